From an optimization exercise on the open Yosys and OpenROAD flow, aimed at small area; shortcuts taken in it are not production practice. RTL that was checked went through simulation tests only; none was proved equivalent to the original. Runs are listed by start time; runs that overlapped did not see each other's results, and the first one shown may already differ from the original design. Not every run is shown, and edits may drop behaviour that the tests do not exercise. The RTL of runs 3, 6, 10, 15 and 18 was laid out without a check of its function. Power figures rest on the tool's default switching activity, not on a simulated workload.

`design/flow/constraint.sdc`:
```
create_clock -name core_clock -period 5.5 [get_ports {clock}]
set_input_delay 1.1000 -clock core_clock [delete_from_list [all_inputs] [get_ports {clock}]]
set_output_delay 1.1000 -clock core_clock [all_outputs]
set_load 0.01 [all_outputs]
```
`design/flow/design.v`:
```
`timescale 1ns/1ps
module gen_delta #(
	parameter	X_DISPLACEMENT	= 16,
	parameter	DSIZE			= 16,
	parameter	DT_I			= 8,
	parameter	DT_D			= 4
)(
	input						clock			,
	input [DSIZE-1:0]			y_displacement	,
	output[DT_I+DT_D-1:0]		delta
);
localparam [DSIZE-1:0]	X_RECIPROCAL	= 2**DSIZE/X_DISPLACEMENT;  
reg [2*DSIZE-1:0]	slope;
always@(posedge clock)
	slope	<= y_displacement * X_RECIPROCAL;
reg [DT_I+DT_D-1:0]	delta_reg;		 
always@(posedge clock)
	if(|slope[2*DSIZE-1:DSIZE+DT_I+1])
			delta_reg	<= {(DT_I+DT_D){1'b1}};
	else 	delta_reg	<= {slope[DSIZE+:DT_I],slope[DSIZE-1-:DT_D]};
assign	delta	= delta_reg;
endmodule
`timescale 1ns/1ps
module gen_deltas_list #(
	parameter					DSIZE			= 16, 
    parameter					DT_I			= 8, 
	parameter					DT_D			= 4, 
	parameter [DSIZE-1:0]		M00				= 0,
	parameter [DSIZE-1:0]		M01         	= 16+M00,
	parameter [DSIZE-1:0]		M02         	= 16+M01,
	parameter [DSIZE-1:0]		M03         	= 16+M02,
	parameter [DSIZE-1:0]		M04         	= 16+M03,
	parameter [DSIZE-1:0]		M05         	= 16+M04,
	parameter [DSIZE-1:0]		M06         	= 16+M05,
	parameter [DSIZE-1:0]		M07         	= 16+M06,
	parameter [DSIZE-1:0]		M08         	= 16+M07,
	parameter [DSIZE-1:0]		M09         	= 16+M08,
	parameter [DSIZE-1:0]		M10         	= 16+M09,
	parameter [DSIZE-1:0]		M11         	= 16+M10,
	parameter [DSIZE-1:0]		M12         	= 16+M11,
	parameter [DSIZE-1:0]		M13         	= 16+M12,
	parameter [DSIZE-1:0]		M14         	= 16+M13,
	parameter [DSIZE-1:0]		M15         	= 16+M14,
	parameter [DSIZE-1:0]		M16         	= 16+M15
)(
	input					clock		,
	input					rst_n       ,
	input					cal_begin   ,
	output					cal_valid   ,
	input [DSIZE-1:0]		C00			, 
	input [DSIZE-1:0]		C01         , 
	input [DSIZE-1:0]		C02         , 
	input [DSIZE-1:0]		C03         , 
	input [DSIZE-1:0]		C04         , 
	input [DSIZE-1:0]		C05         , 
	input [DSIZE-1:0]		C06         , 
	input [DSIZE-1:0]		C07         , 
	input [DSIZE-1:0]		C08         , 
	input [DSIZE-1:0]		C09         , 
	input [DSIZE-1:0]		C10         , 
	input [DSIZE-1:0]		C11         , 
	input [DSIZE-1:0]		C12         , 
	input [DSIZE-1:0]		C13         , 
	input [DSIZE-1:0]		C14         , 
	input [DSIZE-1:0]		C15         ,
	input [DSIZE-1:0]		C16			,  
	output [DT_I+DT_D-1:0]			delta00 	,
	output [DT_I+DT_D-1:0]			delta01     ,
	output [DT_I+DT_D-1:0]			delta02     ,
	output [DT_I+DT_D-1:0]			delta03     ,
	output [DT_I+DT_D-1:0]			delta04     ,
	output [DT_I+DT_D-1:0]			delta05     ,
	output [DT_I+DT_D-1:0]			delta06     ,
	output [DT_I+DT_D-1:0]			delta07     ,
	output [DT_I+DT_D-1:0]			delta08     ,
	output [DT_I+DT_D-1:0]			delta09     ,
	output [DT_I+DT_D-1:0]			delta10     ,
	output [DT_I+DT_D-1:0]			delta11     ,
	output [DT_I+DT_D-1:0]			delta12     ,
	output [DT_I+DT_D-1:0]			delta13     ,
	output [DT_I+DT_D-1:0]			delta14     ,
	output [DT_I+DT_D-1:0]			delta15 
);
reg [3:0]	cstate,nstate;
localparam 	IDLE	= 4'd0	,
			LAT		= 4'd1  ,
			FSH		= 4'd2  ;
always@(posedge clock,negedge rst_n)
	if(~rst_n)	cstate	<= IDLE;
	else		cstate	<= nstate;
reg		cnt_fsh;
always@(*)
	case(cstate)
	IDLE:	nstate	= LAT;
	LAT: 	if(cnt_fsh)		nstate	= FSH;
			else			nstate	= LAT;
	FSH:	if(cal_begin)	nstate	= IDLE;  
			else			nstate	= FSH;
	default:				nstate	= IDLE;
	endcase
always@(posedge clock,negedge rst_n)begin:COUNTER
reg [2:0]	cnt;
	if(~rst_n)begin
		cnt_fsh	<= 1'b0;
		cnt		<= 3'd0;
	end else begin
		cnt_fsh	<= &cnt;
		case(nstate)
		LAT:	cnt	<= cnt + 1'b1;
		default:cnt	<= 3'd0;
		endcase
end end
reg		valid;
always@(posedge clock,negedge rst_n)
	if(~rst_n)	valid	<= 1'b0;
	else 
		case(nstate)
		FSH:	valid	<= 1'b1;
		default:valid	<= 1'b0;
		endcase
reg [DSIZE-1:0]		DC00		;
reg [DSIZE-1:0]		DC01        ;
reg [DSIZE-1:0]		DC02        ;
reg [DSIZE-1:0]		DC03        ;
reg [DSIZE-1:0]		DC04        ;
reg [DSIZE-1:0]		DC05        ;
reg [DSIZE-1:0]		DC06        ;
reg [DSIZE-1:0]		DC07        ;
reg [DSIZE-1:0]		DC08        ;
reg [DSIZE-1:0]		DC09        ;
reg [DSIZE-1:0]		DC10        ;
reg [DSIZE-1:0]		DC11        ;
reg [DSIZE-1:0]		DC12        ;
reg [DSIZE-1:0]		DC13        ;
reg [DSIZE-1:0]		DC14        ;
reg [DSIZE-1:0]		DC15        ;
always@(*)begin
	DC00	= C01	- C00	;	
	DC01    = C02	- C01   ;
	DC02    = C03	- C02   ;
	DC03    = C04	- C03   ;
	DC04    = C05	- C04   ;
	DC05    = C06	- C05   ;
	DC06    = C07	- C06   ;
	DC07    = C08	- C07   ;
	DC08    = C09	- C08   ;
	DC09    = C10	- C09   ;
	DC10    = C11	- C10   ;
	DC11    = C12	- C11   ;
	DC12    = C13	- C12   ;
	DC13    = C14	- C13   ;
	DC14    = C15	- C14   ;
	DC15    = C16	- C15   ;
end
gen_delta #(.X_DISPLACEMENT(M01-M00),.DSIZE(DSIZE),.DT_I(DT_I),.DT_D(DT_D))gen_delta_inst00(.clock(clock),.y_displacement(DC00),.delta(delta00));
gen_delta #(.X_DISPLACEMENT(M02-M01),.DSIZE(DSIZE),.DT_I(DT_I),.DT_D(DT_D))gen_delta_inst01(.clock(clock),.y_displacement(DC01),.delta(delta01));
gen_delta #(.X_DISPLACEMENT(M03-M02),.DSIZE(DSIZE),.DT_I(DT_I),.DT_D(DT_D))gen_delta_inst02(.clock(clock),.y_displacement(DC02),.delta(delta02));
gen_delta #(.X_DISPLACEMENT(M04-M03),.DSIZE(DSIZE),.DT_I(DT_I),.DT_D(DT_D))gen_delta_inst03(.clock(clock),.y_displacement(DC03),.delta(delta03));
gen_delta #(.X_DISPLACEMENT(M05-M04),.DSIZE(DSIZE),.DT_I(DT_I),.DT_D(DT_D))gen_delta_inst04(.clock(clock),.y_displacement(DC04),.delta(delta04));
gen_delta #(.X_DISPLACEMENT(M06-M05),.DSIZE(DSIZE),.DT_I(DT_I),.DT_D(DT_D))gen_delta_inst05(.clock(clock),.y_displacement(DC05),.delta(delta05));
gen_delta #(.X_DISPLACEMENT(M07-M06),.DSIZE(DSIZE),.DT_I(DT_I),.DT_D(DT_D))gen_delta_inst06(.clock(clock),.y_displacement(DC06),.delta(delta06));
gen_delta #(.X_DISPLACEMENT(M08-M07),.DSIZE(DSIZE),.DT_I(DT_I),.DT_D(DT_D))gen_delta_inst07(.clock(clock),.y_displacement(DC07),.delta(delta07));
gen_delta #(.X_DISPLACEMENT(M09-M08),.DSIZE(DSIZE),.DT_I(DT_I),.DT_D(DT_D))gen_delta_inst08(.clock(clock),.y_displacement(DC08),.delta(delta08));
gen_delta #(.X_DISPLACEMENT(M10-M09),.DSIZE(DSIZE),.DT_I(DT_I),.DT_D(DT_D))gen_delta_inst09(.clock(clock),.y_displacement(DC09),.delta(delta09));
gen_delta #(.X_DISPLACEMENT(M11-M10),.DSIZE(DSIZE),.DT_I(DT_I),.DT_D(DT_D))gen_delta_inst10(.clock(clock),.y_displacement(DC10),.delta(delta10));
gen_delta #(.X_DISPLACEMENT(M12-M11),.DSIZE(DSIZE),.DT_I(DT_I),.DT_D(DT_D))gen_delta_inst11(.clock(clock),.y_displacement(DC11),.delta(delta11));
gen_delta #(.X_DISPLACEMENT(M13-M12),.DSIZE(DSIZE),.DT_I(DT_I),.DT_D(DT_D))gen_delta_inst12(.clock(clock),.y_displacement(DC12),.delta(delta12));
gen_delta #(.X_DISPLACEMENT(M14-M13),.DSIZE(DSIZE),.DT_I(DT_I),.DT_D(DT_D))gen_delta_inst13(.clock(clock),.y_displacement(DC13),.delta(delta13));
gen_delta #(.X_DISPLACEMENT(M15-M14),.DSIZE(DSIZE),.DT_I(DT_I),.DT_D(DT_D))gen_delta_inst14(.clock(clock),.y_displacement(DC14),.delta(delta14));   
gen_delta #(.X_DISPLACEMENT(M16-M15),.DSIZE(DSIZE),.DT_I(DT_I),.DT_D(DT_D))gen_delta_inst15(.clock(clock),.y_displacement(DC15),.delta(delta15));   
assign	cal_valid	= !cal_begin && valid;
endmodule
`timescale 1ns/1ps
module linear_transfomation_func #(
	parameter	DSIZE		= 12,
	parameter	DT_I		= 8,
	parameter	DT_D		= 4
)(
	input					clock 		,
	input [DSIZE-1:0]		indata      ,
	output[DSIZE-1:0]		outdata     ,
	input [DT_I+DT_D-1:0]			delta00 	,
	input [DT_I+DT_D-1:0]			delta01     ,
	input [DT_I+DT_D-1:0]			delta02     ,
	input [DT_I+DT_D-1:0]			delta03     ,
	input [DT_I+DT_D-1:0]			delta04     ,
	input [DT_I+DT_D-1:0]			delta05     ,
	input [DT_I+DT_D-1:0]			delta06     ,
	input [DT_I+DT_D-1:0]			delta07     ,
	input [DT_I+DT_D-1:0]			delta08     ,
	input [DT_I+DT_D-1:0]			delta09     ,
	input [DT_I+DT_D-1:0]			delta10     ,
	input [DT_I+DT_D-1:0]			delta11     ,
	input [DT_I+DT_D-1:0]			delta12     ,
	input [DT_I+DT_D-1:0]			delta13     ,
	input [DT_I+DT_D-1:0]			delta14     ,
	input [DT_I+DT_D-1:0]			delta15     ,
	input [DSIZE-1:0]		M00			,
	input [DSIZE-1:0]		M01         ,
	input [DSIZE-1:0]		M02         ,
	input [DSIZE-1:0]		M03         ,
	input [DSIZE-1:0]		M04         ,
	input [DSIZE-1:0]		M05         ,
	input [DSIZE-1:0]		M06         ,
	input [DSIZE-1:0]		M07         ,
	input [DSIZE-1:0]		M08         ,
	input [DSIZE-1:0]		M09         ,
	input [DSIZE-1:0]		M10         ,
	input [DSIZE-1:0]		M11         ,
	input [DSIZE-1:0]		M12         ,
	input [DSIZE-1:0]		M13         ,
	input [DSIZE-1:0]		M14         ,
	input [DSIZE-1:0]		M15			,
	input [DSIZE-1:0]		C00			,
	input [DSIZE-1:0]		C01         ,
	input [DSIZE-1:0]		C02         ,
	input [DSIZE-1:0]		C03         ,
	input [DSIZE-1:0]		C04         ,
	input [DSIZE-1:0]		C05         ,
	input [DSIZE-1:0]		C06         ,
	input [DSIZE-1:0]		C07         ,
	input [DSIZE-1:0]		C08         ,
	input [DSIZE-1:0]		C09         ,
	input [DSIZE-1:0]		C10         ,
	input [DSIZE-1:0]		C11         ,
	input [DSIZE-1:0]		C12         ,
	input [DSIZE-1:0]		C13         ,
	input [DSIZE-1:0]		C14         ,
	input [DSIZE-1:0]		C15          
);
wire[15:0]		cmp;
assign	cmp[ 0]	=  indata > M00;
assign	cmp[ 1]	=  indata > M01;
assign	cmp[ 2]	=  indata > M02;
assign	cmp[ 3]	=  indata > M03;
assign	cmp[ 4]	=  indata > M04;
assign	cmp[ 5]	=  indata > M05;
assign	cmp[ 6]	=  indata > M06;
assign	cmp[ 7]	=  indata > M07;
assign	cmp[ 8]	=  indata > M08;
assign	cmp[ 9]	=  indata > M09;
assign	cmp[10]	=  indata > M10;
assign	cmp[11]	=  indata > M11;
assign	cmp[12]	=  indata > M12;
assign	cmp[13]	=  indata > M13;
assign	cmp[14]	=  indata > M14;
assign	cmp[15]	=  indata > M15;
reg[15:0]		cmp_lat1;
always@(posedge clock)	cmp_lat1	<= cmp;
reg[DSIZE-1:0]	indata_lat1;
always@(posedge clock)	indata_lat1	<= indata;
reg [DSIZE-1:0]	M_L_lat2;
reg [DSIZE-1:0]	M_H_lat2; 
always@(posedge clock)
	M_L_lat2 <= select(	cmp_lat1[7:0],
						M00	,
            			M01	,
            			M02	,
            			M03	,
            			M04	,
            			M05	,
            			M06	,
            			M07	);
always@(posedge clock)
	M_H_lat2 <= select(	cmp_lat1[15:8],
						M08	,
            			M09	,
            			M10	,
            			M11	,
            			M12	,
            			M13	,
            			M14	,
            			M15	);
reg [DT_I+DT_D-1:0]	D_L_lat2;
reg [DT_I+DT_D-1:0]	D_H_lat2;
always@(posedge clock)
	D_L_lat2 <= select(	cmp_lat1[7:0],
						delta00	,
            			delta01	,
            			delta02	,
            			delta03	,
            			delta04	,
            			delta05	,
            			delta06	,
            			delta07	);
always@(posedge clock)
	D_H_lat2 <= select(	cmp_lat1[15:8],
						delta08	,
            			delta09	,
            			delta10	,
            			delta11	,
            			delta12	,
            			delta13	,
            			delta14	,
            			delta15	);
reg 	h_l_lat2;
always@(posedge clock)
	if(|cmp_lat1[15:8])
			h_l_lat2	<= 1'b1;
	else	h_l_lat2	<= 1'b0;
reg [DSIZE-1:0]	indata_lat2;
always@(posedge clock)	indata_lat2	<= indata_lat1;
reg [DSIZE-1:0]	indata_H_lat2;
reg [DSIZE-1:0]	indata_L_lat2;
always@(posedge clock)
	indata_L_lat2 <= select(	cmp_lat1[7:0],
						C00	,
            			C01	,
            			C02	,
            			C03	,
            			C04	,
            			C05	,
            			C06	,
            			C07	);
always@(posedge clock)
	indata_H_lat2 <= select(	cmp_lat1[15:8],
						C08	,
            			C09	,
            			C10	,
            			C11	,
            			C12	,
            			C13	,
            			C14	,
            			C15	);
reg [DSIZE-1:0]		M_lat3;
reg [DT_I+DT_D-1:0]	D_lat3;
always@(posedge clock)	M_lat3	<= h_l_lat2? M_H_lat2 : M_L_lat2;
always@(posedge clock)	D_lat3	<= h_l_lat2? D_H_lat2 : D_L_lat2;
reg [DSIZE-1:0]	indata_lat3;
always@(posedge clock)	indata_lat3	<= indata_lat2;
reg [DSIZE-1:0]	Cdata_lat3;
always@(posedge clock)	Cdata_lat3	<= h_l_lat2? indata_H_lat2 : indata_L_lat2;
reg [DSIZE-1:0]	Sub_lat4;
always@(posedge clock)	Sub_lat4	<= indata_lat3 - M_lat3;
reg [DT_I+DT_D-1:0]	D_lat4;
always@(posedge clock)	D_lat4		<= D_lat3;
reg [DSIZE-1:0]	indata_lat4;
always@(posedge clock)	indata_lat4	<= Cdata_lat3; 
reg [DSIZE+DT_I+DT_D-1:0]	Mul_lat5;
always@(posedge clock)	Mul_lat5	<= Sub_lat4 * D_lat4;
reg [DSIZE-1:0]	indata_lat5;
always@(posedge clock)	indata_lat5	<= indata_lat4; 
reg [DSIZE:0]	odata_lat6;
always@(posedge clock)	odata_lat6	<= indata_lat5 + { Mul_lat5[DSIZE+DT_I+DT_D-1:DT_D+1], |Mul_lat5[DT_D:DT_D-2]};
function automatic [DSIZE-1:0] select;
	input [7:0]				key	;
	input [DSIZE-1:0]		S00	;
	input [DSIZE-1:0]		S01	;
	input [DSIZE-1:0]		S02	;
	input [DSIZE-1:0]		S03	;
	input [DSIZE-1:0]		S04	;
	input [DSIZE-1:0]		S05	;
	input [DSIZE-1:0]		S06	;
	input [DSIZE-1:0]		S07	;		
begin
	casex(key)
	8'b1111_1111:	select	= S07;
	8'b0111_1111:	select	= S06;
	8'b0011_1111:	select	= S05;
	8'b0001_1111:	select	= S04;
	8'b0000_1111:	select	= S03;
	8'b0000_0111:	select	= S02;
	8'b0000_0011:	select	= S01;
	8'b0000_0001:	select	= S00; 
	8'b0000_0000:	select	= S00;
	default:		select	= S00;
	endcase
end
endfunction
assign	outdata	= odata_lat6[DSIZE]? {DSIZE{1'b1}} : odata_lat6[DSIZE-1:0];
integer test_data;
always@(*)	test_data	= { Mul_lat5[DSIZE+DT_I+DT_D-1:DT_D+1], |Mul_lat5[DT_D:DT_D-2]};
endmodule
`timescale 1ns/1ps
module linear_transfomation #(
	parameter					DSIZE			= 12,
	parameter					DT_I			= 8, 
	parameter					DT_D			= 4,
	parameter [DSIZE-1:0]		M00				= 0,
	parameter [DSIZE-1:0]		M01         	= 256+M00,
	parameter [DSIZE-1:0]		M02         	= 256+M01,
	parameter [DSIZE-1:0]		M03         	= 256+M02,
	parameter [DSIZE-1:0]		M04         	= 256+M03,
	parameter [DSIZE-1:0]		M05         	= 256+M04,
	parameter [DSIZE-1:0]		M06         	= 256+M05,
	parameter [DSIZE-1:0]		M07         	= 256+M06,
	parameter [DSIZE-1:0]		M08         	= 256+M07,
	parameter [DSIZE-1:0]		M09         	= 256+M08,
	parameter [DSIZE-1:0]		M10         	= 256+M09,
	parameter [DSIZE-1:0]		M11         	= 256+M10,
	parameter [DSIZE-1:0]		M12         	= 256+M11,
	parameter [DSIZE-1:0]		M13         	= 256+M12,
	parameter [DSIZE-1:0]		M14         	= 256+M13,
	parameter [DSIZE-1:0]		M15         	= 256+M14,
	parameter [DSIZE-1:0]		M16         	= 256+M15-1
)(
	input					clock 		,	
	input					rst_n       ,
	input					cal_begin   ,
	output					cal_valid   ,
	input [DSIZE-1:0]		indata      ,
	output[DSIZE-1:0]		outdata     ,
	input [DSIZE-1:0]		C00			,
	input [DSIZE-1:0]		C01         ,
	input [DSIZE-1:0]		C02         ,
	input [DSIZE-1:0]		C03         ,
	input [DSIZE-1:0]		C04         ,
	input [DSIZE-1:0]		C05         ,
	input [DSIZE-1:0]		C06         ,
	input [DSIZE-1:0]		C07         ,
	input [DSIZE-1:0]		C08         ,
	input [DSIZE-1:0]		C09         ,
	input [DSIZE-1:0]		C10         ,
	input [DSIZE-1:0]		C11         ,
	input [DSIZE-1:0]		C12         ,
	input [DSIZE-1:0]		C13         ,
	input [DSIZE-1:0]		C14         ,
	input [DSIZE-1:0]		C15         ,
	input [DSIZE-1:0]		C16           
);
wire [DT_I+DT_D-1:0]			delta00 	;
wire [DT_I+DT_D-1:0]			delta01     ;
wire [DT_I+DT_D-1:0]			delta02     ;
wire [DT_I+DT_D-1:0]			delta03     ;
wire [DT_I+DT_D-1:0]			delta04     ;
wire [DT_I+DT_D-1:0]			delta05     ;
wire [DT_I+DT_D-1:0]			delta06     ;
wire [DT_I+DT_D-1:0]			delta07     ;
wire [DT_I+DT_D-1:0]			delta08     ;
wire [DT_I+DT_D-1:0]			delta09     ;
wire [DT_I+DT_D-1:0]			delta10     ;
wire [DT_I+DT_D-1:0]			delta11     ;
wire [DT_I+DT_D-1:0]			delta12     ;
wire [DT_I+DT_D-1:0]			delta13     ;
wire [DT_I+DT_D-1:0]			delta14     ;  
wire [DT_I+DT_D-1:0]			delta15     ;     
gen_deltas_list #(
	.DSIZE				(DSIZE		),				 
    .DT_I				(DT_I		),
	.DT_D				(DT_D		),
	.M00				(M00		),
	.M01         		(M01		),
	.M02         		(M02		),
	.M03         		(M03		),
	.M04         		(M04		),
	.M05         		(M05		),
	.M06         		(M06		),
	.M07         		(M07		),
	.M08         		(M08		),
	.M09         		(M09		),
	.M10         		(M10		),
	.M11         		(M11		),
	.M12         		(M12		),
	.M13         		(M13		),
	.M14         		(M14		),
	.M15         		(M15		),
	.M16         		(M16		)
)gen_deltas_list_inst(
 	.clock 		(clock 		),		
 	.rst_n      (rst_n      ), 
 	.cal_begin  (cal_begin  ), 
 	.cal_valid  (cal_valid  ), 
 	.C00		(C00		),			
 	.C01        (C01        ),
 	.C02        (C02        ),
 	.C03        (C03        ),
 	.C04        (C04        ),
 	.C05        (C05        ),
 	.C06        (C06        ),
 	.C07        (C07        ),
 	.C08        (C08        ),
 	.C09        (C09        ),
 	.C10        (C10        ),
 	.C11        (C11        ),
 	.C12        (C12        ),
 	.C13        (C13        ),
 	.C14        (C14        ),
 	.C15        (C15        ),
 	.C16        (C16        ),
 	.delta00	(delta00	), 	
 	.delta01    (delta01    ),
 	.delta02    (delta02    ),
 	.delta03    (delta03    ),
 	.delta04    (delta04    ),
 	.delta05    (delta05    ),
 	.delta06    (delta06    ),
 	.delta07    (delta07    ),
 	.delta08    (delta08    ),
 	.delta09    (delta09    ),
 	.delta10    (delta10    ),
 	.delta11    (delta11    ),
 	.delta12    (delta12    ),
 	.delta13    (delta13    ),
 	.delta14    (delta14    ),
 	.delta15    (delta15    )
);
linear_transfomation_func #(
	.DSIZE			(DSIZE	),	
	.DT_I			(DT_I	),
	.DT_D			(DT_D	)
)linear_transfomation_func_inst(
 	.clock 		(clock 		),		
 	.indata     (indata     ),
 	.outdata    (outdata    ),
 	.delta00 	(delta00	),	
 	.delta01    (delta01    ),
 	.delta02    (delta02    ),
 	.delta03    (delta03    ),
 	.delta04    (delta04    ),
 	.delta05    (delta05    ),
 	.delta06    (delta06    ),
 	.delta07    (delta07    ),
 	.delta08    (delta08    ),
 	.delta09    (delta09    ),
 	.delta10    (delta10    ),
 	.delta11    (delta11    ),
 	.delta12    (delta12    ),
 	.delta13    (delta13    ),
 	.delta14    (delta14    ),
 	.delta15    (delta15 	),
 	.M00		(M00		),			
 	.M01        (M01		),
 	.M02        (M02		),
 	.M03        (M03		),
 	.M04        (M04		),
 	.M05        (M05		),
 	.M06        (M06		),
 	.M07        (M07		),
 	.M08        (M08		),
 	.M09        (M09		),
 	.M10        (M10		),
 	.M11        (M11		),
 	.M12        (M12		),
 	.M13        (M13		),
 	.M14        (M14		),
 	.M15        (M15		),
 	.C00		(C00		),			
 	.C01        (C01        ),
 	.C02        (C02        ),
 	.C03        (C03        ),
 	.C04        (C04        ),
 	.C05        (C05        ),
 	.C06        (C06        ),
 	.C07        (C07        ),
 	.C08        (C08        ),
 	.C09        (C09        ),
 	.C10        (C10        ),
 	.C11        (C11        ),
 	.C12        (C12        ),
 	.C13        (C13        ),
 	.C14        (C14        ),
 	.C15        (C15        )
);
endmodule
```
`design/flow/config.mk`:
```
export PLATFORM = sky130hd
export DESIGN_NAME = linear_transfomation
export DESIGN_NICKNAME = linear_transfomation
export VERILOG_FILES = /design/flow/design.v
export SDC_FILE = /design/flow/constraint.sdc
export NUM_CORES = 4
export LEC_CHECK = 0
export ABC_AREA = 0
export CAP_MARGIN = 20
export CORE_MARGIN = 2
export CORE_UTILIZATION = 40
export PLACE_DENSITY = 0.6
export SLEW_MARGIN = 20
```
`design/flow/run.sh`:
```
#!/bin/bash
# synth_recipe.tcl (not shown) runs the flow's synth.tcl, then flattens the netlist and writes it again
# the make line also repeats each setting of config.mk as NAME=value (left out here)
make -C /OpenROAD-flow-scripts/flow DESIGN_CONFIG=/design/flow/config.mk WORK_HOME=/design/flow/orfs CLKGATE_MAP_FILE= SYNTH_SCRIPT=/design/flow/synth_recipe.tcl finish
```
==> results.py, run 1 <==
metrics = {
    "route": {
        "drc_errors": 0,
        "drt_via_density": 5.03,
        "routed_wire_length_per_instance_um": 18.2,
        "drt_iter0_markers": 1141,
        "detail-route-antenna-nets": 0,
        "drt_pre_antenna_iters": 5,
        "routed_wirelength_mm": 62.4,
        "routed-via-count": 17271,
    },
    "critical_path": {
        "reg2regPathDepth": 16,
        "setup.worst_path.end_class": "flip-flop",
        "critPathArrivalTime_ns": 5.27,
        "critical_path_class": "flip-flop to flip-flop",
        "crit_path_max_fanout": 12,
        "worstPathRequired_ns": 6.01,
        "cp-start-kind": "flip-flop",
    },
    "die": {
        "die_w_um": 243,
        "die_height_um": 243,
        "floorplan.die_area_mm2": 0.0591,
        "initial_core_utilization_pct": 40.5,
        "pin_count": 232,
        "row_count": 87,
        "core_region_area_mm2": 0.0565,
    },
    "place": {
        "gp_congestion": 0.894,
        "hpwlAfterDp_mm": 50.9,
        "portBuffers": 231,
    },
    "synth": {
        "synthSimpleGateAreaFrac_pct": 13.5,
        "yosys.cell_types.count": 72,
        "postSynthRegisterBits": 458,
        "postSynth.topFlopCell": "sky130_fd_sc_hd__dfxtp_1",
        "top_post_synthesis_cells_by_area": "sky130_fd_sc_hd__dfxtp_1 39%, sky130_fd_sc_hd__ha_1 12%, sky130_fd_sc_hd__fa_1 5.2%, sky130_fd_sc_hd__inv_1 4.4%, sky130_fd_sc_hd__a21oi_1 3.7%",
        "syn-mean-instance-area_um2": 9.48,
        "post_synth_mux_area_share_pct": 4.30,
        "fraction_of_the_mapped_netlist_area_in_compound_gates_pct": 14.1,
        "synth_commonest_cells": "451 x sky130_fd_sc_hd__dfxtp_1, 268 x sky130_fd_sc_hd__inv_1, 224 x sky130_fd_sc_hd__ha_1",
        "synth_sequential_area_ratio_pct": 40.3,
        "yosysTopAreaCell": "sky130_fd_sc_hd__dfxtp_1",
        "synthesis.instances": 2413,
        "synth_enable_flop_cells": 0,
        "synth_nets": 2915,
        "synth_fa_ha_area_share_pct": 17.4,
        "synth.yosys.warnings": 4,
        "netlist.area_leader.share_pct": 39.5,
        "synthesis.area_mm2": 0.0229,
        "yosys.cell_count.top_type": "sky130_fd_sc_hd__dfxtp_1",
        "synth_top_family_by_area": "adder cells",
        "proportion_of_register_bits_with_asynchronous_set_or_reset_after_synthesis_pct": 1.53,
        "synth-xor-area-share_pct": 4.79,
    },
    "clock_tree": {
        "clock_latency_ns": 0.59,
        "cts_resized": 0,
        "clk_transition_reported_paths_ns": 0.06,
        "tritoncts": "yes",
        "cts_setup_buffers": 0,
        "cts_hold_repair.buffers": 0,
        "ctsHtreeMaxLevel": 2,
        "cts.path.max_buffers": 3,
        "cts_buffers": 47,
        "sink_count": 458,
        "cts_root_buf": "sky130_fd_sc_hd__clkbuf_16",
    },
    "worst_hold_path": {
        "cell_depth_of_the_worst_min_delay_path": 0,
        "hold_path_class": "flip-flop to flip-flop",
    },
    "run": {
        "drv.max_cap_violation_count": 0,
    },
    "pwr": {
        "power.leakage_nw": 12.4,
        "power_per_cell_area_mw_per_mm2": 449,
        "ir_drop_mv": 0.443,
        "p_total_mw": 12.4,
    },
    "sta": {
        "worst_clock_skew_ns": 0.0171,
        "rsz_0062_raised_after_global_routing": "false",
        "slew_headroom_pct": 26.5,
        "timing.setup.tns_ns": 0,
        "min_period_over_period_pct": 86.5,
        "final_period_minus_worst_setup_slack_ns": 4.76,
        "actual_transition_at_the_worst_max_transition_pin_ns": 1.10,
        "final-max-slew-violation-count": 0,
        "max_freq_mhz": 210,
        "hold_violations": 0,
        "setup_viol": 0,
        "worst_hold_slack_ns": 0.316,
    },
    "layout": {
        "largest_registers": "linear_transfomation_func_inst.cmp_lat1 x16, linear_transfomation_func_inst.Mul_lat5 x15, linear_transfomation_func_inst.odata_lat6 x13",
        "antenna_diode_count": 0,
        "post-route-util_pct": 48.8,
        "regMostFlops": "linear_transfomation_func_inst.cmp_lat1",
        "drive_above_1_share_pct": 7.02,
        "final_nets": 3144,
        "flow.area_growth_from_synthesis_pct": 20.6,
        "max_reg_flops": 16,
    },
    "grt": {
        "number_of_antenna_violations_at_the_first_check_in_global_routing": 0,
        "first_pass_grt_wire_length_mm": 96.9,
        "grt.total_usage_pct": 21.0,
        "grt_max_degree": 33,
        "grt_remaining_overflow": 0,
        "first_global_vias": 17360,
    },
    "outcome": {
        "run_status": "complete, no violations",
    },
}
[worst paths after layout]
| kind | start | slack (ns) | end |
|---|---|---|---|
| setup reg to reg | linear_transfomation_func_inst.D_lat4[4] | 0.74 | linear_transfomation_func_inst.Mul_lat5[15] |
| setup / recovery | linear_transfomation_func_inst.D_lat4[4] | 0.74 | linear_transfomation_func_inst.Mul_lat5[15] |
| hold reg to reg | gen_deltas_list_inst.gen_delta_inst10.slope[8] | 0.32 | gen_deltas_list_inst.gen_delta_inst10.delta_reg[0] |
| max in group asynchronous | rst_n | 4.49 | gen_deltas_list_inst.cstate[1] |
| min in group asynchronous | rst_n | 0.77 | gen_deltas_list_inst.COUNTER.cnt[1] |
| hold / removal | gen_deltas_list_inst.gen_delta_inst10.slope[8] | 0.32 | gen_deltas_list_inst.gen_delta_inst10.delta_reg[0] |
[layout make-up]
class                           count  area [um^2]
Clock buffer                       61         1330
Sequential cell                   458         9200
Multi-Input combinational cell   1622        12400
Clock inverter                     25          315
Tap cell                          756          946
Timing Repair Buffer              244         2410
Fill cell                        5268        28900
Inverter                          269         1010
[critical path, cell delays in order (launching register included)]
cell	delay, ns
sky130_fd_sc_hd__dfxtp_1	0.56
sky130_fd_sc_hd__nand2_1	0.13
sky130_fd_sc_hd__fa_1	0.52
sky130_fd_sc_hd__inv_1	0.05
sky130_fd_sc_hd__fa_1	0.41
sky130_fd_sc_hd__fa_1	0.50
sky130_fd_sc_hd__fa_1	0.49
sky130_fd_sc_hd__inv_1	0.05
sky130_fd_sc_hd__fa_1	0.53
sky130_fd_sc_hd__inv_1	0.04
sky130_fd_sc_hd__ha_1	0.22
sky130_fd_sc_hd__nor3_1	0.24
sky130_fd_sc_hd__o211ai_1	0.18
sky130_fd_sc_hd__a41oi_1	0.33
sky130_fd_sc_hd__o21bai_1	0.10
sky130_fd_sc_hd__a21oi_1	0.20
sky130_fd_sc_hd__xnor2_1	0.13
[stage by stage]
step                instances  worst slack [ns]  area [um^2]
detailed placement       3349             0.720        25900
finish                   3435             0.741        27600
floorplan                2413              1.00        22900
global placement         3349             0.853        25900
CTS                      3435             0.696        27600
global route             3435             0.384        27600
[kinds of logic (layout without fill, tap and decap cells)]
logic type                 after synthesis  count (layout)
buffers and inverters                  333             599
and+or+nand+nor                        620             620
xor gates and xnor gates               125             125
muxes                                   94              94
AOI/OAI and AO/OA                      500             500
DFF                                    458             458
adders and majority gates              283             283
[where the power goes]
group          leakage, nW  internal (mW)  switching (mW)
sequential            3.89           4.06           0.280
combinational         7.73           2.23            2.49
clock                0.789           1.96            1.35
total                 12.4           8.26            4.12
[placed cells by master (no fill, tap or decap), types with 17 or more instances in the layout]
| cell type | count |
|---|---|
| sky130_fd_sc_hd__nand2b_1 | 30 |
| sky130_fd_sc_hd__mux2_2 | 34 |
| sky130_fd_sc_hd__clkdlybuf4s50_1 | 231 |
| sky130_fd_sc_hd__xor2_1 | 47 |
| sky130_fd_sc_hd__nand3_1 | 26 |
| sky130_fd_sc_hd__inv_1 | 268 |
| sky130_fd_sc_hd__a21oi_1 | 171 |
| sky130_fd_sc_hd__and2_1 | 48 |
| sky130_fd_sc_hd__a21o_1 | 29 |
| sky130_fd_sc_hd__fa_1 | 59 |
| sky130_fd_sc_hd__a22oi_1 | 40 |
| sky130_fd_sc_hd__or2_2 | 21 |
| sky130_fd_sc_hd__nor2_1 | 216 |
| sky130_fd_sc_hd__clkbuf_16 | 47 |
| sky130_fd_sc_hd__mux2i_1 | 60 |
| sky130_fd_sc_hd__o21ai_0 | 111 |
| sky130_fd_sc_hd__xnor2_1 | 78 |
| sky130_fd_sc_hd__ha_1 | 224 |
| sky130_fd_sc_hd__nor3_1 | 34 |
| sky130_fd_sc_hd__o22ai_1 | 25 |
| sky130_fd_sc_hd__nand2_1 | 133 |
| sky130_fd_sc_hd__nor2b_1 | 20 |
| sky130_fd_sc_hd__dfxtp_1 | 451 |
| sky130_fd_sc_hd__a21boi_0 | 17 |
[routing by layer]
| layer | part of all wire [%] | track usage (%) | up-vias | wire [um] |
|---|---|---|---|---|
| met4 | 2.5 | 5.86 | 0 | 1590 |
| li1 | - | - | 8645 | - |
| met5 | 0 | 0 | - | 0 |
| met1 | 46 | 28.3 | 8135 | 28900 |
| met3 | 4.2 | 2.81 | 99 | 2620 |
| met2 | 47 | 35.1 | 392 | 29400 |
==> run 2, diff against run 1 <==
==> design/flow/design.v (replaced) <==
`timescale 1ns/1ps
module linear_transfomation (
	input			clock,
	input			rst_n,
	input			cal_begin,
	output			cal_valid,
	input  [11:0]	indata,
	output [11:0]	outdata,
	input  [11:0]	C00, C01, C02, C03, C04, C05, C06, C07, C08,
	input  [11:0]	C09, C10, C11, C12, C13, C14, C15, C16
);
reg  [3:0]	cnt;		 
wire		ready = cnt[3] & cnt[0];
always @(posedge clock, negedge rst_n)
	if (~rst_n)			cnt <= 4'd0;
	else if (ready)		cnt <= cal_begin ? 4'd0 : 4'd9;
	else				cnt <= cnt + 4'd1;
assign cal_valid = ready & ~cal_begin;
reg [11:0]	x1;
always @(posedge clock) x1 <= indata;
wire		lo_zero	= ~|x1[7:0];
wire		full	= lo_zero & |x1[11:8];
wire [3:0]	s		= x1[11:8] - {3'd0, full};
wire [2:0]	j		= s[3:1];
wire [3:0]	e		= {1'b0, j} + {3'd0, s[0]};
reg [11:0]	codd, ceven;
always @(*) begin
	case (j)
	3'd0: codd = C01;
	3'd1: codd = C03;
	3'd2: codd = C05;
	3'd3: codd = C07;
	3'd4: codd = C09;
	3'd5: codd = C11;
	3'd6: codd = C13;
	default: codd = C15;
	endcase
	case (e)
	4'd0: ceven = C00;
	4'd1: ceven = C02;
	4'd2: ceven = C04;
	4'd3: ceven = C06;
	4'd4: ceven = C08;
	4'd5: ceven = C10;
	4'd6: ceven = C12;
	4'd7: ceven = C14;
	default: ceven = C16;
	endcase
end
wire [11:0]	c_lo	= s[0] ? codd  : ceven;
wire [11:0]	c_hi	= s[0] ? ceven : codd;
wire [11:0]	dc		= c_hi - c_lo;
wire [7:0]	d		= dc[11:4];
wire [15:0]	p		= full ? {d, 8'd0} : x1[7:0] * d;
wire [11:0]	a		= {p[15:5], |p[4:2]};
reg [11:0]	y2, y3, y4, y5, y6;
always @(posedge clock) begin
	y2 <= c_lo + a;
	y3 <= y2;
	y4 <= y3;
	y5 <= y4;
	y6 <= y5;
end
assign outdata = y6;
endmodule
==> results.py, run 2 <==
metrics = {
    "clock_tree": {
        "ctsHtreeMaxLevel": 3,
        "cts_root_buf": "sky130_fd_sc_hd__clkbuf_16",
        "cts_buffers": 9,
        "cts_hold_repair.buffers": 0,
        "tritoncts": "yes",
        "clock_latency_ns": 0.34,
        "clk_transition_reported_paths_ns": 0.07,
        "cts.path.max_buffers": 2,
        "sink_count": 76,
    },
    "synth": {
        "synth_commonest_cells": "78 x sky130_fd_sc_hd__inv_1, 72 x sky130_fd_sc_hd__dfxtp_1, 61 x sky130_fd_sc_hd__ha_1",
        "syn-mean-instance-area_um2": 8.96,
        "yosys.cell_types.count": 78,
        "post_synth_mux_area_share_pct": 10.3,
        "synthesis.area_mm2": 0.00691,
        "fraction_of_the_mapped_netlist_area_in_compound_gates_pct": 18.3,
        "postSynthRegisterBits": 76,
        "synth_nets": 1089,
        "synth_enable_flop_cells": 0,
        "netlist.area_leader.share_pct": 20.8,
        "proportion_of_register_bits_with_asynchronous_set_or_reset_after_synthesis_pct": 5.26,
        "synthesis.instances": 772,
        "synth_top_family_by_area": "adder cells",
        "postSynth.topFlopCell": "sky130_fd_sc_hd__dfxtp_1",
        "top_post_synthesis_cells_by_area": "sky130_fd_sc_hd__dfxtp_1 21%, sky130_fd_sc_hd__ha_1 11%, sky130_fd_sc_hd__fa_1 11%, sky130_fd_sc_hd__mux2i_1 8.5%, sky130_fd_sc_hd__and2_1 4.4%",
        "synth_sequential_area_ratio_pct": 22.3,
        "synth_fa_ha_area_share_pct": 21.8,
        "synth-xor-area-share_pct": 5.16,
        "yosysTopAreaCell": "sky130_fd_sc_hd__dfxtp_1",
        "yosys.cell_count.top_type": "sky130_fd_sc_hd__inv_1",
        "synthSimpleGateAreaFrac_pct": 16.2,
        "synth.yosys.warnings": 1,
    },
    "sta": {
        "setup_viol": 12,
        "final-max-slew-violation-count": 0,
        "worst_clock_skew_ns": 0.0109,
        "timing.setup.tns_ns": -42.99,
        "rsz_0062_raised_after_global_routing": "true",
        "slew_headroom_pct": 56.7,
        "max_freq_mhz": 100,
        "min_period_over_period_pct": 182,
        "final.setup.worst_slack_ns": -4.50,
        "actual_transition_at_the_worst_max_transition_pin_ns": 0.643,
        "hold_violations": 0,
        "final_period_minus_worst_setup_slack_ns": 10.0,
    },
    "worst_hold_path": {
        "cell_depth_of_the_worst_min_delay_path": 0,
        "hold_path_class": "flip-flop to flip-flop",
    },
    "die": {
        "row_count": 48,
        "die_w_um": 135,
        "core_region_area_mm2": 0.0171,
        "pin_count": 232,
        "initial_core_utilization_pct": 40.4,
        "die_height_um": 135,
        "floorplan.die_area_mm2": 0.0184,
    },
    "grt": {
        "first_pass_grt_wire_length_mm": 41.1,
        "grt.total_usage_pct": 29.1,
        "grt_remaining_overflow": 0,
        "first_global_vias": 8039,
        "number_of_antenna_violations_at_the_first_check_in_global_routing": 3,
        "grt_max_degree": 36,
    },
    "route": {
        "detail-route-antenna-nets": 0,
        "routed-via-count": 7720,
        "routed_wire_length_per_instance_um": 19.3,
        "drt_pre_antenna_iters": 5,
        "drc_errors": 0,
        "routed_wirelength_mm": 28.3,
        "drt_via_density": 5.27,
        "drt_iter0_markers": 292,
    },
    "critical_path": {
        "critical_path_class": "flip-flop to flip-flop",
        "setup.worst_path.end_class": "flip-flop",
        "slowest_delay_ns": 0.54,
        "timing.critical_path.slowest_stage_cell": "sky130_fd_sc_hd__fa_2",
        "crit_path_frequent_cell": "sky130_fd_sc_hd__ha_4",
        "worstPathRequired_ns": 5.75,
        "cp-start-kind": "flip-flop",
        "reg2regPathDepth": 52,
        "path_depth": 52,
        "critPathArrivalTime_ns": 10.25,
        "path_delay_family": "adder cells",
        "critical_path_buf_inv_count": 10,
        "crit_path_max_fanout": 7,
    },
    "layout": {
        "nFillCells": 1183,
        "drive_above_1_share_pct": 35.8,
        "most-common-layout-cells": "231 x sky130_fd_sc_hd__clkdlybuf4s50_1, 217 x sky130_fd_sc_hd__buf_4, 68 x sky130_fd_sc_hd__dfxtp_1",
        "flow.area_growth_from_synthesis_pct": 82.0,
        "final_nets": 1548,
        "layout_commonest_cell": "sky130_fd_sc_hd__clkdlybuf4s50_1",
        "post-route-util_pct": 73.5,
    },
    "outcome": {
        "run_status": "complete, but fails checks",
        "check.faults": "negative setup slack",
    },
    "place": {
        "portBuffers": 231,
        "hpwlAfterDp_mm": 21.4,
        "gp_congestion": 0.955,
    },
    "run": {
        "drv.max_cap_violation_count": 0,
    },
}
[run 2: cell count changes in the layout (fill, tap and decap cells not counted), sizes merged, moves of 32 or more]
cell / delta
dfxtp: -379
clkbuf: -52
ha: -163
nand2: -83
nor2: -177
or2: -32
buf: +231
a21oi: -130
xor2: -38
inv: -191
xnor2: -51
o21ai: -80
[run 2: area by class of cell]
cell class | instances | area, um^2 | share of cell area [%]
inverter | 79 | 317 | 2.51
clock inverter | 7 | 67.6 | 0.537
clock buffer | 9 | 225 | 1.79
multi-input combinational | 590 | 5880 | 46.7
tap | 225 | 282 | 2.24
sequential | 76 | 1550 | 12.3
antenna | 3 | 7.51 | 0.0596
timing repair buffer | 475 | 4260 | 33.9
[run 2: routing by layer]
| metal | up-vias | GRT usage, % | routed length, um |
|---|---|---|---|
| met3 | 63 | 5.80 | 1520 |
| met5 | - | 0 | 0 |
| met4 | 0 | 13.3 | 1100 |
| met2 | 285 | 52.7 | 14700 |
| li1 | 3654 | - | - |
| met1 | 3718 | 32.9 | 10900 |
[run 2: worst paths after layout]
kind / start / endpoint / slack [ns]
min in group asynchronous: rst_n / cnt[3] / 0.96
max in group asynchronous: rst_n / cnt[1] / 4.37
hold / removal: y5[9] / y6[9] / 0.32
setup reg to reg: x1[11] / y2[11] / -4.50
hold reg to reg: y5[9] / y6[9] / 0.32
setup / recovery: x1[11] / y2[11] / -4.50
[run 2: cell families after synthesis]
family | after synthesis
compound gates | 178
xor+xnor | 36
fa+ha+maj | 98
buf+inv | 106
flops | 76
mux | 67
simple gates | 211
[run 2: repair_timing]
action | in CTS | in global routing
resized for setup | 68 | 121
buffers inserted | 64 | 33
pin swaps | 62 | 104
setup endpoints to repair | 12 | 12
[run 2: stage by stage]
stage	hold WS, ns	setup slack, ns	instance area [um^2]	instances
after CTS	0.324	-4.30	11900	1442
after global placement	0.310	-4.39	10800	1365
after global routing	0.329	-4.89	12600	1464
after floorplan	0.310	-4.80	7220	772
after detailed placement	0.312	-4.79	10800	1365
final	0.324	-4.50	12600	1464
Power of run 2 is left out: the tool's default activity adds up to more than one toggle a clock period on the data nets, which glitch-free logic cannot reach.
==> run 3, diff against run 2 <==
--- a/design/flow/design.v
+++ b/design/flow/design.v
@@ -18,7 +18,5 @@
 assign cal_valid = ready & ~cal_begin;
-reg [11:0]	x1;
-always @(posedge clock) x1 <= indata;
-wire		lo_zero	= ~|x1[7:0];
-wire		full	= lo_zero & |x1[11:8];
-wire [3:0]	s		= x1[11:8] - {3'd0, full};
+wire [11:0]	x		= indata;
+wire		full	= ~|x[7:0] & |x[11:8];
+wire [3:0]	s		= x[11:8] - {3'd0, full};
 wire [2:0]	j		= s[3:1];
@@ -52,9 +50,21 @@
 wire [11:0]	dc		= c_hi - c_lo;
-wire [7:0]	d		= dc[11:4];
-wire [15:0]	p		= full ? {d, 8'd0} : x1[7:0] * d;
+reg [11:0]	c1;
+reg [7:0]	d1, u1;
+reg			full1;
+always @(posedge clock) begin
+	c1		<= c_lo;
+	d1		<= dc[11:4];
+	u1		<= x[7:0];
+	full1	<= full;
+end
+wire [15:0]	p		= full1 ? {d1, 8'd0} : u1 * d1;
 wire [11:0]	a		= {p[15:5], |p[4:2]};
-reg [11:0]	y2, y3, y4, y5, y6;
+reg [11:0]	c2, a2;
 always @(posedge clock) begin
-	y2 <= c_lo + a;
-	y3 <= y2;
+	c2 <= c1;
+	a2 <= a;
+end
+reg [11:0]	y3, y4, y5, y6;
+always @(posedge clock) begin
+	y3 <= c2 + a2;
 	y4 <= y3;
==> results.py, run 3 <==
metrics = {
    "synth": {
        "yosys.cell_types.count": 66,
        "top_post_synthesis_cells_by_area": "sky130_fd_sc_hd__dfxtp_1 29%, sky130_fd_sc_hd__ha_1 11%, sky130_fd_sc_hd__fa_1 10%, sky130_fd_sc_hd__a22oi_1 5.5%, sky130_fd_sc_hd__inv_1 3.5%",
        "proportion_of_register_bits_with_asynchronous_set_or_reset_after_synthesis_pct": 3.81,
        "yosysTopAreaCell": "sky130_fd_sc_hd__dfxtp_1",
        "yosys.cell_count.top_type": "sky130_fd_sc_hd__dfxtp_1",
        "netlist.area_leader.share_pct": 28.6,
        "synth_enable_flop_cells": 0,
        "synthesis.instances": 756,
        "synth_sequential_area_ratio_pct": 30.0,
        "synthesis.area_mm2": 0.00707,
        "synth.yosys.warnings": 1,
        "synth_nets": 1073,
        "postSynthRegisterBits": 105,
        "syn-mean-instance-area_um2": 9.36,
        "postSynth.topFlopCell": "sky130_fd_sc_hd__dfxtp_1",
        "synth_commonest_cells": "101 x sky130_fd_sc_hd__dfxtp_1, 66 x sky130_fd_sc_hd__inv_1, 61 x sky130_fd_sc_hd__ha_1",
    },
    "place": {
        "portBuffers": 231,
        "pre_cts_ws_ns": -0.880,
        "hpwlAfterDp_mm": 19.2,
        "dpl-instance-area_mm2": 0.0103,
        "gp_congestion": 0.942,
    },
    "layout": {
        "final_nets": 1379,
        "nFillCells": 1403,
        "most-common-layout-cells": "219 x sky130_fd_sc_hd__clkdlybuf4s50_1, 101 x sky130_fd_sc_hd__dfxtp_1, 90 x sky130_fd_sc_hd__buf_4",
        "post-route-util_pct": 63.1,
        "layout_commonest_cell": "sky130_fd_sc_hd__clkdlybuf4s50_1",
        "drive_above_1_share_pct": 17.9,
        "area_of_the_multi_input_gates_mm2": 0.00491,
        "final_design_area_no_fill_mm2": 0.0109,
        "flow.area_growth_from_synthesis_pct": 54.2,
        "seqCellArea_mm2": 0.00212,
    },
    "worst_hold_path": {
        "hold_path_class": "flip-flop to flip-flop",
        "worst_hold_startpoint": "c1[11]",
        "min_to": "c2[11]",
        "cell_depth_of_the_worst_min_delay_path": 0,
    },
    "sta": {
        "max_freq_mhz": 182,
        "slew_headroom_pct": 55.0,
        "final_period_minus_worst_setup_slack_ns": 5.51,
        "worst_clock_skew_ns": 0.0164,
        "hold_violations": 0,
        "final.setup.worst_slack_ns": -0.00841,
        "min_period_over_period_pct": 100,
        "setup_viol": 1,
        "rsz_0062_raised_after_global_routing": "true",
        "actual_transition_at_the_worst_max_transition_pin_ns": 0.674,
        "final-max-slew-violation-count": 0,
    },
    "die": {
        "pin_count": 232,
        "initial_core_utilization_pct": 40.9,
        "die_w_um": 137,
        "row_count": 48,
        "core_region_area_mm2": 0.0173,
        "die_height_um": 137,
        "floorplan.die_area_mm2": 0.0188,
    },
    "route": {
        "dr_wl_met2_mm": 11.3,
        "wl_met3_mm": 1.23,
        "wirelength_met1_mm": 9.38,
        "drc_errors": 0,
        "drt_via_density": 5.30,
        "maxUsedRoutingLayer": "met4",
        "drt_pre_antenna_iters": 5,
        "routed-via-count": 6869,
        "routed_wirelength_mm": 22.5,
        "detail-route-antenna-nets": 0,
        "drt_iter0_markers": 416,
        "routed_wire_length_per_instance_um": 17.3,
    },
    "critical_path": {
        "timing.critical_path.slowest_stage_cell": "sky130_fd_sc_hd__or3b_4",
        "r2r-start": "d1[2]",
        "critPathArrivalTime_ns": 5.77,
        "crit_path_max_fanout": 6,
        "worstReg2RegEnd": "a2[11]",
        "critical_path_class": "input port to flip-flop",
        "worstPathRequired_ns": 5.76,
        "cp-start-kind": "input port",
        "reg2regPathDepth": 17,
        "regToRegSetupSlack_ns": 0.58,
        "slowest_delay_ns": 0.41,
        "crit_path_frequent_cell": "sky130_fd_sc_hd__ha_4",
        "setup.worst_path.end_class": "flip-flop",
    },
    "clock_tree": {
        "cts.path.max_buffers": 2,
        "cts_root_buf": "sky130_fd_sc_hd__clkbuf_16",
        "ctsHtreeMaxLevel": 3,
        "sink_count": 105,
        "clock_latency_ns": 0.35,
        "cts_buffers": 9,
        "clk_transition_reported_paths_ns": 0.08,
        "cts_hold_repair.buffers": 0,
        "tritoncts": "yes",
    },
    "pwr": {
        "power_per_cell_area_mw_per_mm2": 558,
        "power.leakage_nw": 4.78,
        "ir_drop_mv": 0.590,
    },
    "grt": {
        "grt_remaining_overflow": 0,
        "first_pass_grt_wire_length_mm": 35.7,
        "number_of_antenna_violations_at_the_first_check_in_global_routing": 4,
        "grt.total_usage_pct": 24.6,
        "grt_max_degree": 26,
        "first_global_vias": 7224,
    },
    "outcome": {
        "run_status": "complete, but fails checks",
        "check.faults": "negative setup slack",
    },
    "run": {
        "drv.max_cap_violation_count": 0,
    },
}
## run 3: cell count changes after synthesis, sizes merged, moves of 12 or more
cell | before | now
a21oi | 50 | 18
dfxtp | 72 | 101
mux2i | 59 | 17
inv | 78 | 66
a22oi | 11 | 53
and2 | 54 | 38
## run 3: logic make-up (layout without fill, tap and decap cells)
family	Yosys count	after routing	share of synthesized area, %
simple gates	209	209	14.7
compound gates	183	183	19.3
flops	105	105	30.0
fa+ha+maj	98	98	21.3
buf+inv	97	408	5.38
xor+xnor	32	32	3.96
mux	32	32	5.43
other cells	0	5	0
## run 3: where the power goes
part,leakage (nW),internal (mW),switching (mW)
logic,3.73,2.05,2.10
clock network,0.150,0.333,0.293
registers,0.900,1.14,0.173
total,4.78,3.52,2.57
## run 3: layer usage
| layer | vias up | GRT usage, % |
|---|---|---|
| met3 | 30 | 3.74 |
| met4 | 0 | 9.51 |
| met5 | - | 0 |
| met1 | 3266 | 30.3 |
| li1 | 3313 | - |
| met2 | 260 | 43.1 |
## run 3: area by class of cell
cell class / count / area share [%]
Tap cell: 225 / 2.58
Antenna cell: 5 / 0.115
Timing Repair Buffer: 325 / 27.7
Inverter: 67 / 2.35
Multi-Input combinational cell: 554 / 45.0
Clock inverter: 6 / 0.596
Clock buffer: 10 / 2.19
Sequential cell: 105 / 19.4
## run 3: worst max-delay path: cells and delay by family
| family | cells | cell delay [ns] |
|---|---|---|
| compound gates | 7 | 1.71 |
| simple gates | 9 | 1.25 |
| fa+ha+maj | 4 | 0.84 |
| buf+inv | 2 | 0.42 |
| xor+xnor | 2 | 0.34 |
| mux | 1 | 0.11 |
## run 3: how the worst max path moves through the flow
stage,start,end,slack (ns)
2_1_floorplan,indata[11],d1[7],-0.50
3_3_place_gp,indata[10],d1[6],-0.66
3_5_place_dp,indata[10],d1[6],-0.88
4_1_cts,indata[11],d1[7],0.03
5_1_grt,indata[6],d1[7],-0.24
6_report,indata[6],d1[7],-0.008
## run 3: repair_timing
item	4_1_cts	5_1_grt
endpoints found under the setup margin	7	6
buffers inserted	7	1
gates resized for setup	47	34
pin swaps	29	24
## run 3: through the flow
step / hold WS [ns] / std cells / setup TNS, ns / power (mW)
floorplan: 0.310 / 756 / -2.18 / 4.29
global placement: 0.310 / 1268 / -3.88 / 5.41
detailed placement: 0.312 / 1268 / -5.77 / 5.46
CTS: 0.318 / 1291 / 0 / 6.18
global route: 0.322 / 1297 / -0.948 / 6.82
finish: 0.314 / 1297 / -0.00841 / 6.09
==> run 4, diff against run 3 <==
--- a/design/flow/design.v
+++ b/design/flow/design.v
@@ -18,3 +18,4 @@
 assign cal_valid = ready & ~cal_begin;
-wire [11:0]	x		= indata;
+reg [11:0]	x;
+always @(posedge clock) x <= indata;
 wire		full	= ~|x[7:0] & |x[11:8];
@@ -66,6 +67,5 @@
 end
-reg [11:0]	y3, y4, y5, y6;
+reg [11:0]	y4, y5, y6;
 always @(posedge clock) begin
-	y3 <= c2 + a2;
-	y4 <= y3;
+	y4 <= c2 + a2;
 	y5 <= y4;
==> design/flow/flow/run.sh (new file) <==
#!/bin/bash
# Standard layout, with the port buffers made from the smallest buffer cell.
export BUFFER_PORTS_ARGS="-buffer_cell sky130_fd_sc_hd__buf_1"
bash standard.sh > standard.log 2>&1
==> design/flow/standard.sh (new file) <==
#!/bin/bash
# synth_recipe.tcl (not shown) runs the flow's synth.tcl, then flattens the netlist and writes it again
# the make line also repeats each setting of config.mk as NAME=value (left out here)
make -C /OpenROAD-flow-scripts/flow DESIGN_CONFIG=/design/flow/config.mk WORK_HOME=/design/flow/orfs CLKGATE_MAP_FILE= SYNTH_SCRIPT=/design/flow/synth_recipe.tcl "${@:-finish}"
--- a/design/flow/config.mk
+++ b/design/flow/config.mk
@@ -10,4 +10,4 @@
 export CORE_MARGIN = 2
-export CORE_UTILIZATION = 40
-export PLACE_DENSITY = 0.6
+export CORE_UTILIZATION = 65
+export PLACE_DENSITY = 0.75
 export SLEW_MARGIN = 20
removed: design/flow/run.sh
==> results.py, run 4 <==
metrics = {
    "run": {
        "drv.max_cap_violation_count": 0,
    },
    "layout": {
        "layout_commonest_cell": "sky130_fd_sc_hd__buf_1",
        "flow.area_growth_from_synthesis_pct": 21.9,
        "final-instance-count-excl-fill": 1143,
        "most-common-layout-cells": "231 x sky130_fd_sc_hd__buf_1, 101 x sky130_fd_sc_hd__dfxtp_1, 65 x sky130_fd_sc_hd__inv_1",
        "drive_above_1_share_pct": 9.67,
        "final_nets": 1315,
        "antenna_diode_count": 0,
    },
    "synth": {
        "postSynthRegisterBits": 105,
        "syn-mean-instance-area_um2": 9.36,
        "yosys.cell_types.count": 66,
        "synth_nets": 1073,
        "synthesis.area_mm2": 0.00707,
        "yosys.cell_count.top_type": "sky130_fd_sc_hd__dfxtp_1",
        "proportion_of_register_bits_with_asynchronous_set_or_reset_after_synthesis_pct": 3.81,
        "top_post_synthesis_cells_by_area": "sky130_fd_sc_hd__dfxtp_1 29%, sky130_fd_sc_hd__ha_1 11%, sky130_fd_sc_hd__fa_1 10%, sky130_fd_sc_hd__a22oi_1 5.5%, sky130_fd_sc_hd__inv_1 3.5%",
        "synth.yosys.warnings": 1,
        "netlist.area_leader.share_pct": 28.6,
        "synth_sequential_area_ratio_pct": 30.0,
        "synth_enable_flop_cells": 0,
        "synthesis.instances": 756,
        "synth_commonest_cells": "101 x sky130_fd_sc_hd__dfxtp_1, 66 x sky130_fd_sc_hd__inv_1, 61 x sky130_fd_sc_hd__ha_1",
        "yosysTopAreaCell": "sky130_fd_sc_hd__dfxtp_1",
        "postSynth.topFlopCell": "sky130_fd_sc_hd__dfxtp_1",
    },
    "critical_path": {
        "setup.worst_path.end_class": "flip-flop",
        "critical_path_class": "flip-flop to flip-flop",
        "cp-start-kind": "flip-flop",
        "regToRegSetupSlack_ns": 0.11,
        "worstPathRequired_ns": 5.76,
        "crit_path_max_fanout": 6,
        "critPathArrivalTime_ns": 5.65,
    },
    "clock_tree": {
        "sink_count": 105,
        "ctsHtreeMaxLevel": 3,
        "cts_root_buf": "sky130_fd_sc_hd__clkbuf_8",
        "clk_transition_reported_paths_ns": 0.12,
        "clock_latency_ns": 0.37,
        "cts.path.max_buffers": 2,
        "tritoncts": "yes",
        "cts_buffers": 9,
    },
    "route": {
        "drc_errors": 0,
        "routed_wire_length_per_instance_um": 18.7,
        "drt_pre_antenna_iters": 6,
        "routed-via-count": 7002,
        "routed_wirelength_mm": 21.4,
        "drt_via_density": 6.13,
        "detail-route-antenna-nets": 0,
        "drt_iter0_markers": 715,
    },
    "pwr": {
        "power.leakage_nw": 3.72,
        "p_total_mw": 5.80,
        "power_per_cell_area_mw_per_mm2": 672,
        "ir_drop_mv": 0.693,
    },
    "die": {
        "pin_count": 232,
        "row_count": 38,
        "die_height_um": 108,
        "initial_core_utilization_pct": 65.8,
        "core_region_area_mm2": 0.0107,
        "die_w_um": 108,
        "floorplan.die_area_mm2": 0.0117,
    },
    "grt": {
        "grt.total_usage_pct": 35.8,
        "number_of_antenna_violations_at_the_first_check_in_global_routing": 0,
        "first_global_vias": 6881,
        "grt_max_degree": 26,
        "grt_remaining_overflow": 0,
        "first_pass_grt_wire_length_mm": 32.5,
    },
    "sta": {
        "hold_violations": 0,
        "final-max-slew-violation-count": 0,
        "setup_viol": 0,
        "final_period_minus_worst_setup_slack_ns": 5.39,
        "min_period_over_period_pct": 97.9,
        "slew_headroom_pct": 37.6,
        "worst_clock_skew_ns": 0.0197,
        "max_freq_mhz": 186,
        "actual_transition_at_the_worst_max_transition_pin_ns": 0.936,
        "final.setup.worst_slack_ns": 0.114,
    },
    "outcome": {
        "run_status": "complete, no violations",
    },
    "worst_hold_path": {
        "hold_path_class": "flip-flop to flip-flop",
    },
    "place": {
        "gp_congestion": 1.06,
        "pre_cts_ws_ns": -0.258,
        "hpwlAfterDp_mm": 17.0,
        "placed_cells": 1117,
        "portBuffers": 231,
    },
}
run 4: changes by cell type in the layout (fill, tap and decap cells not counted), moves of 5 or more:
cell / change
sky130_fd_sc_hd__clkdlybuf4s50_1: -219
sky130_fd_sc_hd__a221oi_2: -5
sky130_fd_sc_hd__clkbuf_8: +8
sky130_fd_sc_hd__clkbuf_16: -9
sky130_fd_sc_hd__clkbuf_2: -7
sky130_fd_sc_hd__buf_4: -61
sky130_fd_sc_hd__diode_2: -5
sky130_fd_sc_hd__a221oi_1: +5
sky130_fd_sc_hd__buf_1: +231
run 4: critical path, cell delays in order (launching register included):
cell	delay (ns)
sky130_fd_sc_hd__dfxtp_1	0.35
sky130_fd_sc_hd__or2_2	0.32
sky130_fd_sc_hd__o311a_4	0.35
sky130_fd_sc_hd__ha_4	0.19
sky130_fd_sc_hd__xor2_4	0.19
sky130_fd_sc_hd__ha_4	0.20
sky130_fd_sc_hd__ha_4	0.17
sky130_fd_sc_hd__or3b_2	0.46
sky130_fd_sc_hd__nand3b_1	0.17
sky130_fd_sc_hd__a22oi_2	0.14
sky130_fd_sc_hd__nor3_2	0.25
sky130_fd_sc_hd__buf_4	0.19
sky130_fd_sc_hd__a22o_1	0.13
sky130_fd_sc_hd__a221oi_1	0.05
sky130_fd_sc_hd__nand4_1	0.14
sky130_fd_sc_hd__o21ai_2	0.10
sky130_fd_sc_hd__mux2_2	0.31
sky130_fd_sc_hd__ha_1	0.33
sky130_fd_sc_hd__nand2_1	0.09
sky130_fd_sc_hd__nor2_2	0.15
sky130_fd_sc_hd__nand2_1	0.10
sky130_fd_sc_hd__o32ai_4	0.34
sky130_fd_sc_hd__nand2_1	0.13
sky130_fd_sc_hd__a311oi_2	0.31
sky130_fd_sc_hd__xnor2_1	0.10
run 4: worst paths after layout:
kind / from / to / cells after the start
setup / recovery: x[11] / d1[7] / 24
max in group asynchronous: rst_n / cnt[0] / 1
min in group asynchronous: rst_n / cnt[3] / 1
hold / removal: y4[4] / y5[4] / 0
hold reg to reg: y4[4] / y5[4] / 0
setup reg to reg: x[11] / d1[7] / 24
run 4: power by group:
part	total, mW	internal (mW)	switching, mW
registers	1.27	1.10	0.173
logic	4.04	1.83	2.21
clock network	0.483	0.186	0.297
total	5.80	3.11	2.68
run 4: cell type report:
class / count / area [um^2]
clock buffer: 9 / 124
clock inverter: 7 / 91.3
fill: 690 / 2120
inverter: 67 / 251
multi-input combinational: 554 / 4770
sequential: 105 / 2120
tap: 140 / 175
timing repair buffer: 261 / 1090
run 4: kinds of logic after synthesis:
group           synth area share, %
compound gates                 19.3
xor+xnor                       3.96
fa+ha+maj                      21.3
buf+inv                        5.38
flops                          30.0
mux                            5.43
simple gates                   14.7
run 4: timing repair:
action                                  4_1_cts  5_1_grt
endpoints found under the setup margin        6        7
resized for setup                             6       31
hold buffers                                  0        0
pin swaps                                     1       15
gates cloned                                  0        1
buffers inserted                              1        8
run 4: through the flow:
stage	area [um^2]	TNS, ns	utilization (%)	hold slack [ns]
after global placement	8150	0	75.8	0.310
after CTS	8390	0	78.1	0.330
after global routing	8620	-0.163	80.3	0.327
after detailed placement	8150	-0.903	75.8	0.312
final	8620	0	80.3	0.332
after floorplan	7090	-0.000428	-	0.310
run 4: per-layer routing:
metal / global-route usage [%] / up-vias / routed length (um)
li1: - / 3187 / -
met1: 42.4 / 3278 / 7950
met2: 61.5 / 440 / 10500
met3: 6.09 / 97 / 1690
met4: 19.6 / 0 / 1200
met5: 0 / - / 0
==> run 5, diff against run 4 <==
--- a/design/flow/config.mk
+++ b/design/flow/config.mk
@@ -10,4 +10,4 @@
 export CORE_MARGIN = 2
-export CORE_UTILIZATION = 65
-export PLACE_DENSITY = 0.75
+export CORE_UTILIZATION = 40
+export PLACE_DENSITY = 0.6
 export SLEW_MARGIN = 20
==> results.py, run 5 <==
metrics = {
    "outcome": {
        "run_status": "complete, no violations",
    },
    "die": {
        "die_height_um": 137,
        "floorplan.die_area_mm2": 0.0188,
        "core_region_area_mm2": 0.0173,
        "die_w_um": 137,
        "initial_core_utilization_pct": 40.9,
        "row_count": 48,
        "pin_count": 232,
    },
    "clock_tree": {
        "cts_buffers": 9,
        "cts.path.max_buffers": 2,
        "clock_latency_ns": 0.35,
        "sink_count": 105,
        "cts_hold_repair.buffers": 0,
        "clk_transition_reported_paths_ns": 0.08,
        "ctsHtreeMaxLevel": 3,
        "tritoncts": "yes",
        "cts_root_buf": "sky130_fd_sc_hd__clkbuf_16",
    },
    "worst_hold_path": {
        "hold_path_class": "flip-flop to flip-flop",
    },
    "grt": {
        "grt_remaining_overflow": 0,
        "first_pass_grt_wire_length_mm": 31.8,
        "number_of_antenna_violations_at_the_first_check_in_global_routing": 1,
        "grt.total_usage_pct": 21.9,
        "grt_max_degree": 26,
        "first_global_vias": 6411,
    },
    "sta": {
        "min_period_over_period_pct": 93.3,
        "final-max-slew-violation-count": 0,
        "slew_headroom_pct": 50.5,
        "worst_clock_skew_ns": 0.0115,
        "final.setup.worst_slack_ns": 0.367,
        "max_freq_mhz": 195,
        "hold_violations": 0,
        "final_period_minus_worst_setup_slack_ns": 5.13,
        "setup_viol": 0,
        "actual_transition_at_the_worst_max_transition_pin_ns": 0.724,
        "timing.setup.tns_ns": 0,
    },
    "place": {
        "portBuffers": 231,
        "hpwlAfterDp_mm": 16.7,
        "gp_congestion": 0.933,
        "dpl-instance-area_mm2": 0.00828,
        "pre_cts_ws_ns": 0.0689,
    },
    "pwr": {
        "clock_network_fraction_of_design_power_pct": 11.3,
        "sequentialPowerShare_pct": 22.2,
        "p_total_mw": 5.70,
        "power_per_cell_area_mw_per_mm2": 655,
        "swShare_pct": 43.9,
        "power.switching_mw": 2.50,
        "ir_drop_mv": 0.492,
        "power_report.internal_total_mw": 3.20,
        "power.leakage_nw": 3.72,
        "combPwrFrac_pct": 66.5,
    },
    "layout": {
        "flow.area_growth_from_synthesis_pct": 22.9,
        "final_nets": 1312,
        "final_design_area_no_fill_mm2": 0.00870,
        "nFillCells": 1687,
        "drive_above_1_share_pct": 8.50,
        "most-common-layout-cells": "231 x sky130_fd_sc_hd__buf_1, 101 x sky130_fd_sc_hd__dfxtp_1, 66 x sky130_fd_sc_hd__inv_1",
        "layout_commonest_cell": "sky130_fd_sc_hd__buf_1",
    },
    "synth": {
        "syn-mean-instance-area_um2": 9.36,
        "yosys.cell_count.top_type": "sky130_fd_sc_hd__dfxtp_1",
        "synthesis.area_mm2": 0.00707,
        "synth_sequential_area_ratio_pct": 30.0,
        "proportion_of_register_bits_with_asynchronous_set_or_reset_after_synthesis_pct": 3.81,
        "postSynth.topFlopCell": "sky130_fd_sc_hd__dfxtp_1",
        "yosysTopAreaCell": "sky130_fd_sc_hd__dfxtp_1",
        "postSynthRegisterBits": 105,
        "synthesis.instances": 756,
        "synth_nets": 1073,
        "netlist.area_leader.share_pct": 28.6,
        "synth_enable_flop_cells": 0,
        "synth_commonest_cells": "101 x sky130_fd_sc_hd__dfxtp_1, 66 x sky130_fd_sc_hd__inv_1, 61 x sky130_fd_sc_hd__ha_1",
        "synth.yosys.warnings": 1,
        "top_post_synthesis_cells_by_area": "sky130_fd_sc_hd__dfxtp_1 29%, sky130_fd_sc_hd__ha_1 11%, sky130_fd_sc_hd__fa_1 10%, sky130_fd_sc_hd__a22oi_1 5.5%, sky130_fd_sc_hd__inv_1 3.5%",
        "yosys.cell_types.count": 66,
    },
    "route": {
        "drt_via_density": 5.28,
        "routed_wire_length_per_instance_um": 16.3,
        "drt_pre_antenna_iters": 5,
        "routed-via-count": 6479,
        "drt_iter0_markers": 393,
        "drc_errors": 0,
        "routed_wirelength_mm": 20.0,
        "detail-route-antenna-nets": 0,
    },
    "critical_path": {
        "cp-start-kind": "flip-flop",
        "worstPathRequired_ns": 5.74,
        "crit_path_max_fanout": 7,
        "setup.worst_path.end_class": "flip-flop",
        "critPathArrivalTime_ns": 5.37,
        "critical_path_class": "flip-flop to flip-flop",
    },
    "run": {
        "drv.max_cap_violation_count": 0,
    },
}
==> run 5: kinds of logic (layout without fill, tap and decap cells) <==
| group | count (synthesis) | count (layout) | synth area share (%) |
|---|---|---|---|
| AND/OR/NAND/NOR | 209 | 209 | 14.7 |
| buffers and inverters | 97 | 341 | 5.38 |
| adder cells (fa/ha/maj) | 98 | 98 | 21.3 |
| XOR/XNOR | 32 | 32 | 3.96 |
| multiplexers | 32 | 32 | 5.43 |
| flip-flops | 105 | 105 | 30.0 |
| AO/OA/AOI/OAI | 183 | 183 | 19.3 |
| other | 0 | 1 | 0 |
==> run 5: per-layer routing <==
| metal | vias up | wire length (um) | track usage [%] | share of wire (%) |
|---|---|---|---|---|
| met1 | 3009 | 8330 | 26.4 | 42 |
| met2 | 249 | 10000 | 38.6 | 50 |
| met5 | - | 0 | 0 | 0 |
| met3 | 35 | 1030 | 3.74 | 5.2 |
| li1 | 3186 | - | - | - |
| met4 | 0 | 671 | 8.93 | 3.3 |
==> run 5: power by group through the flow <==
stage,sequential (mW),combinational [mW],clock (mW)
floorplan,1.22,2.99,0
global placement,1.28,3.81,0
detailed placement,1.29,3.83,0
CTS,1.27,3.87,0.662
global route,1.31,4.41,0.700
finish,1.26,3.79,0.646
==> run 5: cell type report <==
| type | instances | area, um^2 | area share (%) |
|---|---|---|---|
| inverters | 67 | 251 | 2.89 |
| diodes | 1 | 2.50 | 0.0288 |
| clock inverters | 7 | 91.3 | 1.05 |
| well taps | 225 | 282 | 3.24 |
| repair buffers | 258 | 1070 | 12.3 |
| flip-flops and latches | 105 | 2120 | 24.4 |
| clock buffers | 9 | 225 | 2.59 |
| multi-input cells | 554 | 4650 | 53.5 |
==> run 5: critical path, cell delays in order (launching register included) <==
cell                       delay [ns]
sky130_fd_sc_hd__dfxtp_1         0.33
sky130_fd_sc_hd__nor4_2          0.28
sky130_fd_sc_hd__buf_4           0.16
sky130_fd_sc_hd__o311a_1         0.21
sky130_fd_sc_hd__ha_2            0.22
sky130_fd_sc_hd__xor2_2          0.18
sky130_fd_sc_hd__ha_2            0.23
sky130_fd_sc_hd__ha_4            0.17
sky130_fd_sc_hd__or3b_2          0.45
sky130_fd_sc_hd__nand3b_1        0.13
sky130_fd_sc_hd__a22oi_2         0.11
sky130_fd_sc_hd__nor3_2          0.18
sky130_fd_sc_hd__buf_4           0.17
sky130_fd_sc_hd__a22o_1          0.14
sky130_fd_sc_hd__a221oi_1        0.04
sky130_fd_sc_hd__nand4_1         0.14
sky130_fd_sc_hd__o21ai_0         0.11
sky130_fd_sc_hd__mux2_2          0.30
sky130_fd_sc_hd__ha_1            0.33
sky130_fd_sc_hd__nand2_1         0.07
sky130_fd_sc_hd__nor2_1          0.14
sky130_fd_sc_hd__nand2_1         0.10
sky130_fd_sc_hd__o32ai_4         0.38
sky130_fd_sc_hd__nand2_1         0.12
sky130_fd_sc_hd__a311oi_2        0.23
sky130_fd_sc_hd__xnor2_1         0.10
==> run 5: timing repair <==
| action | 4_1_cts | 5_1_grt |
|---|---|---|
| gates resized for setup | 0 | 14 |
| setup endpoints to repair | 0 | 7 |
| setup buffers | 0 | 3 |
==> run 5: final timing paths <==
kind / startpoint / end / slack (ns) / cells after the start
max: x[0] / d1[7] / 0.37 / 25
min in group asynchronous: rst_n / cnt[0] / 0.56 / 1
min: c1[6] / c2[6] / 0.32 / 0
max in group asynchronous: rst_n / cnt[1] / 4.75 / 1
min reg2reg: c1[6] / c2[6] / 0.32 / 0
max reg2reg: x[0] / d1[7] / 0.37 / 25
==> run 5: metrics by stage <==
| step | utilization (%) | hold slack (ns) | instances |
|---|---|---|---|
| final | 50.3 | 0.321 | 1226 |
| after global routing | 50.3 | 0.324 | 1226 |
| after CTS | 49.7 | 0.323 | 1222 |
| after detailed placement | 47.9 | 0.312 | 1206 |
| after global placement | 47.9 | 0.311 | 1206 |
| after floorplan | - | 0.310 | 756 |
==> run 6, diff against run 5 <==
--- a/design/flow/design.v
+++ b/design/flow/design.v
@@ -60,12 +60,9 @@
 end
-wire [15:0]	p		= full1 ? {d1, 8'd0} : u1 * d1;
-wire [11:0]	a		= {p[15:5], |p[4:2]};
-reg [11:0]	c2, a2;
+wire [15:0]	m		= u1 * d1 + {d1 & {8{full1}}, 8'd0}
+					+ {c1[11:1], c1[0], c1[0], c1[0], 2'b00};
+wire [4:0]	pl		= u1[4:0] * d1[4:0];
+reg [11:0]	y3, y4, y5, y6;
 always @(posedge clock) begin
-	c2 <= c1;
-	a2 <= a;
-end
-reg [11:0]	y4, y5, y6;
-always @(posedge clock) begin
-	y4 <= c2 + a2;
+	y3 <= {m[15:5], c1[0] ^ (|pl[4:2])};
+	y4 <= y3;
 	y5 <= y4;
==> results.py, run 6 <==
metrics = {
    "outcome": {
        "run_status": "complete, no violations",
    },
    "synth": {
        "synthesis.instances": 777,
        "synth_nets": 1105,
        "synthesis.area_mm2": 0.00719,
        "synth_commonest_cells": "96 x sky130_fd_sc_hd__inv_1, 93 x sky130_fd_sc_hd__nand2_1, 89 x sky130_fd_sc_hd__dfxtp_1",
        "synth_sequential_area_ratio_pct": 26.2,
        "top_post_synthesis_cells_by_area": "sky130_fd_sc_hd__dfxtp_1 25%, sky130_fd_sc_hd__fa_1 16%, sky130_fd_sc_hd__ha_1 9.0%, sky130_fd_sc_hd__inv_1 5.0%, sky130_fd_sc_hd__mux4_2 5.0%",
        "proportion_of_register_bits_with_asynchronous_set_or_reset_after_synthesis_pct": 4.30,
        "synth_enable_flop_cells": 0,
        "yosys.cell_types.count": 64,
        "postSynthRegisterBits": 93,
        "yosysTopAreaCell": "sky130_fd_sc_hd__dfxtp_1",
        "netlist.area_leader.share_pct": 24.8,
        "yosys.cell_count.top_type": "sky130_fd_sc_hd__inv_1",
        "syn-mean-instance-area_um2": 9.26,
        "synth.yosys.warnings": 1,
        "postSynth.topFlopCell": "sky130_fd_sc_hd__dfxtp_1",
    },
    "die": {
        "core_region_area_mm2": 0.0178,
        "pin_count": 232,
        "die_w_um": 138,
        "floorplan.die_area_mm2": 0.0191,
        "initial_core_utilization_pct": 40.5,
        "row_count": 49,
        "die_height_um": 138,
    },
    "critical_path": {
        "critical_path_class": "flip-flop to flip-flop",
        "setup.worst_path.end_class": "flip-flop",
        "worstPathRequired_ns": 5.73,
        "launch_point_of_the_worst_path": "x[0]",
        "worstReg2RegEnd": "d1[7]",
        "setup.worst_path.end": "d1[7]",
        "critPathArrivalTime_ns": 5.29,
        "r2r-start": "x[0]",
        "reg2regPathDepth": 20,
        "crit_path_max_fanout": 13,
        "cp-start-kind": "flip-flop",
        "regToRegSetupSlack_ns": 0.44,
    },
    "route": {
        "drt_iter0_markers": 260,
        "routed_wirelength_mm": 20.7,
        "drt_pre_antenna_iters": 4,
        "wl_met3_um": 970,
        "drc_errors": 0,
        "dr_wl_met2_mm": 10.8,
        "detail-route-antenna-nets": 0,
        "maxUsedRoutingLayer": "met4",
        "routed_wire_length_per_instance_um": 16.6,
        "routed-via-count": 6343,
        "drt_via_density": 5.07,
        "wirelength_met1_mm": 8.11,
    },
    "layout": {
        "layout_commonest_cell": "sky130_fd_sc_hd__buf_1",
        "drive_above_1_share_pct": 8.33,
        "antenna_diode_count": 0,
        "flow.area_growth_from_synthesis_pct": 21.2,
        "final-instance-count-excl-fill": 1250,
        "nFillCells": 1838,
        "seqCellArea_mm2": 0.00188,
        "most-common-layout-cells": "231 x sky130_fd_sc_hd__buf_1, 96 x sky130_fd_sc_hd__inv_1, 93 x sky130_fd_sc_hd__nand2_1",
        "area_of_the_multi_input_gates_mm2": 0.00484,
        "final_nets": 1344,
        "final_design_area_no_fill_mm2": 0.00872,
    },
    "pwr": {
        "p_total_mw": 6.39,
        "power.leakage_nw": 3.81,
        "ir_drop_mv": 0.569,
        "power_per_cell_area_mw_per_mm2": 733,
    },
    "clock_tree": {
        "tritoncts": "yes",
        "clk_transition_reported_paths_ns": 0.07,
        "cts.path.max_buffers": 2,
        "cts_root_buf": "sky130_fd_sc_hd__clkbuf_16",
        "cts_buffers": 9,
        "ctsHtreeMaxLevel": 3,
        "clock_latency_ns": 0.34,
        "cts_hold_repair.buffers": 0,
        "sink_count": 93,
    },
    "place": {
        "gp_congestion": 0.908,
        "placed_cells": 1234,
        "hpwlAfterDp_mm": 17.6,
        "portBuffers": 231,
        "dpl-instance-area_mm2": 0.00841,
    },
    "grt": {
        "grt_remaining_overflow": 0,
        "number_of_antenna_violations_at_the_first_check_in_global_routing": 0,
        "first_pass_grt_wire_length_mm": 33.5,
        "first_global_vias": 6639,
        "grt.total_usage_pct": 21.9,
        "grt_max_degree": 20,
    },
    "sta": {
        "max_freq_mhz": 198,
        "slew_headroom_pct": 44.1,
        "actual_transition_at_the_worst_max_transition_pin_ns": 0.832,
        "setup_viol": 0,
        "final-max-slew-violation-count": 0,
        "hold_violations": 0,
        "timing.setup.tns_ns": 0,
        "min_period_over_period_pct": 92.0,
        "rsz_0062_raised_after_global_routing": "false",
        "worst_clock_skew_ns": 0.0101,
        "final_period_minus_worst_setup_slack_ns": 5.06,
    },
    "run": {
        "drv.max_cap_violation_count": 0,
    },
    "worst_hold_path": {
        "hold_path_class": "flip-flop to flip-flop",
        "cell_depth_of_the_worst_min_delay_path": 0,
    },
}
[run 6: changes by cell type after synthesis, sizes merged, moves of 18 or more]
cell,change
a22oi,-42
nand2,+37
inv,+31
fa,+20
a221oi,-19
a21oi,+18
[run 6: repair_timing]
action,4_1_cts,5_1_grt
buffers inserted,0,0
resized for setup,0,4
setup endpoints to repair,0,5
[run 6: kinds of logic after synthesis]
kind of cell    share of synthesized area (%)
compound gates                           12.9
mux                                      9.29
simple gates                             15.5
buf+inv                                  6.68
xor+xnor                                 4.47
fa+ha+maj                                24.9
flops                                    26.2
[run 6: power by group]
group / internal (mW) / switching, mW / total [mW]
clock: 0.359 / 0.267 / 0.626
sequential: 1.03 / 0.147 / 1.18
combinational: 2.25 / 2.34 / 4.59
[run 6: cell type report]
| class | instances | area share [%] |
|---|---|---|
| multi-input combinational | 560 | 55.6 |
| sequential | 93 | 21.6 |
| timing repair buffer | 254 | 11.9 |
| inverter | 98 | 4.22 |
| tap | 229 | 3.29 |
| clock buffer | 11 | 2.67 |
| clock inverter | 5 | 0.746 |
[run 6: layer usage]
layer	up-vias	GRT usage, %
li1	3101	-
met5	-	0
met4	0	9.72
met1	2981	24.9
met2	218	40.6
met3	43	3.36
[run 6: worst min-delay path by stage]
stage                     start     to  slack (ns)
after floorplan           y3[0]  y4[0]        0.31
after global placement    y3[7]  y4[7]        0.31
after detailed placement  y5[6]  y6[6]        0.31
after CTS                 y5[6]  y6[6]        0.33
after global routing      y3[9]  y4[9]        0.33
final                     y4[2]  y5[2]        0.33
[run 6: stage by stage]
stage / hold WS (ns) / setup slack [ns] / util, %
floorplan: 0.310 / 0.0723 / -
finish: 0.326 / 0.442 / 49.0
CTS: 0.327 / 0.218 / 49.0
global placement: 0.310 / 0.339 / 47.3
detailed placement: 0.312 / 0.207 / 47.3
global route: 0.329 / 0.00429 / 49.0
[run 6: worst max-delay path: stages (launching register included)]
cell                        delay [ns]
sky130_fd_sc_hd__dfxtp_1          0.31
sky130_fd_sc_hd__nor4_1           0.35
sky130_fd_sc_hd__nand2_1          0.10
sky130_fd_sc_hd__a21oi_1          0.22
sky130_fd_sc_hd__ha_2             0.31
sky130_fd_sc_hd__xnor2_2          0.14
sky130_fd_sc_hd__clkinv_1         0.12
sky130_fd_sc_hd__ha_2             0.23
sky130_fd_sc_hd__ha_2             0.50
sky130_fd_sc_hd__mux4_2           0.34
sky130_fd_sc_hd__a22o_1           0.23
sky130_fd_sc_hd__a21oi_1          0.26
sky130_fd_sc_hd__mux2_2           0.23
sky130_fd_sc_hd__ha_1             0.24
sky130_fd_sc_hd__a21o_1           0.18
sky130_fd_sc_hd__a21oi_1          0.28
sky130_fd_sc_hd__nand4bb_1        0.15
sky130_fd_sc_hd__a41oi_2          0.26
sky130_fd_sc_hd__o31ai_2          0.14
sky130_fd_sc_hd__o41ai_2          0.24
sky130_fd_sc_hd__xnor2_1          0.11
==> run 7, diff against run 6 <==
--- a/design/flow/design.v
+++ b/design/flow/design.v
@@ -60,9 +60,12 @@
 end
-wire [15:0]	m		= u1 * d1 + {d1 & {8{full1}}, 8'd0}
-					+ {c1[11:1], c1[0], c1[0], c1[0], 2'b00};
-wire [4:0]	pl		= u1[4:0] * d1[4:0];
-reg [11:0]	y3, y4, y5, y6;
+wire [15:0]	p		= full1 ? {d1, 8'd0} : u1 * d1;
+wire [11:0]	a		= {p[15:5], |p[4:2]};
+reg [11:0]	c2, a2;
 always @(posedge clock) begin
-	y3 <= {m[15:5], c1[0] ^ (|pl[4:2])};
-	y4 <= y3;
+	c2 <= c1;
+	a2 <= a;
+end
+reg [11:0]	y4, y5, y6;
+always @(posedge clock) begin
+	y4 <= c2 + a2;
 	y5 <= y4;
==> design/flow/flow/run.sh (replaced) <==
#!/bin/bash
# Standard layout, with the port buffers made from the smallest buffer cell,
# a clock tree of small buffers without dummy loads, and power (area)
# recovery on paths with positive slack.
export BUFFER_PORTS_ARGS="-buffer_cell sky130_fd_sc_hd__buf_1"
export CTS_ARGS="-sink_clustering_enable -repair_clock_nets -dont_use_dummy_load -buf_list {sky130_fd_sc_hd__clkbuf_4 sky130_fd_sc_hd__clkbuf_8}"
export RECOVER_POWER=100
bash standard.sh > standard.log 2>&1
==> results.py, run 7 <==
metrics = {
    "grt": {
        "first_pass_grt_wire_length_mm": 31.6,
        "number_of_antenna_violations_at_the_first_check_in_global_routing": 1,
        "grt_max_degree": 26,
        "grt_remaining_overflow": 0,
        "first_global_vias": 6381,
        "grt.total_usage_pct": 21.7,
    },
    "synth": {
        "top_post_synthesis_cells_by_area": "sky130_fd_sc_hd__dfxtp_1 29%, sky130_fd_sc_hd__ha_1 11%, sky130_fd_sc_hd__fa_1 10%, sky130_fd_sc_hd__a22oi_1 5.5%, sky130_fd_sc_hd__inv_1 3.5%",
        "yosysTopAreaCell": "sky130_fd_sc_hd__dfxtp_1",
        "proportion_of_register_bits_with_asynchronous_set_or_reset_after_synthesis_pct": 3.81,
        "synth_nets": 1073,
        "synth_sequential_area_ratio_pct": 30.0,
        "netlist.area_leader.share_pct": 28.6,
        "yosys.cell_count.top_type": "sky130_fd_sc_hd__dfxtp_1",
        "synth_enable_flop_cells": 0,
        "yosys.cell_types.count": 66,
        "syn-mean-instance-area_um2": 9.36,
        "postSynthRegisterBits": 105,
        "synth_commonest_cells": "101 x sky130_fd_sc_hd__dfxtp_1, 66 x sky130_fd_sc_hd__inv_1, 61 x sky130_fd_sc_hd__ha_1",
        "synth.yosys.warnings": 1,
        "postSynth.topFlopCell": "sky130_fd_sc_hd__dfxtp_1",
        "synthesis.area_mm2": 0.00707,
        "synthesis.instances": 756,
    },
    "layout": {
        "final_nets": 1312,
        "flow.area_growth_from_synthesis_pct": 20.2,
        "drive_above_1_share_pct": 7.85,
        "layout_commonest_cell": "sky130_fd_sc_hd__buf_1",
        "most-common-layout-cells": "231 x sky130_fd_sc_hd__buf_1, 101 x sky130_fd_sc_hd__dfxtp_1, 66 x sky130_fd_sc_hd__inv_1",
    },
    "sta": {
        "max_freq_mhz": 195,
        "actual_transition_at_the_worst_max_transition_pin_ns": 0.738,
        "timing.setup.tns_ns": 0,
        "worst_hold_slack_ns": 0.288,
        "min_period_over_period_pct": 93.2,
        "hold_violations": 0,
        "slew_headroom_pct": 49.5,
        "setup_viol": 0,
        "final-max-slew-violation-count": 0,
        "final_period_minus_worst_setup_slack_ns": 5.13,
        "worst_clock_skew_ns": 0.0502,
    },
    "place": {
        "gp_congestion": 0.933,
        "portBuffers": 231,
        "hpwlAfterDp_mm": 16.7,
    },
    "critical_path": {
        "setup.worst_path.end_class": "flip-flop",
        "r2r-start": "x[0]",
        "worstPathRequired_ns": 5.75,
        "reg2regPathDepth": 25,
        "regToRegSetupSlack_ns": 0.37,
        "critical_path_class": "flip-flop to flip-flop",
        "worstReg2RegEnd": "d1[7]",
        "cp-start-kind": "flip-flop",
        "critPathArrivalTime_ns": 5.38,
        "crit_path_max_fanout": 7,
    },
    "clock_tree": {
        "ctsHtreeMaxLevel": 3,
        "tritoncts": "yes",
        "cts_buffers": 9,
        "cts_root_buf": "sky130_fd_sc_hd__clkbuf_8",
        "clk_transition_reported_paths_ns": 0.09,
        "cts.path.max_buffers": 2,
        "cts_hold_repair.buffers": 0,
        "sink_count": 105,
        "clock_latency_ns": 0.38,
    },
    "route": {
        "drc_errors": 0,
        "detail-route-antenna-nets": 0,
        "routed_wire_length_per_instance_um": 16.4,
        "drt_via_density": 5.28,
        "routed-via-count": 6438,
        "routed_wirelength_mm": 20.0,
        "drt_pre_antenna_iters": 7,
        "drt_iter0_markers": 406,
    },
    "die": {
        "core_region_area_mm2": 0.0173,
        "floorplan.die_area_mm2": 0.0188,
        "initial_core_utilization_pct": 40.9,
        "pin_count": 232,
        "die_height_um": 137,
        "die_w_um": 137,
        "row_count": 48,
    },
    "worst_hold_path": {
        "worst_hold_startpoint": "c1[6]",
        "cell_depth_of_the_worst_min_delay_path": 0,
        "min_to": "c2[6]",
        "hold_path_class": "flip-flop to flip-flop",
    },
    "pwr": {
        "power_per_cell_area_mw_per_mm2": 637,
        "ir_drop_mv": 0.476,
        "power.leakage_nw": 3.63,
    },
    "run": {
        "drv.max_cap_violation_count": 0,
    },
    "outcome": {
        "run_status": "complete, no violations",
    },
}
==> run 7: changes by cell type in the layout (fill, tap and decap cells not counted), moves of 9 or more <==
cell / before / now
sky130_fd_sc_hd__a22oi_1: 11 / 51
sky130_fd_sc_hd__nand2_1: 93 / 58
sky130_fd_sc_hd__inv_1: 96 / 66
sky130_fd_sc_hd__fa_1: 57 / 37
sky130_fd_sc_hd__a21oi_1: 36 / 17
sky130_fd_sc_hd__a221oi_1: 3 / 22
sky130_fd_sc_hd__dfxtp_1: 88 / 101
sky130_fd_sc_hd__mux4_2: 16 / 4
sky130_fd_sc_hd__clkbuf_16: 9 / 0
sky130_fd_sc_hd__clkbuf_8: 0 / 9
sky130_fd_sc_hd__ha_1: 49 / 58
sky130_fd_sc_hd__nand4_1: 2 / 11
==> run 7: cell families after synthesis <==
logic type | after synthesis | synth area share [%]
DFF | 105 | 30.0
buffers and inverters | 97 | 5.38
and+or+nand+nor | 209 | 14.7
AOI/OAI and AO/OA | 183 | 19.3
xor gates and xnor gates | 32 | 3.96
muxes | 32 | 5.43
adders and majority gates | 98 | 21.3
==> run 7: stage by stage <==
step	worst slack (ns)	util, %	cells	instance area (um^2)	power, mW
finish	0.372	49.2	1219	8500	5.41
global route	-0.0528	49.2	1219	8500	6.12
CTS	0.0390	48.6	1215	8410	5.52
detailed placement	0.0689	47.9	1206	8280	5.12
global placement	0.117	47.9	1206	8280	5.10
floorplan	-0.000428	-	756	7090	4.22
==> run 7: repair_timing <==
action                                  in CTS  in global routing
gates resized for setup                      0                 14
endpoints found under the setup margin       0                  7
buffers inserted                             0                  3
==> run 7: final cells by class <==
type	count	area (um^2)
Fill cell	1707	8790
Multi-Input combinational cell	554	4650
Sequential cell	105	2120
Timing Repair Buffer	258	1070
Tap cell	225	282
Inverter	67	251
Clock buffer	9	124
Antenna cell	1	2.50
==> run 7: per-layer routing <==
metal	global-route usage, %	up-vias	wire (um)
met3	3.41	40	1080
li1	-	3171	-
met2	38.2	261	9870
met4	9.11	0	731
met1	26.3	2966	8270
met5	0	-	0
==> run 7: how the worst max path moves through the flow <==
| stage | start | endpoint | slack, ns | cells past startpoint |
|---|---|---|---|---|
| 2_1_floorplan | x[11] | d1[6] | -0.0004 | 28 |
| 4_1_cts | x[1] | d1[6] | 0.04 | 24 |
| 3_5_place_dp | x[1] | d1[6] | 0.07 | 24 |
| 5_1_grt | x[0] | d1[7] | -0.05 | 25 |
| 3_3_place_gp | x[11] | d1[6] | 0.12 | 24 |
| 6_report | x[0] | d1[7] | 0.37 | 25 |
==> run 7: report_power, final <==
part           switching, mW  leakage (nW)  internal (mW)
logic                   2.02          2.66           1.77
registers              0.162         0.900           1.10
clock network          0.218        0.0647          0.147
total                   2.40          3.63           3.02
==> run 7: critical path: stages, from the launching register on <==
cell and delay [ns]:
sky130_fd_sc_hd__dfxtp_1 0.33, sky130_fd_sc_hd__nor4_2 0.28, sky130_fd_sc_hd__buf_4 0.16, sky130_fd_sc_hd__o311a_1 0.21, sky130_fd_sc_hd__ha_2 0.22, sky130_fd_sc_hd__xor2_2 0.17, sky130_fd_sc_hd__ha_2 0.22, sky130_fd_sc_hd__ha_4 0.17
sky130_fd_sc_hd__or3b_2 0.45, sky130_fd_sc_hd__nand3b_1 0.13, sky130_fd_sc_hd__a22oi_2 0.11, sky130_fd_sc_hd__nor3_2 0.18, sky130_fd_sc_hd__buf_4 0.17, sky130_fd_sc_hd__a22o_1 0.14, sky130_fd_sc_hd__a221oi_1 0.04, sky130_fd_sc_hd__nand4_1 0.14
sky130_fd_sc_hd__o21ai_0 0.11, sky130_fd_sc_hd__mux2_2 0.30, sky130_fd_sc_hd__ha_1 0.33, sky130_fd_sc_hd__nand2_1 0.07, sky130_fd_sc_hd__nor2_1 0.14, sky130_fd_sc_hd__nand2_1 0.10, sky130_fd_sc_hd__o32ai_4 0.38, sky130_fd_sc_hd__nand2_1 0.12
sky130_fd_sc_hd__a311oi_2 0.23, sky130_fd_sc_hd__xnor2_1 0.10
==> run 8, diff against run 7 <==
--- a/design/flow/flow/run.sh
+++ b/design/flow/flow/run.sh
@@ -5,3 +5,3 @@
 export BUFFER_PORTS_ARGS="-buffer_cell sky130_fd_sc_hd__buf_1"
-export CTS_ARGS="-sink_clustering_enable -repair_clock_nets -dont_use_dummy_load -buf_list {sky130_fd_sc_hd__clkbuf_4 sky130_fd_sc_hd__clkbuf_8}"
+export CTS_ARGS="-sink_clustering_enable -repair_clock_nets -dont_use_dummy_load -sink_clustering_size 30 -buf_list {sky130_fd_sc_hd__clkbuf_4 sky130_fd_sc_hd__clkbuf_8}"
 export RECOVER_POWER=100
--- a/design/flow/config.mk
+++ b/design/flow/config.mk
@@ -11,2 +11,3 @@
 export CORE_UTILIZATION = 40
+export GPL_TIMING_DRIVEN = 0
 export PLACE_DENSITY = 0.6
==> results.py, run 8 <==
metrics = {
    "outcome": {
        "run_status": "complete, no violations",
    },
    "sta": {
        "timing.setup.tns_ns": 0,
        "min_period_over_period_pct": 97.6,
        "worst_clock_skew_ns": 0.0468,
        "final.setup.worst_slack_ns": 0.135,
        "hold_violations": 0,
        "actual_transition_at_the_worst_max_transition_pin_ns": 1.07,
        "slew_headroom_pct": 28.6,
        "setup_viol": 0,
        "final-max-slew-violation-count": 0,
        "final_period_minus_worst_setup_slack_ns": 5.37,
        "max_freq_mhz": 186,
    },
    "grt": {
        "grt.total_usage_pct": 21.3,
        "first_global_vias": 6548,
        "first_pass_grt_wire_length_mm": 31.0,
        "grt_remaining_overflow": 0,
        "grt_max_degree": 22,
        "number_of_antenna_violations_at_the_first_check_in_global_routing": 0,
    },
    "place": {
        "hpwlAfterDp_mm": 16.0,
        "placed_cells": 1212,
        "gp_congestion": 0.960,
        "portBuffers": 231,
        "dpl-instance-area_mm2": 0.00824,
        "pre_cts_ws_ns": -1.14,
    },
    "synth": {
        "synth_commonest_cells": "101 x sky130_fd_sc_hd__dfxtp_1, 66 x sky130_fd_sc_hd__inv_1, 61 x sky130_fd_sc_hd__ha_1",
        "synthesis.instances": 756,
        "synth_enable_flop_cells": 0,
        "postSynthRegisterBits": 105,
        "netlist.area_leader.share_pct": 28.6,
        "syn-mean-instance-area_um2": 9.36,
        "postSynth.topFlopCell": "sky130_fd_sc_hd__dfxtp_1",
        "synth_nets": 1073,
        "synth_sequential_area_ratio_pct": 30.0,
        "proportion_of_register_bits_with_asynchronous_set_or_reset_after_synthesis_pct": 3.81,
        "yosys.cell_count.top_type": "sky130_fd_sc_hd__dfxtp_1",
        "yosysTopAreaCell": "sky130_fd_sc_hd__dfxtp_1",
        "yosys.cell_types.count": 66,
        "top_post_synthesis_cells_by_area": "sky130_fd_sc_hd__dfxtp_1 29%, sky130_fd_sc_hd__ha_1 11%, sky130_fd_sc_hd__fa_1 10%, sky130_fd_sc_hd__a22oi_1 5.5%, sky130_fd_sc_hd__inv_1 3.5%",
        "synth.yosys.warnings": 1,
        "synthesis.area_mm2": 0.00707,
    },
    "clock_tree": {
        "cts_root_buf": "sky130_fd_sc_hd__clkbuf_8",
        "sink_count": 105,
        "cts_buffers": 9,
        "tritoncts": "yes",
        "cts_hold_repair.buffers": 0,
        "cts.path.max_buffers": 2,
        "ctsHtreeMaxLevel": 3,
        "clk_transition_reported_paths_ns": 0.11,
        "clock_latency_ns": 0.38,
    },
    "die": {
        "pin_count": 232,
        "initial_core_utilization_pct": 40.9,
        "die_height_um": 137,
        "die_w_um": 137,
        "floorplan.die_area_mm2": 0.0188,
        "row_count": 48,
        "core_region_area_mm2": 0.0173,
    },
    "route": {
        "routed_wirelength_mm": 19.9,
        "drt_iter0_markers": 460,
        "drt_via_density": 5.25,
        "drt_pre_antenna_iters": 8,
        "detail-route-antenna-nets": 0,
        "drc_errors": 0,
        "routed_wire_length_per_instance_um": 16.0,
        "routed-via-count": 6520,
    },
    "layout": {
        "drive_above_1_share_pct": 11.1,
        "post-route-util_pct": 51.2,
        "final_design_area_no_fill_mm2": 0.00886,
        "flow.area_growth_from_synthesis_pct": 25.3,
        "layout_commonest_cell": "sky130_fd_sc_hd__buf_1",
        "most-common-layout-cells": "232 x sky130_fd_sc_hd__buf_1, 99 x sky130_fd_sc_hd__dfxtp_1, 65 x sky130_fd_sc_hd__inv_1",
        "final_nets": 1336,
        "final-instance-count-excl-fill": 1242,
        "antenna_diode_count": 0,
    },
    "pwr": {
        "ir_drop_mv": 0.571,
        "swShare_pct": 44.8,
        "power_per_cell_area_mw_per_mm2": 629,
        "clock_network_fraction_of_design_power_pct": 6.7,
        "combPwrFrac_pct": 71.2,
        "power.switching_mw": 2.50,
        "power.leakage_nw": 3.75,
        "sequentialPowerShare_pct": 22.1,
        "power_report.internal_total_mw": 3.08,
    },
    "critical_path": {
        "crit_path_max_fanout": 10,
        "setup.worst_path.end_class": "flip-flop",
        "critical_path_class": "flip-flop to flip-flop",
        "worstPathRequired_ns": 5.74,
        "reg2regPathDepth": 25,
        "critPathArrivalTime_ns": 5.60,
        "cp-start-kind": "flip-flop",
    },
    "worst_hold_path": {
        "cell_depth_of_the_worst_min_delay_path": 0,
        "hold_path_class": "flip-flop to flip-flop",
    },
    "run": {
        "drv.max_cap_violation_count": 0,
    },
}
==> run 8: changes by cell type in the layout (fill, tap and decap cells not counted), sizes merged <==
cell	change
buf	+10
clkbuf	+14
diode	-1
==> run 8: timing repair <==
item | CTS | global route
setup buffers | 14 | 11
pin swaps | 18 | 23
endpoints found under the setup margin | 8 | 7
gates resized for setup | 53 | 31
==> run 8: area by class of cell <==
cell class	count	area, um^2
plain buffers	26	173
fillers	1711	8430
flip-flops and latches	105	2130
clock buffers	9	124
well taps	225	282
multi-input cells	554	4850
inverters	67	251
repair buffers	256	1050
==> run 8: final timing paths <==
| path | start | endpoint | slack (ns) |
|---|---|---|---|
| min in group asynchronous | rst_n | cnt[1] | 0.54 |
| max in group asynchronous | rst_n | cnt[0] | 4.78 |
| hold reg to reg | y4[8] | y5[8] | 0.28 |
| setup / recovery | x[11] | d1[6] | 0.13 |
| hold / removal | y4[8] | y5[8] | 0.28 |
| setup reg to reg | x[11] | d1[6] | 0.13 |
==> run 8: cells by family (layout without fill, tap and decap cells) <==
kind of cell             Yosys count  count (layout)  synth area share, %
AO/OA/AOI/OAI                    183             183                 19.3
XOR/XNOR                          32              32                 3.96
adder cells (fa/ha/maj)           98              98                 21.3
buffers and inverters             97             358                 5.38
flip-flops                       105             105                 30.0
multiplexers                      32              32                 5.43
AND/OR/NAND/NOR                  209             209                 14.7
==> run 8: per-layer routing <==
layer	vias up	track usage, %	wire length, um
li1	3214	-	-
met1	3018	24.6	8070
met2	250	38.8	10000
met3	38	3.48	1100
met4	0	9.05	663
met5	-	0	0
==> run 8: worst max-delay path, stage by stage (launching register included) <==
cell and delay [ns]:
sky130_fd_sc_hd__dfxtp_4 0.36, sky130_fd_sc_hd__buf_6 0.14, sky130_fd_sc_hd__or2_4 0.26, sky130_fd_sc_hd__o311a_4 0.38, sky130_fd_sc_hd__ha_4 0.30, sky130_fd_sc_hd__inv_2 0.07, sky130_fd_sc_hd__buf_8 0.13, sky130_fd_sc_hd__ha_4 0.16
sky130_fd_sc_hd__ha_4 0.17, sky130_fd_sc_hd__nand2_1 0.08, sky130_fd_sc_hd__or3b_4 0.39, sky130_fd_sc_hd__a22oi_4 0.22, sky130_fd_sc_hd__nor3_2 0.08, sky130_fd_sc_hd__buf_4 0.20, sky130_fd_sc_hd__a22o_1 0.25, sky130_fd_sc_hd__a221oi_2 0.18
sky130_fd_sc_hd__nand4_1 0.30, sky130_fd_sc_hd__o21ai_2 0.18, sky130_fd_sc_hd__mux2i_1 0.10, sky130_fd_sc_hd__ha_1 0.28, sky130_fd_sc_hd__a21o_1 0.18, sky130_fd_sc_hd__a21o_1 0.19, sky130_fd_sc_hd__a21oi_2 0.17, sky130_fd_sc_hd__a21boi_2 0.21
sky130_fd_sc_hd__o21bai_1 0.10, sky130_fd_sc_hd__xor2_1 0.16
==> run 8: metrics by stage <==
stage / power, mW / hold slack (ns)
floorplan: 4.22 / 0.310
CTS: 5.59 / 0.285
global placement: 5.06 / 0.310
finish: 5.58 / 0.283
detailed placement: 5.10 / 0.312
global route: 6.24 / 0.281
==> run 8: power groups by stage <==
stage	Combinational (mW)	Sequential, mW	Clock, mW
after detailed placement	3.85	1.25	0
after global placement	3.81	1.25	0
after global routing	4.55	1.27	0.424
after CTS	3.96	1.24	0.391
final	3.97	1.23	0.376
after floorplan	2.99	1.22	0
==> run 9, diff against run 8 <==
--- a/design/flow/config.mk
+++ b/design/flow/config.mk
@@ -10,5 +10,5 @@
 export CORE_MARGIN = 2
-export CORE_UTILIZATION = 40
+export CORE_UTILIZATION = 55
 export GPL_TIMING_DRIVEN = 0
-export PLACE_DENSITY = 0.6
+export PLACE_DENSITY = 0.7
 export SLEW_MARGIN = 20
==> results.py, run 9 <==
metrics = {
    "die": {
        "pin_count": 232,
        "die_w_um": 117,
        "floorplan.die_area_mm2": 0.0138,
        "core_region_area_mm2": 0.0126,
        "row_count": 41,
        "die_height_um": 117,
        "initial_core_utilization_pct": 56.3,
    },
    "synth": {
        "synth_enable_flop_cells": 0,
        "syn-mean-instance-area_um2": 9.36,
        "synthesis.area_mm2": 0.00707,
        "postSynth.topFlopCell": "sky130_fd_sc_hd__dfxtp_1",
        "yosys.cell_types.count": 66,
        "synthesis.instances": 756,
        "synth_commonest_cells": "101 x sky130_fd_sc_hd__dfxtp_1, 66 x sky130_fd_sc_hd__inv_1, 61 x sky130_fd_sc_hd__ha_1",
        "synth_nets": 1073,
        "postSynthRegisterBits": 105,
        "netlist.area_leader.share_pct": 28.6,
        "proportion_of_register_bits_with_asynchronous_set_or_reset_after_synthesis_pct": 3.81,
        "top_post_synthesis_cells_by_area": "sky130_fd_sc_hd__dfxtp_1 29%, sky130_fd_sc_hd__ha_1 11%, sky130_fd_sc_hd__fa_1 10%, sky130_fd_sc_hd__a22oi_1 5.5%, sky130_fd_sc_hd__inv_1 3.5%",
        "synth_sequential_area_ratio_pct": 30.0,
        "synth.yosys.warnings": 1,
        "yosysTopAreaCell": "sky130_fd_sc_hd__dfxtp_1",
        "yosys.cell_count.top_type": "sky130_fd_sc_hd__dfxtp_1",
    },
    "critical_path": {
        "cp-start-kind": "flip-flop",
        "critPathArrivalTime_ns": 5.59,
        "crit_path_frequent_cell": "sky130_fd_sc_hd__ha_4",
        "slowest_delay_ns": 0.38,
        "critical_path_class": "flip-flop to flip-flop",
        "timing.critical_path.slowest_stage_cell": "sky130_fd_sc_hd__o311a_4",
        "setup.worst_path.end_class": "flip-flop",
        "crit_path_max_fanout": 10,
        "path_delay_family": "compound AO/OA/AOI/OAI gates",
        "critical_path_buf_inv_count": 5,
        "worstPathRequired_ns": 5.75,
    },
    "place": {
        "hpwlAfterDp_mm": 15.8,
        "gp_congestion": 0.944,
        "pre_cts_ws_ns": -0.986,
        "placed_cells": 1159,
        "portBuffers": 231,
    },
    "route": {
        "routed-via-count": 6583,
        "routed_wire_length_per_instance_um": 16.4,
        "routed_wirelength_mm": 19.5,
        "drt_pre_antenna_iters": 6,
        "drt_iter0_markers": 403,
        "drc_errors": 0,
        "drt_via_density": 5.54,
        "detail-route-antenna-nets": 0,
    },
    "clock_tree": {
        "ctsHtreeMaxLevel": 3,
        "sink_count": 105,
        "clk_transition_reported_paths_ns": 0.08,
        "tritoncts": "yes",
        "clock_latency_ns": 0.38,
        "cts_root_buf": "sky130_fd_sc_hd__clkbuf_8",
        "cts.path.max_buffers": 2,
        "cts_buffers": 9,
    },
    "run": {
        "drv.max_cap_violation_count": 0,
    },
    "layout": {
        "final_nets": 1334,
        "seqCellArea_mm2": 0.00213,
        "nFillCells": 1057,
        "layout_commonest_cell": "sky130_fd_sc_hd__buf_1",
        "flow.area_growth_from_synthesis_pct": 24.6,
        "final-instance-count-excl-fill": 1189,
        "most-common-layout-cells": "231 x sky130_fd_sc_hd__buf_1, 99 x sky130_fd_sc_hd__dfxtp_1, 65 x sky130_fd_sc_hd__inv_1",
        "area_of_the_multi_input_gates_mm2": 0.00487,
        "drive_above_1_share_pct": 11.4,
    },
    "sta": {
        "final-max-slew-violation-count": 0,
        "slew_headroom_pct": 34.0,
        "actual_transition_at_the_worst_max_transition_pin_ns": 0.990,
        "min_period_over_period_pct": 97.1,
        "hold_violations": 0,
        "final.setup.worst_slack_ns": 0.160,
        "setup_viol": 0,
        "final_period_minus_worst_setup_slack_ns": 5.34,
        "worst_clock_skew_ns": 0.0324,
        "max_freq_mhz": 187,
        "timing.setup.tns_ns": 0,
    },
    "outcome": {
        "run_status": "complete, no violations",
    },
    "grt": {
        "first_global_vias": 6496,
        "grt.total_usage_pct": 28.2,
        "first_pass_grt_wire_length_mm": 31.1,
        "grt_remaining_overflow": 0,
        "grt_max_degree": 21,
        "number_of_antenna_violations_at_the_first_check_in_global_routing": 2,
    },
    "pwr": {
        "power_per_cell_area_mw_per_mm2": 621,
        "power.leakage_nw": 3.73,
        "ir_drop_mv": 0.633,
    },
    "worst_hold_path": {
        "hold_path_class": "flip-flop to flip-flop",
    },
}
run 9: worst register-to-register path: cells and delay by family, from the launching register on:
kind,cells,cell delay [ns]
AOI/OAI and AO/OA,10,1.90
and+or+nand+nor,6,1.04
adders and majority gates,4,0.90
buffers and inverters,5,0.66
DFF,1,0.35
muxes,1,0.22
xor gates and xnor gates,1,0.16
run 9: layout make-up:
class / instances / area share, %
multi-input combinational: 554 / 55.2
sequential: 105 / 24.2
antenna: 2 / 0.0568
clock buffer: 9 / 1.40
timing repair buffer: 253 / 11.8
buffer: 27 / 2.06
tap: 172 / 2.44
inverter: 67 / 2.88
run 9: report_power, final:
group | leakage (nW) | switching (mW) | internal (mW) | total [mW]
Clock | 0.0647 | 0.221 | 0.147 | 0.369
Combinational | 2.77 | 2.05 | 1.82 | 3.87
Sequential | 0.900 | 0.136 | 1.10 | 1.24
Total | 3.73 | 2.41 | 3.07 | 5.48
run 9: logic make-up after synthesis:
| kind of cell | synth area share (%) |
|---|---|
| mux | 5.43 |
| simple gates | 14.7 |
| compound gates | 19.3 |
| fa+ha+maj | 21.3 |
| flops | 30.0 |
| buf+inv | 5.38 |
| xor+xnor | 3.96 |
run 9: worst paths after layout:
| path | cells after the start | slack (ns) | to | start |
|---|---|---|---|---|
| min in group asynchronous | 1 | 0.53 | cnt[0] | rst_n |
| max in group asynchronous | 1 | 4.78 | cnt[1] | rst_n |
| hold / removal | 0 | 0.32 | c2[6] | c1[6] |
| hold reg to reg | 0 | 0.32 | c2[6] | c1[6] |
| setup / recovery | 27 | 0.16 | d1[6] | x[11] |
| setup reg to reg | 27 | 0.16 | d1[6] | x[11] |
run 9: timing repair:
action / 4_1_cts / 5_1_grt
hold buffers: 0 / 0
pin swaps: 13 / 31
gates resized for setup: 48 / 48
endpoints found under the setup margin: 8 / 6
setup buffers: 9 / 12
gates cloned: 0 / 1
run 9: per-layer routing:
layer | vias up | share of wire [%] | GRT usage [%]
met2 | 263 | 49 | 47.8
met3 | 67 | 6.7 | 6.86
met5 | - | 0 | 0
met4 | 0 | 4.7 | 13.9
li1 | 3217 | - | -
met1 | 3036 | 40 | 33.4
run 9: metrics by stage:
step | instance area (um^2) | util (%) | power [mW] | hold WS (ns)
after floorplan | 7090 | - | 4.22 | 0.310
after global placement | 8170 | 65.0 | 4.97 | 0.310
after detailed placement | 8170 | 65.0 | 5.03 | 0.312
after CTS | 8530 | 67.9 | 5.47 | 0.317
after global routing | 8820 | 70.2 | 6.14 | 0.318
final | 8820 | 70.2 | 5.48 | 0.321
==> run 10, diff against run 9 <==
==> design/flow/design.v (replaced) <==
`timescale 1ns/1ps
module linear_transfomation (
	input			clock,
	input			rst_n,
	input			cal_begin,
	output			cal_valid,
	input  [11:0]	indata,
	output [11:0]	outdata,
	input  [11:0]	C00, C01, C02, C03, C04, C05, C06, C07, C08,
	input  [11:0]	C09, C10, C11, C12, C13, C14, C15, C16
);
reg  [3:0]	cnt;		 
wire		ready = cnt[3] & cnt[0];
always @(posedge clock, negedge rst_n)
	if (~rst_n)			cnt <= 4'd0;
	else if (ready)		cnt <= cal_begin ? 4'd0 : 4'd9;
	else				cnt <= cnt + 4'd1;
assign cal_valid = ready & ~cal_begin;
reg [11:0]	x;
always @(posedge clock) x <= indata;
wire		full	= ~|x[7:0] & |x[11:8];
wire [3:0]	s		= x[11:8] - {3'd0, full};
wire [2:0]	j		= s[3:1];
wire [3:0]	e		= {1'b0, j} + {3'd0, s[0]};
wire [11:0]	o01		= j[0] ? C03 : C01;
wire [11:0]	o23		= j[0] ? C07 : C05;
wire [11:0]	o45		= j[0] ? C11 : C09;
wire [11:0]	o67		= j[0] ? C15 : C13;
wire [11:0]	o03		= j[1] ? o23 : o01;
wire [11:0]	o47		= j[1] ? o67 : o45;
wire [11:0]	codd	= j[2] ? o47 : o03;
wire [11:0]	e01		= e[0] ? C02 : C00;
wire [11:0]	e23		= e[0] ? C06 : C04;
wire [11:0]	e45		= e[0] ? C10 : C08;
wire [11:0]	e67		= e[0] ? C14 : C12;
wire [11:0]	e03		= e[1] ? e23 : e01;
wire [11:0]	e47		= e[1] ? e67 : e45;
wire [11:0]	ceven	= e[3] ? C16 : e[2] ? e47 : e03;
wire [11:0]	c_lo	= s[0] ? codd  : ceven;
wire [11:0]	t		= codd + ~ceven + {11'd0, ~s[0]};
wire [11:0]	dc		= t ^ {12{s[0]}};
reg [11:0]	c1;
reg [7:0]	d1, u1;
reg			full1;
always @(posedge clock) begin
	c1		<= c_lo;
	d1		<= dc[11:4];
	u1		<= x[7:0];
	full1	<= full;
end
wire [15:0]	m		= u1 * d1 + {d1 & {8{full1}}, 8'd0}
					+ {c1[11:1], c1[0], c1[0], c1[0], 2'b00};
wire [4:0]	pl		= u1[4:0] * d1[4:0];
reg [11:0]	y3, y4, y5, y6;
always @(posedge clock) begin
	y3 <= {m[15:5], c1[0] ^ (|pl[4:2])};
	y4 <= y3;
	y5 <= y4;
	y6 <= y5;
end
assign outdata = y6;
endmodule
==> design/flow/flow/run.sh (replaced) <==
#!/bin/bash
# Standard layout, with the port buffers made from the smallest buffer cell,
# a clock tree of small buffers without dummy loads, and power (area)
# recovery on paths with positive slack.
export BUFFER_PORTS_ARGS="-buffer_cell sky130_fd_sc_hd__buf_1"
export CTS_ARGS="-sink_clustering_enable -repair_clock_nets -dont_use_dummy_load -buf_list {sky130_fd_sc_hd__clkbuf_4 sky130_fd_sc_hd__clkbuf_8}"
export RECOVER_POWER=100
bash standard.sh > standard.log 2>&1
--- a/design/flow/config.mk
+++ b/design/flow/config.mk
@@ -10,5 +10,4 @@
 export CORE_MARGIN = 2
-export CORE_UTILIZATION = 55
-export GPL_TIMING_DRIVEN = 0
-export PLACE_DENSITY = 0.7
+export CORE_UTILIZATION = 40
+export PLACE_DENSITY = 0.6
 export SLEW_MARGIN = 20
==> results.py, run 10 <==
metrics = {
    "clock_tree": {
        "clock_latency_ns": 0.36,
        "cts_hold_repair.buffers": 0,
        "tritoncts": "yes",
        "ctsHtreeMaxLevel": 3,
        "cts_resized": 0,
        "sink_count": 93,
        "clk_transition_reported_paths_ns": 0.08,
        "cts_setup_buffers": 0,
        "cts.path.max_buffers": 2,
        "cts_root_buf": "sky130_fd_sc_hd__clkbuf_8",
        "cts_buffers": 9,
    },
    "layout": {
        "nFillCells": 1587,
        "drive_above_1_share_pct": 10.0,
        "antenna_diode_count": 0,
        "layout_commonest_cell": "sky130_fd_sc_hd__buf_1",
        "flow.area_growth_from_synthesis_pct": 18.5,
        "final_nets": 1171,
        "most-common-layout-cells": "230 x sky130_fd_sc_hd__buf_1, 89 x sky130_fd_sc_hd__dfxtp_1, 87 x sky130_fd_sc_hd__inv_1",
    },
    "route": {
        "routed_wire_length_per_instance_um": 16.1,
        "drt_iter0_markers": 234,
        "detail-route-antenna-nets": 0,
        "drc_errors": 0,
        "drt_pre_antenna_iters": 4,
        "drt_via_density": 4.85,
        "routed_wirelength_mm": 17.1,
        "routed-via-count": 5140,
    },
    "synth": {
        "yosysTopAreaCell": "sky130_fd_sc_hd__dfxtp_1",
        "yosys.cell_types.count": 42,
        "top_post_synthesis_cells_by_area": "sky130_fd_sc_hd__dfxtp_1 26%, sky130_fd_sc_hd__fa_1 17%, sky130_fd_sc_hd__mux4_2 16%, sky130_fd_sc_hd__ha_1 9.7%, sky130_fd_sc_hd__inv_1 4.8%",
        "netlist.area_leader.share_pct": 26.0,
        "synth_sequential_area_ratio_pct": 27.5,
        "proportion_of_register_bits_with_asynchronous_set_or_reset_after_synthesis_pct": 4.30,
        "synthesis.area_mm2": 0.00685,
        "syn-mean-instance-area_um2": 11.2,
        "postSynthRegisterBits": 93,
        "synth_commonest_cells": "89 x sky130_fd_sc_hd__dfxtp_1, 87 x sky130_fd_sc_hd__inv_1, 57 x sky130_fd_sc_hd__fa_1",
        "yosys.cell_count.top_type": "sky130_fd_sc_hd__dfxtp_1",
        "synth.yosys.warnings": 1,
        "synth_enable_flop_cells": 0,
        "synth_nets": 939,
        "postSynth.topFlopCell": "sky130_fd_sc_hd__dfxtp_1",
        "synthesis.instances": 610,
    },
    "die": {
        "initial_core_utilization_pct": 41.1,
        "floorplan.die_area_mm2": 0.0182,
        "pin_count": 232,
        "core_region_area_mm2": 0.0166,
        "die_height_um": 135,
        "row_count": 47,
        "die_w_um": 135,
    },
    "sta": {
        "setup_viol": 0,
        "min_period_over_period_pct": 92.3,
        "final-max-slew-violation-count": 0,
        "actual_transition_at_the_worst_max_transition_pin_ns": 0.583,
        "max_freq_mhz": 197,
        "final_period_minus_worst_setup_slack_ns": 5.08,
        "worst_clock_skew_ns": 0.0239,
        "rsz_0062_raised_after_global_routing": "false",
        "hold_violations": 0,
        "timing.setup.tns_ns": 0,
        "slew_headroom_pct": 61.1,
    },
    "worst_hold_path": {
        "worst_hold_startpoint": "y3[8]",
        "min_to": "y4[8]",
        "cell_depth_of_the_worst_min_delay_path": 0,
        "hold_path_class": "flip-flop to flip-flop",
    },
    "place": {
        "gp_congestion": 0.892,
        "portBuffers": 231,
        "hpwlAfterDp_mm": 15.0,
    },
    "grt": {
        "grt.total_usage_pct": 19.3,
        "grt_remaining_overflow": 0,
        "first_global_vias": 5438,
        "first_pass_grt_wire_length_mm": 26.8,
        "number_of_antenna_violations_at_the_first_check_in_global_routing": 0,
        "grt_max_degree": 33,
    },
    "critical_path": {
        "critical_path_class": "flip-flop to flip-flop",
        "crit_path_max_fanout": 8,
        "path_delay_family": "adder cells",
        "worstReg2RegEnd": "y3[11]",
        "cp-start-kind": "flip-flop",
        "worstPathRequired_ns": 5.73,
        "critical_path_buf_inv_count": 3,
        "reg2regPathDepth": 17,
        "regToRegSetupSlack_ns": 0.42,
        "slowest_delay_ns": 0.51,
        "timing.critical_path.slowest_stage_cell": "sky130_fd_sc_hd__fa_1",
        "crit_path_frequent_cell": "sky130_fd_sc_hd__fa_1",
        "r2r-start": "d1[0]",
        "critPathArrivalTime_ns": 5.31,
        "critical_path_cell_sequence": "nand2_1, fa_1, inv_1, fa_1, inv_1, fa_1, fa_1, inv_1, ha_1, fa_1, a21o_1, a21oi_1, nor2b_1, o21a_1, o41ai_1, o21ai_0, xnor2_1",
        "setup.worst_path.end_class": "flip-flop",
    },
    "run": {
        "drv.max_cap_violation_count": 0,
    },
    "outcome": {
        "run_status": "complete, no violations",
    },
}
-- run 10: kinds of logic (layout without fill, tap and decap cells) --
family	Yosys count	count (layout)	share of synthesized area, %
buffers and inverters	107	337	6.00
DFF	93	93	27.5
and+or+nand+nor	126	126	9.10
adders and majority gates	110	110	26.4
muxes	73	73	19.9
xor gates and xnor gates	40	40	5.54
AOI/OAI and AO/OA	61	61	5.59
-- run 10: layout make-up --
class / instances / area, um^2 / area share [%]
clock buffer: 9 / 124 / 1.53
inverter: 87 / 327 / 4.03
multi-input combinational: 410 / 4550 / 56.1
sequential: 93 / 1880 / 23.2
tap: 220 / 275 / 3.39
timing repair buffer: 241 / 951 / 11.7
-- run 10: worst max-delay path by stage --
stage / start / endpoint / slack [ns] / cells after the start
finish: d1[0] / y3[11] / 0.42 / 17
global route: x[1] / d1[6] / 0.03 / 21
CTS: d1[0] / y3[11] / 0.37 / 17
detailed placement: u1[6] / y3[11] / 0.41 / 17
global placement: u1[6] / y3[11] / 0.50 / 17
floorplan: x[1] / d1[6] / 0.35 / 23
-- run 10: stage by stage --
step	area [um^2]	instances	hold slack (ns)	setup WS, ns	utilization, %
floorplan	6850	610	0.310	0.354	-
global placement	7990	1051	0.310	0.497	48.0
detailed placement	7990	1051	0.312	0.406	48.0
CTS	8120	1060	0.326	0.366	48.8
global route	8110	1060	0.329	0.0343	48.7
finish	8110	1060	0.323	0.424	48.7
-- run 10: layer usage --
| metal | GRT usage, % | vias up | routed length [um] |
|---|---|---|---|
| met5 | 0 | - | 0 |
| met4 | 3.63 | 0 | 165 |
| met3 | 4.47 | 13 | 965 |
| met2 | 35.8 | 171 | 9020 |
| met1 | 22.8 | 2440 | 6930 |
| li1 | - | 2516 | - |
Power of run 10 is not shown: the default activity estimate is doubtful for this run.
==> run 11, diff against run 10 <==
--- a/design/flow/design.v
+++ b/design/flow/design.v
@@ -50,8 +50,7 @@
 end
-wire [15:0]	m		= u1 * d1 + {d1 & {8{full1}}, 8'd0}
-					+ {c1[11:1], c1[0], c1[0], c1[0], 2'b00};
-wire [4:0]	pl		= u1[4:0] * d1[4:0];
+wire [15:0]	p		= full1 ? {d1, 8'd0} : u1 * d1;
+wire [11:0]	a		= {p[15:5], |p[4:2]};
 reg [11:0]	y3, y4, y5, y6;
 always @(posedge clock) begin
-	y3 <= {m[15:5], c1[0] ^ (|pl[4:2])};
+	y3 <= c1 + a;
 	y4 <= y3;
==> results.py, run 11 <==
metrics = {
    "outcome": {
        "run_status": "complete, no violations",
    },
    "synth": {
        "yosys.cell_types.count": 47,
        "synth_enable_flop_cells": 0,
        "synthesis.area_mm2": 0.00680,
        "synth.yosys.warnings": 1,
        "synth_commonest_cells": "89 x sky130_fd_sc_hd__dfxtp_1, 65 x sky130_fd_sc_hd__inv_1, 63 x sky130_fd_sc_hd__ha_1",
        "yosys.cell_count.top_type": "sky130_fd_sc_hd__dfxtp_1",
        "yosysTopAreaCell": "sky130_fd_sc_hd__dfxtp_1",
        "synth_sequential_area_ratio_pct": 27.7,
        "syn-mean-instance-area_um2": 10.8,
        "netlist.area_leader.share_pct": 26.2,
        "postSynthRegisterBits": 93,
        "postSynth.topFlopCell": "sky130_fd_sc_hd__dfxtp_1",
        "top_post_synthesis_cells_by_area": "sky130_fd_sc_hd__dfxtp_1 26%, sky130_fd_sc_hd__mux4_2 16%, sky130_fd_sc_hd__ha_1 12%, sky130_fd_sc_hd__fa_1 11%, sky130_fd_sc_hd__and2_1 5.1%",
        "synthesis.instances": 632,
        "synth_nets": 951,
        "proportion_of_register_bits_with_asynchronous_set_or_reset_after_synthesis_pct": 4.30,
    },
    "sta": {
        "max_freq_mhz": 191,
        "timing.setup.tns_ns": 0,
        "worst_clock_skew_ns": 0.0248,
        "final_period_minus_worst_setup_slack_ns": 5.24,
        "slew_headroom_pct": 35.6,
        "final-max-slew-violation-count": 0,
        "min_period_over_period_pct": 95.3,
        "actual_transition_at_the_worst_max_transition_pin_ns": 0.962,
        "hold_violations": 0,
        "rsz_0062_raised_after_global_routing": "false",
        "setup_viol": 0,
    },
    "die": {
        "row_count": 47,
        "floorplan.die_area_mm2": 0.0181,
        "pin_count": 232,
        "initial_core_utilization_pct": 41.0,
        "core_region_area_mm2": 0.0166,
        "die_height_um": 134,
        "die_w_um": 134,
    },
    "grt": {
        "grt_max_degree": 31,
        "first_global_vias": 5422,
        "grt.total_usage_pct": 19.5,
        "number_of_antenna_violations_at_the_first_check_in_global_routing": 0,
        "first_pass_grt_wire_length_mm": 27.0,
        "grt_remaining_overflow": 0,
    },
    "critical_path": {
        "setup.worst_path.end_class": "flip-flop",
        "critical_path_cell_sequence": "buf_4, and2_1, fa_1, fa_1, fa_1, inv_1, fa_1, inv_1, ha_1, o21a_1, o21a_1, o21ai_2, and2_1, o21ai_1, xnor2_1, o21ai_0, ha_1, a21oi_1, o21bai_1, a41oi_1, xnor2_1, xnor2_1",
        "crit_path_max_fanout": 7,
        "critical_path_class": "flip-flop to flip-flop",
        "cp-start-kind": "flip-flop",
        "slowest_delay_ns": 0.50,
        "worstPathRequired_ns": 5.74,
        "critPathArrivalTime_ns": 5.48,
        "timing.critical_path.slowest_stage_cell": "sky130_fd_sc_hd__fa_1",
        "reg2regPathDepth": 22,
        "crit_path_frequent_cell": "sky130_fd_sc_hd__fa_1",
    },
    "place": {
        "portBuffers": 231,
        "gp_congestion": 0.908,
        "hpwlAfterDp_mm": 15.1,
    },
    "route": {
        "routed-via-count": 5386,
        "drt_iter0_markers": 194,
        "drc_errors": 0,
        "detail-route-antenna-nets": 0,
        "drt_via_density": 4.96,
        "drt_pre_antenna_iters": 4,
        "routed_wire_length_per_instance_um": 15.9,
        "routed_wirelength_mm": 17.3,
    },
    "run": {
        "drv.max_cap_violation_count": 0,
    },
    "worst_hold_path": {
        "hold_path_class": "flip-flop to flip-flop",
        "cell_depth_of_the_worst_min_delay_path": 0,
    },
    "layout": {
        "antenna_diode_count": 0,
        "drive_above_1_share_pct": 10.5,
        "most-common-layout-cells": "230 x sky130_fd_sc_hd__buf_1, 86 x sky130_fd_sc_hd__dfxtp_1, 65 x sky130_fd_sc_hd__inv_1",
        "area_of_the_multi_input_gates_mm2": 0.00457,
        "layout_commonest_cell": "sky130_fd_sc_hd__buf_1",
        "final_nets": 1186,
        "flow.area_growth_from_synthesis_pct": 18.6,
        "seqCellArea_mm2": 0.00189,
        "nFillCells": 1638,
    },
    "clock_tree": {
        "tritoncts": "yes",
        "cts_hold_repair.buffers": 0,
        "clk_transition_reported_paths_ns": 0.09,
        "cts_buffers": 9,
        "cts_root_buf": "sky130_fd_sc_hd__clkbuf_8",
        "clock_latency_ns": 0.36,
        "sink_count": 93,
        "cts.path.max_buffers": 2,
        "ctsHtreeMaxLevel": 3,
    },
}
run 11: cell types whose count changed after synthesis, sizes merged, moves of 3 or more:
cell	previous run	this run
inv	87	65
fa	57	37
o21ai	15	34
and2	39	55
ha	53	63
a21oi	25	33
nand2	47	40
nand2b	2	8
or3	0	4
or4	3	0
run 11: worst paths after layout:
path | startpoint | to | slack (ns)
worst min register to register | y3[4] | y4[4] | 0.30
max in group asynchronous | rst_n | cnt[0] | 4.72
worst min-delay path | y3[4] | y4[4] | 0.30
worst max register to register | d1[2] | y3[11] | 0.26
min in group asynchronous | rst_n | cnt[1] | 0.55
worst max-delay path | d1[2] | y3[11] | 0.26
run 11: worst max-delay path: cells and delay by family (launching register included):
| family | cells | cell delay, ns |
|---|---|---|
| compound gates | 8 | 1.21 |
| xor+xnor | 3 | 0.40 |
| fa+ha+maj | 6 | 2.56 |
| buf+inv | 3 | 0.25 |
| flops | 1 | 0.36 |
| simple gates | 2 | 0.34 |
run 11: repair_timing:
action / CTS / global route
buffers inserted: 0 / 1
resized for setup: 0 / 9
endpoints found under the setup margin: 0 / 2
run 11: cells by family (layout without fill, tap and decap cells):
group,Yosys count,after routing,synth area share [%]
xor+xnor,39,39,5.13
fa+ha+maj,100,100,22.5
mux,74,74,20.0
buf+inv,85,318,4.82
compound gates,94,94,8.61
flops,93,93,27.7
simple gates,147,147,11.3
run 11: per-stage QoR:
stage	utilization (%)	setup WS, ns	std cells	cell area (um^2)	hold WS, ns
after floorplan	-	0.0662	632	6800	0.310
after global placement	47.9	0.243	1075	7950	0.310
after detailed placement	47.9	0.0768	1075	7950	0.312
after CTS	48.7	0.0446	1084	8070	0.300
after global routing	48.6	0.0112	1085	8070	0.310
final	48.6	0.258	1085	8070	0.297
run 11: routing by layer:
layer	share of wire, %	up-vias	routed length (um)	track usage (%)
met4	3.8	0	660	9.06
met5	0	-	0	0
met3	5.1	28	876	3.06
li1	-	2656	-	-
met1	40	2505	6900	22.4
met2	51	197	8850	35.5
run 11: layout make-up:
type                    instances  area share, %
clock buffers                   9           1.54
inverters                      65           3.03
multi-input cells             454           56.7
flip-flops and latches         93           23.4
well taps                     220           3.41
repair buffers                244           12.0
Power of run 11 is left out: the tool's default activity adds up to more than one toggle a clock period on the data nets, which glitch-free logic cannot reach.
==> run 12, diff against run 11 <==
--- a/design/flow/flow/run.sh
+++ b/design/flow/flow/run.sh
@@ -5,3 +5,3 @@
 export BUFFER_PORTS_ARGS="-buffer_cell sky130_fd_sc_hd__buf_1"
-export CTS_ARGS="-sink_clustering_enable -repair_clock_nets -dont_use_dummy_load -buf_list {sky130_fd_sc_hd__clkbuf_4 sky130_fd_sc_hd__clkbuf_8}"
+export CTS_ARGS="-sink_clustering_enable -repair_clock_nets -dont_use_dummy_load -sink_clustering_size 30 -sink_clustering_max_diameter 100 -buf_list {sky130_fd_sc_hd__clkbuf_4 sky130_fd_sc_hd__clkbuf_8}"
 export RECOVER_POWER=100
==> results.py, run 12 <==
metrics = {
    "layout": {
        "seqCellArea_mm2": 0.00189,
        "most-common-layout-cells": "230 x sky130_fd_sc_hd__buf_1, 86 x sky130_fd_sc_hd__dfxtp_1, 65 x sky130_fd_sc_hd__inv_1",
        "final_nets": 1186,
        "layout_commonest_cell": "sky130_fd_sc_hd__buf_1",
        "antenna_diode_count": 0,
        "area_of_the_multi_input_gates_mm2": 0.00457,
        "nFillCells": 1638,
        "flow.area_growth_from_synthesis_pct": 18.6,
        "drive_above_1_share_pct": 10.5,
    },
    "synth": {
        "proportion_of_register_bits_with_asynchronous_set_or_reset_after_synthesis_pct": 4.30,
        "synthesis.area_mm2": 0.00680,
        "yosys.cell_types.count": 47,
        "top_post_synthesis_cells_by_area": "sky130_fd_sc_hd__dfxtp_1 26%, sky130_fd_sc_hd__mux4_2 16%, sky130_fd_sc_hd__ha_1 12%, sky130_fd_sc_hd__fa_1 11%, sky130_fd_sc_hd__and2_1 5.1%",
        "synth_nets": 951,
        "yosys.cell_count.top_type": "sky130_fd_sc_hd__dfxtp_1",
        "synth_commonest_cells": "89 x sky130_fd_sc_hd__dfxtp_1, 65 x sky130_fd_sc_hd__inv_1, 63 x sky130_fd_sc_hd__ha_1",
        "synth_sequential_area_ratio_pct": 27.7,
        "synth_enable_flop_cells": 0,
        "syn-mean-instance-area_um2": 10.8,
        "postSynth.topFlopCell": "sky130_fd_sc_hd__dfxtp_1",
        "yosysTopAreaCell": "sky130_fd_sc_hd__dfxtp_1",
        "synthesis.instances": 632,
        "netlist.area_leader.share_pct": 26.2,
        "synth.yosys.warnings": 1,
        "postSynthRegisterBits": 93,
    },
    "critical_path": {
        "slowest_delay_ns": 0.50,
        "timing.critical_path.slowest_stage_cell": "sky130_fd_sc_hd__fa_1",
        "launch_point_of_the_worst_path": "d1[2]",
        "regToRegSetupSlack_ns": 0.26,
        "worstReg2RegEnd": "y3[11]",
        "crit_path_frequent_cell": "sky130_fd_sc_hd__fa_1",
        "worstPathRequired_ns": 5.74,
        "setup.worst_path.end_class": "flip-flop",
        "cp-start-kind": "flip-flop",
        "crit_path_max_fanout": 7,
        "critPathArrivalTime_ns": 5.48,
        "reg2regPathDepth": 22,
        "critical_path_class": "flip-flop to flip-flop",
        "critical_path_cell_sequence": "buf_4, and2_1, fa_1, fa_1, fa_1, inv_1, fa_1, inv_1, ha_1, o21a_1, o21a_1, o21ai_2, and2_1, o21ai_1, xnor2_1, o21ai_0, ha_1, a21oi_1, o21bai_1, a41oi_1, xnor2_1, xnor2_1",
        "r2r-start": "d1[2]",
    },
    "sta": {
        "worst_clock_skew_ns": 0.0248,
        "min_period_over_period_pct": 95.3,
        "timing.setup.tns_ns": 0,
        "rsz_0062_raised_after_global_routing": "false",
        "actual_transition_at_the_worst_max_transition_pin_ns": 0.962,
        "final-max-slew-violation-count": 0,
        "slew_headroom_pct": 35.6,
        "setup_viol": 0,
        "max_freq_mhz": 191,
        "hold_violations": 0,
        "final_period_minus_worst_setup_slack_ns": 5.24,
    },
    "outcome": {
        "run_status": "complete, no violations",
    },
    "clock_tree": {
        "cts_hold_repair.buffers": 0,
        "clk_transition_reported_paths_ns": 0.09,
        "cts.path.max_buffers": 2,
        "tritoncts": "yes",
        "clock_latency_ns": 0.36,
        "cts_buffers": 9,
        "ctsHtreeMaxLevel": 3,
        "cts_root_buf": "sky130_fd_sc_hd__clkbuf_8",
        "sink_count": 93,
    },
    "worst_hold_path": {
        "min_to": "y4[4]",
        "hold_path_class": "flip-flop to flip-flop",
        "cell_depth_of_the_worst_min_delay_path": 0,
        "worst_hold_startpoint": "y3[4]",
    },
    "die": {
        "row_count": 47,
        "initial_core_utilization_pct": 41.0,
        "die_w_um": 134,
        "core_region_area_mm2": 0.0166,
        "floorplan.die_area_mm2": 0.0181,
        "pin_count": 232,
        "die_height_um": 134,
    },
    "route": {
        "routed_wirelength_mm": 17.3,
        "drc_errors": 0,
        "drt_iter0_markers": 194,
        "drt_via_density": 4.96,
        "routed_wire_length_per_instance_um": 15.9,
        "routed-via-count": 5386,
        "detail-route-antenna-nets": 0,
        "drt_pre_antenna_iters": 4,
    },
    "grt": {
        "first_global_vias": 5422,
        "grt_remaining_overflow": 0,
        "first_pass_grt_wire_length_mm": 27.0,
        "grt.total_usage_pct": 19.5,
        "number_of_antenna_violations_at_the_first_check_in_global_routing": 0,
        "grt_max_degree": 31,
    },
    "place": {
        "portBuffers": 231,
        "gp_congestion": 0.908,
        "hpwlAfterDp_mm": 15.1,
    },
    "run": {
        "drv.max_cap_violation_count": 0,
    },
}
-- run 12: timing repair --
action | CTS | global route
endpoints found under the setup margin | 0 | 2
buffers inserted | 0 | 1
resized for setup | 0 | 9
-- run 12: cells by family (layout without fill, tap and decap cells) --
| family | count (synthesis) | in the layout | synth area share [%] |
|---|---|---|---|
| adder cells (fa/ha/maj) | 100 | 100 | 22.5 |
| AND/OR/NAND/NOR | 147 | 147 | 11.3 |
| AO/OA/AOI/OAI | 94 | 94 | 8.61 |
| flip-flops | 93 | 93 | 27.7 |
| multiplexers | 74 | 74 | 20.0 |
| XOR/XNOR | 39 | 39 | 5.13 |
| buffers and inverters | 85 | 318 | 4.82 |
-- run 12: critical path: cells and delay by family, from the launching register on --
family | cells | cell delay, ns
adder cells (fa/ha/maj) | 6 | 2.56
AO/OA/AOI/OAI | 8 | 1.21
XOR/XNOR | 3 | 0.40
flip-flops | 1 | 0.36
AND/OR/NAND/NOR | 2 | 0.34
buffers and inverters | 3 | 0.25
-- run 12: worst max path at each step --
stage / end / cells after the start
3_5_place_dp: y3[11] / 22
3_3_place_gp: y3[11] / 22
4_1_cts: y3[11] / 22
6_report: y3[11] / 22
5_1_grt: y3[10] / 20
2_1_floorplan: d1[7] / 22
-- run 12: stage by stage --
stage / setup WS [ns] / hold WS, ns / cell area (um^2) / utilization [%] / std cells
finish: 0.258 / 0.297 / 8070 / 48.6 / 1085
global route: 0.0112 / 0.310 / 8070 / 48.6 / 1085
CTS: 0.0446 / 0.300 / 8070 / 48.7 / 1084
detailed placement: 0.0768 / 0.312 / 7950 / 47.9 / 1075
global placement: 0.243 / 0.310 / 7950 / 47.9 / 1075
floorplan: 0.0662 / 0.310 / 6800 / - / 632
-- run 12: cell type report --
cell class	count	area share, %
sequential	93	23.4
clock buffer	9	1.54
timing repair buffer	244	12.0
tap	220	3.41
multi-input combinational	454	56.7
inverter	65	3.03
-- run 12: routing by layer --
| layer | share of wire (%) | vias to the layer above | global-route usage (%) |
|---|---|---|---|
| met3 | 5.1 | 28 | 3.06 |
| met4 | 3.8 | 0 | 9.06 |
| li1 | - | 2656 | - |
| met1 | 40 | 2505 | 22.4 |
| met2 | 51 | 197 | 35.5 |
| met5 | 0 | - | 0 |
Power of run 12 is left out for the same reason.
==> run 13, diff against run 12 <==
==> design/flow/flow/run.sh (replaced) <==
#!/bin/bash
# Standard layout, with the port buffers made from the smallest buffer cell,
# a clock tree of small buffers without dummy loads, and power (area)
# recovery on paths with positive slack.
export BUFFER_PORTS_ARGS="-buffer_cell sky130_fd_sc_hd__buf_1"
export CTS_ARGS="-sink_clustering_enable -repair_clock_nets -dont_use_dummy_load -buf_list {sky130_fd_sc_hd__clkbuf_4 sky130_fd_sc_hd__clkbuf_8}"
export RECOVER_POWER=100
bash standard.sh > standard.log 2>&1
--- a/design/flow/config.mk
+++ b/design/flow/config.mk
@@ -10,4 +10,4 @@
 export CORE_MARGIN = 2
-export CORE_UTILIZATION = 40
-export PLACE_DENSITY = 0.6
+export CORE_UTILIZATION = 55
+export PLACE_DENSITY = 0.7
 export SLEW_MARGIN = 20
==> results.py, run 13 <==
metrics = {
    "layout": {
        "flow.area_growth_from_synthesis_pct": 17.9,
        "final_nets": 1180,
        "drive_above_1_share_pct": 11.8,
        "layout_commonest_cell": "sky130_fd_sc_hd__buf_1",
        "most-common-layout-cells": "231 x sky130_fd_sc_hd__buf_1, 77 x sky130_fd_sc_hd__dfxtp_1, 65 x sky130_fd_sc_hd__inv_1",
    },
    "synth": {
        "synthesis.instances": 632,
        "postSynth.topFlopCell": "sky130_fd_sc_hd__dfxtp_1",
        "synth_commonest_cells": "89 x sky130_fd_sc_hd__dfxtp_1, 65 x sky130_fd_sc_hd__inv_1, 63 x sky130_fd_sc_hd__ha_1",
        "top_post_synthesis_cells_by_area": "sky130_fd_sc_hd__dfxtp_1 26%, sky130_fd_sc_hd__mux4_2 16%, sky130_fd_sc_hd__ha_1 12%, sky130_fd_sc_hd__fa_1 11%, sky130_fd_sc_hd__and2_1 5.1%",
        "proportion_of_register_bits_with_asynchronous_set_or_reset_after_synthesis_pct": 4.30,
        "syn-mean-instance-area_um2": 10.8,
        "netlist.area_leader.share_pct": 26.2,
        "synth_enable_flop_cells": 0,
        "synth_sequential_area_ratio_pct": 27.7,
        "yosys.cell_count.top_type": "sky130_fd_sc_hd__dfxtp_1",
        "synth_nets": 951,
        "yosysTopAreaCell": "sky130_fd_sc_hd__dfxtp_1",
        "yosys.cell_types.count": 47,
        "synth.yosys.warnings": 1,
        "synthesis.area_mm2": 0.00680,
        "postSynthRegisterBits": 93,
    },
    "route": {
        "drt_via_density": 5.45,
        "routed-via-count": 5598,
        "routed_wirelength_mm": 18.2,
        "detail-route-antenna-nets": 0,
        "routed_wire_length_per_instance_um": 17.7,
        "drt_iter0_markers": 404,
        "drc_errors": 0,
        "drt_pre_antenna_iters": 5,
    },
    "clock_tree": {
        "sink_count": 93,
        "cts_setup_buffers": 0,
        "ctsHtreeMaxLevel": 3,
        "tritoncts": "yes",
        "cts_buffers": 9,
        "cts_resized": 0,
        "clk_transition_reported_paths_ns": 0.09,
        "cts_root_buf": "sky130_fd_sc_hd__clkbuf_8",
        "clock_latency_ns": 0.37,
        "cts_hold_repair.buffers": 0,
        "cts.path.max_buffers": 2,
    },
    "critical_path": {
        "critPathArrivalTime_ns": 5.50,
        "worstReg2RegEnd": "y3[11]",
        "timing.critical_path.slowest_stage_cell": "sky130_fd_sc_hd__fa_1",
        "setup.worst_path.end_class": "flip-flop",
        "regToRegSetupSlack_ns": 0.28,
        "reg2regPathDepth": 21,
        "worstPathRequired_ns": 5.79,
        "crit_path_max_fanout": 8,
        "cp-start-kind": "flip-flop",
        "crit_path_frequent_cell": "sky130_fd_sc_hd__fa_1",
        "path_delay_family": "adder cells",
        "critical_path_cell_sequence": "nand2_1, fa_1, fa_1, inv_1, fa_1, inv_1, fa_1, inv_1, ha_1, or3_1, a21oi_2, o21ai_0, xnor2_1, o21ai_2, ha_1, a21o_1, a21oi_1, o21bai_1, a41oi_1, xnor2_1, xnor2_1",
        "r2r-start": "u1[5]",
        "slowest_delay_ns": 0.54,
        "critical_path_class": "flip-flop to flip-flop",
        "critical_path_buf_inv_count": 3,
    },
    "grt": {
        "first_pass_grt_wire_length_mm": 28.8,
        "grt_remaining_overflow": 0,
        "first_global_vias": 5813,
        "number_of_antenna_violations_at_the_first_check_in_global_routing": 0,
        "grt_max_degree": 31,
        "grt.total_usage_pct": 28.9,
    },
    "sta": {
        "final-max-slew-violation-count": 0,
        "setup_viol": 0,
        "hold_violations": 0,
        "rsz_0062_raised_after_global_routing": "false",
        "slew_headroom_pct": 37.8,
        "min_period_over_period_pct": 94.9,
        "worst_clock_skew_ns": 0.0310,
        "actual_transition_at_the_worst_max_transition_pin_ns": 0.928,
        "timing.setup.tns_ns": 0,
        "max_freq_mhz": 192,
        "final_period_minus_worst_setup_slack_ns": 5.22,
    },
    "die": {
        "row_count": 40,
        "pin_count": 232,
        "floorplan.die_area_mm2": 0.0133,
        "die_height_um": 115,
        "initial_core_utilization_pct": 56.4,
        "die_w_um": 115,
        "core_region_area_mm2": 0.0121,
    },
    "place": {
        "portBuffers": 231,
        "hpwlAfterDp_mm": 15.7,
        "gp_congestion": 1.01,
    },
    "run": {
        "drv.max_cap_violation_count": 0,
    },
    "worst_hold_path": {
        "min_to": "y4[6]",
        "hold_path_class": "flip-flop to flip-flop",
        "cell_depth_of_the_worst_min_delay_path": 0,
        "worst_hold_startpoint": "y3[6]",
    },
    "outcome": {
        "run_status": "complete, no violations",
    },
}
-- run 13: metal layers --
metal | vias to the layer above | GRT usage (%) | part of all wire [%]
li1 | 2652 | - | -
met1 | 2685 | 35.3 | 40
met2 | 229 | 49.9 | 50
met3 | 32 | 7.33 | 7.4
met4 | 0 | 9.80 | 2.8
met5 | - | 0 | 0
-- run 13: logic make-up after synthesis --
group / synth area share, %
DFF: 27.7
adders and majority gates: 22.5
xor gates and xnor gates: 5.13
AOI/OAI and AO/OA: 8.61
muxes: 20.0
buffers and inverters: 4.82
and+or+nand+nor: 11.3
-- run 13: how the worst max path moves through the flow --
stage | startpoint | endpoint | slack [ns] | cells past startpoint
floorplan | x[9] | d1[7] | 0.07 | 22
global placement | d1[2] | y3[11] | 0.26 | 22
detailed placement | u1[5] | y3[11] | 0.06 | 21
CTS | u1[5] | y3[11] | 0.04 | 21
global route | u1[3] | y3[10] | 0.01 | 19
finish | u1[5] | y3[11] | 0.28 | 21
-- run 13: layout make-up --
| class | instances | area [um^2] |
|---|---|---|
| Multi-Input combinational cell | 454 | 4620 |
| Fill cell | 974 | 4040 |
| Inverter | 65 | 244 |
| Clock buffer | 9 | 124 |
| Tap cell | 168 | 210 |
| Timing Repair Buffer | 238 | 920 |
| Antenna cell | 1 | 2.50 |
| Sequential cell | 93 | 1900 |
-- run 13: through the flow --
| step | hold slack, ns | instances | utilization (%) | cell area, um^2 | setup WS, ns |
|---|---|---|---|---|---|
| 2_1_floorplan | 0.310 | 632 | - | 6800 | 0.0662 |
| 3_3_place_gp | 0.311 | 1018 | 65.1 | 7850 | 0.264 |
| 3_5_place_dp | 0.312 | 1018 | 65.1 | 7850 | 0.0632 |
| 4_1_cts | 0.315 | 1027 | 66.1 | 7970 | 0.0365 |
| 5_1_grt | 0.327 | 1027 | 66.5 | 8020 | 0.00954 |
| 6_report | 0.319 | 1028 | 66.5 | 8020 | 0.282 |
Power of run 13 is left out for the same reason.
==> run 14, diff against run 13 <==
--- a/design/flow/config.mk
+++ b/design/flow/config.mk
@@ -10,4 +10,4 @@
 export CORE_MARGIN = 2
-export CORE_UTILIZATION = 55
-export PLACE_DENSITY = 0.7
+export CORE_UTILIZATION = 70
+export PLACE_DENSITY = 0.8
 export SLEW_MARGIN = 20
==> results.py, run 14 <==
metrics = {
    "die": {
        "initial_core_utilization_pct": 72.9,
        "row_count": 35,
        "pin_count": 232,
        "core_region_area_mm2": 0.00933,
        "die_w_um": 103,
        "die_height_um": 103,
        "floorplan.die_area_mm2": 0.0105,
    },
    "synth": {
        "synthesis.area_mm2": 0.00680,
        "yosys.cell_types.count": 47,
        "postSynth.topFlopCell": "sky130_fd_sc_hd__dfxtp_1",
        "synth_nets": 951,
        "top_post_synthesis_cells_by_area": "sky130_fd_sc_hd__dfxtp_1 26%, sky130_fd_sc_hd__mux4_2 16%, sky130_fd_sc_hd__ha_1 12%, sky130_fd_sc_hd__fa_1 11%, sky130_fd_sc_hd__and2_1 5.1%",
        "yosysTopAreaCell": "sky130_fd_sc_hd__dfxtp_1",
        "synth_sequential_area_ratio_pct": 27.7,
        "syn-mean-instance-area_um2": 10.8,
        "synthesis.instances": 632,
        "netlist.area_leader.share_pct": 26.2,
        "postSynthRegisterBits": 93,
        "proportion_of_register_bits_with_asynchronous_set_or_reset_after_synthesis_pct": 4.30,
        "synth.yosys.warnings": 1,
        "synth_enable_flop_cells": 0,
        "yosys.cell_count.top_type": "sky130_fd_sc_hd__dfxtp_1",
        "synth_commonest_cells": "89 x sky130_fd_sc_hd__dfxtp_1, 65 x sky130_fd_sc_hd__inv_1, 63 x sky130_fd_sc_hd__ha_1",
    },
    "place": {
        "placed_cells": 979,
        "hpwlAfterDp_mm": 17.2,
        "portBuffers": 231,
        "gp_congestion": 1.07,
        "pre_cts_ws_ns": 0.0510,
    },
    "route": {
        "routed_wirelength_mm": 21.2,
        "detail-route-antenna-nets": 0,
        "drt_via_density": 6.16,
        "drc_errors": 0,
        "drt_iter0_markers": 628,
        "routed-via-count": 6120,
        "routed_wire_length_per_instance_um": 21.3,
        "drt_pre_antenna_iters": 5,
    },
    "layout": {
        "nFillCells": 513,
        "final-instance-count-excl-fill": 994,
        "final_nets": 1181,
        "flow.area_growth_from_synthesis_pct": 17.0,
        "layout_commonest_cell": "sky130_fd_sc_hd__buf_1",
        "most-common-layout-cells": "231 x sky130_fd_sc_hd__buf_1, 78 x sky130_fd_sc_hd__dfxtp_1, 65 x sky130_fd_sc_hd__inv_1",
        "drive_above_1_share_pct": 11.3,
    },
    "clock_tree": {
        "sink_count": 93,
        "cts_hold_repair.buffers": 0,
        "cts.path.max_buffers": 2,
        "clock_latency_ns": 0.36,
        "tritoncts": "yes",
        "cts_root_buf": "sky130_fd_sc_hd__clkbuf_8",
        "clk_transition_reported_paths_ns": 0.09,
        "ctsHtreeMaxLevel": 3,
        "cts_buffers": 9,
    },
    "critical_path": {
        "worstPathRequired_ns": 5.80,
        "slowest_delay_ns": 0.54,
        "path_delay_family": "adder cells",
        "cp-start-kind": "flip-flop",
        "crit_path_frequent_cell": "sky130_fd_sc_hd__fa_1",
        "reg2regPathDepth": 21,
        "regToRegSetupSlack_ns": 0.22,
        "critical_path_cell_sequence": "nand2_1, fa_1, fa_1, inv_1, fa_1, inv_1, fa_1, inv_1, ha_1, or3_1, a21oi_2, o21ai_0, xnor2_1, o21ai_1, ha_1, a21o_1, a21oi_1, o21bai_1, a41oi_1, xnor2_1, xnor2_1",
        "path_depth": 21,
        "setup.worst_path.end": "y3[11]",
        "crit_path_max_fanout": 8,
        "critPathArrivalTime_ns": 5.58,
        "timing.critical_path.slowest_stage_cell": "sky130_fd_sc_hd__fa_1",
        "critical_path_buf_inv_count": 3,
        "critical_path_class": "flip-flop to flip-flop",
        "r2r-start": "u1[5]",
        "setup.worst_path.end_class": "flip-flop",
        "worstReg2RegEnd": "y3[11]",
        "launch_point_of_the_worst_path": "u1[5]",
    },
    "sta": {
        "worst_clock_skew_ns": 0.0309,
        "min_period_over_period_pct": 96.0,
        "actual_transition_at_the_worst_max_transition_pin_ns": 0.979,
        "final_period_minus_worst_setup_slack_ns": 5.28,
        "rsz_0062_raised_after_global_routing": "false",
        "setup_viol": 0,
        "final-max-slew-violation-count": 0,
        "final.setup.worst_slack_ns": 0.220,
        "hold_violations": 0,
        "timing.setup.tns_ns": 0,
        "max_freq_mhz": 189,
        "slew_headroom_pct": 34.4,
    },
    "grt": {
        "grt_remaining_overflow": 0,
        "first_global_vias": 6418,
        "grt_max_degree": 31,
        "grt.total_usage_pct": 41.5,
        "globalRouteMet3Util_pct": 12.7,
        "number_of_antenna_violations_at_the_first_check_in_global_routing": 4,
        "use_met1_pct": 50.2,
        "first_pass_grt_wire_length_mm": 32.1,
        "busiest_layer": "met2",
        "use_met2_pct": 67.9,
    },
    "run": {
        "drv.max_cap_violation_count": 0,
    },
    "worst_hold_path": {
        "hold_path_class": "flip-flop to flip-flop",
        "worst_hold_startpoint": "y3[1]",
    },
    "outcome": {
        "run_status": "complete, no violations",
    },
}
==> run 14: what timing repair did <==
action                     in CTS  in global routing
pin swaps                       0                  1
gates resized for setup         1                 17
setup buffers                   0                  1
setup endpoints to repair       1                  4
hold endpoints to repair        0                  0
==> run 14: logic make-up (layout without fill, tap and decap cells) <==
group / count (synthesis) / after routing / synth area share (%)
simple gates: 147 / 147 / 11.3
fa+ha+maj: 100 / 100 / 22.5
compound gates: 94 / 94 / 8.61
flops: 93 / 93 / 27.7
buf+inv: 85 / 313 / 4.82
mux: 74 / 74 / 20.0
xor+xnor: 39 / 39 / 5.13
other cells: 0 / 5 / 0
==> run 14: layout make-up <==
cell class / instances / area, um^2 / area share (%)
Antenna cell: 5 / 12.5 / 0.157
Clock buffer: 9 / 124 / 1.56
Inverter: 65 / 244 / 3.07
Multi-Input combinational cell: 454 / 4600 / 57.8
Sequential cell: 93 / 1900 / 23.8
Tap cell: 129 / 161 / 2.03
Timing Repair Buffer: 239 / 923 / 11.6
==> run 14: worst register-to-register path, stage by stage, from the launching register on <==
cell and delay [ns]:
sky130_fd_sc_hd__dfxtp_2 0.42, sky130_fd_sc_hd__nand2_1 0.10, sky130_fd_sc_hd__fa_1 0.51, sky130_fd_sc_hd__fa_1 0.54
sky130_fd_sc_hd__inv_1 0.05, sky130_fd_sc_hd__fa_1 0.48, sky130_fd_sc_hd__inv_1 0.05, sky130_fd_sc_hd__fa_1 0.47
sky130_fd_sc_hd__inv_1 0.04, sky130_fd_sc_hd__ha_1 0.20, sky130_fd_sc_hd__or3_1 0.42, sky130_fd_sc_hd__a21oi_2 0.24
sky130_fd_sc_hd__o21ai_0 0.16, sky130_fd_sc_hd__xnor2_1 0.16, sky130_fd_sc_hd__o21ai_1 0.19, sky130_fd_sc_hd__ha_1 0.27
sky130_fd_sc_hd__a21o_1 0.20, sky130_fd_sc_hd__a21oi_1 0.15, sky130_fd_sc_hd__o21bai_1 0.08, sky130_fd_sc_hd__a41oi_1 0.22
sky130_fd_sc_hd__xnor2_1 0.17, sky130_fd_sc_hd__xnor2_1 0.13
==> run 14: worst min-delay path by stage <==
stage / to / slack [ns] / depth (start not counted)
CTS: y4[1] / 0.30 / 0
global route: y4[1] / 0.31 / 0
global placement: y4[4] / 0.31 / 0
finish: y4[1] / 0.30 / 0
detailed placement: y5[5] / 0.31 / 0
floorplan: y4[0] / 0.31 / 0
==> run 14: through the flow <==
stage | utilization (%) | hold slack [ns] | cell area (um^2)
after global placement | 83.6 | 0.311 | 7800
final | 85.3 | 0.296 | 7960
after global routing | 85.2 | 0.308 | 7950
after detailed placement | 83.6 | 0.312 | 7800
after CTS | 85.0 | 0.304 | 7930
after floorplan | - | 0.310 | 6800
==> run 14: routing by layer <==
metal / vias to the layer above / routed length (um)
met1: 2908 / 7510
li1: 2659 / -
met3: 94 / 2480
met5: - / 12
met4: 2 / 1100
met2: 457 / 10100
Power of run 14 is left out for the same reason.
==> run 15, diff against run 14 <==
--- a/design/flow/design.v
+++ b/design/flow/design.v
@@ -50,7 +50,219 @@
 end
-wire [15:0]	p		= full1 ? {d1, 8'd0} : u1 * d1;
-wire [11:0]	a		= {p[15:5], |p[4:2]};
+wire b1, b2, b3, b4, b5, b6, b7, b8, b9, b10, b11, b12, b13, b14, b15, b16, b17, b18, b19, b20, b21, b22, b23, b24, b25, b26, b27, b28, b29, b30, b31, b32, b33, b34, b35, b36, b37, b38, b39, b40, b41, b42, b43, b44, b45, b46, b47, b48, b49, b50, b51, b52, b53, b54, b55, b56, b57, b58, b59, b60, b61, b62, b63, b64, b65, b66, b67, b68, b69, b70, b71, b72, b73, b74, b75, b76, b77, b78, b79, s80, k81, s82, k83, s84, k85, s86, k87, s88, k89, s90, k91, s92, k93, s94, k95, s96, k97, s98, k99, s100, k101, s102, k103, s104, k105, s106, k107, s108, k109, s110, k111, s112, k113, s114, k115, s116, k117, s118, k119, s120, k121, s122, k123, s124, k125, s126, k127, s128, k129, s130, k131, s132, k133, s134, k135, s136, k137, s138, k139, s140, k141, s142, k143, s144, k145, s146, k147, s148, k149, s150, k151, s152, k153, s154, k155, s156, k157, s158, k159, s160, k161, s162, k163, s164, k165, s166, k167, s168, k169, s170, k171, s172, k173, s174, k175, s176, k177, s178, k179, s180, k181, s182, k183, s184, k185, s186, k187, s188, k189, s190, k191;
+assign b1 = (u1[0] & d1[0]);
+assign b2 = (u1[0] & d1[1]);
+assign b3 = (u1[1] & d1[0]);
+assign b4 = (u1[0] & d1[2]);
+assign b5 = (u1[1] & d1[1]);
+assign b6 = (u1[2] & d1[0]);
+assign b7 = c1[0];
+assign b8 = (u1[0] & d1[3]);
+assign b9 = (u1[1] & d1[2]);
+assign b10 = (u1[2] & d1[1]);
+assign b11 = (u1[3] & d1[0]);
+assign b12 = c1[0];
+assign b13 = (u1[0] & d1[4]);
+assign b14 = (u1[1] & d1[3]);
+assign b15 = (u1[2] & d1[2]);
+assign b16 = (u1[3] & d1[1]);
+assign b17 = (u1[4] & d1[0]);
+assign b18 = c1[0];
+assign b19 = (u1[0] & d1[5]);
+assign b20 = (u1[1] & d1[4]);
+assign b21 = (u1[2] & d1[3]);
+assign b22 = (u1[3] & d1[2]);
+assign b23 = (u1[4] & d1[1]);
+assign b24 = (u1[5] & d1[0]);
+assign b25 = c1[1];
+assign b26 = (u1[0] & d1[6]);
+assign b27 = (u1[1] & d1[5]);
+assign b28 = (u1[2] & d1[4]);
+assign b29 = (u1[3] & d1[3]);
+assign b30 = (u1[4] & d1[2]);
+assign b31 = (u1[5] & d1[1]);
+assign b32 = (u1[6] & d1[0]);
+assign b33 = c1[2];
+assign b34 = (u1[0] & d1[7]);
+assign b35 = (u1[1] & d1[6]);
+assign b36 = (u1[2] & d1[5]);
+assign b37 = (u1[3] & d1[4]);
+assign b38 = (u1[4] & d1[3]);
+assign b39 = (u1[5] & d1[2]);
+assign b40 = (u1[6] & d1[1]);
+assign b41 = (u1[7] & d1[0]);
+assign b42 = c1[3];
+assign b43 = (u1[1] & d1[7]);
+assign b44 = (u1[2] & d1[6]);
+assign b45 = (u1[3] & d1[5]);
+assign b46 = (u1[4] & d1[4]);
+assign b47 = (u1[5] & d1[3]);
+assign b48 = (u1[6] & d1[2]);
+assign b49 = (u1[7] & d1[1]) | (full1 & d1[0]);
+assign b50 = c1[4];
+assign b51 = (u1[2] & d1[7]);
+assign b52 = (u1[3] & d1[6]);
+assign b53 = (u1[4] & d1[5]);
+assign b54 = (u1[5] & d1[4]);
+assign b55 = (u1[6] & d1[3]);
+assign b56 = (u1[7] & d1[2]) | (full1 & d1[1]);
+assign b57 = c1[5];
+assign b58 = (u1[3] & d1[7]);
+assign b59 = (u1[4] & d1[6]);
+assign b60 = (u1[5] & d1[5]);
+assign b61 = (u1[6] & d1[4]);
+assign b62 = (u1[7] & d1[3]) | (full1 & d1[2]);
+assign b63 = c1[6];
+assign b64 = (u1[4] & d1[7]);
+assign b65 = (u1[5] & d1[6]);
+assign b66 = (u1[6] & d1[5]);
+assign b67 = (u1[7] & d1[4]) | (full1 & d1[3]);
+assign b68 = c1[7];
+assign b69 = (u1[5] & d1[7]);
+assign b70 = (u1[6] & d1[6]);
+assign b71 = (u1[7] & d1[5]) | (full1 & d1[4]);
+assign b72 = c1[8];
+assign b73 = (u1[6] & d1[7]);
+assign b74 = (u1[7] & d1[6]) | (full1 & d1[5]);
+assign b75 = c1[9];
+assign b76 = (u1[7] & d1[7]) | (full1 & d1[6]);
+assign b77 = c1[10];
+assign b78 = (full1 & d1[7]);
+assign b79 = c1[11];
+assign s80 = b19 ^ b20;
+assign k81 = b19 & b20;
+assign s82 = b26 ^ b27 ^ b28;
+assign k83 = (b26 & b27) | (b26 & b28) | (b27 & b28);
+assign s84 = b29 ^ b30;
+assign k85 = b29 & b30;
+assign s86 = b34 ^ b35 ^ b36;
+assign k87 = (b34 & b35) | (b34 & b36) | (b35 & b36);
+assign s88 = b37 ^ b38 ^ b39;
+assign k89 = (b37 & b38) | (b37 & b39) | (b38 & b39);
+assign s90 = b40 ^ b41;
+assign k91 = b40 & b41;
+assign s92 = b43 ^ b44 ^ b45;
+assign k93 = (b43 & b44) | (b43 & b45) | (b44 & b45);
+assign s94 = b46 ^ b47 ^ b48;
+assign k95 = (b46 & b47) | (b46 & b48) | (b47 & b48);
+assign s96 = b49 ^ b50;
+assign k97 = b49 & b50;
+assign s98 = b51 ^ b52 ^ b53;
+assign k99 = (b51 & b52) | (b51 & b53) | (b52 & b53);
+assign s100 = b54 ^ b55 ^ b56;
+assign k101 = (b54 & b55) | (b54 & b56) | (b55 & b56);
+assign s102 = b58 ^ b59 ^ b60;
+assign k103 = (b58 & b59) | (b58 & b60) | (b59 & b60);
+assign s104 = b8 ^ b9;
+assign k105 = b8 & b9;
+assign s106 = b13 ^ b14 ^ b15;
+assign k107 = (b13 & b14) | (b13 & b15) | (b14 & b15);
+assign s108 = b16 ^ b17;
+assign k109 = b16 & b17;
+assign s110 = s80 ^ b21 ^ b22;
+assign k111 = (s80 & b21) | (s80 & b22) | (b21 & b22);
+assign s112 = b23 ^ b24 ^ b25;
+assign k113 = (b23 & b24) | (b23 & b25) | (b24 & b25);
+assign s114 = k81 ^ s82 ^ s84;
+assign k115 = (k81 & s82) | (k81 & s84) | (s82 & s84);
+assign s116 = b31 ^ b32 ^ b33;
+assign k117 = (b31 & b32) | (b31 & b33) | (b32 & b33);
+assign s118 = k83 ^ k85 ^ s86;
+assign k119 = (k83 & k85) | (k83 & s86) | (k85 & s86);
+assign s120 = s88 ^ s90 ^ b42;
+assign k121 = (s88 & s90) | (s88 & b42) | (s90 & b42);
+assign s122 = k87 ^ k89 ^ k91;
+assign k123 = (k87 & k89) | (k87 & k91) | (k89 & k91);
+assign s124 = s92 ^ s94 ^ s96;
+assign k125 = (s92 & s94) | (s92 & s96) | (s94 & s96);
+assign s126 = k93 ^ k95 ^ k97;
+assign k127 = (k93 & k95) | (k93 & k97) | (k95 & k97);
+assign s128 = s98 ^ s100 ^ b57;
+assign k129 = (s98 & s100) | (s98 & b57) | (s100 & b57);
+assign s130 = k99 ^ k101 ^ s102;
+assign k131 = (k99 & k101) | (k99 & s102) | (k101 & s102);
+assign s132 = b61 ^ b62 ^ b63;
+assign k133 = (b61 & b62) | (b61 & b63) | (b62 & b63);
+assign s134 = k103 ^ b64 ^ b65;
+assign k135 = (k103 & b64) | (k103 & b65) | (b64 & b65);
+assign s136 = b66 ^ b67 ^ b68;
+assign k137 = (b66 & b67) | (b66 & b68) | (b67 & b68);
+assign s138 = b69 ^ b70 ^ b71;
+assign k139 = (b69 & b70) | (b69 & b71) | (b70 & b71);
+assign s140 = b4 ^ b5;
+assign k141 = b4 & b5;
+assign s142 = s104 ^ b10 ^ b11;
+assign k143 = (s104 & b10) | (s104 & b11) | (b10 & b11);
+assign s144 = k105 ^ s106 ^ s108;
+assign k145 = (k105 & s106) | (k105 & s108) | (s106 & s108);
+assign s146 = k107 ^ k109 ^ s110;
+assign k147 = (k107 & k109) | (k107 & s110) | (k109 & s110);
+assign s148 = k111 ^ k113 ^ s114;
+assign k149 = (k111 & k113) | (k111 & s114) | (k113 & s114);
+assign s150 = k115 ^ k117 ^ s118;
+assign k151 = (k115 & k117) | (k115 & s118) | (k117 & s118);
+assign s152 = k119 ^ k121 ^ s122;
+assign k153 = (k119 & k121) | (k119 & s122) | (k121 & s122);
+assign s154 = k123 ^ k125 ^ s126;
+assign k155 = (k123 & k125) | (k123 & s126) | (k125 & s126);
+assign s156 = k127 ^ k129 ^ s130;
+assign k157 = (k127 & k129) | (k127 & s130) | (k129 & s130);
+assign s158 = k131 ^ k133 ^ s134;
+assign k159 = (k131 & k133) | (k131 & s134) | (k133 & s134);
+assign s160 = k135 ^ k137 ^ s138;
+assign k161 = (k135 & k137) | (k135 & s138) | (k137 & s138);
+assign s162 = k139 ^ b73 ^ b74;
+assign k163 = (k139 & b73) | (k139 & b74) | (b73 & b74);
+assign s164 = s140 ^ b6;
+assign k165 = s140 & b6;
+assign s166 = k141 ^ s142 ^ b12;
+assign k167 = (k141 & s142) | (k141 & b12) | (s142 & b12);
+assign s168 = k143 ^ s144 ^ b18;
+assign k169 = (k143 & s144) | (k143 & b18) | (s144 & b18);
+assign s170 = k145 ^ s146 ^ s112;
+assign k171 = (k145 & s146) | (k145 & s112) | (s146 & s112);
+assign s172 = k147 ^ s148 ^ s116;
+assign k173 = (k147 & s148) | (k147 & s116) | (s148 & s116);
+assign s174 = k149 ^ s150 ^ s120;
+assign k175 = (k149 & s150) | (k149 & s120) | (s150 & s120);
+assign s176 = k151 ^ s152 ^ s124;
+assign k177 = (k151 & s152) | (k151 & s124) | (s152 & s124);
+assign s178 = k153 ^ s154 ^ s128;
+assign k179 = (k153 & s154) | (k153 & s128) | (s154 & s128);
+assign s180 = k155 ^ s156 ^ s132;
+assign k181 = (k155 & s156) | (k155 & s132) | (s156 & s132);
+assign s182 = k157 ^ s158 ^ s136;
+assign k183 = (k157 & s158) | (k157 & s136) | (s158 & s136);
+assign s184 = k159 ^ s160 ^ b72;
+assign k185 = (k159 & s160) | (k159 & b72) | (s160 & b72);
+assign s186 = k161 ^ s162 ^ b75;
+assign k187 = (k161 & s162) | (k161 & b75) | (s162 & b75);
+assign s188 = k163 ^ b76 ^ b77;
+assign k189 = (k163 & b76) | (k163 & b77) | (b76 & b77);
+assign s190 = b78 ^ b79;
+assign k191 = b78 & b79;
+wire [15:0]	ra = {k189 , k187 , k185 , k183 , k181 , k179 , k177 , k175 , k173 , k171 , k169 , k167 , k165 , s164 , b2 , b1};
+wire [15:0]	rb = {s190 , s188 , s186 , s184 , s182 , s180 , s178 , s176 , s174 , s172 , s170 , s168 , s166 , b7 , b3 , 1'b0};
+wire [16:0]	rc;
+wire [15:0]	m;
+assign rc[0] = 1'b0;
+assign m[0] = ra[0] ^ rb[0] ^ rc[0];
+assign rc[1] = (ra[0] & rb[0]) | (ra[0] & rc[0]) | (rb[0] & rc[0]);
+assign m[1] = ra[1] ^ rb[1] ^ rc[1];
+assign rc[2] = (ra[1] & rb[1]) | (ra[1] & rc[1]) | (rb[1] & rc[1]);
+assign m[2] = ra[2] ^ rb[2] ^ rc[2];
+assign rc[3] = (ra[2] & rb[2]) | (ra[2] & rc[2]) | (rb[2] & rc[2]);
+assign m[3] = ra[3] ^ rb[3] ^ rc[3];
+assign rc[4] = (ra[3] & rb[3]) | (ra[3] & rc[3]) | (rb[3] & rc[3]);
+assign m[4] = ra[4] ^ rb[4] ^ rc[4];
+assign rc[5] = (ra[4] & rb[4]) | (ra[4] & rc[4]) | (rb[4] & rc[4]);
+assign m[5] = ra[5] ^ rb[5] ^ rc[5];
+assign rc[6] = (ra[5] & rb[5]) | (ra[5] & rc[5]) | (rb[5] & rc[5]);
+assign m[6] = ra[6] ^ rb[6] ^ rc[6];
+assign rc[7] = (ra[6] & rb[6]) | (ra[6] & rc[6]) | (rb[6] & rc[6]);
+assign m[7] = ra[7] ^ rb[7] ^ rc[7];
+assign rc[8] = (ra[7] & rb[7]) | (ra[7] & rc[7]) | (rb[7] & rc[7]);
+assign m[15:8] = ra[15:8] + rb[15:8] + rc[8];
 reg [11:0]	y3, y4, y5, y6;
 always @(posedge clock) begin
-	y3 <= c1 + a;
+	y3 <= {m[15:5], c1[0] ? &m[4:2] : |m[4:2]};
 	y4 <= y3;
--- a/design/flow/config.mk
+++ b/design/flow/config.mk
@@ -10,4 +10,4 @@
 export CORE_MARGIN = 2
-export CORE_UTILIZATION = 70
-export PLACE_DENSITY = 0.8
+export CORE_UTILIZATION = 40
+export PLACE_DENSITY = 0.6
 export SLEW_MARGIN = 20
==> results.py, run 15 <==
metrics = {
    "outcome": {
        "run_status": "complete, no violations",
    },
    "sta": {
        "final_period_minus_worst_setup_slack_ns": 5.19,
        "rsz_0062_raised_after_global_routing": "false",
        "max_freq_mhz": 193,
        "worst_clock_skew_ns": 0.0300,
        "hold_violations": 0,
        "actual_transition_at_the_worst_max_transition_pin_ns": 0.706,
        "final-max-slew-violation-count": 0,
        "slew_headroom_pct": 52.7,
        "min_period_over_period_pct": 94.4,
        "setup_viol": 0,
    },
    "synth": {
        "synth.yosys.warnings": 1,
        "syn-mean-instance-area_um2": 11.6,
        "synth_nets": 844,
        "proportion_of_register_bits_with_asynchronous_set_or_reset_after_synthesis_pct": 4.30,
        "synthesis.area_mm2": 0.00626,
        "yosys.cell_count.top_type": "sky130_fd_sc_hd__dfxtp_1",
        "yosysTopAreaCell": "sky130_fd_sc_hd__dfxtp_1",
        "synthSimpleGateAreaFrac_pct": 8.18,
        "synth_sequential_area_ratio_pct": 30.1,
        "postSynth.topFlopCell": "sky130_fd_sc_hd__dfxtp_1",
        "postSynthRegisterBits": 93,
        "synth_commonest_cells": "89 x sky130_fd_sc_hd__dfxtp_1, 75 x sky130_fd_sc_hd__inv_1, 55 x sky130_fd_sc_hd__fa_1",
        "synth_fa_ha_area_share_pct": 23.6,
        "synthesis.instances": 540,
        "post_synth_mux_area_share_pct": 21.5,
        "fraction_of_the_mapped_netlist_area_in_compound_gates_pct": 5.94,
        "synth-xor-area-share_pct": 4.54,
        "synth_enable_flop_cells": 0,
        "yosys.cell_types.count": 42,
        "synth_top_family_by_area": "adder cells",
        "netlist.area_leader.share_pct": 28.5,
        "top_post_synthesis_cells_by_area": "sky130_fd_sc_hd__dfxtp_1 28%, sky130_fd_sc_hd__fa_1 18%, sky130_fd_sc_hd__mux4_2 17%, sky130_fd_sc_hd__ha_1 6.0%, sky130_fd_sc_hd__inv_1 4.5%",
    },
    "route": {
        "drt_pre_antenna_iters": 4,
        "detail-route-antenna-nets": 0,
        "drt_via_density": 4.76,
        "routed_wirelength_mm": 15.8,
        "drc_errors": 0,
        "drt_iter0_markers": 142,
        "routed-via-count": 4700,
        "routed_wire_length_per_instance_um": 16.0,
    },
    "place": {
        "hpwlAfterDp_mm": 14.0,
        "dpl-instance-area_mm2": 0.00742,
        "portBuffers": 231,
        "gp_congestion": 0.905,
    },
    "die": {
        "die_w_um": 129,
        "initial_core_utilization_pct": 41.0,
        "core_region_area_mm2": 0.0153,
        "floorplan.die_area_mm2": 0.0167,
        "row_count": 45,
        "pin_count": 232,
        "die_height_um": 129,
    },
    "pwr": {
        "sequentialPowerShare_pct": 22.9,
        "combPwrFrac_pct": 70.2,
        "power_per_cell_area_mw_per_mm2": 650,
        "p_total_mw": 4.92,
        "power.switching_mw": 2.07,
        "power_report.internal_total_mw": 2.85,
        "clock_network_fraction_of_design_power_pct": 6.9,
        "swShare_pct": 42.0,
        "power.leakage_nw": 3.21,
        "ir_drop_mv": 0.452,
    },
    "grt": {
        "number_of_antenna_violations_at_the_first_check_in_global_routing": 1,
        "grt.total_usage_pct": 20.0,
        "first_global_vias": 5175,
        "grt_remaining_overflow": 0,
        "grt_max_degree": 31,
        "first_pass_grt_wire_length_mm": 25.4,
    },
    "critical_path": {
        "slowest_delay_ns": 0.52,
        "critical_path_cell_sequence": "and2_0, ha_1, inv_1, fa_1, fa_1, inv_1, fa_2, fa_1, inv_1, fa_1, inv_1, fa_2, fa_1, inv_1, fa_1, inv_1, fa_2, a21o_1, a21oi_2, o21bai_1, a21oi_1, xnor2_1",
        "cp-start-kind": "flip-flop",
        "setup.worst_path.end_class": "flip-flop",
        "worstPathRequired_ns": 5.77,
        "crit_path_max_fanout": 2,
        "path_delay_family": "adder cells",
        "critical_path_buf_inv_count": 6,
        "critPathArrivalTime_ns": 5.47,
        "timing.critical_path.slowest_stage_cell": "sky130_fd_sc_hd__fa_1",
        "critical_path_class": "flip-flop to flip-flop",
    },
    "clock_tree": {
        "ctsHtreeMaxLevel": 3,
        "cts_root_buf": "sky130_fd_sc_hd__clkbuf_8",
        "clock_latency_ns": 0.36,
        "cts.path.max_buffers": 2,
        "cts_buffers": 9,
        "clk_transition_reported_paths_ns": 0.09,
        "sink_count": 93,
        "tritoncts": "yes",
    },
    "worst_hold_path": {
        "hold_path_class": "flip-flop to flip-flop",
    },
    "layout": {
        "most-common-layout-cells": "231 x sky130_fd_sc_hd__buf_1, 89 x sky130_fd_sc_hd__dfxtp_1, 75 x sky130_fd_sc_hd__inv_1",
        "nFillCells": 1468,
        "final_design_area_no_fill_mm2": 0.00757,
        "flow.area_growth_from_synthesis_pct": 21.0,
        "drive_above_1_share_pct": 12.3,
        "post-route-util_pct": 49.6,
        "final_nets": 1081,
        "layout_commonest_cell": "sky130_fd_sc_hd__buf_1",
    },
    "run": {
        "drv.max_cap_violation_count": 0,
    },
}
[run 15: worst paths after layout]
path                       startpoint     end  slack [ns]  depth (start not counted)
max in group asynchronous       rst_n  cnt[2]        4.78                          1
setup reg to reg                u1[1]  y3[10]        0.31                         22
setup / recovery                u1[1]  y3[10]        0.31                         22
hold reg to reg                 y3[8]   y4[8]        0.31                          0
min in group asynchronous       rst_n  cnt[3]        0.55                          1
hold / removal                  y3[8]   y4[8]        0.31                          0
[run 15: timing repair]
| action | CTS | global route |
|---|---|---|
| pin swaps | 0 | 4 |
| setup endpoints to repair | 1 | 3 |
| setup buffers | 0 | 1 |
| hold endpoints to repair | 0 | 0 |
| hold buffers | 0 | 0 |
| gates resized for setup | 2 | 4 |
[run 15: cell type report]
cell class                 count  area [um^2]  share of cell area [%]
multi-input combinational    348         4010                    52.9
tap                          211          264                    3.49
inverter                      75          282                    3.72
timing repair buffer         250         1010                    13.3
antenna                        2         5.00                  0.0661
sequential                    93         1880                    24.9
clock buffer                   9          124                    1.64
[run 15: cell families after synthesis]
logic type / after synthesis
AOI/OAI and AO/OA: 61
xor gates and xnor gates: 29
muxes: 72
DFF: 93
adders and majority gates: 85
buffers and inverters: 99
and+or+nand+nor: 101
[run 15: worst reg2reg max path, cell delays in order (launching register included)]
cell                       delay [ns]
sky130_fd_sc_hd__dfxtp_1         0.32
sky130_fd_sc_hd__and2_0          0.13
sky130_fd_sc_hd__ha_1            0.29
sky130_fd_sc_hd__inv_1           0.08
sky130_fd_sc_hd__fa_1            0.45
sky130_fd_sc_hd__fa_1            0.52
sky130_fd_sc_hd__inv_1           0.06
sky130_fd_sc_hd__fa_2            0.36
sky130_fd_sc_hd__fa_1            0.43
sky130_fd_sc_hd__inv_1           0.09
sky130_fd_sc_hd__fa_1            0.17
sky130_fd_sc_hd__inv_1           0.06
sky130_fd_sc_hd__fa_2            0.39
sky130_fd_sc_hd__fa_1            0.42
sky130_fd_sc_hd__inv_1           0.09
sky130_fd_sc_hd__fa_1            0.17
sky130_fd_sc_hd__inv_1           0.06
sky130_fd_sc_hd__fa_2            0.35
sky130_fd_sc_hd__a21o_1          0.19
sky130_fd_sc_hd__a21oi_2         0.14
sky130_fd_sc_hd__o21bai_1        0.08
sky130_fd_sc_hd__a21oi_1         0.16
sky130_fd_sc_hd__xnor2_1         0.13
[run 15: per-stage QoR]
stage / hold slack, ns / cells / worst slack [ns] / TNS [ns]
2_1_floorplan: 0.310 / 540 / 0.169 / 0
6_report: 0.308 / 988 / 0.307 / 0
3_3_place_gp: 0.311 / 976 / 0.00344 / 0
3_5_place_dp: 0.312 / 976 / -0.0475 / -0.0475
4_1_cts: 0.305 / 985 / 0.0320 / 0
5_1_grt: 0.300 / 987 / 0.00910 / 0
[run 15: routing by layer]
layer | part of all wire (%) | global-route usage [%]
met1 | 38 | 22.0
met4 | 2.5 | 7.99
met5 | 0 | 0
met2 | 54 | 37.4
met3 | 5.2 | 4.29
[run 15: power groups by stage]
stage | registers, mW | clock network [mW] | logic [mW]
final | 1.13 | 0.339 | 3.45
after global routing | 1.16 | 0.386 | 4.09
after CTS | 1.13 | 0.359 | 3.41
after detailed placement | 1.15 | 0 | 3.36
after global placement | 1.14 | 0 | 3.25
after floorplan | 1.13 | 0 | 2.62
==> run 16, diff against run 15 <==
--- a/design/flow/design.v
+++ b/design/flow/design.v
@@ -259,7 +259,3 @@
 assign rc[6] = (ra[5] & rb[5]) | (ra[5] & rc[5]) | (rb[5] & rc[5]);
-assign m[6] = ra[6] ^ rb[6] ^ rc[6];
-assign rc[7] = (ra[6] & rb[6]) | (ra[6] & rc[6]) | (rb[6] & rc[6]);
-assign m[7] = ra[7] ^ rb[7] ^ rc[7];
-assign rc[8] = (ra[7] & rb[7]) | (ra[7] & rc[7]) | (rb[7] & rc[7]);
-assign m[15:8] = ra[15:8] + rb[15:8] + rc[8];
+assign m[15:6] = ra[15:6] + rb[15:6] + rc[6];
 reg [11:0]	y3, y4, y5, y6;
==> results.py, run 16 <==
metrics = {
    "outcome": {
        "run_status": "complete, no violations",
    },
    "place": {
        "portBuffers": 231,
        "gp_congestion": 0.875,
        "placed_cells": 971,
        "pre_cts_ws_ns": 0.557,
        "hpwlAfterDp_mm": 14.3,
    },
    "synth": {
        "synthSimpleGateAreaFrac_pct": 8.48,
        "yosys.cell_types.count": 41,
        "fraction_of_the_mapped_netlist_area_in_compound_gates_pct": 6.16,
        "syn-mean-instance-area_um2": 11.5,
        "synth_nets": 848,
        "synthesis.instances": 544,
        "postSynth.topFlopCell": "sky130_fd_sc_hd__dfxtp_1",
        "synth.yosys.warnings": 1,
        "synth_top_family_by_area": "adder cells",
        "synth-xor-area-share_pct": 4.70,
        "synth_fa_ha_area_share_pct": 23.4,
        "yosysTopAreaCell": "sky130_fd_sc_hd__dfxtp_1",
        "proportion_of_register_bits_with_asynchronous_set_or_reset_after_synthesis_pct": 4.30,
        "yosys.cell_count.top_type": "sky130_fd_sc_hd__dfxtp_1",
        "synth_sequential_area_ratio_pct": 30.1,
        "synth_commonest_cells": "89 x sky130_fd_sc_hd__dfxtp_1, 65 x sky130_fd_sc_hd__inv_1, 53 x sky130_fd_sc_hd__fa_1",
        "netlist.area_leader.share_pct": 28.5,
        "synthesis.area_mm2": 0.00625,
        "top_post_synthesis_cells_by_area": "sky130_fd_sc_hd__dfxtp_1 28%, sky130_fd_sc_hd__mux4_2 17%, sky130_fd_sc_hd__fa_1 17%, sky130_fd_sc_hd__ha_1 6.4%, sky130_fd_sc_hd__inv_1 3.9%",
        "post_synth_mux_area_share_pct": 21.7,
        "postSynthRegisterBits": 93,
        "synth_enable_flop_cells": 0,
    },
    "clock_tree": {
        "ctsHtreeMaxLevel": 3,
        "cts_setup_buffers": 0,
        "sink_count": 93,
        "clock_latency_ns": 0.36,
        "tritoncts": "yes",
        "cts_resized": 0,
        "cts.path.max_buffers": 2,
        "cts_root_buf": "sky130_fd_sc_hd__clkbuf_8",
        "cts_hold_repair.buffers": 0,
        "clk_transition_reported_paths_ns": 0.08,
        "cts_buffers": 9,
    },
    "route": {
        "detail-route-antenna-nets": 0,
        "routed_wirelength_mm": 16.3,
        "drt_pre_antenna_iters": 4,
        "drt_via_density": 4.85,
        "routed-via-count": 4757,
        "routed_wire_length_per_instance_um": 16.7,
        "drt_iter0_markers": 179,
        "drc_errors": 0,
    },
    "grt": {
        "grt_max_degree": 31,
        "grt.total_usage_pct": 20.6,
        "first_pass_grt_wire_length_mm": 25.8,
        "first_global_vias": 5108,
        "grt_remaining_overflow": 0,
        "number_of_antenna_violations_at_the_first_check_in_global_routing": 2,
    },
    "pwr": {
        "power.leakage_nw": 3.07,
        "p_total_mw": 4.92,
        "power_per_cell_area_mw_per_mm2": 658,
        "ir_drop_mv": 0.430,
    },
    "sta": {
        "worst_clock_skew_ns": 0.0177,
        "actual_transition_at_the_worst_max_transition_pin_ns": 0.539,
        "setup_viol": 0,
        "hold_violations": 0,
        "final_period_minus_worst_setup_slack_ns": 4.97,
        "final-max-slew-violation-count": 0,
        "timing.setup.tns_ns": 0,
        "final.setup.worst_slack_ns": 0.534,
        "slew_headroom_pct": 63.7,
        "max_freq_mhz": 201,
        "min_period_over_period_pct": 90.3,
        "worst_hold_slack_ns": 0.311,
        "rsz_0062_raised_after_global_routing": "false",
    },
    "die": {
        "row_count": 45,
        "die_w_um": 129,
        "die_height_um": 129,
        "initial_core_utilization_pct": 41.0,
        "core_region_area_mm2": 0.0153,
        "floorplan.die_area_mm2": 0.0167,
        "pin_count": 232,
    },
    "layout": {
        "most-common-layout-cells": "231 x sky130_fd_sc_hd__buf_1, 89 x sky130_fd_sc_hd__dfxtp_1, 65 x sky130_fd_sc_hd__inv_1",
        "layout_commonest_cell": "sky130_fd_sc_hd__buf_1",
        "antenna_diode_count": 0,
        "area_of_the_multi_input_gates_mm2": 0.00403,
        "seqCellArea_mm2": 0.00188,
        "nFillCells": 1437,
        "final_nets": 1075,
        "drive_above_1_share_pct": 11.1,
        "flow.area_growth_from_synthesis_pct": 19.6,
        "final-instance-count-excl-fill": 980,
    },
    "critical_path": {
        "cp-start-kind": "flip-flop",
        "crit_path_max_fanout": 15,
        "worstPathRequired_ns": 5.78,
        "critPathArrivalTime_ns": 5.24,
        "setup.worst_path.end_class": "flip-flop",
        "critical_path_class": "flip-flop to flip-flop",
    },
    "run": {
        "drv.max_cap_violation_count": 0,
    },
    "worst_hold_path": {
        "hold_path_class": "flip-flop to flip-flop",
    },
}
run 16: cell type report:
type,count,area share (%)
Multi-Input combinational cell,362,53.9
Sequential cell,93,25.2
Timing Repair Buffer,240,12.5
Tap cell,211,3.53
Inverter,65,3.26
Clock buffer,9,1.66
run 16: worst paths after layout:
| check | slack [ns] | to | cells past startpoint | start |
|---|---|---|---|---|
| min in group asynchronous | 0.56 | cnt[1] | 1 | rst_n |
| worst max-delay path | 0.53 | d1[7] | 19 | x[4] |
| max in group asynchronous | 4.77 | cnt[0] | 1 | rst_n |
| worst max register to register | 0.53 | d1[7] | 19 | x[4] |
| worst min register to register | 0.31 | y4[6] | 0 | y3[6] |
| worst min-delay path | 0.31 | y4[6] | 0 | y3[6] |
run 16: kinds of logic (layout without fill, tap and decap cells):
logic type,after synthesis,in the layout
adders and majority gates,85,85
xor gates and xnor gates,31,31
and+or+nand+nor,108,108
buffers and inverters,89,314
muxes,73,73
DFF,93,93
AOI/OAI and AO/OA,65,65
run 16: stage by stage:
step,util [%],area [um^2]
3_5_place_dp,48.2,7360
5_1_grt,49.0,7480
6_report,49.0,7480
2_1_floorplan,-,6250
3_3_place_gp,48.2,7360
4_1_cts,49.0,7480
run 16: metal layers:
metal | global-route usage, % | wire length, um
met1 | 24.3 | 6410
met4 | 5.18 | 222
met2 | 37.3 | 8700
met3 | 5.57 | 981
met5 | 0 | 13
run 16: critical path, stage by stage, from the launching register on:
cell and delay, ns:
sky130_fd_sc_hd__dfxtp_1 0.32, sky130_fd_sc_hd__or4_1 0.52, sky130_fd_sc_hd__nor3_1 0.30, sky130_fd_sc_hd__ha_1 0.25, sky130_fd_sc_hd__ha_1 0.15, sky130_fd_sc_hd__inv_1 0.10
sky130_fd_sc_hd__ha_1 0.21, sky130_fd_sc_hd__ha_1 0.53, sky130_fd_sc_hd__buf_4 0.31, sky130_fd_sc_hd__mux4_2 0.33, sky130_fd_sc_hd__mux2i_1 0.14, sky130_fd_sc_hd__nand2_1 0.07
sky130_fd_sc_hd__o21ai_0 0.12, sky130_fd_sc_hd__ha_1 0.28, sky130_fd_sc_hd__a21o_1 0.15, sky130_fd_sc_hd__a21o_1 0.19, sky130_fd_sc_hd__o31ai_2 0.33, sky130_fd_sc_hd__o21ai_0 0.22
sky130_fd_sc_hd__a21oi_1 0.21, sky130_fd_sc_hd__xnor2_1 0.14
run 16: where the power goes:
part           total, mW  switching, mW  internal (mW)
Clock              0.341          0.195          0.146
Combinational       3.41           1.77           1.64
Sequential          1.17          0.152           1.02
Total               4.92           2.12           2.80
==> run 17, diff against run 16 <==
--- a/design/flow/design.v
+++ b/design/flow/design.v
@@ -18,25 +18,24 @@
 assign cal_valid = ready & ~cal_begin;
-reg [11:0]	x;
-always @(posedge clock) x <= indata;
-wire		full	= ~|x[7:0] & |x[11:8];
-wire [3:0]	s		= x[11:8] - {3'd0, full};
-wire [2:0]	j		= s[3:1];
-wire [3:0]	e		= {1'b0, j} + {3'd0, s[0]};
-wire [11:0]	o01		= j[0] ? C03 : C01;
-wire [11:0]	o23		= j[0] ? C07 : C05;
-wire [11:0]	o45		= j[0] ? C11 : C09;
-wire [11:0]	o67		= j[0] ? C15 : C13;
-wire [11:0]	o03		= j[1] ? o23 : o01;
-wire [11:0]	o47		= j[1] ? o67 : o45;
-wire [11:0]	codd	= j[2] ? o47 : o03;
-wire [11:0]	e01		= e[0] ? C02 : C00;
-wire [11:0]	e23		= e[0] ? C06 : C04;
-wire [11:0]	e45		= e[0] ? C10 : C08;
-wire [11:0]	e67		= e[0] ? C14 : C12;
-wire [11:0]	e03		= e[1] ? e23 : e01;
-wire [11:0]	e47		= e[1] ? e67 : e45;
-wire [11:0]	ceven	= e[3] ? C16 : e[2] ? e47 : e03;
-wire [11:0]	c_lo	= s[0] ? codd  : ceven;
-wire [11:0]	t		= codd + ~ceven + {11'd0, ~s[0]};
-wire [11:0]	dc		= t ^ {12{s[0]}};
+wire		full0	= ~|indata[7:0] & |indata[11:8];
+wire [3:0]	s0		= indata[11:8] - {3'd0, full0};
+wire [3:0]	e0		= {1'b0, s0[3:1]} + {3'd0, s0[0]};
+reg [7:0]	jo;			 
+reg [8:0]	eo;			 
+reg			odd, full;
+reg [7:0]	u;
+always @(posedge clock) begin
+	jo		<= 8'd1 << s0[3:1];
+	eo		<= 9'd1 << e0;
+	odd		<= s0[0];
+	full	<= full0;
+	u		<= indata[7:0];
+end
+wire [11:0]	codd	= ({12{jo[0]}} & C01 | {12{jo[1]}} & C03) | ({12{jo[2]}} & C05 | {12{jo[3]}} & C07)
+					| ({12{jo[4]}} & C09 | {12{jo[5]}} & C11) | ({12{jo[6]}} & C13 | {12{jo[7]}} & C15);
+wire [11:0]	ceven	= ({12{eo[0]}} & C00 | {12{eo[1]}} & C02 | {12{eo[2]}} & C04)
+					| ({12{eo[3]}} & C06 | {12{eo[4]}} & C08 | {12{eo[5]}} & C10)
+					| ({12{eo[6]}} & C12 | {12{eo[7]}} & C14 | {12{eo[8]}} & C16);
+wire [11:0]	c_lo	= odd ? codd  : ceven;
+wire [11:0]	t		= codd + ~ceven + {11'd0, ~odd};
+wire [11:0]	dc		= t ^ {12{odd}};
 reg [11:0]	c1;
@@ -47,3 +46,3 @@
 	d1		<= dc[11:4];
-	u1		<= x[7:0];
+	u1		<= u;
 	full1	<= full;
==> results.py, run 17 <==
metrics = {
    "grt": {
        "busiest_layer": "met2",
        "use_met1_pct": 26.2,
        "grt_max_degree": 25,
        "globalRouteMet3Util_pct": 4.56,
        "use_met2_pct": 41.6,
        "grt.total_usage_pct": 23.3,
        "number_of_antenna_violations_at_the_first_check_in_global_routing": 1,
        "first_global_vias": 5845,
        "grt_remaining_overflow": 0,
        "first_pass_grt_wire_length_mm": 28.9,
    },
    "route": {
        "detail-route-antenna-nets": 0,
        "routed_wire_length_per_instance_um": 18.1,
        "routed-via-count": 5473,
        "drt_pre_antenna_iters": 6,
        "drc_errors": 0,
        "drt_via_density": 5.40,
        "drt_iter0_markers": 274,
        "routed_wirelength_mm": 18.4,
    },
    "pwr": {
        "power.leakage_nw": 2.90,
        "sequentialPowerShare_pct": 24.9,
        "power_report.internal_total_mw": 2.94,
        "p_total_mw": 5.22,
        "power_per_cell_area_mw_per_mm2": 724,
        "combPwrFrac_pct": 68.0,
        "ir_drop_mv": 0.679,
        "power.switching_mw": 2.28,
        "clock_network_fraction_of_design_power_pct": 7.1,
        "swShare_pct": 43.7,
    },
    "critical_path": {
        "setup.worst_path.end_class": "flip-flop",
        "critical_path_class": "flip-flop to flip-flop",
        "launch_point_of_the_worst_path": "u1[1]",
        "critPathArrivalTime_ns": 5.45,
        "r2r-start": "u1[1]",
        "worstPathRequired_ns": 5.80,
        "crit_path_max_fanout": 7,
        "cp-start-kind": "flip-flop",
        "worstReg2RegEnd": "y3[10]",
        "regToRegSetupSlack_ns": 0.35,
        "reg2regPathDepth": 18,
    },
    "clock_tree": {
        "cts_setup_buffers": 0,
        "cts_root_buf": "sky130_fd_sc_hd__clkbuf_8",
        "clk_transition_reported_paths_ns": 0.08,
        "cts.path.max_buffers": 2,
        "tritoncts": "yes",
        "sink_count": 108,
        "cts_buffers": 9,
        "ctsHtreeMaxLevel": 3,
        "clock_latency_ns": 0.39,
    },
    "layout": {
        "final-instance-count-excl-fill": 1013,
        "final_design_area_no_fill_mm2": 0.00721,
        "most-common-layout-cells": "231 x sky130_fd_sc_hd__buf_1, 102 x sky130_fd_sc_hd__dfxtp_1, 74 x sky130_fd_sc_hd__a22oi_1",
        "drive_above_1_share_pct": 1.58,
        "final_nets": 1130,
        "flow.area_growth_from_synthesis_pct": 18.2,
        "layout_commonest_cell": "sky130_fd_sc_hd__buf_1",
        "nFillCells": 1488,
    },
    "synth": {
        "proportion_of_register_bits_with_asynchronous_set_or_reset_after_synthesis_pct": 3.70,
        "synthesis.instances": 610,
        "postSynth.topFlopCell": "sky130_fd_sc_hd__dfxtp_1",
        "synth_sequential_area_ratio_pct": 35.8,
        "yosys.cell_count.top_type": "sky130_fd_sc_hd__dfxtp_1",
        "netlist.area_leader.share_pct": 34.1,
        "postSynthRegisterBits": 108,
        "synthesis.area_mm2": 0.00610,
        "top_post_synthesis_cells_by_area": "sky130_fd_sc_hd__dfxtp_1 34%, sky130_fd_sc_hd__fa_1 17%, sky130_fd_sc_hd__a22oi_1 9.1%, sky130_fd_sc_hd__ha_1 6.6%, sky130_fd_sc_hd__inv_1 3.9%",
        "synth_nets": 914,
        "yosysTopAreaCell": "sky130_fd_sc_hd__dfxtp_1",
        "yosys.cell_types.count": 42,
        "syn-mean-instance-area_um2": 10.0,
        "synth.yosys.warnings": 1,
        "synth_commonest_cells": "104 x sky130_fd_sc_hd__dfxtp_1, 74 x sky130_fd_sc_hd__a22oi_1, 64 x sky130_fd_sc_hd__inv_1",
        "synth_enable_flop_cells": 0,
    },
    "worst_hold_path": {
        "min_to": "y4[5]",
        "hold_path_class": "flip-flop to flip-flop",
        "cell_depth_of_the_worst_min_delay_path": 0,
        "worst_hold_startpoint": "y3[5]",
    },
    "sta": {
        "actual_transition_at_the_worst_max_transition_pin_ns": 0.699,
        "rsz_0062_raised_after_global_routing": "false",
        "timing.setup.tns_ns": 0,
        "setup_viol": 0,
        "final_period_minus_worst_setup_slack_ns": 5.15,
        "slew_headroom_pct": 53.4,
        "final.setup.worst_slack_ns": 0.350,
        "max_freq_mhz": 194,
        "final-max-slew-violation-count": 0,
        "min_period_over_period_pct": 93.6,
        "hold_violations": 0,
        "worst_clock_skew_ns": 0.0216,
    },
    "place": {
        "pre_cts_ws_ns": 0.318,
        "portBuffers": 231,
        "hpwlAfterDp_mm": 15.6,
        "placed_cells": 1003,
        "dpl-instance-area_mm2": 0.00710,
        "gp_congestion": 0.958,
    },
    "die": {
        "initial_core_utilization_pct": 40.6,
        "row_count": 45,
        "core_region_area_mm2": 0.0150,
        "die_height_um": 128,
        "die_w_um": 128,
        "floorplan.die_area_mm2": 0.0163,
        "pin_count": 232,
    },
    "run": {
        "drv.max_cap_violation_count": 0,
    },
    "outcome": {
        "run_status": "complete, no violations",
    },
}
-- run 17: cell count changes in the layout (fill, tap and decap cells not counted), moves of 10 or more --
| cell | previous run | this run |
|---|---|---|
| sky130_fd_sc_hd__a222oi_1 | 0 | 12 |
| sky130_fd_sc_hd__nand3_1 | 1 | 13 |
| sky130_fd_sc_hd__mux2i_1 | 12 | 2 |
| sky130_fd_sc_hd__dfxtp_1 | 89 | 102 |
| sky130_fd_sc_hd__nand4_1 | 0 | 11 |
| sky130_fd_sc_hd__mux2_2 | 11 | 0 |
| sky130_fd_sc_hd__o21ai_0 | 16 | 3 |
| sky130_fd_sc_hd__a22oi_1 | 4 | 74 |
| sky130_fd_sc_hd__mux4_2 | 48 | 0 |
| sky130_fd_sc_hd__nor2_1 | 19 | 33 |
| sky130_fd_sc_hd__a221oi_1 | 0 | 13 |
-- run 17: logic make-up (layout without fill, tap and decap cells) --
logic type               Yosys count  in the layout  synth area share, %
AO/OA/AOI/OAI                    147            147                 17.9
XOR/XNOR                          31             31                 4.45
adder cells (fa/ha/maj)           85             85                 24.0
buffers and inverters             91            305                 5.72
flip-flops                       108            108                 35.8
multiplexers                       2              2                0.328
other                              0              1                    0
AND/OR/NAND/NOR                  146            146                 11.9
-- run 17: how the worst max path moves through the flow --
stage	cells past startpoint	endpoint	slack (ns)
4_1_cts	18	y3[10]	0.27
5_1_grt	18	y3[10]	0.05
3_5_place_dp	18	y3[10]	0.32
3_3_place_gp	18	y3[10]	0.42
6_report	18	y3[10]	0.35
2_1_floorplan	18	y3[10]	0.71
-- run 17: power by group through the flow --
stage               Combinational [mW]  Sequential, mW  Clock [mW]
finish                            3.55            1.30       0.373
global route                      4.13            1.34       0.419
global placement                  3.55            1.30           0
floorplan                         2.90            1.25           0
CTS                               3.65            1.30       0.391
detailed placement                3.64            1.31           0
-- run 17: metrics by stage --
| stage | utilization [%] | hold WS [ns] |
|---|---|---|
| floorplan | - | 0.310 |
| global placement | 47.2 | 0.310 |
| detailed placement | 47.2 | 0.312 |
| CTS | 48.0 | 0.323 |
| global route | 48.0 | 0.336 |
| finish | 48.0 | 0.320 |
-- run 17: area by class of cell --
class,instances,area (um^2),share of cell area [%]
Timing Repair Buffer,231,867,12.0
Antenna cell,1,2.50,0.0347
Tap cell,188,235,3.26
Multi-Input combinational cell,411,3560,49.3
Inverter,65,244,3.38
Sequential cell,108,2180,30.3
Clock buffer,9,124,1.72
-- run 17: what timing repair did --
item	CTS	global route
resized for setup	0	2
hold buffers	0	0
setup endpoints to repair	0	2
hold endpoints to repair	0	0
-- run 17: worst max-delay path, stage by stage, from the launching register on --
cell and delay, ns:
sky130_fd_sc_hd__dfxtp_1 0.37, sky130_fd_sc_hd__and2_1 0.18, sky130_fd_sc_hd__ha_1 0.29, sky130_fd_sc_hd__inv_1 0.07, sky130_fd_sc_hd__fa_1 0.44, sky130_fd_sc_hd__fa_1 0.52
sky130_fd_sc_hd__inv_1 0.05, sky130_fd_sc_hd__fa_1 0.42, sky130_fd_sc_hd__fa_1 0.43, sky130_fd_sc_hd__inv_1 0.09, sky130_fd_sc_hd__fa_1 0.17, sky130_fd_sc_hd__inv_1 0.05
sky130_fd_sc_hd__fa_1 0.48, sky130_fd_sc_hd__fa_1 0.47, sky130_fd_sc_hd__a21o_1 0.17, sky130_fd_sc_hd__a21oi_1 0.25, sky130_fd_sc_hd__o21ai_1 0.14, sky130_fd_sc_hd__o41ai_1 0.31
sky130_fd_sc_hd__xnor2_1 0.16
-- run 17: routing by layer --
| layer | wire (um) | vias to the layer above |
|---|---|---|
| met2 | 9280 | 239 |
| met5 | 0 | - |
| met4 | 772 | 0 |
| met1 | 7160 | 2625 |
| li1 | - | 2566 |
| met3 | 1160 | 43 |
==> run 18, diff against run 17 <==
--- a/design/flow/design.v
+++ b/design/flow/design.v
@@ -18,16 +18,8 @@
 assign cal_valid = ready & ~cal_begin;
-wire		full0	= ~|indata[7:0] & |indata[11:8];
-wire [3:0]	s0		= indata[11:8] - {3'd0, full0};
-wire [3:0]	e0		= {1'b0, s0[3:1]} + {3'd0, s0[0]};
-reg [7:0]	jo;			 
-reg [8:0]	eo;			 
-reg			odd, full;
-reg [7:0]	u;
-always @(posedge clock) begin
-	jo		<= 8'd1 << s0[3:1];
-	eo		<= 9'd1 << e0;
-	odd		<= s0[0];
-	full	<= full0;
-	u		<= indata[7:0];
-end
+reg [11:0]	x;
+always @(posedge clock) x <= indata;
+wire [7:0]	jo;
+wire [8:0]	eo;
+wire		odd, full;
+seg_select seg_select_inst (.x(x), .jo(jo), .eo(eo), .odd(odd), .full(full));
 wire [11:0]	codd	= ({12{jo[0]}} & C01 | {12{jo[1]}} & C03) | ({12{jo[2]}} & C05 | {12{jo[3]}} & C07)
@@ -46,3 +38,3 @@
 	d1		<= dc[11:4];
-	u1		<= u;
+	u1		<= x[7:0];
 	full1	<= full;
@@ -268 +260,15 @@
 endmodule
+module seg_select (
+	input  [11:0]	x,
+	output [7:0]	jo,
+	output [8:0]	eo,
+	output			odd,
+	output			full
+);
+assign full	= ~|x[7:0] & |x[11:8];
+wire [3:0]	s	= x[11:8] - {3'd0, full};
+wire [3:0]	e	= {1'b0, s[3:1]} + {3'd0, s[0]};
+assign jo	= 8'd1 << s[3:1];
+assign eo	= 9'd1 << e;
+assign odd	= s[0];
+endmodule
--- a/design/flow/config.mk
+++ b/design/flow/config.mk
@@ -13 +13,2 @@
 export SLEW_MARGIN = 20
+export SYNTH_HIERARCHICAL = 1
==> results.py, run 18 <==
metrics = {
    "sta": {
        "timing.setup.tns_ns": 0,
        "hold_violations": 0,
        "rsz_0062_raised_after_global_routing": "false",
        "final.setup.worst_slack_ns": 0.339,
        "final-max-slew-violation-count": 0,
        "max_freq_mhz": 194,
        "actual_transition_at_the_worst_max_transition_pin_ns": 0.960,
        "setup_viol": 0,
        "min_period_over_period_pct": 93.8,
        "slew_headroom_pct": 35.7,
        "worst_hold_slack_ns": 0.310,
        "worst_clock_skew_ns": 0.0287,
        "final_period_minus_worst_setup_slack_ns": 5.16,
    },
    "layout": {
        "post-route-util_pct": 48.8,
        "final_design_area_no_fill_mm2": 0.00742,
        "most-common-layout-cells": "231 x sky130_fd_sc_hd__buf_1, 88 x sky130_fd_sc_hd__dfxtp_1, 76 x sky130_fd_sc_hd__a22oi_1",
        "flow.area_growth_from_synthesis_pct": 19.6,
        "drive_above_1_share_pct": 4.82,
        "nFillCells": 1500,
        "antenna_diode_count": 0,
        "final-instance-count-excl-fill": 1060,
        "layout_commonest_cell": "sky130_fd_sc_hd__buf_1",
        "final_nets": 1178,
    },
    "die": {
        "row_count": 45,
        "floorplan.die_area_mm2": 0.0165,
        "initial_core_utilization_pct": 40.8,
        "core_region_area_mm2": 0.0152,
        "die_w_um": 129,
        "die_height_um": 129,
        "pin_count": 232,
    },
    "critical_path": {
        "cp-start-kind": "flip-flop",
        "crit_path_frequent_cell": "sky130_fd_sc_hd__fa_1",
        "critical_path_class": "flip-flop to flip-flop",
        "crit_path_max_fanout": 7,
        "worstPathRequired_ns": 5.78,
        "setup.worst_path.end_class": "flip-flop",
        "r2r-start": "u1[1]",
        "critical_path_buf_inv_count": 4,
        "launch_point_of_the_worst_path": "u1[1]",
        "timing.critical_path.slowest_stage_cell": "sky130_fd_sc_hd__fa_1",
        "critical_path_cell_sequence": "and2_0, ha_1, inv_1, fa_1, fa_1, inv_1, fa_1, fa_1, inv_1, fa_1, inv_1, fa_1, fa_1, a21o_1, a21oi_1, o21ai_1, o41ai_1, xnor2_1",
        "slowest_delay_ns": 0.52,
        "path_delay_family": "adder cells",
        "critPathArrivalTime_ns": 5.45,
    },
    "route": {
        "drt_pre_antenna_iters": 6,
        "drc_errors": 0,
        "routed_wirelength_mm": 18.6,
        "routed_wire_length_per_instance_um": 17.5,
        "drt_iter0_markers": 484,
        "drt_via_density": 5.42,
        "routed-via-count": 5745,
        "detail-route-antenna-nets": 0,
    },
    "synth": {
        "postSynthRegisterBits": 93,
        "synth_commonest_cells": "89 x sky130_fd_sc_hd__dfxtp_1, 76 x sky130_fd_sc_hd__a22oi_1, 62 x sky130_fd_sc_hd__inv_1",
        "syn-mean-instance-area_um2": 9.56,
        "synthesis.area_mm2": 0.00620,
        "synth_sequential_area_ratio_pct": 30.3,
        "proportion_of_register_bits_with_asynchronous_set_or_reset_after_synthesis_pct": 4.30,
        "yosys.cell_types.count": 58,
        "postSynth.topFlopCell": "sky130_fd_sc_hd__dfxtp_1",
        "synth.yosys.warnings": 7,
        "synth_enable_flop_cells": 0,
        "synth_nets": 953,
        "yosys.cell_count.top_type": "sky130_fd_sc_hd__dfxtp_1",
        "synthesis.instances": 649,
        "top_post_synthesis_cells_by_area": "sky130_fd_sc_hd__dfxtp_1 29%, sky130_fd_sc_hd__fa_1 17%, sky130_fd_sc_hd__a22oi_1 9.2%, sky130_fd_sc_hd__ha_1 6.5%, sky130_fd_sc_hd__inv_1 3.8%",
        "netlist.area_leader.share_pct": 28.7,
        "yosysTopAreaCell": "sky130_fd_sc_hd__dfxtp_1",
    },
    "clock_tree": {
        "clock_latency_ns": 0.35,
        "clk_transition_reported_paths_ns": 0.09,
        "tritoncts": "yes",
        "ctsHtreeMaxLevel": 3,
        "cts_buffers": 9,
        "cts.path.max_buffers": 2,
        "sink_count": 93,
        "cts_setup_buffers": 0,
        "cts_root_buf": "sky130_fd_sc_hd__clkbuf_8",
    },
    "grt": {
        "number_of_antenna_violations_at_the_first_check_in_global_routing": 0,
        "first_global_vias": 5756,
        "grt.total_usage_pct": 23.0,
        "grt_remaining_overflow": 0,
        "first_pass_grt_wire_length_mm": 29.4,
        "grt_max_degree": 24,
    },
    "worst_hold_path": {
        "worst_hold_startpoint": "y3[6]",
        "hold_path_class": "flip-flop to flip-flop",
    },
    "place": {
        "pre_cts_ws_ns": 0.0679,
        "portBuffers": 231,
        "placed_cells": 1051,
        "hpwlAfterDp_mm": 15.7,
        "dpl-instance-area_mm2": 0.00726,
        "gp_congestion": 0.925,
    },
    "outcome": {
        "run_status": "complete, no violations",
    },
    "pwr": {
        "power_per_cell_area_mw_per_mm2": 692,
        "power.leakage_nw": 2.97,
        "p_total_mw": 5.13,
        "ir_drop_mv": 0.505,
    },
    "run": {
        "drv.max_cap_violation_count": 0,
    },
}
[run 18: cell types whose count changed in the layout (fill, tap and decap cells not counted), moves of 4 or more]
cell / before / now
sky130_fd_sc_hd__xnor2_1: 24 / 19
sky130_fd_sc_hd__a221oi_2: 0 / 4
sky130_fd_sc_hd__nor2b_1: 0 / 5
sky130_fd_sc_hd__o21ai_0: 3 / 8
sky130_fd_sc_hd__dfxtp_1: 102 / 88
sky130_fd_sc_hd__nand2_1: 36 / 48
sky130_fd_sc_hd__buf_4: 0 / 15
sky130_fd_sc_hd__a221oi_1: 13 / 8
sky130_fd_sc_hd__nor3_1: 7 / 12
[run 18: path summary, 6_finish.rpt]
path / to / slack (ns) / cells past startpoint
max: y3[10] / 0.34 / 18
max reg2reg: y3[10] / 0.34 / 18
min reg2reg: y4[6] / 0.31 / 0
max in group asynchronous: cnt[0] / 4.75 / 1
min in group asynchronous: cnt[2] / 0.57 / 1
min: y4[6] / 0.31 / 0
[run 18: area by class of cell]
type	count	area, um^2	area share (%)
multi-input cells	461	3960	53.4
repair buffers	247	983	13.3
flip-flops and latches	93	1880	25.4
well taps	188	235	3.17
clock buffers	9	124	1.67
inverters	62	233	3.14
[run 18: repair_timing]
action,in CTS,in global routing
setup endpoints to repair,0,9
hold buffers,0,0
gates resized for setup,0,11
hold endpoints to repair,0,0
[run 18: cell families (layout without fill, tap and decap cells)]
kind of cell	after synthesis	count (layout)	share of synthesized area [%]
flops	93	93	30.3
fa+ha+maj	85	85	23.6
mux	3	3	0.484
buf+inv	95	318	6.39
simple gates	178	178	14.7
compound gates	166	166	20.2
xor+xnor	29	29	4.40
[run 18: per-module statistics from Yosys, one instance, submodules excluded]
module                cell area [um^2]  cells inside
linear_transfomation              5680           572
seg_select                         522            77
[run 18: report_power, final]
part / internal [mW] / switching (mW)
registers: 1.02 / 0.135
clock network: 0.147 / 0.197
logic: 1.69 / 1.95
[run 18: per-layer routing]
metal | GRT usage [%] | routed length [um] | vias to the layer above
li1 | - | - | 2756
met1 | 28.0 | 7440 | 2671
met2 | 40.7 | 9190 | 275
met3 | 3.16 | 1180 | 43
met4 | 10.3 | 767 | 0
met5 | 0 | 0 | -
[run 18: worst reg2reg max path, stage by stage (launching register included)]
cell and delay, ns:
sky130_fd_sc_hd__dfxtp_1 0.38, sky130_fd_sc_hd__and2_0 0.18, sky130_fd_sc_hd__ha_1 0.28, sky130_fd_sc_hd__inv_1 0.07, sky130_fd_sc_hd__fa_1 0.43, sky130_fd_sc_hd__fa_1 0.53, sky130_fd_sc_hd__inv_1 0.06, sky130_fd_sc_hd__fa_1 0.42
sky130_fd_sc_hd__fa_1 0.42, sky130_fd_sc_hd__inv_1 0.09, sky130_fd_sc_hd__fa_1 0.17, sky130_fd_sc_hd__inv_1 0.05, sky130_fd_sc_hd__fa_1 0.47, sky130_fd_sc_hd__fa_1 0.48, sky130_fd_sc_hd__a21o_1 0.19, sky130_fd_sc_hd__a21oi_1 0.23
sky130_fd_sc_hd__o21ai_1 0.13, sky130_fd_sc_hd__o41ai_1 0.36, sky130_fd_sc_hd__xnor2_1 0.16
==> run 19, diff against run 18 <==
--- a/design/flow/design.v
+++ b/design/flow/design.v
@@ -18,8 +18,16 @@
 assign cal_valid = ready & ~cal_begin;
-reg [11:0]	x;
-always @(posedge clock) x <= indata;
-wire [7:0]	jo;
-wire [8:0]	eo;
-wire		odd, full;
-seg_select seg_select_inst (.x(x), .jo(jo), .eo(eo), .odd(odd), .full(full));
+wire		full0	= ~|indata[7:0] & |indata[11:8];
+wire [3:0]	s0		= indata[11:8] - {3'd0, full0};
+wire [3:0]	e0		= {1'b0, s0[3:1]} + {3'd0, s0[0]};
+reg [7:0]	jo;			 
+reg [8:0]	eo;			 
+reg			odd, full;
+reg [7:0]	u;
+always @(posedge clock) begin
+	jo		<= 8'd1 << s0[3:1];
+	eo		<= 9'd1 << e0;
+	odd		<= s0[0];
+	full	<= full0;
+	u		<= indata[7:0];
+end
 wire [11:0]	codd	= ({12{jo[0]}} & C01 | {12{jo[1]}} & C03) | ({12{jo[2]}} & C05 | {12{jo[3]}} & C07)
@@ -38,3 +46,3 @@
 	d1		<= dc[11:4];
-	u1		<= x[7:0];
+	u1		<= u;
 	full1	<= full;
@@ -260,15 +268 @@
 endmodule
-module seg_select (
-	input  [11:0]	x,
-	output [7:0]	jo,
-	output [8:0]	eo,
-	output			odd,
-	output			full
-);
-assign full	= ~|x[7:0] & |x[11:8];
-wire [3:0]	s	= x[11:8] - {3'd0, full};
-wire [3:0]	e	= {1'b0, s[3:1]} + {3'd0, s[0]};
-assign jo	= 8'd1 << s[3:1];
-assign eo	= 9'd1 << e;
-assign odd	= s[0];
-endmodule
--- a/design/flow/flow/run.sh
+++ b/design/flow/flow/run.sh
@@ -5,3 +5,3 @@
 export BUFFER_PORTS_ARGS="-buffer_cell sky130_fd_sc_hd__buf_1"
-export CTS_ARGS="-sink_clustering_enable -repair_clock_nets -dont_use_dummy_load -buf_list {sky130_fd_sc_hd__clkbuf_4 sky130_fd_sc_hd__clkbuf_8}"
+export CTS_ARGS="-sink_clustering_enable -sink_clustering_size 40 -sink_clustering_max_diameter 300 -repair_clock_nets -dont_use_dummy_load -buf_list {sky130_fd_sc_hd__clkbuf_8 sky130_fd_sc_hd__clkbuf_16}"
 export RECOVER_POWER=100
--- a/design/flow/config.mk
+++ b/design/flow/config.mk
@@ -13,2 +13 @@
 export SLEW_MARGIN = 20
-export SYNTH_HIERARCHICAL = 1
==> results.py, run 19 <==
metrics = {
    "synth": {
        "synth.yosys.warnings": 1,
        "synth_enable_flop_cells": 0,
        "syn-mean-instance-area_um2": 10.0,
        "synth-xor-area-share_pct": 4.45,
        "postSynth.topFlopCell": "sky130_fd_sc_hd__dfxtp_1",
        "yosysTopAreaCell": "sky130_fd_sc_hd__dfxtp_1",
        "synth_sequential_area_ratio_pct": 35.8,
        "synth_fa_ha_area_share_pct": 24.0,
        "yosys.cell_types.count": 42,
        "netlist.area_leader.share_pct": 34.1,
        "fraction_of_the_mapped_netlist_area_in_compound_gates_pct": 17.9,
        "synthesis.area_mm2": 0.00610,
        "proportion_of_register_bits_with_asynchronous_set_or_reset_after_synthesis_pct": 3.70,
        "postSynthRegisterBits": 108,
        "synthSimpleGateAreaFrac_pct": 11.9,
        "yosys.cell_count.top_type": "sky130_fd_sc_hd__dfxtp_1",
        "post_synth_mux_area_share_pct": 0.328,
        "synthesis.instances": 610,
        "synth_nets": 914,
        "top_post_synthesis_cells_by_area": "sky130_fd_sc_hd__dfxtp_1 34%, sky130_fd_sc_hd__fa_1 17%, sky130_fd_sc_hd__a22oi_1 9.1%, sky130_fd_sc_hd__ha_1 6.6%, sky130_fd_sc_hd__inv_1 3.9%",
        "synth_top_family_by_area": "adder cells",
        "synth_commonest_cells": "104 x sky130_fd_sc_hd__dfxtp_1, 74 x sky130_fd_sc_hd__a22oi_1, 64 x sky130_fd_sc_hd__inv_1",
    },
    "grt": {
        "use_met1_pct": 26.3,
        "use_met2_pct": 41.7,
        "first_global_vias": 5813,
        "busiest_layer": "met2",
        "number_of_antenna_violations_at_the_first_check_in_global_routing": 1,
        "first_pass_grt_wire_length_mm": 28.9,
        "globalRouteMet3Util_pct": 4.52,
        "grt.total_usage_pct": 23.2,
        "grt_remaining_overflow": 0,
        "grt_max_degree": 25,
    },
    "pwr": {
        "power_per_cell_area_mw_per_mm2": 737,
        "power.leakage_nw": 2.94,
        "p_total_mw": 5.39,
        "ir_drop_mv": 0.673,
    },
    "layout": {
        "final-instance-count-excl-fill": 1013,
        "nFillCells": 1473,
        "layout_commonest_cell": "sky130_fd_sc_hd__buf_1",
        "final_nets": 1130,
        "drive_above_1_share_pct": 1.58,
        "flow.area_growth_from_synthesis_pct": 19.9,
        "most-common-layout-cells": "231 x sky130_fd_sc_hd__buf_1, 102 x sky130_fd_sc_hd__dfxtp_1, 74 x sky130_fd_sc_hd__a22oi_1",
    },
    "critical_path": {
        "critical_path_class": "flip-flop to flip-flop",
        "worstPathRequired_ns": 5.77,
        "crit_path_max_fanout": 7,
        "reg2regPathDepth": 18,
        "critical_path_cell_sequence": "and2_0, ha_1, inv_1, fa_1, fa_1, inv_1, fa_1, fa_1, inv_1, fa_1, inv_1, fa_1, fa_1, a21o_1, a21oi_1, o21ai_1, o41ai_1, xnor2_1",
        "cp-start-kind": "flip-flop",
        "regToRegSetupSlack_ns": 0.36,
        "crit_path_frequent_cell": "sky130_fd_sc_hd__fa_1",
        "r2r-start": "u1[1]",
        "worstReg2RegEnd": "y3[10]",
        "timing.critical_path.slowest_stage_cell": "sky130_fd_sc_hd__fa_1",
        "setup.worst_path.end_class": "flip-flop",
        "critPathArrivalTime_ns": 5.41,
        "slowest_delay_ns": 0.52,
        "launch_point_of_the_worst_path": "u1[1]",
    },
    "clock_tree": {
        "cts.path.max_buffers": 2,
        "sink_count": 108,
        "cts_root_buf": "sky130_fd_sc_hd__clkbuf_16",
        "tritoncts": "yes",
        "clk_transition_reported_paths_ns": 0.06,
        "clock_latency_ns": 0.35,
        "cts_buffers": 9,
        "ctsHtreeMaxLevel": 3,
        "cts_setup_buffers": 0,
    },
    "route": {
        "routed_wire_length_per_instance_um": 18.2,
        "drt_pre_antenna_iters": 5,
        "routed_wirelength_mm": 18.4,
        "drt_iter0_markers": 278,
        "detail-route-antenna-nets": 0,
        "drt_via_density": 5.42,
        "routed-via-count": 5488,
        "drc_errors": 0,
    },
    "die": {
        "core_region_area_mm2": 0.0150,
        "row_count": 45,
        "floorplan.die_area_mm2": 0.0163,
        "die_height_um": 128,
        "initial_core_utilization_pct": 40.6,
        "pin_count": 232,
        "die_w_um": 128,
    },
    "sta": {
        "min_period_over_period_pct": 93.5,
        "final_period_minus_worst_setup_slack_ns": 5.14,
        "worst_clock_skew_ns": 0.0145,
        "hold_violations": 0,
        "worst_hold_slack_ns": 0.320,
        "slew_headroom_pct": 53.8,
        "actual_transition_at_the_worst_max_transition_pin_ns": 0.693,
        "final.setup.worst_slack_ns": 0.360,
        "setup_viol": 0,
        "final-max-slew-violation-count": 0,
        "timing.setup.tns_ns": 0,
        "rsz_0062_raised_after_global_routing": "false",
        "max_freq_mhz": 195,
    },
    "worst_hold_path": {
        "cell_depth_of_the_worst_min_delay_path": 0,
        "min_to": "y4[5]",
        "hold_path_class": "flip-flop to flip-flop",
        "worst_hold_startpoint": "y3[5]",
    },
    "place": {
        "gp_congestion": 0.958,
        "pre_cts_ws_ns": 0.318,
        "placed_cells": 1003,
        "portBuffers": 231,
        "hpwlAfterDp_mm": 15.6,
    },
    "run": {
        "drv.max_cap_violation_count": 0,
    },
    "outcome": {
        "run_status": "complete, no violations",
    },
}
## run 19: cell count changes after synthesis, sizes merged, moves of 5 or more
cell | before | now
buf | 11 | 1
dfxtp | 89 | 104
nand2 | 48 | 36
nor2b | 7 | 0
nor3 | 12 | 7
o21ai | 11 | 5
## run 19: repair_timing
item                                    in CTS  in global routing
hold buffers                                 0                  0
endpoints found under the setup margin       0                  2
resized for setup                            0                  3
## run 19: kinds of logic after synthesis
kind of cell,after synthesis
AO/OA/AOI/OAI,147
XOR/XNOR,31
adder cells (fa/ha/maj),85
buffers and inverters,91
flip-flops,108
multiplexers,2
AND/OR/NAND/NOR,146
## run 19: critical path: cells and delay by family (launching register included)
| family | cells | cell delay, ns |
|---|---|---|
| buf+inv | 4 | 0.27 |
| flops | 1 | 0.36 |
| xor+xnor | 1 | 0.16 |
| simple gates | 1 | 0.18 |
| fa+ha+maj | 8 | 3.22 |
| compound gates | 4 | 0.88 |
## run 19: final cells by class
class	count	area (um^2)	share of cell area, %
Multi-Input combinational cell	411	3560	48.6
Sequential cell	108	2180	29.9
Timing Repair Buffer	231	867	11.9
Inverter	65	244	3.34
Tap cell	188	235	3.22
Clock buffer	9	225	3.08
Antenna cell	1	2.50	0.0342
## run 19: routing by layer
layer | vias to the layer above | wire [um]
li1 | 2568 | -
met1 | 2643 | 7290
met2 | 234 | 9300
met3 | 43 | 1120
met4 | 0 | 734
met5 | - | 0
## run 19: how the worst max path moves through the flow
| stage | slack (ns) | end |
|---|---|---|
| global placement | 0.42 | y3[10] |
| detailed placement | 0.32 | y3[10] |
| finish | 0.36 | y3[10] |
| floorplan | 0.71 | y3[10] |
| CTS | 0.28 | y3[10] |
| global route | 0.07 | y3[10] |
## run 19: through the flow
step                      instance area [um^2]  util, %
after floorplan                           6100        -
after global placement                    7100     47.2
after detailed placement                  7100     47.2
after CTS                                 7320     48.7
after global routing                      7320     48.7
final                                     7320     48.7
## run 19: power by group
part           switching [mW]  internal [mW]  total [mW]
Combinational            1.89           1.67        3.56
Clock                   0.242          0.288       0.530
Sequential              0.168           1.13        1.30
==> run 20, diff against run 19 <==
==> design/flow/flow/run.sh (replaced) <==
#!/bin/bash
# Standard layout, with the port buffers made from the smallest buffer cell,
# a clock tree of small buffers without dummy loads, and power (area)
# recovery on paths with positive slack.
export BUFFER_PORTS_ARGS="-buffer_cell sky130_fd_sc_hd__buf_1"
export CTS_ARGS="-repair_clock_nets -dont_use_dummy_load -buf_list {sky130_fd_sc_hd__clkbuf_8}"
export RECOVER_POWER=100
bash standard.sh > standard.log 2>&1
==> results.py, run 20 <==
metrics = {
    "die": {
        "core_region_area_mm2": 0.0150,
        "die_height_um": 128,
        "row_count": 45,
        "initial_core_utilization_pct": 40.6,
        "pin_count": 232,
        "floorplan.die_area_mm2": 0.0163,
        "die_w_um": 128,
    },
    "layout": {
        "drive_above_1_share_pct": 1.58,
        "layout_commonest_cell": "sky130_fd_sc_hd__buf_1",
        "post-route-util_pct": 48.0,
        "final_nets": 1130,
        "final-instance-count-excl-fill": 1013,
        "most-common-layout-cells": "231 x sky130_fd_sc_hd__buf_1, 102 x sky130_fd_sc_hd__dfxtp_1, 74 x sky130_fd_sc_hd__a22oi_1",
        "flow.area_growth_from_synthesis_pct": 18.2,
        "final_design_area_no_fill_mm2": 0.00721,
    },
    "pwr": {
        "power.leakage_nw": 2.90,
        "ir_drop_mv": 0.679,
        "p_total_mw": 5.22,
        "power_per_cell_area_mw_per_mm2": 724,
    },
    "sta": {
        "worst_clock_skew_ns": 0.0216,
        "actual_transition_at_the_worst_max_transition_pin_ns": 0.699,
        "hold_violations": 0,
        "final-max-slew-violation-count": 0,
        "timing.setup.tns_ns": 0,
        "rsz_0062_raised_after_global_routing": "false",
        "setup_viol": 0,
        "min_period_over_period_pct": 93.6,
        "max_freq_mhz": 194,
        "final_period_minus_worst_setup_slack_ns": 5.15,
        "slew_headroom_pct": 53.4,
    },
    "clock_tree": {
        "ctsHtreeMaxLevel": 3,
        "cts.path.max_buffers": 2,
        "cts_resized": 0,
        "cts_hold_repair.buffers": 0,
        "clk_transition_reported_paths_ns": 0.08,
        "cts_buffers": 9,
        "tritoncts": "yes",
        "sink_count": 108,
        "cts_root_buf": "sky130_fd_sc_hd__clkbuf_8",
        "clock_latency_ns": 0.39,
        "cts_setup_buffers": 0,
    },
    "synth": {
        "top_post_synthesis_cells_by_area": "sky130_fd_sc_hd__dfxtp_1 34%, sky130_fd_sc_hd__fa_1 17%, sky130_fd_sc_hd__a22oi_1 9.1%, sky130_fd_sc_hd__ha_1 6.6%, sky130_fd_sc_hd__inv_1 3.9%",
        "proportion_of_register_bits_with_asynchronous_set_or_reset_after_synthesis_pct": 3.70,
        "postSynthRegisterBits": 108,
        "synth_enable_flop_cells": 0,
        "syn-mean-instance-area_um2": 10.0,
        "yosysTopAreaCell": "sky130_fd_sc_hd__dfxtp_1",
        "synthesis.area_mm2": 0.00610,
        "synth_sequential_area_ratio_pct": 35.8,
        "synthesis.instances": 610,
        "synth.yosys.warnings": 1,
        "postSynth.topFlopCell": "sky130_fd_sc_hd__dfxtp_1",
        "netlist.area_leader.share_pct": 34.1,
        "yosys.cell_count.top_type": "sky130_fd_sc_hd__dfxtp_1",
        "synth_commonest_cells": "104 x sky130_fd_sc_hd__dfxtp_1, 74 x sky130_fd_sc_hd__a22oi_1, 64 x sky130_fd_sc_hd__inv_1",
        "yosys.cell_types.count": 42,
        "synth_nets": 914,
    },
    "critical_path": {
        "regToRegSetupSlack_ns": 0.35,
        "critical_path_class": "flip-flop to flip-flop",
        "worstPathRequired_ns": 5.80,
        "r2r-start": "u1[1]",
        "crit_path_max_fanout": 7,
        "launch_point_of_the_worst_path": "u1[1]",
        "critPathArrivalTime_ns": 5.45,
        "setup.worst_path.end_class": "flip-flop",
        "cp-start-kind": "flip-flop",
    },
    "grt": {
        "grt_max_degree": 25,
        "first_global_vias": 5845,
        "number_of_antenna_violations_at_the_first_check_in_global_routing": 1,
        "grt.total_usage_pct": 23.3,
        "grt_remaining_overflow": 0,
        "first_pass_grt_wire_length_mm": 28.9,
    },
    "route": {
        "routed_wire_length_per_instance_um": 18.1,
        "routed-via-count": 5473,
        "detail-route-antenna-nets": 0,
        "drt_iter0_markers": 274,
        "drt_via_density": 5.40,
        "routed_wirelength_mm": 18.4,
        "drc_errors": 0,
        "drt_pre_antenna_iters": 6,
    },
    "worst_hold_path": {
        "hold_path_class": "flip-flop to flip-flop",
        "worst_hold_startpoint": "y3[5]",
    },
    "run": {
        "drv.max_cap_violation_count": 0,
    },
    "place": {
        "portBuffers": 231,
        "dpl-instance-area_mm2": 0.00710,
        "gp_congestion": 0.958,
        "placed_cells": 1003,
        "hpwlAfterDp_mm": 15.6,
    },
    "outcome": {
        "run_status": "complete, no violations",
    },
}
## run 20: layout make-up
cell class | instances | area (um^2)
Fill cell | 1488 | 7820
Multi-Input combinational cell | 411 | 3560
Sequential cell | 108 | 2180
Timing Repair Buffer | 231 | 867
Inverter | 65 | 244
Tap cell | 188 | 235
Clock buffer | 9 | 124
Antenna cell | 1 | 2.50
## run 20: worst paths after layout
check                          to  cells after the start
hold reg to reg             y4[5]                      0
min in group asynchronous  cnt[2]                      1
max in group asynchronous  cnt[1]                      1
hold / removal              y4[5]                      0
setup reg to reg           y3[10]                     18
setup / recovery           y3[10]                     18
## run 20: critical path: stages, from the launching register on
cell and delay, ns:
sky130_fd_sc_hd__dfxtp_1 0.37, sky130_fd_sc_hd__and2_1 0.18, sky130_fd_sc_hd__ha_1 0.29, sky130_fd_sc_hd__inv_1 0.07
sky130_fd_sc_hd__fa_1 0.44, sky130_fd_sc_hd__fa_1 0.52, sky130_fd_sc_hd__inv_1 0.05, sky130_fd_sc_hd__fa_1 0.42
sky130_fd_sc_hd__fa_1 0.43, sky130_fd_sc_hd__inv_1 0.09, sky130_fd_sc_hd__fa_1 0.17, sky130_fd_sc_hd__inv_1 0.05
sky130_fd_sc_hd__fa_1 0.48, sky130_fd_sc_hd__fa_1 0.47, sky130_fd_sc_hd__a21o_1 0.17, sky130_fd_sc_hd__a21oi_1 0.25
sky130_fd_sc_hd__o21ai_1 0.14, sky130_fd_sc_hd__o41ai_1 0.31, sky130_fd_sc_hd__xnor2_1 0.16
## run 20: layer usage
layer / wire [um] / global-route usage, % / up-vias
li1: - / - / 2566
met1: 7160 / 26.2 / 2625
met2: 9280 / 41.6 / 239
met3: 1160 / 4.56 / 43
met4: 772 / 12.2 / 0
met5: 0 / 0 / -
## run 20: through the flow
| step | worst slack (ns) | hold WS, ns |
|---|---|---|
| finish | 0.350 | 0.320 |
| CTS | 0.267 | 0.323 |
| floorplan | 0.707 | 0.310 |
| detailed placement | 0.318 | 0.312 |
| global placement | 0.421 | 0.310 |
| global route | 0.0543 | 0.336 |
## run 20: kinds of logic after synthesis
kind of cell             share of synthesized area, %
AO/OA/AOI/OAI                                    17.9
XOR/XNOR                                         4.45
adder cells (fa/ha/maj)                          24.0
buffers and inverters                            5.72
flip-flops                                       35.8
multiplexers                                    0.328
AND/OR/NAND/NOR                                  11.9
## run 20: power by group
group	internal (mW)	switching, mW	leakage, nW
Combinational	1.66	1.89	1.91
Sequential	1.13	0.168	0.921
Clock	0.147	0.226	0.0647
Total	2.94	2.28	2.90

==> separate check: timing with driven ports <==
The results above use ideal ports. As a check the final layouts listed here were re-extracted and re-timed, cells and wires unchanged.
Step 1 (the two cells are an assumption about what drives the block):
set clk [get_ports {clock}]
set_driving_cell -lib_cell sky130_fd_sc_hd__clkbuf_16 $clk
set_driving_cell -lib_cell sky130_fd_sc_hd__buf_2 [delete_from_list [all_inputs] $clk]
Step 2 adds t to the input delays and takes it off the output delays; t is the mean of the earliest and latest rising clock arrival at the registers after step 1. Input paths then give back, and output paths get back, about the clock's delay inside the block.
a / b / c = ideal ports / drivers / drivers and shift; a / b = the first two.
run	t (ns)	setup WS [ns]	worst setup path after step 2	clock arrival spread, ns
run 1	0.637	0.741 / 0.741 / 0.741	register to register	0.019 / 0.020
run 2	0.370	-4.497 / -4.497 / -4.497	register to register	0.012 / 0.011
run 3	0.376	-0.008 / 0.009 / -0.367	input to register	0.016 / 0.016
run 4	0.393	0.114 / 0.114 / 0.114	register to register	0.019 / 0.020
run 5	0.386	0.367 / 0.367 / 0.367	register to register	0.012 / 0.011
run 6	0.373	0.442 / 0.442 / 0.442	register to register	0.011 / 0.011
run 7	0.388	0.372 / 0.372 / 0.372	register to register	0.051 / 0.050
run 8	0.397	0.135 / 0.135 / 0.135	register to register	0.047 / 0.046
run 9	0.397	0.160 / 0.160 / 0.160	register to register	0.033 / 0.032
run 10	0.385	0.424 / 0.424 / 0.424	register to register	0.024 / 0.024
run 11	0.385	0.258 / 0.258 / 0.258	register to register	0.025 / 0.025
run 12	0.385	0.258 / 0.258 / 0.258	register to register	0.025 / 0.025
run 13	0.390	0.282 / 0.282 / 0.282	register to register	0.031 / 0.031
run 14	0.382	0.220 / 0.220 / 0.220	register to register	0.032 / 0.032
run 15	0.374	0.307 / 0.307 / 0.307	register to register	0.031 / 0.031
run 16	0.384	0.534 / 0.534 / 0.534	register to register	0.020 / 0.020
run 17	0.409	0.350 / 0.350 / 0.350	register to register	0.022 / 0.023
run 18	0.373	0.339 / 0.339 / 0.339	register to register	0.029 / 0.030
run 19	0.381	0.360 / 0.359 / 0.359	register to register	0.015 / 0.015
run 20	0.409	0.350 / 0.350 / 0.350	register to register	0.022 / 0.023
The setup slack of run 3, which loses most, moves by +0.017 ns with the drivers and by -0.359 ns with both steps.
